This design comes from an exercise in tuning for small area on the open sky130 flow, not from production work.
Where RTL was checked, it was by simulation tests only, not by an equivalence proof against the original.
The runs stand in the order in which they began. Some may have run side by side, so a run need not build on the results above it, and the first need not be the original design.
Not every run is shown, and edits may drop behaviour that the tests do not exercise.
For runs 1, 3 to 6 and 10, only the layout was checked, not whether the RTL still works.
In runs 6 to 15 and 17 the design's own scripts or RTL, not TritonCTS, make the clock network.
No driver is modelled on the clock port, so clock power and skew are understated where the tree is cut down; a real chip needs a root buffer or a tree.
Power figures rest on the tool's default switching activity, not on a simulated workload.

`flow/design.v`:
```
`timescale 1ns / 1ps
module uart_send #(
    parameter int unsigned DIVIDER = 0) (
    input logic clk,
    input logic rst,
    input logic [7:0] d,
    input logic send,
    output logic rdy,
    output logic tx);
    logic clr;
    logic baud_clk;
    baud_clk_gen #(.DIVIDER(DIVIDER)) baud_clk_gen(
        .clk(clk),
        .rst(rst),
        .clr(clr),
        .baud_clk_tx(baud_clk),
        .baud_clk_rx( )
    );
    logic [9:0] frame;
    logic send_prev;
    always_ff @(posedge clk) begin
        if (rst) begin
            send_prev <= 1;
        end else begin
            send_prev <= send;
        end
    end
    int i;
    localparam int START_I = 0;
    localparam int DONE_I  = 10;
    localparam int WAIT_I  = 11;
    int w;
    localparam int WAIT_COUNT = (3 * DIVIDER) / 4;
    always_ff @(posedge clk) begin
        if (rst) begin
            clr <= 1;
            i   <= WAIT_I;
            rdy <= 1;
            tx  <= 1;
            w   <= WAIT_COUNT;
        end else if (i == WAIT_I) begin
            tx <= 1;
            if (!send_prev && send) begin
                clr   <= 0;
                i     <= START_I;
                frame <= {1'b1, d, 1'b0};
                rdy   <= 0;
                w     <= WAIT_COUNT;
            end
        end else if (i == DONE_I) begin
            clr <= 1;
            i   <= w <= 0 ? WAIT_I : i;
            rdy <= w <= 0 ? 1      : 0;
            w   <= w - 1;
        end else if (baud_clk) begin
            tx <= frame[i];
            i  <= i + 1;
        end
    end
endmodule
module uart_recv #(
    parameter int unsigned DIVIDER = 0) (
    input logic clk,
    input logic rst,
    input logic rx,
    output logic [7:0] d,
    output logic rdy);
    logic baud_clk;
    logic clr;
    baud_clk_gen #(.DIVIDER(DIVIDER)) baud_clk_gen(
        .clk(clk),
        .rst(rst),
        .clr(clr),
        .baud_clk_tx( ),
        .baud_clk_rx(baud_clk)
    );
    logic [7:0] recv_byte;
    enum {
        WAITING,
        READ_0,
        READ_1,
        READ_2,
        READ_3,
        READ_4,
        READ_5,
        READ_6,
        READ_7,
        READ_8,
        READ_9
    } state;
    always_ff @(posedge clk) begin
        if (rst) begin
            clr   <= 0;
            d     <= '0;
            rdy   <= 0;
            state <= WAITING;
        end else begin
            case (state)
                WAITING: begin
                    rdy <= 0;
                    clr <= 1;
                    if (~rx) begin
                        state <= READ_0;
                    end
                end
                READ_0: begin
                    clr <= 0;
                    if (baud_clk) begin
                        state <= READ_1;
                    end
                end
        READ_1: if (baud_clk) begin                   
            recv_byte[0] <= rx;                                 
            state  <= READ_2;                         
        end
        READ_2: if (baud_clk) begin                   
            recv_byte[1] <= rx;                                 
            state  <= READ_3;                         
        end
        READ_3: if (baud_clk) begin                   
            recv_byte[2] <= rx;                                 
            state  <= READ_4;                         
        end
        READ_4: if (baud_clk) begin                   
            recv_byte[3] <= rx;                                 
            state  <= READ_5;                         
        end
        READ_5: if (baud_clk) begin                   
            recv_byte[4] <= rx;                                 
            state  <= READ_6;                         
        end
        READ_6: if (baud_clk) begin                   
            recv_byte[5] <= rx;                                 
            state  <= READ_7;                         
        end
        READ_7: if (baud_clk) begin                   
            recv_byte[6] <= rx;                                 
            state  <= READ_8;                         
        end
        READ_8: if (baud_clk) begin                   
            recv_byte[7] <= rx;                                 
            state  <= READ_9;                         
        end
                READ_9: if (baud_clk) begin
                    if (rx) begin
                        d   <= recv_byte;
                        rdy <= 1;
                    end
                    state <= WAITING;
                end
            endcase
        end
    end
endmodule
module baud_clk_gen #(
    parameter int unsigned DIVIDER = 0) (
    input logic clk,
    input logic rst,
    input logic clr,
    output logic baud_clk_tx,
    output logic baud_clk_rx);
    localparam int COUNTER_SIZE = $clog2(DIVIDER - 1) + 1;
    typedef logic unsigned [COUNTER_SIZE-1:0] CounterInt;
    localparam CounterInt COUNTER_MAX  = DIVIDER - 1;
    localparam CounterInt COUNTER_ONE  = 1;
    localparam CounterInt COUNTER_HALF = COUNTER_MAX / 2;
    CounterInt counter;
    always_ff @(posedge clk) begin
        if (rst || clr || counter >= COUNTER_MAX) begin
            baud_clk_tx <= 0;
            baud_clk_rx <= 0;
            counter     <= '0;
        end else begin
            baud_clk_tx <= counter == COUNTER_ONE;
            baud_clk_rx <= counter == COUNTER_HALF;
            counter     <= counter + 1;
        end
    end
endmodule
`timescale 1ns / 1ps
module uart_core(
    input logic clk,
    input logic rst,
    input logic [7:0] tx_d,
    input logic tx_send,
    output logic tx_rdy,
    output logic tx,
    input logic rx,
    output logic [7:0] rx_d,
    output logic rx_rdy);
    localparam int DIVIDER = 868;
    uart_recv #(.DIVIDER(DIVIDER)) uart_recv(
        .clk(clk),
        .rst(rst),
        .rx(rx),
        .d(rx_d),
        .rdy(rx_rdy)
    );
    uart_send #(.DIVIDER(DIVIDER)) uart_send(
        .clk(clk),
        .rst(rst),
        .d(tx_d),
        .send(tx_send),
        .rdy(tx_rdy),
        .tx(tx)
    );
endmodule
```
`flow/run.sh`:
```
#!/bin/bash
# synth_recipe.tcl (not shown) runs the flow's synth.tcl, then flattens the netlist and writes it again
# the make line also repeats each setting of config.mk as NAME=value (left out here)
make -C /OpenROAD-flow-scripts/flow DESIGN_CONFIG=/design/flow/config.mk WORK_HOME=/design/flow/orfs CLKGATE_MAP_FILE= SYNTH_SCRIPT=/design/flow/synth_recipe.tcl finish
```
`flow/config.mk`:
```
export PLATFORM = sky130hd
export DESIGN_NAME = uart_core
export DESIGN_NICKNAME = uart_core
export VERILOG_FILES = /design/flow/design.v
export SDC_FILE = /design/flow/constraint.sdc
export NUM_CORES = 4
export LEC_CHECK = 0
export CAP_MARGIN = 20
export CORE_MARGIN = 2
export CORE_UTILIZATION = 40
export SLEW_MARGIN = 20
```
`flow/constraint.sdc`:
```
create_clock -name core_clock -period 10.0 [get_ports {clk}]
set_input_delay 2.0000 -clock core_clock [delete_from_list [all_inputs] [get_ports {clk}]]
set_output_delay 2.0000 -clock core_clock [all_outputs]
set_load 0.01 [all_outputs]
```
==> results of run 1 <==
worst reg2reg max path, delay by kind of cell (launching register included):
kind / cells / cell delay, ps
AO/OA/AOI/OAI: 2 / 880
flip-flops: 1 / 370
AND/OR/NAND/NOR: 4 / 1930
through the flow:
stage / instance area [um^2] / setup slack (ps)
final: 6740 / 6290
after detailed placement: 6160 / 5890
after floorplan: 5820 / 6290
after global placement: 6160 / 5970
after CTS: 6740 / 6310
after global routing: 6740 / 6160
sequential cells by signal, summed over array words and instances, names as in the netlist:
name / cells
uart_send.clr: 1
uart_recv.state: 4
uart_send.tx: 1
uart_recv.d: 8
uart_send.w: 32
uart_send.send_prev: 1
uart_recv.clr: 1
uart_send.frame: 8
uart_recv.baud_clk_gen.counter: 11
uart_send.baud_clk_gen.baud_clk_tx: 1
uart_recv.rdy: 1
uart_recv.recv_byte: 8
uart_recv.baud_clk_gen.baud_clk_rx: 1
uart_send.baud_clk_gen.counter: 11
uart_send.i: 32
uart_send.rdy: 1
final cells by class:
class / instances / area, um^2
clock buffer: 26 / 520
multi-input combinational: 498 / 3030
clock inverter: 6 / 60.1
sequential: 122 / 2600
inverter: 14 / 52.6
fill: 1329 / 7630
tap: 184 / 230
timing repair buffer: 26 / 245
cell usage after synthesis (2+ instances only):
cell / number / share of area, %
dfxtp_1: 106 / 36
nor2_1: 87 / 5.6
nand2_1: 67 / 4.3
a21oi_1: 36 / 3.1
nand3_1: 35 / 3.0
clkbuf_1: 29 / 1.9
nor3_1: 24 / 2.1
nor4_1: 17 / 1.8
xnor2_1: 17 / 2.6
edfxtp_1: 16 / 8.3
nand4_1: 16 / 1.7
or3_1: 16 / 1.7
inv_1: 14 / 0.90
o21ai_0: 13 / 1.1
or4_1: 13 / 1.7
a31oi_1: 12 / 1.3
xor2_1: 11 / 1.7
mux2i_1: 10 / 1.7
and3_1: 9 / 0.97
o211ai_1: 9 / 1.2
and4_1: 7 / 1.1
ha_1: 7 / 1.5
or2_2: 7 / 0.75
a211oi_1: 6 / 0.77
mux2_2: 6 / 1.2
nand3b_1: 6 / 0.77
o311ai_0: 5 / 0.75
a21o_1: 4 / 0.52
a311oi_1: 4 / 0.60
and2_1: 4 / 0.43
nand2b_1: 4 / 0.43
nor4b_1: 4 / 0.60
o31ai_1: 4 / 0.52
buf_1: 3 / 0.19
o21a_1: 3 / 0.39
a211o_1: 2 / 0.30
a31o_2: 2 / 0.30
a32o_1: 2 / 0.34
a41oi_1: 2 / 0.30
nand4bb_1: 2 / 0.39
nor2b_1: 2 / 0.22
or4_4: 2 / 0.39
worst max path at each step:
stage                                    end    start
final                        uart_send.i[20]  tx_send
after global routing         uart_send.i[23]  tx_send
after CTS                    uart_send.i[20]  tx_send
after detailed placement     uart_send.i[20]  tx_send
after global placement    uart_send.frame[1]  tx_send
after floorplan           uart_send.frame[1]  tx_send
cells by family (layout without fill, tap and decap cells):
kind of cell               Yosys count  after routing  synth area share (%)
xor gates and xnor gates            28             28                  4.22
buffers and inverters               48             72                  3.18
muxes                               17             17                  3.27
other                                1              2                0.0645
and+or+nand+nor                    327            327                  29.3
adders and majority gates            7              7                  1.51
AOI/OAI and AO/OA                  117            117                  13.7
DFF                                122            122                  44.8
layer usage:
metal  global-route usage [%]  share of wire (%)  vias to the layer above
met5                        0                  0                        -
met4                     5.68                1.4                        0
met3                     5.93                5.1                       18
met2                     28.2                 47                      101
met1                     21.6                 47                     2337
li1                         -                  -                     2478
power groups by stage:
stage | Combinational, uW | Clock, uW | Sequential [uW]
2_1_floorplan | 53.1 | 0 | 519
3_3_place_gp | 69.1 | 0 | 524
3_5_place_dp | 70.3 | 0 | 524
4_1_cts | 70.5 | 606 | 514
5_1_grt | 77.4 | 629 | 515
6_report | 71.2 | 591 | 514
==> metrics.csv, run 1 <==
stage;metric;value;unit
worst_hold_path;worstHoldStart;uart_recv.baud_clk_gen.counter[0];
clock_network;numCtsBuffers;17;
critical_path;cp_top_family;simple AND/OR/NAND/NOR gates;
detailed_routing;drc;0;
die;ios;23;
layout;final_cell_mix;dfxtp_1, nor2_1, nand2_1;
detailed_routing;postRouteWirelength;13100;um
timing;max_slew.worst_pin.slew;730;ps
layout;post-route-util;46.9;%
die;die_w;125;um
timing;fmax;269;MHz
timing;setup_violations;0;
critical_path;cp_slowest_cell;nor3_1;
detailed_routing;vias;4934;
detailed_routing;wl_per_cell;15.0;um
clock_network;cts_buffer_depth;2;
die;start_util;40.5;%
power_and_ir_drop;combPwrFrac;6.1;%
worst_hold_path;worst_hold_path_type;register to register;
critical_path;cp-start-kind;primary input;
power_and_ir_drop;total_power;1180;uW
layout;mostFrequentLayoutCell;dfxtp_1;
job;drv_cap;0;
power_and_ir_drop;switchingPower;269;uW
critical_path;worstSetupEndpointType;register;
timing;fin_crit_sh;37.1;%
die;dieArea;15500;um^2
grt;overflow;0;
power_and_ir_drop;switching_share;22.9;%
placed_design;port-buffer-count;22;
logic_synthesis;synth_top_flop_cell;dfxtp_1;
timing;tns;0;ps
layout;finalNetCount;698;
placed_design;place.gp.congestion;0.834;
placed_design;dpl.cell_count;844;
clock_network;htreeDepth;4;
critical_path;rr_endpoint;uart_send.i[20];
grt;grt_pass1_vias;4695;
logic_synthesis;syn_avg_cell_area;8.72;um^2
clock_network;ctsResizeCount;0;
critical_path;crit_path_cell_trace;clkdlybuf4s50_1, nand3b_1, nor3_1, a21oi_2, nand2_1, a311oi_1;
grt;antenna_found_initial;0;
power_and_ir_drop;power_frac_clock;50.3;%
power_and_ir_drop;leakagePower;0.00220;uW
grt;grt_max_degree;61;
clock_network;hold_buffers;0;
clock_network;cts_setup_buffers;0;
logic_synthesis;synth_cells;667;
detailed_routing;postRouteAntennaNets;0;
timing;slew_violations;0;
layout;syn_to_final_growth;15.9;%
timing;finClkSkew;7.23;ps
critical_path;r2r_cells;6;
die;die_h;125;um
critical_path;timing.critical_path.slowest_cell_delay;520;ps
worst_hold_path;whs_endpoint;uart_recv.baud_clk_gen.counter[0];
clock_network;root_buffer;clkbuf_16;
timing;fin_crit;3710;ps
outcome;status;finished clean;
critical_path;worstPathMaxFanout;12;
die;rows;44;
grt;grt_pass1_wl;22100;um
power_and_ir_drop;ir_drop;0.134;mV
clock_network;cts_tree;done;
logic_synthesis;async_flop_share;0;%
critical_path;path_buf_inv;1;
timing;rsz0062_at_grt;false;
power_and_ir_drop;powerDensity;174;nW/um^2
detailed_routing;drtIter0Drc;355;
timing;hold_violations;0;
critical_path;crit_cells;6;
logic_synthesis;ys_seq_elements;122;
layout;drive_gt1_share;8.96;%
logic_synthesis;yosysUniqueCellTypes;64;
critical_path;worst_ep_arrival_time;3980;ps
logic_synthesis;ys_warn_count;3;
timing;maxSlewHeadroom;51.0;%
grt;grt_util_all_layers;17.3;%
placed_design;dpl.hpwl;8790;um
clock_network;path_clk_slew;50;ps
logic_synthesis;synth_edf_count;16;
layout;final_cells;876;
critical_path;worstReg2RegStart;uart_send.i[20];
clock_network;clock_sinks;122;
detailed_routing;drtPass1Iterations;5;
critical_path;required;10270;ps
layout;diodes;0;
detailed_routing;vias_per_cell;5.63;
timing;fin_worst_hold_slack;464;ps
clock_network;worstSkewPairLatency;420;ps
power_and_ir_drop;seqPwrFrac;43.7;%
critical_path;r2r_slack;6740;ps
logic_synthesis;ys_seq_area_share;44.8;%
power_and_ir_drop;p_int;908;uW
die;core_area;14400;um^2
worst_hold_path;holdPathStages;1;
critical_path;critPathKind;primary input to register;
logic_synthesis;syn_area;5820;um^2
==> run 2, diff against run 1 <==
==> flow/design.v (replaced) <==
`timescale 1ns / 1ps
module uart_send (
    input  logic       clk,
    input  logic       rst,
    input  logic [7:0] d,
    input  logic       send,
    output logic       rdy,
    output logic       tx);
    logic        send_prev;
    logic [10:0] ring;
    logic [1:0]  a;
    logic [2:0]  b;
    logic [4:0]  c;
    wire start = rdy & ~send_prev & send;
    wire tick  = ~rdy & a[0] & a[1] & b[0] & b[1] & ~c[0] & c[1] & c[2] & c[3] & ~c[4];
    wire fin   = ~rdy & ~|ring & a[0] & a[1] & b[1] & b[2] & ~c[0] & c[2] & c[4];
    always_ff @(posedge clk) begin
        send_prev <= rst | send;
        if (start) begin
            a <= 2'b00;
            b <= 3'b000;
            c <= 5'b00011;
        end else begin
            a <= {a[0], ~a[1]};
            b <= {b[1:0], ~(b[2] ^ b[1])};
            c <= {c[3:0], ~(c[4] ^ c[2])};
        end
        if (start)     ring <= {d[2], d[3], d[4], d[5], d[6], d[7], 1'b1, 1'b0, 1'b0, d[0], d[1]};
        else if (tick) ring <= {1'b0, ring[10:1]};
        else           ring <= {ring[0], ring[10:1]};
        if (rst)       tx <= 1'b1;
        else if (tick) tx <= ring[0];
        if (rst)        rdy <= 1'b1;
        else if (start) rdy <= 1'b0;
        else if (fin)   rdy <= 1'b1;
    end
endmodule
module uart_recv (
    input  logic       clk,
    input  logic       rst,
    input  logic       rx,
    output logic [7:0] d,
    output logic       rdy);
    logic       idle;
    logic [8:0] ring;
    logic [1:0] a;
    logic [2:0] b;
    logic [4:0] c;
    logic [3:0] e;
    wire start = idle & ~rx;
    wire tick  = ~idle & ~a[0] & a[1] & b[0] & b[1] & c[0] & c[1] & c[2] & c[4];
    wire stop  = tick & e[1] & ~e[2];
    always_ff @(posedge clk) begin
        if (start) begin
            a <= 2'b00;
            b <= 3'b001;
            c <= 5'b01011;
            e <= 4'b0000;
        end else begin
            a <= {a[0], ~a[1]};
            b <= {b[1:0], ~(b[2] ^ b[1])};
            c <= {c[3:0], ~(c[4] ^ c[2])};
            e <= {e[2:0], ~(e[3] ^ e[2])};
        end
        ring <= {tick ? rx : ring[0], ring[8:1]};
        rdy <= ~rst & stop & rx;
        if (rst)            d <= '0;
        else if (stop & rx) d <= {ring[5], ring[1], ring[6], ring[2], ring[7], ring[3], ring[8], ring[4]};
        if (rst)        idle <= 1'b1;
        else if (start) idle <= 1'b0;
        else if (stop)  idle <= 1'b1;
    end
endmodule
`timescale 1ns / 1ps
module uart_core(
    input logic clk,
    input logic rst,
    input logic [7:0] tx_d,
    input logic tx_send,
    output logic tx_rdy,
    output logic tx,
    input logic rx,
    output logic [7:0] rx_d,
    output logic rx_rdy);
    uart_recv uart_recv(
        .clk(clk),
        .rst(rst),
        .rx(rx),
        .d(rx_d),
        .rdy(rx_rdy)
    );
    uart_send uart_send(
        .clk(clk),
        .rst(rst),
        .d(tx_d),
        .send(tx_send),
        .rdy(tx_rdy),
        .tx(tx)
    );
endmodule
==> run 2 against run 1 <==
- still clean
- routed wire length down 77%
- first-iteration DRC count decreased by 89%
- fmax rose by 12%
- final area down 66%
==> metrics.csv, run 2 <==
stage;metric;value;unit
clock_network;hold_buffers;0;
critical_path;worstPathMaxFanout;8;
placed_design;port-buffer-count;22;
logic_synthesis;yosysUniqueCellTypes;26;
critical_path;path_buf_inv;1;
grt;grt_max_degree;23;
logic_synthesis;syn_area;1860;um^2
logic_synthesis;yosys.area_share.simple;23.7;%
logic_synthesis;synth_top_family_by_area;simple AND/OR/NAND/NOR gates;
grt;grt_pass1_vias;1148;
logic_synthesis;synth_top_flop_cell;dfxtp_1;
timing;hold_violations;0;
logic_synthesis;synth_top_area_cell;dfxtp_1;
die;core_area;4410;um^2
timing;setup_violations;0;
layout;largest_reg_flops;11;
grt;grt_util_all_layers;13.6;%
clock_network;ctsResizeCount;0;
logic_synthesis;synthMuxAreaShare;9.71;%
logic_synthesis;syn_avg_cell_area;11.9;um^2
placed_design;dpl.hpwl;2000;um
worst_hold_path;worst_hold_path_type;register to register;
critical_path;cp_top_family;simple AND/OR/NAND/NOR gates;
clock_network;htreeDepth;3;
detailed_routing;postRouteAntennaNets;0;
grt;overflow;0;
timing;fin_crit;3320;ps
die;start_util;42.0;%
clock_network;path_clk_slew;50;ps
critical_path;rr_endpoint;uart_recv.d[4];
logic_synthesis;async_flop_share;0;%
logic_synthesis;synthTopCellsByArea;dfxtp_1, nand2b_1, and2_1;
critical_path;r2r_cells;3;
detailed_routing;vias;1126;
layout;reg_top3;uart_send.ring (11), uart_recv.ring (9), uart_recv.d (8);
die;ios;23;
logic_synthesis;ys_seq_area_share;61.5;%
logic_synthesis;synth-adder-area-share;0;%
timing;max_slew.worst_pin.slew;746;ps
timing;fin_crit_sh;33.2;%
grt;grt_pass1_wl;5220;um
layout;mostFrequentLayoutCell;dfxtp_1;
critical_path;cp-start-kind;primary input;
timing;fmax;302;MHz
logic_synthesis;synth_compound_area_share;1.75;%
grt;antenna_found_initial;0;
power_and_ir_drop;powerDensity;225;nW/um^2
clock_network;clock_sinks;57;
logic_synthesis;ys_seq_elements;57;
layout;diodes;0;
die;die_w;72.1;um
clock_network;cts_tree;done;
detailed_routing;drtPass1Iterations;4;
detailed_routing;postRouteWirelength;3040;um
clock_network;cts_setup_buffers;0;
die;die_h;72.1;um
critical_path;cp_slowest_cell;nor4_4;
layout;largest_register;uart_send.ring;
critical_path;crit_path_cell_trace;clkdlybuf4s50_1, nand3b_1, nor4_4, mux2i_1;
critical_path;r2r_slack;8430;ps
clock_network;worstSkewPairLatency;310;ps
layout;drive_gt1_share;12.3;%
clock_network;cts_buffer_depth;2;
layout;final_cell_mix;dfxtp_1, nand2b_1, clkdlybuf4s50_1;
placed_design;place.gp.congestion;0.799;
detailed_routing;drc;0;
power_and_ir_drop;ir_drop;0.129;mV
critical_path;timing.critical_path.slowest_cell_delay;590;ps
job;drv_cap;0;
clock_network;numCtsBuffers;9;
logic_synthesis;synth_most_common_cell;dfxtp_1;
logic_synthesis;synth_commonest_cells;dfxtp_1, nand2b_1, and2_1, mux2i_1, mux2_2;
logic_synthesis;synth_xor_xnor_area_share;2.36;%
logic_synthesis;synth_cells;156;
detailed_routing;wl_per_cell;12.7;um
die;rows;24;
critical_path;critPathKind;primary input to register;
timing;maxSlewHeadroom;49.9;%
timing;fin_worst_hold_slack;351;ps
outcome;status;finished clean;
worst_hold_path;whs_endpoint;uart_recv.ring[4];
detailed_routing;drtIter0Drc;38;
worst_hold_path;worstHoldStart;uart_recv.ring[5];
logic_synthesis;ys_warn_count;2;
logic_synthesis;synth_edf_count;0;
critical_path;worstReg2RegStart;uart_recv.b[1];
detailed_routing;vias_per_cell;4.71;
timing;slew_violations;0;
critical_path;required;10240;ps
worst_hold_path;holdPathStages;0;
logic_synthesis;synth_top_area_share;61.5;%
critical_path;worstSetupEndpointType;register;
timing;finClkSkew;3.34;ps
layout;syn_to_final_growth;22.7;%
layout;finalNetCount;197;
power_and_ir_drop;leakagePower;0.000870;uW
timing;rsz0062_at_grt;false;
critical_path;worst_ep_arrival_time;3560;ps
timing;tns;0;ps
clock_network;root_buffer;clkbuf_8;
die;dieArea;5200;um^2
==> run 2: changes by cell type in the layout (fill, tap and decap cells not counted), sizes merged, moves of 16 or more <==
cell / change
xnor2: -17
nand2: -62
a21oi: -36
edfxtp: -16
nand4: -17
dfxtp: -49
nand2b: +19
nor3: -23
or3: -16
nor2: -80
nand3: -34
==> run 2: power breakdown <==
group          leakage [uW]  switching (uW)  internal (uW)
combinational      0.000319            20.4           33.1
sequential         0.000472            22.9            267
clock             0.0000782            76.2           92.1
==> run 2: kinds of logic (layout without fill, tap and decap cells) <==
kind of cell / count (synthesis) / in the layout
AND/OR/NAND/NOR: 68 / 68
flip-flops: 57 / 57
multiplexers: 17 / 17
XOR/XNOR: 5 / 5
buffers and inverters: 5 / 36
AO/OA/AOI/OAI: 4 / 4
==> run 2: metrics by stage <==
| step | total power, uW | instances | worst slack (ps) | cell area, um^2 | utilization, % |
|---|---|---|---|---|---|
| final | 512 | 239 | 6680 | 2280 | 51.6 |
| after global routing | 541 | 239 | 6610 | 2280 | 51.6 |
| after CTS | 519 | 239 | 6690 | 2280 | 51.6 |
| after detailed placement | 349 | 226 | 6340 | 2130 | 48.2 |
| after global placement | 346 | 226 | 6380 | 2130 | 48.2 |
| after floorplan | 331 | 156 | 7130 | 1860 | - |
==> run 2: worst max-delay path by stage <==
stage | start | to | slack (ps) | cells after the start
floorplan | rx | uart_recv.d[0] | 7130 | 3
global placement | rx | uart_recv.d[2] | 6380 | 4
detailed placement | rx | uart_recv.d[4] | 6340 | 4
CTS | rx | uart_recv.d[4] | 6690 | 4
global route | tx_send | uart_send.rdy | 6610 | 4
finish | rx | uart_recv.d[4] | 6680 | 4
==> run 2: layer usage <==
| metal | global-route usage (%) | wire length (um) | up-vias |
|---|---|---|---|
| met5 | 0 | 0 | - |
| met2 | 19.1 | 1280 | 27 |
| met1 | 16.8 | 1520 | 518 |
| met4 | 8.18 | 25 | 0 |
| met3 | 6.67 | 217 | 2 |
| li1 | - | - | 579 |
==> run 2: cell type report <==
cell class	instances	area, um^2
Sequential cell	57	1140
Clock buffer	12	145
Inverter	1	3.75
Fill cell	378	2140
Tap cell	52	65.1
Timing Repair Buffer	22	220
Clock inverter	1	5.00
Multi-Input combinational cell	94	696
==> run 3, diff against run 2 <==
--- a/flow/design.v
+++ b/flow/design.v
@@ -66,4 +66,3 @@
         rdy <= ~rst & stop & rx;
-        if (rst)            d <= '0;
-        else if (stop & rx) d <= {ring[5], ring[1], ring[6], ring[2], ring[7], ring[3], ring[8], ring[4]};
+        if (rst | (stop & rx)) d <= {8{~rst}} & {ring[5], ring[1], ring[6], ring[2], ring[7], ring[3], ring[8], ring[4]};
         if (rst)        idle <= 1'b1;
--- a/flow/config.mk
+++ b/flow/config.mk
@@ -10,2 +10,4 @@
 export CORE_UTILIZATION = 40
+export CTS_CLUSTER_DIAMETER = 500
+export CTS_CLUSTER_SIZE = 100
 export SLEW_MARGIN = 20
==> run 3 against run 2 <==
- final cell count is 5.9% lower
- core utilization is 0.83 points higher
- sequential share of layout area is 3.4 points higher
- final area up 0.22%
- total power up 13%
- global-route usage down 0.55 points
- via count shrank 7.5%
- first-iteration DRC count is 11% higher
- worst hold slack worse by 12 ps
- sequential power is 2% higher
- combinational power rose by 6.0%
- critical endpoint is now tx_rdy
- largest power group unchanged
- highest routed layer unchanged
==> metrics.csv, run 3 <==
stage;metric;value;unit
placed_design;port-buffer-count;22;
outcome;status;finished clean;
power_and_ir_drop;ir_drop;0.134;mV
clock_network;hold_buffers;0;
critical_path;cp_top_family;buffers and inverters;
layout;final_cell_mix;dfxtp_1, clkdlybuf4s50_1, and2_1;
layout;drive_gt1_share;16.8;%
logic_synthesis;ys_seq_area_share;68.0;%
timing;fin_crit;3340;ps
layout;finalNetCount;180;
logic_synthesis;syn_avg_cell_area;13.0;um^2
logic_synthesis;synth_cells;138;
layout;mostFrequentLayoutCell;dfxtp_1;
die;ios;23;
logic_synthesis;ys_warn_count;2;
power_and_ir_drop;powerDensity;253;nW/um^2
logic_synthesis;synth_commonest_cells;dfxtp_1, and2_1, nor2b_1, edfxtp_1, nand2b_1;
clock_network;cts_buffer_depth;2;
timing;hold_violations;0;
timing;max_slew.worst_pin.slew;513;ps
placed_design;place.gp.congestion;0.682;
die;die_h;71.0;um
logic_synthesis;synth_most_common_cell;dfxtp_1;
timing;maxSlewHeadroom;65.7;%
clock_network;path_clk_slew;60;ps
critical_path;worstSetupEndpointType;output port;
timing;finalWorstSetupSlack;6660;ps
logic_synthesis;yosysUniqueCellTypes;29;
detailed_routing;vias_per_cell;4.63;
critical_path;crit_cells;1;
placed_design;place_ws;6580;ps
worst_hold_path;worst_hold_path_type;register to register;
detailed_routing;drtPass1Iterations;2;
grt;antenna_found_initial;0;
clock_network;clock_sinks;57;
grt;grt_util_all_layers;13.1;%
clock_network;root_buffer;clkbuf_8;
timing;tns;0;ps
logic_synthesis;async_flop_share;0;%
critical_path;required;8000;ps
logic_synthesis;synth_top_area_share;54.6;%
layout;reg_top3;uart_send.ring (11), uart_recv.ring (9), uart_recv.d (8);
power_and_ir_drop;leakagePower;0.000910;uW
layout;post-route-util;52.4;%
detailed_routing;drc;0;
critical_path;worstPathMaxFanout;5;
detailed_routing;postRouteWirelength;2780;um
clock_network;worstSkewPairLatency;320;ps
detailed_routing;wl_per_cell;12.3;um
critical_path;path_buf_inv;1;
grt;grt_max_degree;20;
clock_network;cts_setup_buffers;0;
logic_synthesis;syn_area;1800;um^2
logic_synthesis;synth_top_area_cell;dfxtp_1;
layout;largest_reg_flops;11;
critical_path;timing.critical_path.slowest_cell_delay;580;ps
logic_synthesis;synthTopCellsByArea;dfxtp_1, edfxtp_1, and2_1;
clock_network;numCtsBuffers;9;
placed_design;dpl.hpwl;1920;um
layout;largest_register;uart_send.ring;
clock_network;cts_tree;done;
logic_synthesis;synth_top_flop_cell;dfxtp_1;
die;core_area;4350;um^2
grt;grt_pass1_wl;4890;um
timing;finClkSkew;6.52;ps
critical_path;worst_ep_arrival_time;1340;ps
die;dieArea;5040;um^2
detailed_routing;postRouteAntennaNets;0;
die;rows;24;
grt;overflow;0;
grt;grt_pass1_vias;1076;
critical_path;cp-start-kind;register;
logic_synthesis;ys_seq_elements;57;
die;start_util;41.3;%
layout;syn_to_final_growth;27.0;%
timing;setup_violations;0;
die;die_w;71.0;um
timing;fmax;299;MHz
detailed_routing;vias;1042;
layout;diodes;0;
timing;rsz0062_at_grt;false;
timing;slew_violations;0;
logic_synthesis;synth_edf_count;8;
clock_network;ctsResizeCount;0;
detailed_routing;drtIter0Drc;42;
timing;fin_crit_sh;33.4;%
clock_network;htreeDepth;3;
worst_hold_path;holdPathStages;0;
critical_path;cp_slowest_cell;clkdlybuf4s50_1;
critical_path;crit_path_cell_trace;clkdlybuf4s50_1;
job;drv_cap;0;
critical_path;critPathKind;register to output port;
critical_path;r2r_cells;3;
==> run 3: cell types whose count changed after synthesis, sizes merged <==
cell	delta
nand2b	-15
dfxtp	-8
edfxtp	+8
mux2i	-8
nor2b	+8
nand3b	-2
a31o	+1
and4b	+1
clkbuf	-1
nand4	+1
nand4b	-1
nor3	-1
nor3b	-1
==> run 3: final cells by class <==
type | instances | area, um^2
Clock buffer | 10 | 128
Clock inverter | 6 | 82.6
Fill cell | 364 | 2070
Inverter | 1 | 3.75
Multi-Input combinational cell | 77 | 561
Sequential cell | 57 | 1220
Tap cell | 52 | 65.1
Timing Repair Buffer | 22 | 220
==> run 3: worst paths after layout <==
check                    start  slack, ps                 to
max              uart_send.rdy       6660             tx_rdy
min          uart_recv.ring[8]        340  uart_recv.ring[7]
max reg2reg     uart_recv.b[1]       8490     uart_recv.d[7]
min reg2reg  uart_recv.ring[8]        340  uart_recv.ring[7]
==> run 3: routing by layer <==
layer  GRT usage [%]  wire length [um]  share of wire, %  vias to the layer above
li1                -                 -                 -                      527
met3            5.70               123               4.4                        6
met5               0                 0                 0                        -
met1            15.4              1350                48                      485
met4            8.81                56               2.0                        0
met2            19.2              1250                45                       24
==> run 3: kinds of logic after synthesis <==
group / after synthesis / share of synthesized area (%)
AOI/OAI and AO/OA: 5 / 2.37
xor gates and xnor gates: 5 / 2.44
buffers and inverters: 4 / 0.835
DFF: 57 / 68.0
muxes: 9 / 5.78
and+or+nand+nor: 58 / 20.6
==> run 3: stage by stage <==
step / total power, uW / std cells / hold WS (ps) / area [um^2]
after floorplan: 337 / 138 / 324 / 1800
after global placement: 354 / 209 / 335 / 2070
after detailed placement: 358 / 209 / 333 / 2070
after CTS: 585 / 225 / 342 / 2280
after global routing: 606 / 225 / 345 / 2280
final: 576 / 225 / 339 / 2280
==> run 3: power by group <==
group          internal (uW)  switching (uW)
Sequential               273            22.4
Combinational           34.4            22.3
Clock                    139            84.7
Total                    447             129
==> run 4, diff against run 3 <==
--- a/flow/config.mk
+++ b/flow/config.mk
@@ -9,3 +9,4 @@
 export CORE_MARGIN = 2
-export CORE_UTILIZATION = 40
+export CORE_UTILIZATION = 70
+export CTS_BUF_LIST = sky130_fd_sc_hd__clkbuf_8
 export CTS_CLUSTER_DIAMETER = 500
==> run 4 against run 3 <==
- area after synthesis stayed put
- worst setup slack worse by 8.2 ps
- clock-buffer cell count stayed put
- still clean on timing, DRC and antenna
- register-to-register slack worse by 70 ps
- largest power group unchanged
- first-iteration DRC count is 14% lower
- final cell count is 9.8% lower
- sequential power is 2% higher
- sequential cell count stayed put
- combinational power is 9.9% higher
- via count is 8.1% higher
- global-route usage is 16 points higher
==> metrics.csv, run 4 <==
stage;metric;value;unit
outcome;status;finished clean;
grt;grt_max_degree;20;
logic_synthesis;syn_avg_cell_area;13.0;um^2
timing;setup_violations;0;
detailed_routing;vias;1126;
grt;grt_util_all_layers;29.5;%
detailed_routing;postRouteWirelength;3660;um
layout;reg_top3;uart_send.ring (11), uart_recv.ring (9), uart_recv.d (8);
critical_path;worst_ep_arrival_time;1350;ps
logic_synthesis;ys_seq_elements;57;
critical_path;r2r_slack;8420;ps
die;start_util;73.2;%
timing;tns;0;ps
logic_synthesis;synth_top_area_share;54.6;%
logic_synthesis;synth_edf_count;8;
critical_path;cp-start-kind;register;
layout;largest_register;uart_send.ring;
clock_network;path_clk_slew;70;ps
critical_path;cp_top_family;buffers and inverters;
critical_path;endpoint;tx_rdy;
layout;post-route-util;93.1;%
detailed_routing;wl_per_cell;18.0;um
logic_synthesis;async_flop_share;0;%
logic_synthesis;synth_most_common_cell;dfxtp_1;
clock_network;htreeDepth;3;
critical_path;rr_endpoint;uart_recv.d[3];
placed_design;port-buffer-count;22;
die;ios;23;
power_and_ir_drop;powerDensity;274;nW/um^2
logic_synthesis;ys_warn_count;2;
layout;syn_to_final_growth;27.2;%
critical_path;worstSetupEndpointType;output port;
die;dieArea;2990;um^2
clock_network;ctsResizeCount;0;
logic_synthesis;synth_cells;138;
grt;antenna_found_initial;0;
critical_path;crit_path_cell_trace;clkdlybuf4s50_1;
power_and_ir_drop;power_frac_clock;41.8;%
clock_network;hold_buffers;0;
clock_network;root_buffer;clkbuf_8;
layout;final_cells;203;
logic_synthesis;synth_top_area_cell;dfxtp_1;
placed_design;place.gp.congestion;0.732;
placed_design;dpl.hpwl;1830;um
clock_network;cts_tree;done;
worst_hold_path;worst_hold_path_type;register to register;
clock_network;cts_buffer_depth;2;
critical_path;path_buf_inv;1;
detailed_routing;drc;0;
grt;overflow;0;
power_and_ir_drop;switching_share;23.6;%
detailed_routing;drtPass1Iterations;4;
die;die_w;54.7;um
timing;fin_crit;3350;ps
timing;rsz0062_at_grt;false;
layout;largest_reg_flops;11;
critical_path;timing.critical_path.slowest_cell_delay;590;ps
power_and_ir_drop;leakagePower;0.000929;uW
logic_synthesis;syn_area;1800;um^2
critical_path;r2r_cells;3;
layout;finalNetCount;180;
critical_path;crit_cells;1;
critical_path;worstReg2RegStart;uart_recv.b[1];
critical_path;worstPathMaxFanout;5;
logic_synthesis;yosysUniqueCellTypes;29;
critical_path;critPathKind;register to output port;
critical_path;cp_slowest_cell;clkdlybuf4s50_1;
job;drv_cap;0;
timing;slew_violations;0;
power_and_ir_drop;combPwrFrac;9.9;%
die;core_area;2450;um^2
detailed_routing;drtIter0Drc;36;
logic_synthesis;synth_top_flop_cell;dfxtp_1;
worst_hold_path;holdPathStages;0;
die;rows;18;
timing;finClkSkew;9.76;ps
detailed_routing;postRouteAntennaNets;0;
placed_design;dpl.cell_count;187;
layout;drive_gt1_share;17.9;%
power_and_ir_drop;seqPwrFrac;48.2;%
clock_network;clock_sinks;57;
layout;diodes;0;
timing;fin_crit_sh;33.5;%
timing;hold_violations;0;
logic_synthesis;ys_seq_area_share;68.0;%
clock_network;numCtsBuffers;9;
layout;mostFrequentLayoutCell;dfxtp_1;
layout;final_cell_mix;dfxtp_1, clkdlybuf4s50_1, and2_1;
timing;max_slew.worst_pin.slew;523;ps
grt;grt_pass1_wl;5610;um
logic_synthesis;synthTopCellsByArea;dfxtp_1, edfxtp_1, and2_1;
critical_path;required;8000;ps
die;die_h;54.7;um
power_and_ir_drop;p_int;479;uW
logic_synthesis;synth_commonest_cells;dfxtp_1, and2_1, nor2b_1, edfxtp_1, nand2b_1;
clock_network;worstSkewPairLatency;330;ps
timing;fmax;298;MHz
critical_path;startpoint;uart_send.rdy;
grt;grt_pass1_vias;1143;
power_and_ir_drop;switchingPower;148;uW
timing;maxSlewHeadroom;65.0;%
detailed_routing;vias_per_cell;5.55;
power_and_ir_drop;ir_drop;0.320;mV
clock_network;cts_setup_buffers;0;
-- run 4: worst min-delay path by stage --
stage	slack, ps	end	start
floorplan	320	uart_recv.ring[0]	uart_recv.ring[1]
global placement	330	uart_recv.ring[0]	uart_recv.ring[1]
detailed placement	330	uart_recv.ring[3]	uart_recv.ring[4]
global route	350	uart_recv.ring[7]	uart_recv.ring[8]
finish	350	uart_recv.ring[6]	uart_recv.ring[7]
CTS	350	uart_recv.ring[6]	uart_recv.ring[7]
-- run 4: cell type report --
| class | count | area (um^2) |
|---|---|---|
| clock buffer | 10 | 138 |
| clock inverter | 6 | 105 |
| fill | 74 | 169 |
| inverter | 1 | 3.75 |
| multi-input combinational | 77 | 561 |
| sequential | 57 | 1220 |
| tap | 30 | 37.5 |
| timing repair buffer | 22 | 220 |
-- run 4: cells by family after synthesis --
| logic type | after synthesis | synth area share [%] |
|---|---|---|
| flip-flops | 57 | 68.0 |
| XOR/XNOR | 5 | 2.44 |
| AND/OR/NAND/NOR | 58 | 20.6 |
| AO/OA/AOI/OAI | 5 | 2.37 |
| buffers and inverters | 4 | 0.835 |
| multiplexers | 9 | 5.78 |
-- run 4: power groups by stage --
stage	clock network (uW)	logic, uW	registers [uW]
2_1_floorplan	0	41.9	295
3_3_place_gp	0	53.8	299
3_5_place_dp	0	57.0	300
4_1_cts	264	62.1	301
5_1_grt	274	66.8	305
6_report	262	62.3	302
-- run 4: layer usage --
metal	up-vias	global-route usage (%)	part of all wire (%)
li1	525	-	-
met1	536	32.4	41
met2	54	47.4	50
met3	11	13.4	6.2
met4	0	15.8	2.1
met5	-	0	0
-- run 4: through the flow --
| stage | cell area [um^2] | power [uW] | setup WS (ps) | hold slack [ps] |
|---|---|---|---|---|
| finish | 2290 | 626 | 6650 | 348 |
| global route | 2290 | 646 | 6610 | 355 |
| CTS | 2290 | 627 | 6640 | 353 |
| detailed placement | 2040 | 357 | 6610 | 335 |
| global placement | 2040 | 353 | 6640 | 330 |
| floorplan | 1800 | 337 | 7200 | 324 |
==> run 5, diff against run 4 <==
==> flow/flow/run.sh (new file) <==
#!/bin/bash
# Own layout flow: the standard flow (standard.sh, unchanged synthesis,
# floorplan, power grid and tap cells) with smaller cells where the standard
# flow picks large ones:
#  - after the floorplan, every combinational cell is set to its smallest
#    drive strength (repair_design later upsizes any that need it);
#  - input and output ports are buffered with buf_1;
#  - clock tree synthesis without dummy loads and with small clock buffers.
set -euo pipefail
HERE=$(cd "$(dirname "$0")" && pwd)
export POST_FLOORPLAN_TCL=$HERE/downsize.tcl
export BUFFER_PORTS_ARGS="-buffer_cell sky130_fd_sc_hd__buf_1"
export CTS_ARGS="-sink_clustering_enable -repair_clock_nets -dont_use_dummy_load -buf_list sky130_fd_sc_hd__clkbuf_8 -root_buf sky130_fd_sc_hd__clkbuf_8 -sink_clustering_size 30 -sink_clustering_max_diameter 60"
bash standard.sh > standard_flow.log 2>&1
==> flow/flow/downsize.tcl (new file) <==
# Set every combinational cell to the smallest-area cell of the same function
# family (same name up to the drive-strength suffix). Registers keep their
# cell type; only their drive strength could change, and it is left alone.
set n 0
foreach inst [get_cells *] {
  set master [get_property $inst ref_name]
  if {![regexp {^(sky130_fd_sc_hd__[a-z0-9]+)_([0-9]+)$} $master -> base drive]} { continue }
  if {[regexp {df|edf|sdf|dl|tap|fill|decap|conb|clk} $base]} { continue }
  set best ""
  set best_area 1e9
  foreach lc [get_lib_cells ${base}_*] {
    set nm [get_property $lc name]
    if {![regexp "^${base}_\[0-9\]+\$" $nm]} { continue }
    if {[get_property $lc dont_use]} { continue }
    set a [get_property $lc area]
    if {$a < $best_area} { set best_area $a; set best $nm }
  }
  if {$best ne "" && $best ne $master} {
    replace_cell $inst $best
    incr n
  }
}
puts "downsize: replaced $n cells"
==> flow/standard.sh (new file) <==
#!/bin/bash
# synth_recipe.tcl (not shown) runs the flow's synth.tcl, then flattens the netlist and writes it again
# the make line also repeats each setting of config.mk as NAME=value (left out here)
make -C /OpenROAD-flow-scripts/flow DESIGN_CONFIG=/design/flow/config.mk WORK_HOME=/design/flow/orfs CLKGATE_MAP_FILE= SYNTH_SCRIPT=/design/flow/synth_recipe.tcl "${@:-finish}"
--- a/flow/config.mk
+++ b/flow/config.mk
@@ -9,6 +9,3 @@
 export CORE_MARGIN = 2
-export CORE_UTILIZATION = 70
-export CTS_BUF_LIST = sky130_fd_sc_hd__clkbuf_8
-export CTS_CLUSTER_DIAMETER = 500
-export CTS_CLUSTER_SIZE = 100
+export CORE_UTILIZATION = 40
 export SLEW_MARGIN = 20
removed: flow/run.sh
==> run 5 against run 4 <==
- via count fell by 8.2%
- clock skew fell by 2.4 ps
- final cell count rose by 7.4%
- still clean on timing, DRC and antenna
- total power fell by 21%
- critical path depth rose by 2
==> metrics.csv, run 5 <==
stage;metric;value;unit
clock_network;root_buffer;clkbuf_8;
die;core_area;4350;um^2
logic_synthesis;synth_most_common_cell;dfxtp_1;
critical_path;cp-start-kind;primary input;
layout;largest_register;uart_send.ring;
die;die_w;71.0;um
timing;fin_crit;2970;ps
clock_network;cts_tree;done;
worst_hold_path;worstHoldStart;uart_recv.ring[1];
logic_synthesis;synth_top_flop_cell;dfxtp_1;
timing;finClkSkew;7.39;ps
clock_network;path_clk_slew;60;ps
layout;mostFrequentLayoutCell;dfxtp_1;
critical_path;worstSetupEndpointType;register;
die;dieArea;5040;um^2
grt;antenna_found_initial;0;
die;rows;24;
logic_synthesis;syn_avg_cell_area;13.0;um^2
layout;drive_gt1_share;5.42;%
grt;grt_pass1_vias;1118;
timing;max_slew.worst_pin.slew;724;ps
timing;setup_violations;0;
placed_design;dpl.hpwl;1920;um
clock_network;cts_buffer_depth;2;
timing;slew_violations;0;
critical_path;critPathKind;primary input to register;
grt;grt_pass1_wl;4960;um
logic_synthesis;syn_area;1800;um^2
logic_synthesis;synth_top_area_cell;dfxtp_1;
critical_path;r2r_slack;8180;ps
logic_synthesis;synth_commonest_cells;dfxtp_1, and2_1, nor2b_1, edfxtp_1, nand2b_1;
critical_path;worstPathMaxFanout;19;
die;start_util;41.3;%
detailed_routing;vias_per_cell;4.74;
logic_synthesis;async_flop_share;0;%
logic_synthesis;synth_cells;138;
placed_design;place.gp.congestion;0.745;
die;die_h;71.0;um
layout;fillers;408;
timing;tns;0;ps
clock_network;cts_setup_buffers;0;
logic_synthesis;ys_warn_count;2;
layout;reg_top3;uart_send.ring (11), uart_recv.ring (9), uart_recv.d (8);
worst_hold_path;worst_hold_path_type;register to register;
logic_synthesis;ys_seq_elements;57;
logic_synthesis;ys_seq_area_share;68.0;%
grt;grt_util_all_layers;13.3;%
detailed_routing;vias;1034;
timing;fin_crit_sh;29.7;%
power_and_ir_drop;powerDensity;244;nW/um^2
logic_synthesis;synthTopCellsByArea;dfxtp_1, edfxtp_1, and2_1;
timing;hold_violations;0;
detailed_routing;drtIter0Drc;47;
detailed_routing;drtPass1Iterations;4;
detailed_routing;postRouteWirelength;2800;um
layout;finalInstanceArea;2030;um^2
timing;fmax;337;MHz
layout;diodes;0;
detailed_routing;drc;0;
clock_network;hold_buffers;0;
logic_synthesis;synth_top_area_share;54.6;%
outcome;status;finished clean;
layout;final_cell_mix;dfxtp_1, buf_1, and2_0;
grt;grt_max_degree;20;
clock_network;htreeDepth;3;
layout;syn_to_final_growth;12.7;%
timing;rsz0062_at_grt;false;
layout;largest_reg_flops;11;
critical_path;required;10190;ps
power_and_ir_drop;leakagePower;0.000783;uW
placed_design;post_dp_cell_area;1900;um^2
layout;finalNetCount;180;
critical_path;worst_ep_arrival_time;3160;ps
detailed_routing;postRouteAntennaNets;0;
clock_network;numCtsBuffers;9;
clock_network;worstSkewPairLatency;320;ps
critical_path;worstReg2RegStart;uart_recv.b[1];
die;ios;23;
clock_network;ctsResizeCount;0;
logic_synthesis;synth_edf_count;8;
logic_synthesis;yosysUniqueCellTypes;29;
detailed_routing;wl_per_cell;12.8;um
power_and_ir_drop;ir_drop;0.105;mV
critical_path;startpoint;tx_send;
timing;maxSlewHeadroom;51.6;%
placed_design;port-buffer-count;22;
grt;overflow;0;
clock_network;clock_sinks;57;
job;drv_cap;0;
[run 5: cell counts after synthesis]
Identical to the previous run, type by type.
[run 5: final timing paths]
| path | cells past startpoint | endpoint |
|---|---|---|
| worst min-delay path | 0 | uart_recv.ring[0] |
| worst max-delay path | 3 | uart_send.ring[9] |
| worst max register to register | 3 | uart_recv.d[7] |
| worst min register to register | 0 | uart_recv.ring[0] |
[run 5: logic make-up after synthesis]
kind of cell    Yosys count  share of synthesized area, %
compound gates            5                          2.37
simple gates             58                          20.6
mux                       9                          5.78
flops                    57                          68.0
buf+inv                   4                         0.835
xor+xnor                  5                          2.44
[run 5: area by class of cell]
class,instances,area [um^2],share of cell area [%]
Sequential cell,57,1220,60.3
Multi-Input combinational cell,77,529,26.1
Clock buffer,9,124,6.11
Timing Repair Buffer,22,82.6,4.08
Tap cell,52,65.1,3.21
Inverter,1,3.75,0.185
[run 5: metrics by stage]
step	total power [uW]	worst slack [ps]	cells	util [%]	hold slack (ps)
3_5_place_dp	348	6710	209	43.7	333
6_report	494	7030	218	46.5	343
4_1_cts	499	7040	218	46.5	343
2_1_floorplan	337	7200	138	-	324
3_3_place_gp	345	6820	209	43.7	324
5_1_grt	521	6950	218	46.5	351
[run 5: per-layer routing]
layer	vias to the layer above	track usage, %	wire length (um)
met3	8	5.41	142
met1	485	14.8	1290
met2	23	20.6	1290
met5	-	0	0
met4	0	9.85	76
li1	518	-	-
[run 5: critical path: stages]
cell and delay [ps]:
buf_1 110, nand3b_1 520, mux2_1 530
[run 5: power by group]
part	switching (uW)	internal, uW
clock	70.9	79.5
combinational	20.9	26.0
sequential	23.2	274
==> run 6, diff against run 5 <==
==> flow/flow/run.sh (replaced) <==
#!/bin/bash
# Own layout flow: the standard flow (standard.sh: unchanged synthesis,
# floorplan, power grid and tap cells) with smaller cells where the standard
# flow picks large ones:
#  - after the floorplan, every combinational cell is set to its smallest
#    drive strength (repair_design later upsizes any that need it);
#  - input and output ports are buffered with buf_1;
#  - after clock tree synthesis the tree is replaced by 4 buffers, one per
#    quarter of the registers (balanced), each driven by the clock port.
# All tool output goes to standard_flow.log here and ORFS's own logs.
set -euo pipefail
HERE=$(cd "$(dirname "$0")" && pwd)
export POST_FLOORPLAN_TCL=$HERE/downsize.tcl
export POST_CTS_TCL=$HERE/clock_tree.tcl
export BUFFER_PORTS_ARGS="-buffer_cell sky130_fd_sc_hd__buf_1"
bash standard.sh > standard_flow.log 2>&1
==> flow/flow/clock_tree.tcl (new file) <==
# Replace the clock tree built by CTS with K buffers, each driving one
# cluster of register clock pins (k-means on the pins' cell positions), all
# driven straight from the clock port.
proc clock_clusters {cell k} {
  set block [ord::get_db_block]
  set db [ord::get_db]
  set clk [$block findNet clk]
  set sinks {}
  set oldinsts {}
  set todo [list $clk]
  while {[llength $todo]} {
    set net [lindex $todo 0]; set todo [lrange $todo 1 end]
    foreach it [$net getITerms] {
      if {[$it isOutputSignal]} { continue }
      set inst [$it getInst]
      if {[[$inst getMaster] isSequential]} {
        lappend sinks $it
      } else {
        lappend oldinsts $inst
        foreach o [$inst getITerms] { if {[$o isOutputSignal] && [$o getNet] ne "NULL"} { lappend todo [$o getNet] } }
      }
    }
  }
  set pts {}
  foreach it $sinks {
    set b [[$it getInst] getBBox]
    lappend pts [list [expr {([$b xMin] + [$b xMax]) / 2.0}] [expr {([$b yMin] + [$b yMax]) / 2.0}]]
  }
  set n [llength $sinks]
  # balanced clusters: split the pins in half at the median of the longer
  # side of their bounding box, recursively, until there are k groups
  set groups [list [lsearch -all -inline -not $pts {}]]
  set idx {}
  for {set i 0} {$i < $n} {incr i} { lappend idx $i }
  set groups [list $idx]
  while {[llength $groups] < $k} {
    # split the largest group
    set gi 0; set gl -1
    for {set j 0} {$j < [llength $groups]} {incr j} { if {[llength [lindex $groups $j]] > $gl} { set gl [llength [lindex $groups $j]]; set gi $j } }
    set g [lindex $groups $gi]
    set x0 1e30; set x1 -1e30; set y0 1e30; set y1 -1e30
    foreach i $g { set p [lindex $pts $i]; set x [lindex $p 0]; set y [lindex $p 1]
      if {$x < $x0} {set x0 $x}; if {$x > $x1} {set x1 $x}; if {$y < $y0} {set y0 $y}; if {$y > $y1} {set y1 $y} }
    set ax [expr {($x1 - $x0) >= ($y1 - $y0) ? 0 : 1}]
    set keyed {}
    foreach i $g { lappend keyed [list $i [lindex [lindex $pts $i] $ax]] }
    set keyed [lsort -real -index 1 $keyed]
    set h [expr {[llength $keyed] / 2}]
    set a {}; set b {}
    foreach e [lrange $keyed 0 [expr {$h - 1}]] { lappend a [lindex $e 0] }
    foreach e [lrange $keyed $h end] { lappend b [lindex $e 0] }
    set groups [lreplace $groups $gi $gi $a $b]
  }
  set asg [lrepeat $n 0]
  set cs {}
  for {set j 0} {$j < $k} {incr j} {
    set sx 0; set sy 0
    foreach i [lindex $groups $j] { lset asg $i $j; set sx [expr {$sx + [lindex [lindex $pts $i] 0]}]; set sy [expr {$sy + [lindex [lindex $pts $i] 1]}] }
    set m [llength [lindex $groups $j]]
    lappend cs [list [expr {$sx / $m}] [expr {$sy / $m}]]
  }
  # remove the old tree
  foreach it $sinks { $it disconnect }
  foreach old $oldinsts {
    foreach o [$old getITerms] {
      if {[$o isOutputSignal] && [$o getNet] ne "NULL"} { set on [$o getNet]; $o disconnect; if {[llength [$on getITerms]] == 0} { odb::dbNet_destroy $on } }
    }
    odb::dbInst_destroy $old
  }
  for {set j 0} {$j < $k} {incr j} {
    set net [odb::dbNet_create $block clknet_leaf_$j]
    $net setSigType CLOCK
    set inst [odb::dbInst_create $block [$db findMaster $cell] clkbuf_leaf_$j]
    foreach it [$inst getITerms] {
      set mn [[$it getMTerm] getName]
      if {$mn eq "A"} { $it connect $clk }
      if {$mn eq "X"} { $it connect $net }
    }
    set m 0
    foreach it $sinks a $asg { if {$a == $j} { $it connect $net; incr m } }
    set c [lindex $cs $j]
    $inst setLocation [expr {int([lindex $c 0])}] [expr {int([lindex $c 1])}]
    $inst setPlacementStatus PLACED
    puts "clock_clusters: $cell clkbuf_leaf_$j drives $m sinks"
  }
  puts "clock_clusters: removed [llength $oldinsts] cells"
}

clock_clusters sky130_fd_sc_hd__buf_6 4
detailed_placement
estimate_parasitics -placement
==> run 6 against run 5 <==
- area after synthesis stayed put
- final area is 3.9% lower
- sequential power hardly changed
- final cell count is 2.3% lower
- first-iteration DRC count is 13% lower
- total power is 14% lower
- die area stayed put
- sequential cell count stayed put
- fmax is 5.3% lower
==> metrics.csv, run 6 <==
stage;metric;value;unit
outcome;status;finished clean;
layout;final_cell_mix;dfxtp_1, buf_1, and2_0;
timing;rsz0062_at_grt;false;
placed_design;port-buffer-count;22;
die;die_h;71.0;um
clock_network;worstSkewPairLatency;120;ps
placed_design;dpl.cell_count;209;
layout;finalNetCount;183;
critical_path;critPathKind;primary input to register;
timing;fin_crit;3130;ps
layout;largest_reg_flops;11;
die;ios;23;
layout;fillers;411;
die;die_w;71.0;um
detailed_routing;vias_per_cell;4.71;
die;rows;24;
placed_design;place.gp.congestion;0.745;
logic_synthesis;synth_top_area_share;54.6;%
timing;fmax;319;MHz
grt;grt_max_degree;20;
logic_synthesis;synth_top_flop_cell;dfxtp_1;
logic_synthesis;ys_seq_elements;57;
critical_path;crit_path_cell_trace;buf_1, nand3b_1, mux2_1;
job;drv_cap;0;
critical_path;worstSetupEndpointType;register;
detailed_routing;vias;1004;
logic_synthesis;synth_edf_count;8;
critical_path;required;10010;ps
logic_synthesis;synth_commonest_cells;dfxtp_1, and2_1, nor2b_1, edfxtp_1, nand2b_1;
logic_synthesis;syn_avg_cell_area;13.0;um^2
timing;maxSlewHeadroom;52.7;%
logic_synthesis;ys_warn_count;2;
layout;syn_to_final_growth;8.36;%
timing;finClkSkew;4.67;ps
placed_design;post_dp_cell_area;1900;um^2
layout;reg_top3;uart_send.ring (11), uart_recv.ring (9), uart_recv.d (8);
logic_synthesis;yosysUniqueCellTypes;29;
timing;hold_violations;0;
worst_hold_path;worst_hold_path_type;register to register;
die;start_util;41.3;%
logic_synthesis;synth_top_area_cell;dfxtp_1;
power_and_ir_drop;leakagePower;0.000742;uW
die;core_area;4350;um^2
grt;overflow;0;
timing;setup_violations;0;
timing;fin_crit_sh;31.3;%
critical_path;cp_top_family;multiplexers;
clock_network;path_clk_slew;90;ps
logic_synthesis;async_flop_share;0;%
power_and_ir_drop;ir_drop;0.100;mV
critical_path;cp-start-kind;primary input;
detailed_routing;wl_per_cell;12.5;um
placed_design;dpl.hpwl;1920;um
layout;largest_register;uart_send.ring;
critical_path;worst_ep_arrival_time;3140;ps
grt;grt_util_all_layers;12.4;%
logic_synthesis;syn_area;1800;um^2
detailed_routing;postRouteAntennaNets;0;
logic_synthesis;synthTopCellsByArea;dfxtp_1, edfxtp_1, and2_1;
layout;mostFrequentLayoutCell;dfxtp_1;
layout;post-route-util;44.7;%
grt;antenna_found_initial;0;
critical_path;cp_slowest_cell;mux2_1;
detailed_routing;postRouteWirelength;2660;um
power_and_ir_drop;powerDensity;219;nW/um^2
logic_synthesis;synth_most_common_cell;dfxtp_1;
layout;diodes;0;
detailed_routing;drtIter0Drc;41;
timing;max_slew.worst_pin.slew;708;ps
logic_synthesis;synth_cells;138;
layout;drive_gt1_share;2.48;%
critical_path;worstPathMaxFanout;19;
grt;grt_pass1_vias;1064;
layout;final_cells;213;
clock_network;clock_sinks;57;
timing;slew_violations;0;
detailed_routing;drtPass1Iterations;2;
critical_path;timing.critical_path.slowest_cell_delay;520;ps
critical_path;path_buf_inv;1;
layout;finalInstanceArea;1950;um^2
grt;grt_pass1_wl;4800;um
timing;tns;0;ps
detailed_routing;drc;0;
logic_synthesis;ys_seq_area_share;68.0;%
die;dieArea;5040;um^2
-- run 6: worst paths after layout --
path / start / to / slack [ps] / cells past startpoint
min reg2reg: uart_recv.ring[1] / uart_recv.ring[0] / 350 / 0
min: uart_recv.ring[1] / uart_recv.ring[0] / 350 / 0
max reg2reg: uart_recv.b[1] / uart_recv.d[6] / 8180 / 3
max: tx_send / uart_send.ring[9] / 6870 / 3
-- run 6: stage by stage --
step                      total power [uW]  hold WS, ps  setup slack (ps)
final                                  427          350              6870
after global routing                   451          362              6750
after detailed placement               348          333              6710
after global placement                 345          324              6820
after floorplan                        337          324              7200
-- run 6: final cells by class --
type / count / area (um^2) / share of cell area (%)
buffer: 4 / 45.0 / 2.31
tap: 52 / 65.1 / 3.34
sequential: 57 / 1220 / 62.7
timing repair buffer: 22 / 82.6 / 4.24
inverter: 1 / 3.75 / 0.193
multi-input combinational: 77 / 529 / 27.2
-- run 6: report_power, final --
part,switching (uW),total (uW),internal (uW)
clock,52.0,84.1,32.1
sequential,23.3,296,273
combinational,20.6,46.6,26.0
-- run 6: worst reg2reg max path: cells and delay by family, from the launching register on --
kind               cells  cell delay, ps
and+or+nand+nor        2             640
AOI/OAI and AO/OA      1             470
DFF                    1             370
-- run 6: layer usage --
layer,part of all wire [%],up-vias,global-route usage (%)
met5,0,-,0
met4,1.4,0,4.82
li1,-,513,-
met2,48,19,20.4
met3,5.5,3,5.84
met1,45,469,14.0
-- run 6: kinds of logic (layout without fill, tap and decap cells) --
group	Yosys count	in the layout	share of synthesized area [%]
AO/OA/AOI/OAI	5	5	2.37
XOR/XNOR	5	5	2.44
buffers and inverters	4	27	0.835
flip-flops	57	57	68.0
multiplexers	9	9	5.78
AND/OR/NAND/NOR	58	58	20.6
==> run 7, diff against run 6 <==
--- a/flow/design.v
+++ b/flow/design.v
@@ -51,3 +51,6 @@
     wire tick  = ~idle & ~a[0] & a[1] & b[0] & b[1] & c[0] & c[1] & c[2] & c[4];
+    wire ld, keep;
     wire stop  = tick & e[1] & ~e[2];
+    assign ld   = ~rst & stop & rx;
+    assign keep = ~rst & ~(stop & rx);
     always_ff @(posedge clk) begin
@@ -66,3 +69,3 @@
         rdy <= ~rst & stop & rx;
-        if (rst | (stop & rx)) d <= {8{~rst}} & {ring[5], ring[1], ring[6], ring[2], ring[7], ring[3], ring[8], ring[4]};
+        d <= ({8{ld}} & {ring[5], ring[1], ring[6], ring[2], ring[7], ring[3], ring[8], ring[4]}) | ({8{keep}} & d);
         if (rst)        idle <= 1'b1;
==> run 7 against run 6 <==
- critical path type unchanged
- largest cell class unchanged
- largest power group unchanged
- die area shrank 3.7%
- critical endpoint is now uart_recv.d[1]
- highest routed layer unchanged
- first-iteration DRC count shrank 7.3%
- worst setup slack lost 120 ps
==> metrics.csv, run 7 <==
stage;metric;value;unit
power_and_ir_drop;leakagePower;0.000753;uW
logic_synthesis;yosysUniqueCellTypes;25;
timing;setup_violations;0;
critical_path;required;10070;ps
die;core_area;4090;um^2
die;die_w;69.7;um
detailed_routing;drc;0;
layout;reg_top3;uart_send.ring (11), uart_recv.ring (9), uart_recv.d (8);
logic_synthesis;synth_top_family_by_area;simple AND/OR/NAND/NOR gates;
logic_synthesis;synth_most_common_cell;dfxtp_1;
layout;mostFrequentLayoutCell;dfxtp_1;
layout;post-route-util;45.9;%
critical_path;critPathKind;primary input to register;
logic_synthesis;syn_avg_cell_area;11.1;um^2
layout;finalNetCount;200;
worst_hold_path;worst_hold_path_type;register to register;
layout;fillers;411;
die;die_h;69.7;um
timing;rsz0062_at_grt;false;
timing;hold_violations;0;
detailed_routing;postRouteWirelength;2820;um
critical_path;worstSetupEndpointType;register;
logic_synthesis;synth_cells;155;
logic_synthesis;synthMuxAreaShare;0;%
clock_network;clock_sinks;57;
power_and_ir_drop;switching_share;23.0;%
grt;grt_pass1_wl;4750;um
logic_synthesis;synth_compound_area_share;7.61;%
clock_network;path_clk_slew;90;ps
detailed_routing;drtIter0Drc;38;
logic_synthesis;syn_area;1730;um^2
timing;fin_crit;3250;ps
layout;final_cell_mix;dfxtp_1, nand2_1, buf_1;
grt;grt_pass1_vias;1054;
layout;largest_register;uart_send.ring;
logic_synthesis;synth_top_flop_cell;dfxtp_1;
timing;max_slew.worst_pin.slew;997;ps
die;dieArea;4860;um^2
logic_synthesis;synth_top_area_share;66.1;%
logic_synthesis;synthTopCellsByArea;dfxtp_1, nand2_1, and2_1;
layout;drive_gt1_share;2.25;%
logic_synthesis;synth_commonest_cells;dfxtp_1, nand2_1, and2_1, a22o_1, nor2_1;
placed_design;dpl.hpwl;1990;um
grt;antenna_found_initial;0;
grt;overflow;0;
critical_path;worst_ep_arrival_time;3320;ps
logic_synthesis;synth_xor_xnor_area_share;2.54;%
timing;maxSlewHeadroom;33.4;%
power_and_ir_drop;p_int;321;uW
placed_design;place.gp.congestion;0.764;
critical_path;worstPathMaxFanout;9;
power_and_ir_drop;switchingPower;95.9;uW
logic_synthesis;synth_edf_count;0;
placed_design;port-buffer-count;22;
detailed_routing;postRouteAntennaNets;0;
detailed_routing;vias_per_cell;4.81;
die;rows;23;
power_and_ir_drop;total_power;417;uW
timing;fin_crit_sh;32.5;%
timing;tns;0;ps
outcome;status;finished clean;
layout;largest_reg_flops;11;
logic_synthesis;async_flop_share;0;%
power_and_ir_drop;seqPwrFrac;68.9;%
logic_synthesis;synth-adder-area-share;0;%
logic_synthesis;synth_top_area_cell;dfxtp_1;
critical_path;cp-start-kind;primary input;
placed_design;dpl.cell_count;224;
critical_path;r2r_slack;7650;ps
power_and_ir_drop;combPwrFrac;10.7;%
logic_synthesis;ys_seq_area_share;66.1;%
die;ios;23;
timing;fmax;308;MHz
detailed_routing;vias;1096;
logic_synthesis;ys_warn_count;2;
timing;slew_violations;0;
timing;finClkSkew;7.61;ps
power_and_ir_drop;power_frac_clock;20.3;%
layout;diodes;0;
grt;grt_util_all_layers;12.2;%
logic_synthesis;ys_seq_elements;57;
power_and_ir_drop;powerDensity;222;nW/um^2
job;drv_cap;0;
layout;syn_to_final_growth;8.70;%
detailed_routing;wl_per_cell;12.4;um
detailed_routing;drtPass1Iterations;4;
power_and_ir_drop;ir_drop;0.0950;mV
logic_synthesis;yosys.area_share.simple;22.9;%
die;start_util;42.3;%
grt;grt_max_degree;21;
layout;final_cells;228;
clock_network;worstSkewPairLatency;120;ps
run 7: power groups by stage:
stage | clock [uW] | sequential [uW] | combinational, uW
6_report | 84.8 | 287 | 44.7
5_1_grt | 93.6 | 291 | 51.6
3_5_place_dp | 0 | 291 | 44.7
3_3_place_gp | 0 | 291 | 42.5
2_1_floorplan | 0 | 285 | 39.1
run 7: final cells by class:
type                    count  area, um^2  area share [%]
flip-flops and latches     57        1140            60.8
multi-input cells          94         542            28.9
repair buffers             22        82.6            4.40
well taps                  50        62.6            3.33
plain buffers               4        45.0            2.40
inverters                   1        3.75           0.200
run 7: metal layers:
| layer | global-route usage [%] | wire, um |
|---|---|---|
| met1 | 15.4 | 1330 |
| met2 | 19.3 | 1320 |
| met3 | 4.51 | 135 |
| met4 | 3.85 | 40 |
| met5 | 0 | 0 |
run 7: worst max-delay path, cell delays in order:
cell     delay (ps)
buf_1           160
inv_1            90
nor3b_1         800
a22o_1          260
run 7: per-stage QoR:
step	hold slack (ps)	setup WS, ps	instance area, um^2
2_1_floorplan	331	7180	1730
3_3_place_gp	335	6730	1830
3_5_place_dp	341	6580	1830
5_1_grt	358	6590	1880
6_report	350	6750	1880
run 7: kinds of logic after synthesis:
group	Yosys count
and+or+nand+nor	72
buffers and inverters	4
xor gates and xnor gates	5
DFF	57
AOI/OAI and AO/OA	17
run 7: path summary, 6_finish.rpt:
kind                     start                end  depth (start not counted)
max                         rx     uart_recv.d[1]                          4
min          uart_recv.ring[5]  uart_recv.ring[4]                          0
max reg2reg     uart_recv.idle     uart_recv.d[1]                          4
min reg2reg  uart_recv.ring[5]  uart_recv.ring[4]                          0
==> run 8, diff against run 7 <==
==> flow/design.v (replaced) <==
`timescale 1ns / 1ps
module uart_send (
    input  logic       clk,
    input  logic       rst,
    input  logic [7:0] d,
    input  logic       send,
    output logic       rdy,
    output logic       tx);
    logic        send_prev;
    logic [10:0] ring;
    logic [1:0]  a;
    logic [2:0]  b;
    logic [4:0]  c;
    wire start = rdy & ~send_prev & send;
    wire tick  = ~rdy & a[0] & a[1] & ~b[0] & ~b[2] & c[0] & ~c[1] & ~c[3] & c[4];
    wire fin   = ~rdy & (&ring) & a[0] & ~b[0] & b[1] & ~c[1] & c[3] & c[4];
    always_ff @(posedge clk) begin
        send_prev <= rst | send;
            a <= start ? 2'b00 : {~a[0], a[1]};
            b <= start ? 3'b100 : {~b[1], ~b[0], (b[0] ^ b[2])};
            c <= start ? 5'b11100 : {~c[3], ~c[2], ~c[1], ~c[0], (c[1] ^ c[4])};
        ring[0] <= start ? ~d[1] : ~ring[1];
        ring[1] <= start ? ~d[0] : ~ring[2];
        ring[2] <= start ? 1'b1 : ~ring[3];
        ring[3] <= start ? 1'b1 : ~ring[4];
        ring[4] <= start ? 1'b0 : ~ring[5];
        ring[5] <= start ? ~d[7] : ~ring[6];
        ring[6] <= start ? ~d[6] : ~ring[7];
        ring[7] <= start ? ~d[5] : ~ring[8];
        ring[8] <= start ? ~d[4] : ~ring[9];
        ring[9] <= start ? ~d[3] : ~ring[10];
        ring[10] <= start ? ~d[2] : (~ring[0] & ~tick);
        if (rst)       tx <= 1'b1;
        else if (tick) tx <= ~ring[0];
        if (rst)        rdy <= 1'b1;
        else if (start) rdy <= 1'b0;
        else if (fin)   rdy <= 1'b1;
    end
endmodule
module uart_recv (
    input  logic       clk,
    input  logic       rst,
    input  logic       rx,
    output logic [7:0] d,
    output logic       rdy);
    logic        idle;
    logic [10:0] ring;
    logic [1:0]  a;
    logic [2:0]  b;
    logic [4:0]  c;
    wire start = idle & ~rx;
    wire tick  = ~idle & a[0] & ~a[1] & ~b[0] & b[1] & c[0] & ~c[1] & ~c[3] & c[4];
    wire stop  = tick & ring[0];
    wire ld    = ~rst & stop & rx;
    wire keep  = ~rst & ~(stop & rx);
    always_ff @(posedge clk) begin
            a <= start ? 2'b00 : {~a[0], a[1]};
            b <= start ? 3'b000 : {~b[1], ~b[0], (b[0] ^ b[2])};
            c <= start ? 5'b00111 : {~c[3], ~c[2], ~c[1], ~c[0], (c[1] ^ c[4])};
        ring[0] <= start ? 1'b1 : ~ring[1];
        ring[1] <= start ? 1'b1 : ~ring[2];
        ring[2] <= start ? 1'b1 : ~ring[3];
        ring[3] <= start ? 1'b1 : ~ring[4];
        ring[4] <= start ? 1'b1 : ~ring[5];
        ring[5] <= start ? 1'b1 : ~ring[6];
        ring[6] <= start ? 1'b1 : ~ring[7];
        ring[7] <= start ? 1'b1 : ~ring[8];
        ring[8] <= start ? 1'b0 : ~ring[9];
        ring[9] <= start ? 1'b1 : ~ring[10];
        ring[10] <= start ? 1'b1 : ~(tick ? rx : ring[0]);
        rdy <= ld;
        d <= ({8{ld}} & {ring[1], ring[2], ring[3], ring[4], ring[5], ring[6], ring[7], ring[8]}) | ({8{keep}} & d);
        if (rst)        idle <= 1'b1;
        else if (start) idle <= 1'b0;
        else if (stop)  idle <= 1'b1;
    end
endmodule
`timescale 1ns / 1ps
module uart_core(
    input logic clk,
    input logic rst,
    input logic [7:0] tx_d,
    input logic tx_send,
    output logic tx_rdy,
    output logic tx,
    input logic rx,
    output logic [7:0] rx_d,
    output logic rx_rdy);
    uart_recv uart_recv(
        .clk(clk),
        .rst(rst),
        .rx(rx),
        .d(rx_d),
        .rdy(rx_rdy)
    );
    uart_send uart_send(
        .clk(clk),
        .rst(rst),
        .d(tx_d),
        .send(tx_send),
        .rdy(tx_rdy),
        .tx(tx)
    );
endmodule
==> flow/flow/run.sh (replaced) <==
#!/bin/bash
# Own layout flow: the standard flow (standard.sh: standard synthesis,
# floorplan, power grid and tap cells, placement, routing) with these changes:
#  - the combinational logic of the standard synthesis netlist is re-mapped
#    for area by ABC (resynth.sh); register instances are kept as they are;
#  - after the floorplan, every combinational cell is set to its smallest
#    drive strength (downsize.tcl; repair_design upsizes any that need it);
#  - input and output ports are buffered with buf_1;
#  - after clock tree synthesis the tree is replaced by 4 buffers, each
#    driving a quarter of the registers, all driven by the clock port
#    (clock_tree.tcl).
# Each tool's output goes to a log file here (and ORFS's own logs).
set -euo pipefail
HERE=$(cd "$(dirname "$0")" && pwd)
RES=orfs/results/$FLOW_PLATFORM/uart_core/base
LIB=$FLOW_HOME/platforms/$FLOW_PLATFORM/lib/sky130_fd_sc_hd__tt_025C_1v80.lib

bash standard.sh synth > synth.log 2>&1
cp $RES/1_2_yosys.v standard_synth.v
bash $HERE/resynth.sh standard_synth.v resynth.v $HERE/abc_area.script $LIB > resynth.log 2>&1
cp resynth.v $RES/1_2_yosys.v
touch $RES/1_2_yosys.v

export POST_FLOORPLAN_TCL=$HERE/downsize.tcl
export POST_CTS_TCL=$HERE/clock_tree.tcl
export BUFFER_PORTS_ARGS="-buffer_cell sky130_fd_sc_hd__buf_1"
bash standard.sh > standard_flow.log 2>&1
==> flow/flow/abc_area.script (new file) <==
strash
dc2
dch
amap
==> flow/flow/resynth.sh (new file) <==
#!/bin/bash
# Re-map the combinational logic of the standard synthesis netlist for area
# with ABC, keeping every register instance (its name, cell and nets) as the
# standard synthesis made it.
# usage: resynth.sh IN.v OUT.v ABC_SCRIPT LIBERTY
set -euo pipefail
IN=$1; OUT=$2; ABCS=$3; LIB=$4
YOSYS=${YOSYS_EXE:-yosys}
KEEP=""
for m in dfxtp_1 dfxtp_2 dfxtp_4 edfxtp_1 conb_1; do
  KEEP="$KEEP setattr -mod -set keep_hierarchy 1 sky130_fd_sc_hd__$m;"
done
# The combinational cells are read with their functions and flattened into
# plain logic; the register cells stay instances (keep_hierarchy).
# Flattened cell-internal wires are made private so that every net keeps
# the standard netlist's name.
$YOSYS -p "read_liberty -ignore_miss_func -ignore_miss_data_latch $LIB; $KEEP
  read_verilog $IN; hierarchy -top uart_core; flatten; rename -hide w:_*_.*;
  opt_clean -purge;
  abc -liberty $LIB -dont_use sky130_fd_sc_hd__probe_p_8 -dont_use sky130_fd_sc_hd__probec_p_8 -script $ABCS;
  opt_clean -purge; tee -o $OUT.stat stat -liberty $LIB;
  select uart_core; write_verilog -noattr -selected $OUT"
==> run 8 against run 7 <==
- routed wire length is 1.6% lower
- area after synthesis is 8.6% lower
- die area is 8.1% lower
- largest cell class unchanged
==> metrics.csv, run 8 <==
stage;metric;value;unit
critical_path;path_buf_inv;2;
detailed_routing;postRouteWirelength;2780;um
detailed_routing;drc;0;
critical_path;timing.critical_path.slowest_cell_delay;740;ps
detailed_routing;vias_per_cell;5.11;
critical_path;cp_top_family;simple AND/OR/NAND/NOR gates;
power_and_ir_drop;powerDensity;226;nW/um^2
timing;rsz0062_at_grt;false;
outcome;status;finished clean;
critical_path;worstReg2RegStart;uart_recv.c[1];
layout;diodes;0;
die;die_h;66.8;um
layout;seq_area;1100;um^2
detailed_routing;postRouteAntennaNets;0;
placed_design;dpl.cell_count;213;
timing;tns;0;ps
detailed_routing;vias;1108;
critical_path;critPathKind;primary input to register;
logic_synthesis;ys_warn_count;2;
critical_path;r2r_slack;7810;ps
timing;finalWorstSetupSlack;6280;ps
placed_design;place.gp.congestion;0.771;
placed_design;dpl.hpwl;2040;um
die;dieArea;4460;um^2
clock_network;worstSkewPairLatency;120;ps
grt;antenna_found_initial;0;
critical_path;cp_slowest_cell;nor2_1;
die;die_w;66.8;um
critical_path;worstSetupEndpointType;register;
logic_synthesis;syn_avg_cell_area;11.0;um^2
timing;fmax;269;MHz
timing;maxSlewHeadroom;34.1;%
timing;setup_violations;0;
critical_path;worst_ep_arrival_time;3750;ps
critical_path;startpoint;tx_send;
grt;grt_pass1_wl;4620;um
layout;multiInputGateArea;447;um^2
detailed_routing;drtPass1Iterations;4;
layout;final_cells;217;
critical_path;rr_endpoint;uart_recv.d[5];
grt;overflow;0;
layout;post-route-util;47.5;%
die;core_area;3720;um^2
logic_synthesis;syn_area;1580;um^2
detailed_routing;drtIter0Drc;110;
timing;max_slew.worst_pin.slew;984;ps
timing;finClkSkew;5.49;ps
timing;slew_violations;0;
placed_design;place_ws;6110;ps
grt;grt_max_degree;18;
layout;mostFrequentLayoutCell;dfxtp_1;
power_and_ir_drop;leakagePower;0.000658;uW
layout;final_cell_mix;dfxtp_1, buf_1, nor2_1;
job;drv_cap;0;
critical_path;cp-start-kind;primary input;
clock_network;path_clk_slew;80;ps
logic_synthesis;synth_cells;143;
die;start_util;42.5;%
critical_path;crit_path_cell_trace;buf_1, nand2_1, nor2_1, clkinv_1, o22ai_1;
layout;fillers;375;
timing;fin_crit;3720;ps
timing;fin_crit_sh;37.2;%
clock_network;clock_sinks;55;
critical_path;required;10030;ps
critical_path;r2r_cells;7;
grt;grt_pass1_vias;1067;
die;rows;22;
timing;hold_violations;0;
detailed_routing;wl_per_cell;12.8;um
layout;reg_top3;uart_recv.ring (11), uart_send.ring (11), uart_recv.d (8);
die;ios;23;
power_and_ir_drop;ir_drop;0.153;mV
placed_design;port-buffer-count;22;
critical_path;worstPathMaxFanout;17;
critical_path;endpoint;uart_send.ring[5];
layout;syn_to_final_growth;11.9;%
worst_hold_path;worst_hold_path_type;register to register;
layout;finalNetCount;187;
grt;grt_util_all_layers;14.1;%
layout;drive_gt1_share;2.37;%
critical_path;crit_cells;5;
[run 8: changes by cell type in the layout (fill, tap and decap cells not counted), sizes merged, moves of 5 or more]
cell,before,now
nand2,30,11
and2,16,0
nor2,8,20
o21ai,2,14
a22o,8,0
a32o,0,8
clkinv,0,8
o22ai,0,7
xor2,5,0
[run 8: through the flow]
stage | power (uW) | hold slack [ps] | cell area, um^2
global route | 423 | 390 | 1770
detailed placement | 323 | 355 | 1720
global placement | 321 | 348 | 1720
floorplan | 308 | 343 | 1580
finish | 399 | 365 | 1770
[run 8: worst min path at each step]
stage / from / to / slack, ps / depth (start not counted)
3_5_place_dp: uart_send.c[2] / uart_send.c[3] / 360 / 1
2_1_floorplan: uart_send.c[2] / uart_send.c[3] / 340 / 1
3_3_place_gp: uart_send.c[2] / uart_send.c[3] / 350 / 1
5_1_grt: uart_send.c[2] / uart_send.c[3] / 390 / 1
6_report: uart_send.c[2] / uart_send.c[3] / 370 / 1
[run 8: layer usage]
metal / part of all wire (%) / track usage [%]
met1: 45 / 15.9
met2: 47 / 23.9
met3: 5.8 / 5.07
met4: 2.3 / 5.61
met5: 0 / 0
[run 8: layout make-up]
| type | instances | share of cell area (%) |
|---|---|---|
| inverters | 8 | 1.70 |
| multi-input cells | 80 | 25.3 |
| well taps | 48 | 3.40 |
| flip-flops and latches | 55 | 62.4 |
| plain buffers | 4 | 2.55 |
| repair buffers | 22 | 4.68 |
[run 8: where the power goes]
group / leakage [uW] / total (uW) / switching [uW] / internal [uW]
sequential: 0.000459 / 282 / 22.9 / 259
combinational: 0.000175 / 35.7 / 18.0 / 17.7
clock: 0.0000242 / 81.2 / 49.2 / 32.0
total: 0.000658 / 399 / 90.1 / 309
==> run 9, diff against run 8 <==
==> flow/flow/abc_area.script (replaced) <==
strash
dc2
dch
amap -F 1000 -A 1000
==> run 9 against run 8 <==
- critical path depth stayed put
- worst hold slack better by 5.0 ps
- final cell count stayed put
- sequential power hardly changed
==> metrics.csv, run 9 <==
stage;metric;value;unit
layout;finalInstanceArea;1750;um^2
detailed_routing;postRouteAntennaNets;0;
job;drv_cap;0;
timing;max_slew.worst_pin.slew;1050;ps
timing;finClkSkew;2.87;ps
placed_design;port-buffer-count;22;
logic_synthesis;syn_area;1560;um^2
critical_path;r2r_cells;4;
placed_design;dpl.cell_count;213;
power_and_ir_drop;powerDensity;229;nW/um^2
power_and_ir_drop;ir_drop;0.107;mV
placed_design;place.gp.congestion;0.759;
timing;setup_violations;0;
die;core_area;3720;um^2
layout;syn_to_final_growth;12.0;%
worst_hold_path;worst_hold_path_type;register to register;
die;dieArea;4420;um^2
critical_path;worstReg2RegStart;uart_send.rdy;
critical_path;worstSetupEndpointType;register;
die;start_util;42.0;%
die;die_h;66.5;um
grt;grt_pass1_wl;4620;um
die;ios;23;
timing;fin_crit_sh;38.5;%
detailed_routing;wl_per_cell;12.5;um
detailed_routing;postRouteWirelength;2710;um
critical_path;r2r_slack;7730;ps
grt;grt_max_degree;18;
critical_path;rr_endpoint;uart_send.ring[8];
layout;mostFrequentLayoutCell;dfxtp_1;
critical_path;worst_ep_arrival_time;3870;ps
layout;finalNetCount;187;
logic_synthesis;ys_warn_count;2;
timing;tns;0;ps
critical_path;required;10030;ps
grt;overflow;0;
layout;post-route-util;47.0;%
die;die_w;66.5;um
placed_design;dpl.hpwl;2010;um
worst_hold_path;worstHoldStart;uart_recv.ring[10];
timing;hold_violations;0;
detailed_routing;drtIter0Drc;56;
worst_hold_path;holdPathStages;1;
placed_design;post_dp_cell_area;1700;um^2
worst_hold_path;whs_endpoint;uart_recv.ring[9];
clock_network;path_clk_slew;90;ps
logic_synthesis;synth_cells;143;
detailed_routing;vias;1083;
timing;fmax;260;MHz
layout;drive_gt1_share;2.37;%
detailed_routing;vias_per_cell;4.99;
power_and_ir_drop;total_power;400;uW
detailed_routing;drtPass1Iterations;4;
critical_path;worstPathMaxFanout;17;
critical_path;critPathKind;primary input to register;
clock_network;clock_sinks;55;
grt;grt_util_all_layers;14.1;%
timing;maxSlewHeadroom;29.9;%
detailed_routing;drc;0;
logic_synthesis;syn_avg_cell_area;10.9;um^2
layout;final_cells;217;
layout;reg_top3;uart_recv.ring (11), uart_send.ring (11), uart_recv.d (8);
clock_network;worstSkewPairLatency;120;ps
timing;fin_crit;3850;ps
die;rows;22;
timing;rsz0062_at_grt;false;
critical_path;cp-start-kind;primary input;
grt;grt_pass1_vias;1027;
layout;diodes;0;
grt;antenna_found_initial;0;
outcome;status;finished clean;
power_and_ir_drop;leakagePower;0.000683;uW
timing;slew_violations;0;
layout;final_cell_mix;dfxtp_1, buf_1, nand2_1;
==> run 9: where the power goes <==
group	switching [uW]	internal (uW)	total [uW]
Sequential	22.2	259	281
Clock	50.5	32.0	82.5
Combinational	18.7	17.3	36.1
==> run 9: area by class of cell <==
class,count,area (um^2)
multi-input cells,80,429
well taps,48,60.1
repair buffers,22,82.6
fillers,362,1970
inverters,8,30.0
plain buffers,4,45.0
flip-flops and latches,55,1100
==> run 9: worst max path at each step <==
stage                     slack [ps]  startpoint            endpoint  cells after the start
after global routing            5960     tx_send   uart_send.ring[8]                      5
after detailed placement        6000     tx_send   uart_send.ring[8]                      5
after global placement          6250     tx_send  uart_send.ring[10]                      5
final                           6150     tx_send   uart_send.ring[8]                      5
after floorplan                 6660     tx_send  uart_send.ring[10]                      4
==> run 9: metrics by stage <==
stage	hold WS (ps)	setup WS (ps)
6_report	370	6150
5_1_grt	402	5960
3_5_place_dp	354	6000
3_3_place_gp	349	6250
2_1_floorplan	343	6660
==> run 9: critical path: stages <==
cell and delay [ps]:
buf_1 80, nand2_1 50, nor2_1 790, clkinv_1 640
o22ai_1 300
==> run 9: metal layers <==
| layer | track usage (%) | share of wire (%) | vias up |
|---|---|---|---|
| met4 | 4.59 | 0.30 | 0 |
| met2 | 24.1 | 50 | 17 |
| met3 | 5.24 | 5.4 | 3 |
| met5 | 0 | 0 | - |
| met1 | 16.3 | 45 | 511 |
| li1 | - | - | 552 |
==> run 10, diff against run 9 <==
--- a/flow/design.v
+++ b/flow/design.v
@@ -15,8 +15,8 @@
     wire tick  = ~rdy & a[0] & a[1] & ~b[0] & ~b[2] & c[0] & ~c[1] & ~c[3] & c[4];
-    wire fin   = ~rdy & (&ring) & a[0] & ~b[0] & b[1] & ~c[1] & c[3] & c[4];
+    wire fin   = ~rdy & ring[0] & ring[1] & ring[2] & ring[3] & ring[4] & ring[5] & ring[6] & ring[7] & ring[10] & a[0] & ~b[0] & b[1] & c[0] & ~c[1] & c[2] & c[4];
     always_ff @(posedge clk) begin
         send_prev <= rst | send;
-            a <= start ? 2'b00 : {~a[0], a[1]};
-            b <= start ? 3'b100 : {~b[1], ~b[0], (b[0] ^ b[2])};
-            c <= start ? 5'b11100 : {~c[3], ~c[2], ~c[1], ~c[0], (c[1] ^ c[4])};
+        a <= start ? 2'b00 : {~a[0], a[1]};
+        b <= start ? 3'b100 : {~b[1], ~b[0], (b[0] ^ b[2])};
+        c <= start ? 5'b11100 : {~c[3], ~c[2], ~c[1], ~c[0], (c[1] ^ c[4])};
         ring[0] <= start ? ~d[1] : ~ring[1];
@@ -56,5 +56,5 @@
     always_ff @(posedge clk) begin
-            a <= start ? 2'b00 : {~a[0], a[1]};
-            b <= start ? 3'b000 : {~b[1], ~b[0], (b[0] ^ b[2])};
-            c <= start ? 5'b00111 : {~c[3], ~c[2], ~c[1], ~c[0], (c[1] ^ c[4])};
+        a <= start ? 2'b00 : {~a[0], a[1]};
+        b <= start ? 3'b000 : {~b[1], ~b[0], (b[0] ^ b[2])};
+        c <= start ? 5'b00111 : {~c[3], ~c[2], ~c[1], ~c[0], (c[1] ^ c[4])};
         ring[0] <= start ? 1'b1 : ~ring[1];
--- a/flow/flow/clock_tree.tcl
+++ b/flow/flow/clock_tree.tcl
@@ -88,4 +88,21 @@
 
-clock_clusters sky130_fd_sc_hd__buf_6 4
+proc worst_clock_slew {} {
+  set w 0
+  foreach pin [get_pins -hierarchical */CLK] {
+    set s [get_property $pin slew_max]
+    if {$s > $w} { set w $s }
+  }
+  return $w
+}
+clock_clusters sky130_fd_sc_hd__clkbuf_4 4
 detailed_placement
+set_propagated_clock [all_clocks]
+foreach cell {sky130_fd_sc_hd__clkbuf_4 sky130_fd_sc_hd__buf_6 sky130_fd_sc_hd__clkbuf_8 sky130_fd_sc_hd__clkbuf_16} {
+  foreach inst [get_cells clkbuf_leaf_*] { replace_cell $inst $cell }
+  detailed_placement
+  estimate_parasitics -placement
+  set w [worst_clock_slew]
+  puts "clock_tree: $cell worst clock pin slew [format %.1f [expr {$w * 1000}]] ps"
+  if {$w < 0.112} { break }
+}
 estimate_parasitics -placement
--- a/flow/config.mk
+++ b/flow/config.mk
@@ -9,3 +9,3 @@
 export CORE_MARGIN = 2
-export CORE_UTILIZATION = 40
+export CORE_UTILIZATION = 65
 export SLEW_MARGIN = 20
==> run 10 against run 9 <==
- clock skew increased by 1.8 ps
- final area fell by 0.22%
- fmax is 2.2% higher
- sequential share of layout area rose by 0.14 points
- critical path type unchanged
- critical endpoint is now uart_recv.d[3]
==> metrics.csv, run 10 <==
stage;metric;value;unit
outcome;status;finished clean;
timing;fin_crit;3760;ps
grt;grt_max_degree;17;
logic_synthesis;synth_cells;142;
layout;drive_gt1_share;2.38;%
die;core_area;2250;um^2
timing;fmax;266;MHz
layout;syn_to_final_growth;10.3;%
layout;diodes;0;
detailed_routing;vias_per_cell;5.81;
layout;finalNetCount;186;
clock_network;worstSkewPairLatency;120;ps
detailed_routing;wl_per_cell;14.7;um
timing;maxSlewHeadroom;60.2;%
critical_path;startpoint;rx;
detailed_routing;vias;1138;
placed_design;dpl.cell_count;192;
die;die_h;53.3;um
die;dieArea;2840;um^2
critical_path;worst_ep_arrival_time;3770;ps
clock_network;path_clk_slew;90;ps
worst_hold_path;worstHoldStart;uart_send.ring[3];
critical_path;required;10010;ps
power_and_ir_drop;leakagePower;0.000650;uW
detailed_routing;drtPass1Iterations;5;
layout;fillers;144;
worst_hold_path;worst_hold_path_type;register to register;
logic_synthesis;syn_area;1580;um^2
power_and_ir_drop;ir_drop;0.186;mV
logic_synthesis;ys_warn_count;2;
critical_path;worstSetupEndpointType;register;
grt;grt_util_all_layers;23.6;%
die;rows;17;
timing;rsz0062_at_grt;false;
critical_path;worstPathMaxFanout;13;
timing;finalWorstSetupSlack;6240;ps
grt;grt_pass1_wl;4630;um
die;start_util;70.1;%
power_and_ir_drop;powerDensity;229;nW/um^2
detailed_routing;drc;0;
layout;multiInputGateArea;447;um^2
layout;reg_top3;uart_recv.ring (11), uart_send.ring (11), uart_recv.d (8);
timing;fin_crit_sh;37.6;%
die;ios;23;
layout;post-route-util;77.4;%
placed_design;port-buffer-count;22;
placed_design;place_ws;6120;ps
layout;mostFrequentLayoutCell;dfxtp_1;
grt;overflow;0;
layout;final_cell_mix;dfxtp_1, buf_1, nor2_1;
clock_network;clock_sinks;55;
placed_design;place.gp.congestion;0.828;
critical_path;worstReg2RegStart;uart_recv.c[4];
grt;antenna_found_initial;0;
critical_path;critPathKind;primary input to register;
timing;finClkSkew;4.68;ps
timing;max_slew.worst_pin.slew;595;ps
timing;slew_violations;0;
logic_synthesis;syn_avg_cell_area;11.1;um^2
layout;seq_area;1100;um^2
timing;hold_violations;0;
placed_design;dpl.hpwl;2070;um
timing;setup_violations;0;
detailed_routing;postRouteAntennaNets;0;
layout;final_cells;196;
grt;grt_pass1_vias;1034;
die;die_w;53.3;um
critical_path;cp-start-kind;primary input;
detailed_routing;postRouteWirelength;2890;um
timing;tns;0;ps
detailed_routing;drtIter0Drc;15;
job;drv_cap;0;
run 10: final cells by class:
class,count,area share (%)
Sequential cell,55,63.1
Multi-Input combinational cell,78,25.6
Timing Repair Buffer,22,4.73
Buffer,4,2.58
Tap cell,28,2.01
Inverter,9,1.94
run 10: metal layers:
| layer | vias to the layer above | part of all wire [%] | GRT usage, % |
|---|---|---|---|
| li1 | 559 | - | - |
| met1 | 542 | 42 | 27.3 |
| met2 | 35 | 51 | 39.5 |
| met3 | 2 | 6.6 | 6.50 |
| met4 | 0 | 0.28 | 12.0 |
| met5 | - | 0 | 0 |
run 10: metrics by stage:
step | area, um^2 | power [uW] | hold WS (ps)
global route | 1740 | 417 | 396
floorplan | 1580 | 306 | 354
finish | 1740 | 399 | 389
global placement | 1700 | 316 | 361
detailed placement | 1700 | 321 | 371
run 10: final timing paths:
path                  endpoint  slack (ps)  cells after the start
min          uart_send.ring[2]         390                      1
min reg2reg  uart_send.ring[2]         390                      1
max             uart_recv.d[3]        6240                      5
max reg2reg     uart_recv.d[3]        7290                      8
run 10: power breakdown:
| part | total [uW] | internal (uW) | switching, uW |
|---|---|---|---|
| clock network | 81.5 | 32.0 | 49.5 |
| logic | 35.1 | 16.4 | 18.7 |
| registers | 283 | 259 | 23.7 |
run 10: worst max-delay path: stages:
cell	delay, ps
buf_1	310
clkinv_1	180
nor2_1	510
clkinv_1	420
o221a_1	360
==> run 11, diff against run 10 <==
--- a/flow/design.v
+++ b/flow/design.v
@@ -9,2 +9,3 @@
     logic        send_prev;
+    logic        tx_q;
     logic [10:0] ring;
@@ -13,5 +14,8 @@
     logic [4:0]  c;
-    wire start = rdy & ~send_prev & send;
-    wire tick  = ~rdy & a[0] & a[1] & ~b[0] & ~b[2] & c[0] & ~c[1] & ~c[3] & c[4];
-    wire fin   = ~rdy & ring[0] & ring[1] & ring[2] & ring[3] & ring[4] & ring[5] & ring[6] & ring[7] & ring[10] & a[0] & ~b[0] & b[1] & c[0] & ~c[1] & c[2] & c[4];
+    wire idle  = b == 3'b010;
+    wire start = idle & ~send_prev & send;
+    wire tick  = a[0] & a[1] & b[0] & b[1] & ~b[2] & c[0] & ~c[1] & ~c[3] & c[4];
+    wire fin   = ring[0] & ring[1] & ring[2] & ring[3] & ring[4] & ring[5] & ring[6] & ring[7] & ring[10] & a[0] & b[0] & ~b[1] & ~b[2] & c[0] & ~c[1] & c[2] & c[4];
+    assign rdy = idle;
+    assign tx  = tx_q;
     always_ff @(posedge clk) begin
@@ -19,3 +23,3 @@
         a <= start ? 2'b00 : {~a[0], a[1]};
-        b <= start ? 3'b100 : {~b[1], ~b[0], (b[0] ^ b[2])};
+        b <= (rst | fin) ? 3'b010 : start ? 3'b000 : {~b[1], ~b[0], (b[0] ^ b[2])};
         c <= start ? 5'b11100 : {~c[3], ~c[2], ~c[1], ~c[0], (c[1] ^ c[4])};
@@ -32,7 +36,4 @@
         ring[10] <= start ? ~d[2] : (~ring[0] & ~tick);
-        if (rst)       tx <= 1'b1;
-        else if (tick) tx <= ~ring[0];
-        if (rst)        rdy <= 1'b1;
-        else if (start) rdy <= 1'b0;
-        else if (fin)   rdy <= 1'b1;
+        if (rst)       tx_q <= 1'b1;
+        else if (tick) tx_q <= ~ring[0];
     end
@@ -45,3 +46,2 @@
     output logic       rdy);
-    logic        idle;
     logic [10:0] ring;
@@ -50,4 +50,5 @@
     logic [4:0]  c;
+    wire idle  = b == 3'b010;
     wire start = idle & ~rx;
-    wire tick  = ~idle & a[0] & ~a[1] & ~b[0] & b[1] & c[0] & ~c[1] & ~c[3] & c[4];
+    wire tick  = a[0] & ~a[1] & ~b[0] & b[1] & b[2] & c[0] & ~c[1] & ~c[3] & c[4];
     wire stop  = tick & ring[0];
@@ -57,3 +58,3 @@
         a <= start ? 2'b00 : {~a[0], a[1]};
-        b <= start ? 3'b000 : {~b[1], ~b[0], (b[0] ^ b[2])};
+        b <= (rst | stop) ? 3'b010 : start ? 3'b000 : {~b[1], ~b[0], (b[0] ^ b[2])};
         c <= start ? 5'b00111 : {~c[3], ~c[2], ~c[1], ~c[0], (c[1] ^ c[4])};
@@ -72,5 +73,2 @@
         d <= ({8{ld}} & {ring[1], ring[2], ring[3], ring[4], ring[5], ring[6], ring[7], ring[8]}) | ({8{keep}} & d);
-        if (rst)        idle <= 1'b1;
-        else if (start) idle <= 1'b0;
-        else if (stop)  idle <= 1'b1;
     end
--- a/flow/flow/run.sh
+++ b/flow/flow/run.sh
@@ -4,3 +4,4 @@
 #  - the combinational logic of the standard synthesis netlist is re-mapped
-#    for area by ABC (resynth.sh); register instances are kept as they are;
+#    for area by ABC (resynth.sh) with each of the abc_*.script scripts, and
+#    the smallest result is kept; register instances are kept as they are;
 #  - after the floorplan, every combinational cell is set to its smallest
@@ -19,4 +20,15 @@
 cp $RES/1_2_yosys.v standard_synth.v
-bash $HERE/resynth.sh standard_synth.v resynth.v $HERE/abc_area.script $LIB > resynth.log 2>&1
-cp resynth.v $RES/1_2_yosys.v
+best=""
+best_area=""
+for s in $HERE/abc_*.script; do
+  n=$(basename $s .script)
+  bash $HERE/resynth.sh standard_synth.v resynth_$n.v $s $LIB > resynth_$n.log 2>&1
+  a=$(awk '/Chip area for top module/ {print $NF}' resynth_$n.v.stat)
+  echo "$n $a" >> resynth_areas.txt
+  if [[ -z "$best" ]] || awk -v a="$a" -v b="$best_area" 'BEGIN{exit !(a < b)}'; then
+    best=$n; best_area=$a
+  fi
+done
+echo "kept $best $best_area" >> resynth_areas.txt
+cp resynth_$best.v $RES/1_2_yosys.v
 touch $RES/1_2_yosys.v
==> flow/flow/abc_2.script (new file) <==
strash
dc2
dch
amap
==> flow/flow/abc_4.script (new file) <==
strash
&get -n
&syn2
&dch
&put
amap
==> flow/flow/abc_41.script (new file) <==
strash
dc2
dch
amap -F 1000 -A 1000
==> flow/flow/abc_5.script (new file) <==
strash
dc2
dc2
dch -f
amap
--- a/flow/config.mk
+++ b/flow/config.mk
@@ -9,3 +9,4 @@
 export CORE_MARGIN = 2
-export CORE_UTILIZATION = 65
+export CORE_UTILIZATION = 40
+export PLACE_DENSITY = 0.85
 export SLEW_MARGIN = 20
removed: flow/flow/abc_area.script
==> run 11 against run 10 <==
- die area increased by 51%
- area after synthesis is 4.1% lower
- first-iteration DRC count grew to 2.7 times the previous value
- combinational power increased by 3%
- global-route usage fell by 9.4 points
- routed wire length down 3.8%
- synthesized cell count down 1.4%
- core utilization down 31 points
- clock skew rose by 3.9 ps
- final cell count is 9.2% higher
==> metrics.csv, run 11 <==
stage;metric;value;unit
critical_path;timing.critical_path.slowest_cell_delay;690;ps
critical_path;cp_top_family;simple AND/OR/NAND/NOR gates;
detailed_routing;vias;1102;
critical_path;critPathKind;primary input to register;
grt;overflow;0;
layout;mostFrequentLayoutCell;dfxtp_1;
layout;final_cells;214;
placed_design;port-buffer-count;22;
timing;fin_crit;3660;ps
clock_network;clock_sinks;53;
detailed_routing;drtPass1Iterations;5;
logic_synthesis;syn_area;1520;um^2
layout;seq_area;1060;um^2
critical_path;crit_cells;5;
clock_network;worstSkewPairLatency;120;ps
critical_path;r2r_cells;6;
die;rows;22;
critical_path;worstReg2RegStart;uart_send.b[1];
timing;setup_violations;0;
detailed_routing;drc;0;
critical_path;worstPathMaxFanout;15;
layout;finalInstanceArea;1700;um^2
critical_path;r2r_slack;7660;ps
layout;drive_gt1_share;2.41;%
logic_synthesis;syn_avg_cell_area;10.8;um^2
placed_design;dpl.hpwl;1930;um
grt;antenna_found_initial;0;
power_and_ir_drop;powerDensity;229;nW/um^2
layout;reg_top3;uart_recv.ring (11), uart_send.ring (11), uart_recv.d (8);
timing;max_slew.worst_pin.slew;908;ps
layout;post-route-util;46.5;%
critical_path;cp-start-kind;primary input;
power_and_ir_drop;p_int;299;uW
power_and_ir_drop;power_frac_clock;21.1;%
power_and_ir_drop;switching_share;23.4;%
timing;fmax;273;MHz
critical_path;required;10030;ps
placed_design;post_dp_cell_area;1660;um^2
layout;final_cell_mix;dfxtp_1, nand2_1, buf_1;
power_and_ir_drop;switchingPower;91.2;uW
die;dieArea;4300;um^2
detailed_routing;drtIter0Drc;40;
timing;rsz0062_at_grt;false;
timing;tns;0;ps
power_and_ir_drop;seqPwrFrac;69.6;%
timing;fin_crit_sh;36.6;%
logic_synthesis;synth_cells;140;
grt;grt_pass1_wl;4600;um
critical_path;worst_ep_arrival_time;3690;ps
die;start_util;41.4;%
layout;multiInputGateArea;425;um^2
power_and_ir_drop;combPwrFrac;9.3;%
outcome;status;finished clean;
die;die_w;65.6;um
placed_design;place.gp.congestion;0.786;
timing;hold_violations;0;
die;ios;23;
critical_path;endpoint;uart_send.ring[8];
power_and_ir_drop;total_power;390;uW
grt;grt_util_all_layers;14.2;%
detailed_routing;wl_per_cell;13.0;um
power_and_ir_drop;ir_drop;0.117;mV
detailed_routing;vias_per_cell;5.15;
detailed_routing;postRouteAntennaNets;0;
die;die_h;65.6;um
critical_path;crit_path_cell_trace;buf_1, nand2_1, nor2_1, clkinv_1, o22ai_1;
die;core_area;3660;um^2
job;drv_cap;0;
critical_path;rr_endpoint;uart_send.ring[8];
layout;diodes;0;
timing;maxSlewHeadroom;39.2;%
critical_path;cp_slowest_cell;nor2_1;
power_and_ir_drop;leakagePower;0.000659;uW
timing;finClkSkew;8.55;ps
critical_path;startpoint;tx_send;
layout;syn_to_final_growth;12.4;%
timing;slew_violations;0;
placed_design;dpl.cell_count;210;
critical_path;worstSetupEndpointType;register;
critical_path;path_buf_inv;2;
layout;finalNetCount;183;
worst_hold_path;holdPathStages;1;
worst_hold_path;worst_hold_path_type;register to register;
grt;grt_pass1_vias;1030;
logic_synthesis;ys_warn_count;2;
grt;grt_max_degree;16;
clock_network;path_clk_slew;80;ps
detailed_routing;postRouteWirelength;2780;um
layout;fillers;342;
==> run 11: cell types whose count changed in the layout (fill, tap and decap cells not counted), moves of 2 or more <==
cell | previous run | this run
nand2_1 | 8 | 23
o21ai_0 | 16 | 2
a32o_1 | 0 | 8
o221a_1 | 8 | 0
dfxtp_1 | 55 | 53
nor2b_1 | 2 | 4
==> run 11: how the worst min path moves through the flow <==
stage | to | slack (ps) | from
2_1_floorplan | uart_recv.ring[9] | 340 | uart_recv.ring[10]
3_3_place_gp | uart_recv.ring[9] | 350 | uart_recv.ring[10]
3_5_place_dp | uart_recv.ring[9] | 370 | uart_recv.ring[10]
5_1_grt | uart_recv.c[2] | 410 | uart_recv.c[1]
6_report | uart_recv.c[3] | 390 | uart_recv.c[2]
==> run 11: power groups by stage <==
stage / sequential (uW) / combinational (uW) / clock, uW
after detailed placement: 275 / 36.3 / 0
after global placement: 274 / 34.1 / 0
after global routing: 276 / 43.4 / 91.9
final: 271 / 36.1 / 82.3
after floorplan: 269 / 28.1 / 0
==> run 11: cell type report <==
| class | count | share of cell area [%] |
|---|---|---|
| flip-flops and latches | 53 | 62.3 |
| multi-input cells | 79 | 25.0 |
| repair buffers | 22 | 4.85 |
| well taps | 48 | 3.52 |
| plain buffers | 4 | 2.64 |
| inverters | 8 | 1.76 |
==> run 11: per-layer routing <==
metal | track usage [%] | vias up | share of wire, %
met5 | 0 | - | 0
li1 | - | 538 | -
met1 | 18.6 | 528 | 47
met4 | 4.95 | 0 | 1.3
met2 | 22.4 | 31 | 46
met3 | 4.28 | 5 | 5.1
==> run 11: stage by stage <==
step	hold slack, ps	setup slack [ps]
2_1_floorplan	343	6750
3_3_place_gp	350	6360
6_report	387	6340
5_1_grt	410	6110
3_5_place_dp	369	6240
==> run 12, diff against run 11 <==
--- a/flow/config.mk
+++ b/flow/config.mk
@@ -10,3 +10,2 @@
 export CORE_UTILIZATION = 40
-export PLACE_DENSITY = 0.85
 export SLEW_MARGIN = 20
==> run 12 against run 11 <==
- still clean
- sequential share of layout area unchanged
- sequential power hardly changed
- register-to-register slack better by 60 ps
- sequential cell count unchanged
- largest cell class unchanged
==> metrics.csv, run 12 <==
stage;metric;value;unit
detailed_routing;drtPass1Iterations;3;
layout;drive_gt1_share;2.41;%
timing;slew_violations;0;
clock_network;clock_sinks;53;
placed_design;port-buffer-count;22;
detailed_routing;drtIter0Drc;27;
placed_design;dpl.hpwl;1920;um
grt;grt_util_all_layers;14.7;%
logic_synthesis;ys_warn_count;2;
grt;grt_pass1_vias;1088;
power_and_ir_drop;total_power;387;uW
detailed_routing;wl_per_cell;12.8;um
clock_network;path_clk_slew;90;ps
power_and_ir_drop;powerDensity;227;nW/um^2
die;dieArea;4300;um^2
detailed_routing;drc;0;
layout;mostFrequentLayoutCell;dfxtp_1;
layout;syn_to_final_growth;12.4;%
timing;setup_violations;0;
die;ios;23;
timing;fmax;281;MHz
grt;antenna_found_initial;0;
die;die_w;65.6;um
critical_path;worst_ep_arrival_time;3580;ps
die;core_area;3660;um^2
timing;max_slew.worst_pin.slew;885;ps
layout;diodes;0;
layout;finalInstanceArea;1700;um^2
layout;finalNetCount;184;
placed_design;post_dp_cell_area;1660;um^2
power_and_ir_drop;ir_drop;0.0995;mV
critical_path;worstPathMaxFanout;15;
critical_path;startpoint;tx_send;
timing;finClkSkew;11.0;ps
grt;grt_util_met2;24.0;%
detailed_routing;vias;1045;
layout;final_cell_mix;dfxtp_1, nand2_1, buf_1;
logic_synthesis;syn_area;1520;um^2
grt;grt_pass1_wl;4770;um
grt;use_met3;4.62;%
grt;grt_most_used_layer;met2;
detailed_routing;postRouteAntennaNets;0;
critical_path;worstReg2RegStart;uart_send.b[1];
critical_path;required;10030;ps
critical_path;critPathKind;primary input to register;
clock_network;worstSkewPairLatency;120;ps
grt;overflow;0;
outcome;status;finished clean;
detailed_routing;postRouteWirelength;2750;um
layout;reg_top3;uart_recv.ring (11), uart_send.ring (11), uart_recv.d (8);
logic_synthesis;synth_cells;140;
power_and_ir_drop;leakagePower;0.000659;uW
critical_path;cp-start-kind;primary input;
worst_hold_path;worst_hold_path_type;register to register;
layout;post-route-util;46.5;%
grt;grt_max_degree;16;
detailed_routing;vias_per_cell;4.88;
timing;tns;0;ps
timing;fin_crit;3560;ps
worst_hold_path;worstHoldStart;uart_recv.ring[10];
die;start_util;41.4;%
die;rows;22;
logic_synthesis;syn_avg_cell_area;10.8;um^2
timing;hold_violations;0;
job;drv_cap;0;
critical_path;worstSetupEndpointType;register;
timing;fin_crit_sh;35.6;%
die;die_h;65.6;um
grt;grtUsageMet1;17.9;%
placed_design;place.gp.congestion;0.742;
timing;rsz0062_at_grt;false;
timing;maxSlewHeadroom;40.8;%
## run 12: critical path, stage by stage
cell,delay (ps)
buf_1,80
nand2_1,50
nor2_1,670
clkinv_1,550
o32ai_1,230
## run 12: report_power, final
group,total [uW],switching (uW),internal [uW]
combinational,35.8,19.5,16.3
clock,80.8,48.8,32.0
sequential,270,19.7,250
## run 12: worst paths after layout
path / to / cells past startpoint / slack [ps]
worst min-delay path: uart_recv.ring[9] / 1 / 380
worst min register to register: uart_recv.ring[9] / 1 / 380
worst max register to register: uart_send.ring[10] / 6 / 7720
worst max-delay path: uart_send.ring[10] / 5 / 6440
## run 12: layout make-up
type / count / area (um^2)
well taps: 48 / 60.1
flip-flops and latches: 53 / 1060
multi-input cells: 79 / 425
fillers: 363 / 1960
repair buffers: 22 / 82.6
inverters: 8 / 30.0
plain buffers: 4 / 45.0
## run 12: stage by stage
stage               setup WS [ps]  cells  hold WS [ps]
floorplan                    6750    140           343
detailed placement           6250    210           355
finish                       6440    214           377
global route                 6170    214           400
global placement             6410    210           353
## run 12: metal layers
layer,up-vias,part of all wire (%)
li1,541,-
met1,487,47
met2,13,47
met3,4,3.6
met4,0,1.9
met5,-,0
==> run 13, diff against run 12 <==
--- a/flow/flow/clock_tree.tcl
+++ b/flow/flow/clock_tree.tcl
@@ -88,5 +88,6 @@
 
-proc worst_clock_slew {} {
+proc leaf_slew {inst} {
   set w 0
-  foreach pin [get_pins -hierarchical */CLK] {
+  set net [get_nets -of_objects [get_pins [get_property $inst name]/X]]
+  foreach pin [get_pins -of_objects $net -filter "direction == input"] {
     set s [get_property $pin slew_max]
@@ -99,10 +100,14 @@
 set_propagated_clock [all_clocks]
-foreach cell {sky130_fd_sc_hd__clkbuf_4 sky130_fd_sc_hd__buf_6 sky130_fd_sc_hd__clkbuf_8 sky130_fd_sc_hd__clkbuf_16} {
-  foreach inst [get_cells clkbuf_leaf_*] { replace_cell $inst $cell }
-  detailed_placement
-  estimate_parasitics -placement
-  set w [worst_clock_slew]
-  puts "clock_tree: $cell worst clock pin slew [format %.1f [expr {$w * 1000}]] ps"
-  if {$w < 0.112} { break }
+estimate_parasitics -placement
+set sizes {sky130_fd_sc_hd__clkbuf_4 sky130_fd_sc_hd__buf_6 sky130_fd_sc_hd__clkbuf_8 sky130_fd_sc_hd__clkbuf_16}
+foreach inst [get_cells clkbuf_leaf_*] {
+  foreach cell $sizes {
+    replace_cell $inst $cell
+    estimate_parasitics -placement
+    set w [leaf_slew $inst]
+    puts "clock_tree: [get_property $inst name] $cell worst clock pin slew [format %.1f [expr {$w * 1000}]] ps"
+    if {$w < 0.112} { break }
+  }
 }
+detailed_placement
 estimate_parasitics -placement
==> run 13 against run 12 <==
- worst hold slack unchanged
- final cell count stayed put
- clock skew is the same
==> metrics.csv, run 13 <==
stage;metric;value;unit
outcome;status;finished clean;
critical_path;worst_ep_arrival_time;3580;ps
detailed_routing;wl_met3;100;um
critical_path;cp-start-kind;primary input;
detailed_routing;drtIter0Drc;27;
placed_design;dpl.cell_count;210;
timing;slew_violations;0;
layout;drive_gt1_share;2.41;%
clock_network;path_clk_slew;90;ps
job;drv_cap;0;
placed_design;place.gp.congestion;0.742;
placed_design;port-buffer-count;22;
critical_path;worstReg2RegStart;uart_send.b[1];
layout;fillers;363;
timing;fin_crit_sh;35.6;%
layout;final_cells;214;
timing;tns;0;ps
worst_hold_path;worst_hold_path_type;register to register;
clock_network;worstSkewPairLatency;120;ps
logic_synthesis;ys_warn_count;2;
detailed_routing;wl_met2;1310;um
timing;fmax;281;MHz
die;die_w;65.6;um
die;die_h;65.6;um
timing;finClkSkew;11.0;ps
logic_synthesis;syn_area;1520;um^2
detailed_routing;top_layer_used;met4;
layout;syn_to_final_growth;12.4;%
logic_synthesis;syn_avg_cell_area;10.8;um^2
critical_path;r2r_cells;6;
timing;setup_violations;0;
detailed_routing;postRouteAntennaNets;0;
die;dieArea;4300;um^2
grt;antenna_found_initial;0;
detailed_routing;vias;1045;
critical_path;required;10030;ps
timing;fin_crit;3560;ps
layout;reg_top3;uart_recv.ring (11), uart_send.ring (11), uart_recv.d (8);
layout;finalNetCount;184;
layout;diodes;0;
die;core_area;3660;um^2
detailed_routing;wl_per_cell;12.8;um
worst_hold_path;whs_endpoint;uart_recv.ring[9];
critical_path;worstSetupEndpointType;register;
logic_synthesis;synth_cells;140;
clock_network;clock_sinks;53;
timing;max_slew.worst_pin.slew;885;ps
die;ios;23;
worst_hold_path;worstHoldStart;uart_recv.ring[10];
die;rows;22;
die;start_util;41.4;%
critical_path;critPathKind;primary input to register;
timing;maxSlewHeadroom;40.8;%
detailed_routing;vias_per_cell;4.88;
detailed_routing;postRouteWirelength;2750;um
grt;grt_max_degree;16;
grt;overflow;0;
power_and_ir_drop;powerDensity;227;nW/um^2
power_and_ir_drop;total_power;387;uW
layout;final_cell_mix;dfxtp_1, nand2_1, buf_1;
grt;grt_util_all_layers;14.7;%
grt;grt_pass1_wl;4770;um
critical_path;rr_endpoint;uart_send.ring[10];
layout;mostFrequentLayoutCell;dfxtp_1;
power_and_ir_drop;leakagePower;0.000659;uW
power_and_ir_drop;ir_drop;0.0995;mV
detailed_routing;wl_met1;1290;um
grt;grt_pass1_vias;1088;
critical_path;worstPathMaxFanout;15;
critical_path;r2r_slack;7720;ps
placed_design;dpl.hpwl;1920;um
timing;hold_violations;0;
worst_hold_path;holdPathStages;1;
timing;rsz0062_at_grt;false;
detailed_routing;drc;0;
detailed_routing;drtPass1Iterations;3;
run 13: cell type report:
| class | count | area [um^2] | area share (%) |
|---|---|---|---|
| sequential | 53 | 1060 | 62.3 |
| tap | 48 | 60.1 | 3.52 |
| buffer | 4 | 45.0 | 2.64 |
| timing repair buffer | 22 | 82.6 | 4.85 |
| multi-input combinational | 79 | 425 | 25.0 |
| inverter | 8 | 30.0 | 1.76 |
run 13: per-layer routing:
layer  vias up  track usage (%)
met1       487             17.9
met5         -                0
li1        541                -
met2        13             24.0
met4         0             6.25
met3         4             4.62
run 13: worst max-delay path, cell delays in order:
cell and delay, ps:
buf_1 80, nand2_1 50, nor2_1 670, clkinv_1 550, o32ai_1 230
run 13: report_power, final:
group	leakage [uW]	switching [uW]	internal, uW	total, uW
logic	0.000194	19.5	16.3	35.8
clock network	0.0000242	48.8	32.0	80.8
registers	0.000441	19.7	250	270
run 13: worst max path at each step:
stage	start	end	slack (ps)	depth (start not counted)
floorplan	tx_send	uart_send.ring[10]	6750	4
global placement	tx_send	uart_send.ring[10]	6410	5
detailed placement	tx_send	uart_send.ring[10]	6250	5
global route	tx_send	uart_send.ring[10]	6170	5
finish	tx_send	uart_send.ring[10]	6440	5
run 13: stage by stage:
step | worst slack [ps] | utilization (%) | hold WS (ps) | instance area (um^2)
3_5_place_dp | 6250 | 45.3 | 355 | 1660
6_report | 6440 | 46.5 | 377 | 1700
5_1_grt | 6170 | 46.5 | 400 | 1700
3_3_place_gp | 6410 | 45.3 | 353 | 1660
2_1_floorplan | 6750 | - | 343 | 1520
==> run 14, diff against run 13 <==
--- a/flow/design.v
+++ b/flow/design.v
@@ -8,3 +8,3 @@
     output logic       tx);
-    logic        send_prev;
+    logic        send_prev_n;    
     logic        tx_q;
@@ -15,3 +15,3 @@
     wire idle  = b == 3'b010;
-    wire start = idle & ~send_prev & send;
+    wire start = idle & send_prev_n & send;
     wire tick  = a[0] & a[1] & b[0] & b[1] & ~b[2] & c[0] & ~c[1] & ~c[3] & c[4];
@@ -21,3 +21,3 @@
     always_ff @(posedge clk) begin
-        send_prev <= rst | send;
+        send_prev_n <= ~(rst | send);
         a <= start ? 2'b00 : {~a[0], a[1]};
--- a/flow/flow/clock_tree.tcl
+++ b/flow/flow/clock_tree.tcl
@@ -88,6 +88,5 @@
 
-proc leaf_slew {inst} {
+proc worst_clock_slew {} {
   set w 0
-  set net [get_nets -of_objects [get_pins [get_property $inst name]/X]]
-  foreach pin [get_pins -of_objects $net -filter "direction == input"] {
+  foreach pin [get_pins -hierarchical */CLK] {
     set s [get_property $pin slew_max]
@@ -100,14 +99,10 @@
 set_propagated_clock [all_clocks]
+foreach cell {sky130_fd_sc_hd__clkbuf_4 sky130_fd_sc_hd__buf_6 sky130_fd_sc_hd__clkbuf_8 sky130_fd_sc_hd__clkbuf_16} {
+  foreach inst [get_cells clkbuf_leaf_*] { replace_cell $inst $cell }
+  detailed_placement
+  estimate_parasitics -placement
+  set w [worst_clock_slew]
+  puts "clock_tree: $cell worst clock pin slew [format %.1f [expr {$w * 1000}]] ps"
+  if {$w < 0.112} { break }
+}
 estimate_parasitics -placement
-set sizes {sky130_fd_sc_hd__clkbuf_4 sky130_fd_sc_hd__buf_6 sky130_fd_sc_hd__clkbuf_8 sky130_fd_sc_hd__clkbuf_16}
-foreach inst [get_cells clkbuf_leaf_*] {
-  foreach cell $sizes {
-    replace_cell $inst $cell
-    estimate_parasitics -placement
-    set w [leaf_slew $inst]
-    puts "clock_tree: [get_property $inst name] $cell worst clock pin slew [format %.1f [expr {$w * 1000}]] ps"
-    if {$w < 0.112} { break }
-  }
-}
-detailed_placement
-estimate_parasitics -placement
==> run 14 against run 13 <==
- register-to-register slack better by 40 ps
- final area down 0.51%
- final cell count decreased by 0.47%
- global-route usage shrank 0.89 points
- first-iteration DRC count rose to 2.7 times the previous value
- synthesized cell count fell by 0.71%
- critical endpoint is now uart_recv.ring[10]
- die area is 0.53% lower
- worst setup slack improved by 92 ps
- still clean on timing, DRC and antenna
==> metrics.csv, run 14 <==
stage;metric;value;unit
outcome;status;finished clean;
timing;fin_crit_sh;34.7;%
die;dieArea;4280;um^2
power_and_ir_drop;ir_drop;0.0970;mV
layout;finalNetCount;183;
power_and_ir_drop;powerDensity;228;nW/um^2
critical_path;worstSetupEndpointType;register;
critical_path;worst_ep_arrival_time;3510;ps
timing;tns;0;ps
timing;maxSlewHeadroom;40.3;%
die;ios;23;
die;rows;22;
detailed_routing;drtPass1Iterations;4;
logic_synthesis;synth_cells;139;
placed_design;dpl.hpwl;1860;um
placed_design;port-buffer-count;22;
job;drv_cap;0;
detailed_routing;vias_per_cell;4.91;
detailed_routing;drtIter0Drc;72;
die;die_w;65.4;um
die;core_area;3630;um^2
timing;slew_violations;0;
critical_path;critPathKind;primary input to register;
grt;grt_most_used_layer;met2;
timing;max_slew.worst_pin.slew;888;ps
layout;diodes;0;
layout;final_cell_mix;dfxtp_1, buf_1, nand2_1;
logic_synthesis;syn_area;1510;um^2
power_and_ir_drop;leakagePower;0.000662;uW
logic_synthesis;ys_warn_count;2;
detailed_routing;postRouteAntennaNets;0;
logic_synthesis;syn_avg_cell_area;10.8;um^2
placed_design;place.gp.congestion;0.791;
clock_network;worstSkewPairLatency;120;ps
critical_path;cp-start-kind;primary input;
grt;grtUsageMet1;16.0;%
clock_network;path_clk_slew;90;ps
worst_hold_path;worst_hold_path_type;register to register;
grt;antenna_found_initial;0;
detailed_routing;wl_per_cell;11.8;um
critical_path;timing.critical_path.slowest_cell_delay;510;ps
layout;reg_top3;uart_recv.ring (11), uart_send.ring (11), uart_recv.d (8);
timing;fin_crit;3470;ps
timing;fin_worst_hold_slack;386;ps
layout;drive_gt1_share;2.42;%
critical_path;worstPathMaxFanout;13;
layout;mostFrequentLayoutCell;dfxtp_1;
detailed_routing;postRouteWirelength;2510;um
grt;use_met3;3.60;%
detailed_routing;drc;0;
grt;overflow;0;
timing;finClkSkew;4.68;ps
detailed_routing;vias;1045;
critical_path;crit_path_cell_trace;buf_1, clkinv_1, nand2_1, nor3_1, clkinv_1, a32oi_1;
grt;grt_pass1_vias;1057;
grt;grt_util_all_layers;13.8;%
timing;fmax;289;MHz
grt;grt_max_degree;15;
layout;syn_to_final_growth;12.4;%
die;die_h;65.4;um
critical_path;required;10050;ps
critical_path;crit_path_frequent_cell;clkinv_1;
clock_network;clock_sinks;53;
grt;grt_pass1_wl;4490;um
timing;rsz0062_at_grt;false;
timing;setup_violations;0;
critical_path;cp_slowest_cell;nor3_1;
die;start_util;41.5;%
timing;hold_violations;0;
grt;grt_util_met2;23.9;%
-- run 14: worst max-delay path, delay by kind of cell --
family | cells | cell delay, ps
buffers and inverters | 3 | 650
AND/OR/NAND/NOR | 2 | 550
AO/OA/AOI/OAI | 1 | 300
-- run 14: final timing paths --
path                     start            endpoint  slack (ps)  depth (start not counted)
max                         rx  uart_recv.ring[10]        6530                          6
min          uart_send.ring[3]   uart_send.ring[2]         390                          1
max reg2reg     uart_recv.b[0]      uart_recv.d[6]        7760                          5
min reg2reg  uart_send.ring[3]   uart_send.ring[2]         390                          1
-- run 14: power by group --
part           internal, uW  total [uW]  switching (uW)
clock                  32.0        81.0            49.0
sequential              250         269            19.4
combinational          15.8        35.4            19.6
total                   298         386            88.1
-- run 14: cell type report --
cell class | instances | area (um^2)
buffer | 4 | 45.0
fill | 367 | 1940
inverter | 11 | 41.3
multi-input combinational | 75 | 405
sequential | 53 | 1060
tap | 48 | 60.1
timing repair buffer | 22 | 82.6
-- run 14: per-stage QoR --
step | total power, uW | instances | setup slack, ps | util [%] | area, um^2
finish | 386 | 213 | 6530 | 46.7 | 1700
global route | 411 | 213 | 6310 | 46.7 | 1700
detailed placement | 310 | 209 | 6400 | 45.4 | 1650
global placement | 307 | 209 | 6470 | 45.4 | 1650
floorplan | 295 | 139 | 6790 | - | 1510
-- run 14: per-layer routing --
metal / vias to the layer above / part of all wire [%]
met2: 20 / 48
li1: 537 / -
met4: 0 / 2.3
met1: 482 / 45
met5: - / 0
met3: 6 / 4.5
==> run 15, diff against run 14 <==
--- a/flow/design.v
+++ b/flow/design.v
@@ -14,6 +14,6 @@
     logic [4:0]  c;
-    wire idle  = b == 3'b010;
+    wire idle  = b == 3'b101;
     wire start = idle & send_prev_n & send;
-    wire tick  = a[0] & a[1] & b[0] & b[1] & ~b[2] & c[0] & ~c[1] & ~c[3] & c[4];
-    wire fin   = ring[0] & ring[1] & ring[2] & ring[3] & ring[4] & ring[5] & ring[6] & ring[7] & ring[10] & a[0] & b[0] & ~b[1] & ~b[2] & c[0] & ~c[1] & c[2] & c[4];
+    wire tick  = ~a[0] & a[1] & ~b[0] & ~b[1] & ~b[2] & ~c[0] & ~c[2] & c[3] & ~c[4];
+    wire fin   = ~idle & ring[0] & ring[1] & ring[2] & ring[3] & ring[4] & ring[5] & ring[6] & ring[7] & ring[10] & ~a[0] & b[0] & b[2] & ~c[0] & c[1] & c[3] & ~c[4];
     assign rdy = idle;
@@ -22,5 +22,5 @@
         send_prev_n <= ~(rst | send);
-        a <= start ? 2'b00 : {~a[0], a[1]};
-        b <= (rst | fin) ? 3'b010 : start ? 3'b000 : {~b[1], ~b[0], (b[0] ^ b[2])};
-        c <= start ? 5'b11100 : {~c[3], ~c[2], ~c[1], ~c[0], (c[1] ^ c[4])};
+        a <= start ? 2'b01 : {~a[0], a[1]};
+        b <= (rst | fin) ? 3'b101 : start ? 3'b010 : {~b[1], ~b[0], ~(b[0] ^ b[2])};
+        c <= start ? 5'b11010 : {~c[3], ~c[2], ~c[1], ~c[0], (c[2] ^ c[4])};
         ring[0] <= start ? ~d[1] : ~ring[1];
@@ -50,5 +50,5 @@
     logic [4:0]  c;
-    wire idle  = b == 3'b010;
+    wire idle  = b == 3'b101;
     wire start = idle & ~rx;
-    wire tick  = a[0] & ~a[1] & ~b[0] & b[1] & b[2] & c[0] & ~c[1] & ~c[3] & c[4];
+    wire tick  = ~a[0] & ~a[1] & b[0] & b[1] & b[2] & c[1] & ~c[2] & c[3] & ~c[4];
     wire stop  = tick & ring[0];
@@ -57,5 +57,5 @@
     always_ff @(posedge clk) begin
-        a <= start ? 2'b00 : {~a[0], a[1]};
-        b <= (rst | stop) ? 3'b010 : start ? 3'b000 : {~b[1], ~b[0], (b[0] ^ b[2])};
-        c <= start ? 5'b00111 : {~c[3], ~c[2], ~c[1], ~c[0], (c[1] ^ c[4])};
+        a <= start ? 2'b10 : {~a[0], a[1]};
+        b <= (rst | stop) ? 3'b101 : start ? 3'b000 : {~b[1], ~b[0], ~(b[0] ^ b[2])};
+        c <= start ? 5'b11010 : {~c[3], ~c[2], ~c[1], ~c[0], (c[2] ^ c[4])};
         ring[0] <= start ? 1'b1 : ~ring[1];
==> run 15 against run 14 <==
- core utilization shrank 0.21 points
- final area down 0.44%
- final cell count is 1.4% lower
- sequential cell count unchanged
- clock power hardly changed
- worst hold slack lost 23 ps
- via count rose by 0.29%
- clock skew grew 4.6 ps
- critical path type unchanged
- critical endpoint is now uart_send.ring[10]
- highest routed layer unchanged
==> metrics.csv, run 15 <==
stage;metric;value;unit
outcome;status;finished clean;
detailed_routing;postRouteWirelength;2650;um
logic_synthesis;synth_cells;136;
grt;grt_util_all_layers;14.6;%
critical_path;r2r_cells;6;
timing;fmax;295;MHz
timing;fin_crit_sh;33.9;%
critical_path;crit_path_cell_trace;buf_1, nand3_1, clkinv_1, o32ai_1;
timing;finClkSkew;9.32;ps
clock_network;clock_sinks;53;
power_and_ir_drop;powerDensity;245;nW/um^2
timing;tns;0;ps
layout;reg_top3;uart_recv.ring (11), uart_send.ring (11), uart_recv.d (8);
placed_design;place_ws;6500;ps
die;rows;22;
detailed_routing;postRouteAntennaNets;0;
detailed_routing;drc;0;
power_and_ir_drop;leakagePower;0.000671;uW
layout;finalNetCount;180;
power_and_ir_drop;combPwrFrac;10.4;%
placed_design;post_dp_cell_area;1640;um^2
grt;grt_pass1_wl;4690;um
die;die_w;65.2;um
critical_path;critPathKind;primary input to register;
layout;final_cell_mix;dfxtp_1, nand2_1, buf_1;
logic_synthesis;ys_warn_count;2;
critical_path;path_buf_inv;2;
power_and_ir_drop;p_int;314;uW
layout;diodes;0;
critical_path;cp_slowest_cell;clkinv_1;
timing;finalWorstSetupSlack;6610;ps
die;core_area;3630;um^2
power_and_ir_drop;power_frac_clock;19.6;%
logic_synthesis;syn_area;1500;um^2
worst_hold_path;holdPathStages;1;
detailed_routing;wl_per_cell;12.6;um
critical_path;worst_ep_arrival_time;3420;ps
placed_design;port-buffer-count;22;
power_and_ir_drop;switching_share;24.1;%
critical_path;timing.critical_path.slowest_cell_delay;520;ps
die;die_h;65.2;um
job;drv_cap;0;
timing;setup_violations;0;
layout;mostFrequentLayoutCell;dfxtp_1;
power_and_ir_drop;switchingPower;99.9;uW
critical_path;crit_cells;4;
timing;rsz0062_at_grt;false;
critical_path;required;10030;ps
placed_design;dpl.hpwl;1890;um
power_and_ir_drop;seqPwrFrac;70.0;%
detailed_routing;vias_per_cell;4.99;
grt;overflow;0;
timing;max_slew.worst_pin.slew;913;ps
die;ios;23;
worst_hold_path;worst_hold_path_type;register to register;
critical_path;worstPathMaxFanout;17;
critical_path;cp_top_family;buffers and inverters;
timing;slew_violations;0;
die;start_util;41.3;%
timing;hold_violations;0;
detailed_routing;drtIter0Drc;55;
placed_design;place.gp.congestion;0.799;
die;dieArea;4260;um^2
grt;antenna_found_initial;0;
layout;syn_to_final_growth;12.5;%
timing;maxSlewHeadroom;38.7;%
layout;finalInstanceArea;1690;um^2
critical_path;worstSetupEndpointType;register;
timing;fin_crit;3390;ps
clock_network;path_clk_slew;90;ps
detailed_routing;vias;1048;
layout;drive_gt1_share;2.47;%
detailed_routing;drtPass1Iterations;4;
critical_path;cp-start-kind;primary input;
grt;grt_max_degree;18;
grt;grt_pass1_vias;1054;
logic_synthesis;syn_avg_cell_area;11.0;um^2
power_and_ir_drop;ir_drop;0.110;mV
clock_network;worstSkewPairLatency;120;ps
==> run 15: cell count changes in the layout (fill, tap and decap cells not counted), sizes merged, moves of 3 or more <==
cell	previous run	this run
clkinv	11	7
nand2	20	24
nor2	15	12
o221ai	0	3
==> run 15: area by class of cell <==
class	instances	area (um^2)
Sequential cell	53	1060
Buffer	4	45.0
Inverter	7	26.3
Tap cell	48	60.1
Timing Repair Buffer	22	82.6
Multi-Input combinational cell	76	413
Fill cell	360	1950
==> run 15: worst register-to-register path: stages, from the launching register on <==
cell and delay, ps:
dfxtp_1 330, nor2_1 140, nand3_1 100, nor4_1 430, nand2_1 140, nor3_1 760, a22o_1 250
==> run 15: path summary, 6_finish.rpt <==
path	from	to	slack [ps]
setup reg to reg	uart_recv.c[2]	uart_recv.d[1]	7790
hold / removal	uart_recv.ring[10]	uart_recv.ring[9]	360
hold reg to reg	uart_recv.ring[10]	uart_recv.ring[9]	360
setup / recovery	tx_send	uart_send.ring[10]	6610
==> run 15: power groups by stage <==
stage	sequential, uW	combinational [uW]	clock [uW]
finish	290	43.2	81.3
global route	296	51.5	90.9
detailed placement	293	43.9	0
global placement	292	41.1	0
floorplan	285	33.3	0
==> run 15: per-stage QoR <==
step / utilization [%] / total power [uW] / instances / hold WS (ps)
2_1_floorplan: - / 318 / 136 / 343
5_1_grt: 46.5 / 439 / 210 / 385
6_report: 46.5 / 414 / 210 / 363
3_5_place_dp: 45.2 / 337 / 206 / 358
3_3_place_gp: 45.2 / 333 / 206 / 348
==> run 15: routing by layer <==
metal  wire, um  share of wire, %  vias up  global-route usage (%)
met2       1290                49       19                    24.5
met5          0                 0        -                       0
li1           -                 -      534                       -
met4         42               1.6        0                    5.47
met1       1200                46      492                    17.0
met3        111               4.2        3                    5.48
==> run 16, diff against run 15 <==
--- a/flow/flow/run.sh
+++ b/flow/flow/run.sh
@@ -9,6 +9,2 @@
 #  - input and output ports are buffered with buf_1;
-#  - after clock tree synthesis the tree is replaced by 4 buffers, each
-#    driving a quarter of the registers, all driven by the clock port
-#    (clock_tree.tcl).
-# Each tool's output goes to a log file here (and ORFS's own logs).
 set -euo pipefail
--- a/flow/flow/clock_tree.tcl
+++ b/flow/flow/clock_tree.tcl
@@ -3,3 +3,4 @@
 # driven straight from the clock port.
-proc clock_clusters {cell k} {
+proc clock_clusters {cell sizes} {
+  set k [llength $sizes]
   set block [ord::get_db_block]
@@ -31,11 +32,13 @@
   # side of their bounding box, recursively, until there are k groups
-  set groups [list [lsearch -all -inline -not $pts {}]]
+  # groups of the given sizes: split the pins at a point along the longer
+  # side of their bounding box, recursively, the first part taking the sizes
+  # of the first half of the list
   set idx {}
   for {set i 0} {$i < $n} {incr i} { lappend idx $i }
-  set groups [list $idx]
-  while {[llength $groups] < $k} {
-    # split the largest group
-    set gi 0; set gl -1
-    for {set j 0} {$j < [llength $groups]} {incr j} { if {[llength [lindex $groups $j]] > $gl} { set gl [llength [lindex $groups $j]]; set gi $j } }
-    set g [lindex $groups $gi]
+  set todo [list [list $idx $sizes]]
+  set groups {}
+  while {[llength $todo]} {
+    lassign [lindex $todo 0] g sz
+    set todo [lrange $todo 1 end]
+    if {[llength $sz] == 1} { lappend groups $g; continue }
     set x0 1e30; set x1 -1e30; set y0 1e30; set y1 -1e30
@@ -47,3 +50,7 @@
     set keyed [lsort -real -index 1 $keyed]
-    set h [expr {[llength $keyed] / 2}]
+    set hs [expr {[llength $sz] / 2}]
+    set sa [lrange $sz 0 [expr {$hs - 1}]]
+    set sb [lrange $sz $hs end]
+    set h 0
+    foreach v $sa { incr h $v }
     set a {}; set b {}
@@ -51,3 +58,3 @@
     foreach e [lrange $keyed $h end] { lappend b [lindex $e 0] }
-    set groups [lreplace $groups $gi $gi $a $b]
+    lappend todo [list $a $sa] [list $b $sb]
   }
@@ -88,5 +95,6 @@
 
-proc worst_clock_slew {} {
+proc leaf_slew {inst} {
   set w 0
-  foreach pin [get_pins -hierarchical */CLK] {
+  set net [get_nets -of_objects [get_pins [get_property $inst name]/X]]
+  foreach pin [get_pins -of_objects $net -filter "direction == input"] {
     set s [get_property $pin slew_max]
@@ -96,13 +104,37 @@
 }
-clock_clusters sky130_fd_sc_hd__clkbuf_4 4
-detailed_placement
-set_propagated_clock [all_clocks]
-foreach cell {sky130_fd_sc_hd__clkbuf_4 sky130_fd_sc_hd__buf_6 sky130_fd_sc_hd__clkbuf_8 sky130_fd_sc_hd__clkbuf_16} {
-  foreach inst [get_cells clkbuf_leaf_*] { replace_cell $inst $cell }
+proc build_and_size {sizes} {
+  clock_clusters sky130_fd_sc_hd__clkbuf_4 $sizes
+  detailed_placement
+  set_propagated_clock [all_clocks]
+  estimate_parasitics -placement
+  set area 0
+  foreach inst [get_cells clkbuf_leaf_*] {
+    foreach cell {sky130_fd_sc_hd__clkbuf_4 sky130_fd_sc_hd__buf_6 sky130_fd_sc_hd__clkbuf_8 sky130_fd_sc_hd__clkbuf_16} {
+      replace_cell $inst $cell
+      estimate_parasitics -placement
+      set w [leaf_slew $inst]
+      if {$w < 0.112} { break }
+    }
+    puts "clock_tree: [get_property $inst name] $cell worst clock pin slew [format %.1f [expr {$w * 1000}]] ps"
+    set area [expr {$area + [get_property [get_lib_cells $cell] area]}]
+  }
   detailed_placement
   estimate_parasitics -placement
-  set w [worst_clock_slew]
-  puts "clock_tree: $cell worst clock pin slew [format %.1f [expr {$w * 1000}]] ps"
-  if {$w < 0.112} { break }
+  puts "clock_tree: sizes $sizes buffer area $area"
+  return $area
 }
-estimate_parasitics -placement
+set nreg 0
+foreach pin [get_pins -hierarchical */CLK] { incr nreg }
+set q [expr {$nreg / 4}]
+set schemes [list [list $q $q $q [expr {$nreg - 3 * $q}]]]
+foreach s {12 11 10} {
+  lappend schemes [list $s $s $s [expr {$nreg - 3 * $s}]]
+}
+set best ""
+set best_area 1e9
+foreach sz $schemes {
+  set a [build_and_size $sz]
+  if {$a < $best_area - 1e-6} { set best_area $a; set best $sz }
+}
+build_and_size $best
+puts "clock_tree: kept sizes $best"
--- a/flow/config.mk
+++ b/flow/config.mk
@@ -9,3 +9,3 @@
 export CORE_MARGIN = 2
-export CORE_UTILIZATION = 40
+export CORE_UTILIZATION = 80
 export SLEW_MARGIN = 20
==> run 16 against run 15 <==
- the flow now stops in clock tree synthesis (4_1_cts)
- area after synthesis unchanged
- synthesized cell count unchanged
==> metrics.csv, run 16 <==
stage;metric;value;unit
outcome;status;did not finish;
outcome;stop_stage;clock tree synthesis (4_1_cts);
outcome;error_line;[ERROR DPL-0033] detailed placement checks failed during check placement.;
placed_design;post_dp_cell_area;1610;um^2
logic_synthesis;ys_warn_count;2;
die;die_h;47.3;um
die;start_util;85.9;%
logic_synthesis;synth_cells;136;
die;die_w;47.3;um
placed_design;dpl.cell_count;183;
placed_design;port-buffer-count;22;
logic_synthesis;syn_area;1500;um^2
logic_synthesis;syn_avg_cell_area;11.0;um^2
die;rows;15;
placed_design;place.gp.congestion;0.801;
die;ios;23;
placed_design;dpl.hpwl;2280;um
run 16: stage by stage:
stage                     hold WS [ps]  total power (uW)  worst slack [ps]
after floorplan                    343               318              6940
after global placement             347               331              6580
after detailed placement           350               342              6490
run 16: worst min path at each step:
stage                         startpoint  cells after the start  slack (ps)              to
after floorplan           uart_recv.c[0]                      1         340  uart_recv.c[1]
after global placement    uart_recv.c[0]                      1         350  uart_recv.c[1]
after detailed placement  uart_recv.c[0]                      1         350  uart_recv.c[1]
run 16: power groups by stage:
stage                     clock [uW]  combinational [uW]  sequential, uW
after floorplan                    0                33.3             285
after global placement             0                39.7             291
after detailed placement           0                47.2             295
==> run 17, diff against run 16 <==
--- a/flow/flow/clock_tree.tcl
+++ b/flow/flow/clock_tree.tcl
@@ -111,3 +111,3 @@
   foreach inst [get_cells clkbuf_leaf_*] {
-    foreach cell {sky130_fd_sc_hd__clkbuf_4 sky130_fd_sc_hd__buf_6 sky130_fd_sc_hd__clkbuf_8 sky130_fd_sc_hd__clkbuf_16} {
+    foreach cell {sky130_fd_sc_hd__clkbuf_4 sky130_fd_sc_hd__buf_6 sky130_fd_sc_hd__clkbuf_8 sky130_fd_sc_hd__buf_8 sky130_fd_sc_hd__buf_12 sky130_fd_sc_hd__clkbuf_16} {
       replace_cell $inst $cell
@@ -128,6 +128,4 @@
 set q [expr {$nreg / 4}]
-set schemes [list [list $q $q $q [expr {$nreg - 3 * $q}]]]
-foreach s {12 11 10} {
-  lappend schemes [list $s $s $s [expr {$nreg - 3 * $s}]]
-}
+set t [expr {$nreg / 3}]
+set schemes [list [list $q $q $q [expr {$nreg - 3 * $q}]] [list $t $t [expr {$nreg - 2 * $t}]]]
 set best ""
--- a/flow/config.mk
+++ b/flow/config.mk
@@ -9,3 +9,3 @@
 export CORE_MARGIN = 2
-export CORE_UTILIZATION = 80
+export CORE_UTILIZATION = 40
 export SLEW_MARGIN = 20
==> run 17 against run 16 <==
- area after synthesis unchanged
- synthesized cell count unchanged
- the run now finishes clean
==> metrics.csv, run 17 <==
stage;metric;value;unit
logic_synthesis;ys_warn_count;2;
detailed_routing;drc;0;
grt;overflow;0;
die;rows;22;
timing;fmax;297;MHz
clock_network;worstSkewPairLatency;170;ps
critical_path;worst_ep_arrival_time;3420;ps
placed_design;place.gp.congestion;0.799;
detailed_routing;drtIter0Drc;79;
placed_design;port-buffer-count;22;
power_and_ir_drop;p_int;307;uW
timing;finalWorstSetupSlack;6630;ps
job;drv_cap;0;
die;core_area;3630;um^2
detailed_routing;vias_per_cell;5.08;
critical_path;crit_cells;4;
grt;grt_util_all_layers;14.1;%
timing;fin_crit_sh;33.7;%
timing;finClkSkew;37.5;ps
timing;max_slew.worst_pin.slew;899;ps
power_and_ir_drop;combPwrFrac;10.5;%
die;dieArea;4260;um^2
timing;slew_violations;0;
power_and_ir_drop;leakagePower;0.000666;uW
critical_path;required;10050;ps
layout;syn_to_final_growth;11.9;%
worst_hold_path;worst_hold_path_type;register to register;
timing;tns;0;ps
die;die_h;65.2;um
critical_path;timing.critical_path.slowest_cell_delay;510;ps
critical_path;r2r_slack;7810;ps
grt;grt_max_degree;20;
die;ios;23;
timing;fin_crit;3370;ps
clock_network;clock_sinks;53;
critical_path;worstSetupEndpointType;register;
power_and_ir_drop;switchingPower;101;uW
detailed_routing;postRouteAntennaNets;0;
die;die_w;65.2;um
critical_path;cp_top_family;buffers and inverters;
critical_path;r2r_cells;6;
die;start_util;41.3;%
logic_synthesis;syn_avg_cell_area;11.0;um^2
logic_synthesis;synth_cells;136;
placed_design;dpl.hpwl;1890;um
layout;fillers;360;
power_and_ir_drop;seqPwrFrac;70.9;%
grt;grt_pass1_wl;4660;um
layout;mostFrequentLayoutCell;dfxtp_1;
critical_path;crit_path_cell_trace;buf_1, nand3_1, clkinv_1, o32ai_1;
power_and_ir_drop;total_power;408;uW
power_and_ir_drop;powerDensity;243;nW/um^2
critical_path;worstReg2RegStart;uart_recv.c[2];
clock_network;path_clk_slew;110;ps
power_and_ir_drop;switching_share;24.7;%
critical_path;path_buf_inv;2;
timing;hold_violations;0;
critical_path;cp_slowest_cell;clkinv_1;
layout;reg_top3;uart_recv.ring (11), uart_send.ring (11), uart_recv.d (8);
outcome;status;finished clean;
power_and_ir_drop;power_frac_clock;18.5;%
placed_design;place_ws;6500;ps
timing;rsz0062_at_grt;false;
detailed_routing;vias;1062;
critical_path;endpoint;uart_send.ring[10];
critical_path;critPathKind;primary input to register;
logic_synthesis;syn_area;1500;um^2
layout;diodes;0;
critical_path;cp-start-kind;primary input;
critical_path;rr_endpoint;uart_recv.d[1];
power_and_ir_drop;ir_drop;0.115;mV
grt;grt_pass1_vias;1040;
critical_path;worstPathMaxFanout;17;
critical_path;startpoint;tx_send;
detailed_routing;wl_per_cell;12.7;um
timing;maxSlewHeadroom;39.6;%
layout;finalNetCount;179;
detailed_routing;postRouteWirelength;2660;um
timing;setup_violations;0;
layout;final_cell_mix;dfxtp_1, nand2_1, buf_1;
layout;drive_gt1_share;1.86;%
grt;antenna_found_initial;0;
detailed_routing;drtPass1Iterations;4;
[run 17: how the worst min path moves through the flow]
stage / start / endpoint / slack (ps) / cells past startpoint
final: uart_recv.ring[10] / uart_recv.ring[9] / 340 / 1
after detailed placement: uart_recv.c[0] / uart_recv.c[1] / 360 / 1
after floorplan: uart_recv.c[0] / uart_recv.c[1] / 340 / 1
after global placement: uart_recv.c[0] / uart_recv.c[1] / 350 / 1
after global routing: uart_recv.a[0] / uart_recv.a[1] / 370 / 1
[run 17: stage by stage]
stage	std cells	utilization [%]	cell area [um^2]	hold WS, ps
after floorplan	136	-	1500	343
after global placement	206	45.2	1640	348
after detailed placement	206	45.2	1640	358
after global routing	209	46.2	1680	370
final	209	46.2	1680	342
[run 17: layout make-up]
cell class	instances	area, um^2	share of cell area [%]
timing repair buffer	22	82.6	4.92
tap	48	60.1	3.58
multi-input combinational	76	413	24.6
buffer	3	36.3	2.16
inverter	7	26.3	1.56
sequential	53	1060	63.2
[run 17: worst reg2reg max path, cell delays in order (launching register included)]
cell and delay [ps]:
dfxtp_1 340, nor2_1 140, nand3_1 100, nor4_1 420, nand2_1 140, nor3_1 750
a22o_1 250
[run 17: power groups by stage]
stage                     Combinational [uW]  Clock [uW]  Sequential (uW)
after detailed placement                43.9           0              293
after floorplan                         33.3           0              285
after global placement                  41.1           0              292
final                                   43.1        75.6              290
after global routing                    51.5        84.8              296
[run 17: per-layer routing]
| metal | vias to the layer above | track usage [%] | wire length [um] |
|---|---|---|---|
| li1 | 532 | - | - |
| met2 | 22 | 24.2 | 1280 |
| met5 | - | 0 | 0 |
| met1 | 503 | 17.3 | 1220 |
| met3 | 5 | 3.42 | 114 |
| met4 | 0 | 4.69 | 35 |

[static timing again, ports no longer ideal]
The results above use ideal ports. As a check the final layouts listed here were re-extracted and re-timed, cells and wires unchanged. Step 1, drivers: a clkbuf_16 drives clk and a buf_2 each remaining input, both assumed. Step 2 moves the port delays by t, midway between the first and last clock arrival at a register: inputs arrive t later, outputs are due t later. That takes back most of the time a late clock gives input paths. a / b / c = no drivers / after step 1 / after step 2; a / b = the first two.
run	t, ns	slack for setup (ns)	worst setup path after step 2	latest minus earliest clock arrival (ns)	worst slew at a driven data input, ns
run 1	0.458	6.288 / 6.306 / 5.848	input to register	0.008 / 0.009	0.04
run 2	0.340	6.684 / 6.685 / 6.346	input to register	0.004 / 0.003	0.03
run 3	0.345	6.658 / 6.631 / 6.569	input to register	0.007 / 0.006	0.03
run 4	0.353	6.650 / 6.623 / 6.452	input to register	0.011 / 0.011	0.04
run 5	0.340	7.032 / 7.036 / 6.696	input to register	0.007 / 0.008	0.03
run 6	0.176	6.867 / 6.903 / 6.727	input to register	0.006 / 0.007	0.03
run 7	0.174	6.750 / 6.773 / 6.599	input to register	0.008 / 0.008	0.03
run 8	0.169	6.282 / 6.315 / 6.145	input to register	0.006 / 0.005	0.03
run 9	0.170	6.154 / 6.185 / 6.015	input to register	0.003 / 0.003	0.04
run 10	0.170	6.238 / 6.269 / 6.099	input to register	0.006 / 0.006	0.04
run 11	0.174	6.343 / 6.375 / 6.201	input to register	0.010 / 0.010	0.04
run 12	0.172	6.443 / 6.471 / 6.299	input to register	0.011 / 0.012	0.03
run 13	0.172	6.443 / 6.471 / 6.299	input to register	0.011 / 0.012	0.03
run 14	0.172	6.535 / 6.570 / 6.398	input to register	0.007 / 0.006	0.03
run 15	0.171	6.612 / 6.645 / 6.474	input to register	0.009 / 0.010	0.03
run 17	0.190	6.631 / 6.651 / 6.461	input to register	0.038 / 0.038	0.03
After both steps every run listed still meets setup and hold. For run 1, which loses most, drivers alone change the setup slack by +0.018 ns; drivers and shift together by -0.440 ns.
